Source: an optimization exercise on an open RTL-to-GDS flow (aim: small area). Production flows keep margins and buffers that such runs may drop.
Function was checked by simulation only, so behaviour that the tests miss may differ from the original.
The runs stand in the order in which they began. Some may have run side by side, so a run need not build on the results above it, and the first need not be the original design.
Not every run is shown, and edits may drop behaviour that the tests do not exercise.
Power figures rest on the tool's default switching activity, not on a simulated workload.

## flow/design.v

```verilog
`timescale 1ns / 1ps
module ALU(
    input [7:0] A,
    input [7:0] B,
    output [7:0] Y
    );    
    assign Y = A + B;
endmodule
`timescale 1ns / 1ps
module ControlUnit(
    input [1:0] op,
    output reg ALUControl,
    output reg RegWrite,
    output reg MemRead,
    output reg MemWrite,
    output reg Branch
    );
    always @(op) begin
        case (op)
            2'b00: begin  
                ALUControl <= 1;
                RegWrite <= 1;
                MemRead <= 0;
                MemWrite <= 0;
                Branch <= 0;
            end
            2'b01: begin  
                ALUControl <= 0;
                RegWrite <= 1;
                MemRead <= 1;
                MemWrite <= 0;
                Branch <= 0;
            end
            2'b10: begin  
                ALUControl <= 0;
                RegWrite <= 0;
                MemRead <= 0;
                MemWrite <= 1;
                Branch <= 0;
            end
            2'b11: begin  
                ALUControl <= 0;
                RegWrite <= 0;
                MemRead <= 0;
                MemWrite <= 0;
                Branch <= 1;
            end
        endcase
    end
endmodule
`timescale 1ns / 1ps
module DataMemory(
	 input reset, 
    input clk,
    input [7:0] address,
    input [7:0] writeData,
    input MemWrite,
    input MemRead,
    output [7:0] readData
    );
    wire [7:0] memory [31:0];
    wire [4:0] index = address[4:0];
    genvar g;
    generate
        for (g = 0; g < 32; g = g + 1) begin : word
            reg [7:0] q;
            always @(posedge clk or posedge reset) begin
                if (reset)
                    q <= (g < 16) ? g : (8'd0 - (g - 16));
                else if (MemWrite && index == g)
                    q <= writeData;
            end
            assign memory[g] = q;
        end
    endgenerate
    assign readData = (MemRead) ? memory[index] : writeData;
endmodule
`timescale 1ns / 1ps
module Hex_to_7seg(
    input [3:0] hex,
    output reg [6:0] seg
    );
    always @ (hex) begin
        case (hex)
            4'd0: seg = 7'b0111111;  
            4'd1: seg = 7'b0000110;  
            4'd2: seg = 7'b1011011;  
            4'd3: seg = 7'b1001111;  
            4'd4: seg = 7'b1100110;  
            4'd5: seg = 7'b1101101;  
            4'd6: seg = 7'b1111101;  
            4'd7: seg = 7'b0000111;  
            4'd8: seg = 7'b1111111;  
            4'd9: seg = 7'b1101111;  
            4'd10: seg = 7'b1110111;  
            4'd11: seg = 7'b1111100;  
            4'd12: seg = 7'b0111001;  
            4'd13: seg = 7'b1011110;  
            4'd14: seg = 7'b1111001;  
            4'd15: seg = 7'b1110001;  
            default: seg = 7'b0000000;  
        endcase
    end
endmodule
`timescale 1ns / 1ps
module ProgramCounter(
    input clk,
    input reset,
    input [7:0] nextPC,
    output reg [7:0] PC
    );
    always @(posedge clk or posedge reset) begin
        if (reset)
            PC <= 8'b0;
        else
            PC <= nextPC;
    end
endmodule
`timescale 1ns / 1ps
module RegisterFile(
	 input reset,
    input [1:0] rs, rt, rd,
    input [7:0] writeData,
    input RegWrite,
    input clk,
    output [7:0] rsData, rtData
    );
    reg [7:0] registers [3:0];
always @(posedge clk or posedge reset) begin
    if (reset) begin
        registers[0] <= 8'b00000000;
        registers[1] <= 8'b00000000;
        registers[2] <= 8'b00000000;
        registers[3] <= 8'b00000000;
    end else if (RegWrite) begin
        registers[rd] <= writeData;
    end
end
    assign rsData = registers[rs];
    assign rtData = registers[rt];
endmodule
`timescale 1ns / 1ps
module Microprocessor(
    input oscillator,
    input reset,
    input [7:0] instruction,
    output [6:0] seg1,
    output [6:0] seg2,
    output [6:0] seg3,
    output [6:0] seg4,
    output [7:0] PC
);
    wire clk;
    wire [7:0] nextPC;
    wire [1:0] rs, rt, rd, RegisterDestination, operation;
    wire [7:0] rsData, rtData, writeData, ALUResult, MemoryResult, MemoryAddress;
    wire RegWrite, MemRead, MemWrite, Branch;
    assign clk = oscillator;
    assign rs = instruction[5:4];
    assign rt = instruction[3:2];
    assign rd = instruction[1:0];
    assign operation = instruction[7:6];
    ControlUnit cu(
        .op(instruction[7:6]),
        .ALUControl(ALUControl),
        .RegWrite(RegWrite),
        .MemRead(MemRead),
        .MemWrite(MemWrite),
        .Branch(Branch)
    );
	 assign writeData = (operation==2'b00) ? ALUResult 
	 			: (operation == 2'b11) ? {6'b000000, rd}
	 			: MemoryResult;
	 assign RegisterDestination = ALUControl ? rd : rt;
    RegisterFile rf(
        .reset(reset),
        .rs(rs),
        .rt(rt),
        .rd(RegisterDestination),
        .writeData(writeData),
        .RegWrite(RegWrite),
        .clk(clk),
        .rsData(rsData),
        .rtData(rtData)
    );
    ALU alu(
        .A(rsData),
        .B(rtData),
        .Y(ALUResult)
    );
	 assign MemoryAddress = (rd == 2'b00) ? rsData :
									(rd ==2'b01) ? rsData + 8'b00000001:
									(rd ==2'b10) ? rsData - 8'b00000010:
									(rd ==2'b11) ? rsData - 8'b00000001 :
									rsData;
    DataMemory dm(
        .reset(reset),
        .clk(clk),
        .address(MemoryAddress),
        .writeData(rtData),
        .MemWrite(MemWrite),
        .MemRead(MemRead),
        .readData(MemoryResult)
    );
    ProgramCounter pc(
        .clk(clk),
        .reset(reset),
        .nextPC(nextPC),
        .PC(PC)
    );
	 assign nextPC = (rd == 2'b00) ? PC + 1 :
                    (rd == 2'b01) ? (Branch ? PC + 2 : PC + 1) :
                    (rd == 2'b10) ? (Branch ? PC - 1 : PC + 1) :
                    (rd == 2'b11) ? (Branch ? PC : PC + 1) :
                    PC + 1;
    Hex_to_7seg display1(
        .hex(writeData[7:4]),
        .seg(seg1)
    );
    Hex_to_7seg display2(
        .hex(writeData[3:0]),
        .seg(seg2)
    );
	 Hex_to_7seg display3(
        .hex(PC[7:4]),
        .seg(seg3)
    );
    Hex_to_7seg display4(
        .hex(PC[3:0]),
        .seg(seg4)
    );
endmodule
```

## flow/run.sh

```bash
#!/bin/bash
# synth_recipe.tcl (not shown) runs the flow's synth.tcl, then flattens the netlist and writes it again
# the make line also repeats each setting of config.mk as NAME=value (left out here)
make -C /OpenROAD-flow-scripts/flow DESIGN_CONFIG=/design/flow/config.mk WORK_HOME=/design/flow/orfs CLKGATE_MAP_FILE= SYNTH_SCRIPT=/design/flow/synth_recipe.tcl finish
```

## flow/config.mk

```make
export PLATFORM = sky130hd
export DESIGN_NAME = Microprocessor
export DESIGN_NICKNAME = Microprocessor
export VERILOG_FILES = /design/flow/design.v
export SDC_FILE = /design/flow/constraint.sdc
export NUM_CORES = 4
export LEC_CHECK = 0
export CAP_MARGIN = 20
export CORE_MARGIN = 2
export CORE_UTILIZATION = 40
export SLEW_MARGIN = 20
```

## flow/constraint.sdc

```tcl
create_clock -name core_clock -period 10.0 [get_ports {oscillator}]
set_input_delay 2.0000 -clock core_clock [delete_from_list [all_inputs] [get_ports {oscillator}]]
set_output_delay 2.0000 -clock core_clock [all_outputs]
set_load 0.01 [all_outputs]
```

==> flow_metrics.tcl, run 1 <==
set metrics [dict create \
    outcome "complete, no violations" \
    vias 13429 \
    hold_ws_ps 499 \
    routabilityCongestion 1.02 \
    post-dp-hpwl_microns 43100 \
    ys_warn_count 7 \
    dr.pass1.iters 5 \
    rows 74 \
    yosys_register_bits 296 \
    fmax_mhz 104 \
    setup_viol 0 \
    cts-root-buf "clkbuf_16" \
    drc 0 \
    nFillCells 3804 \
    design_area_sq_mm 0.0196 \
    ios 46 \
    numCtsBuffers 34 \
    hold_class "register to register" \
    crit_chain "dlymetal6s2s_1 -> mux4_2 -> buf_4 -> ha_1 -> nor3_1 -> a211o_1 -> nand3_1 -> buf_4 -> nor3_1 -> a221oi_1 -> nand4_1 -> a211o_1 -> a21oi_2 -> buf_4 -> ha_1 -> a21oi_1 -> o21ai_0 -> o21ai_0 -> clkdlybuf4s50_1" \
    drt_wl_total_microns 60800 \
    crit_top_cell "buf_4" \
    worst_r2r_path_depth 17 \
    layout_commonest_cell "mux2_2" \
    dpl_cell_area_sq_mm 0.0184 \
    synthTopCellsByArea "dfrtp_1 26%, dfstp_2 20%, mux2_2 18%" \
    worst-endpoint-required_ps 8000 \
    cp.arrival_ps 7650 \
    die_y_microns 208 \
    drtAntennaViolNets 0 \
    cts_hold_buf 0 \
    grt-ovfl-total 0 \
    r2r_slack_ps 4860 \
    syn_inst 1502 \
    drive_gt1_share_pct 39.2 \
    grt_pass1_vias 13473 \
    powerDensity_mw_per_mm2 265 \
    timing.rr.start "rf.registers[1][1]" \
    post-route-util_pct 47.9 \
    yosysUniqueCellTypes 89 \
    first_iter_violations 1466 \
    peakVddDrop_mv 0.134 \
    endpoint "seg1[3]" \
    avgRoutedWirePerCell_microns 28.0 \
    port_buffers 45 \
    final.min_clock_period_ps 9650 \
    r2r-end "rf.registers[1][7]" \
    endpoint_kind "output pin" \
    yosysTopAreaCell "dfrtp_1" \
    slowest_delay_ps 800 \
    yosysSeqAreaShare_pct 45.5 \
    p_leak_uw 0.00842 \
    cap_violations 0 \
    worstPathMaxFanout 10 \
    antenna_found_initial 2 \
    synth_edf_count 0 \
    grt_use_total_pct 28.1 \
    path_clk_slew_ps 60 \
    rsz0062_at_grt "no" \
    tritoncts "built" \
    timing.slew.headroom_pct 21.3 \
    synthArstFlopShare_pct 100 \
    vias_per_cell 6.19 \
    most-common-layout-cells "266 x mux2_2, 172 x dfrtp_1, 139 x nand2_1" \
    grt_pass1_wl_microns 90600 \
    synth_area_sq_mm 0.0166 \
    grt_start_max_net_pins 145 \
    core_sq_mm 0.0409 \
    cts_sinks 296 \
    criticalPathCategory "primary input to output pin" \
    cts-htree-levels 2 \
    nets 1670 \
    fin_total_pwr_uw 5200 \
    worst_path_max_delay_cell "nor3_1" \
    initial_core_util_pct 40.6 \
    fp.dieArea_sq_mm 0.0432 \
    startpoint "instruction[5]" \
    period_share_pct 96.5 \
    final.setup_skew_ps 16.7 \
    synth_area_per_cell_sq_um 11.1 \
    synth_flop_cell "dfrtp_1" \
    clock_path_buffers 3 \
    slew_violations 0 \
    die_x_microns 208 \
    tightestPinTransition_ps 1170 \
    clk_latency_ps 550 \
    synth_top_area_share_pct 25.9 \
    area_growth_pct 17.9 \
    hold_viol 0 \
    synth_nets 1560 \
    start_kind "primary input" \
]
==> Yosys cell counts, drive strengths merged, types with 8 or more instances <==
cell type	number
mux2	267
dfrtp	172
nand2	140
dfstp	124
o21ai	79
clkbuf	65
nor3	58
nor2	56
nand3	51
a21oi	48
ha	47
a22oi	40
mux2i	38
buf	34
inv	32
a31oi	25
nand4	20
mux4	16
a22o	13
xnor2	13
a32oi	12
a2111oi	8
a211oi	8
and3	8
o31ai	8
==> logic make-up (layout without fill, tap and decap cells) <==
group           after synthesis  in the layout  synth area share [%]
xor+xnor                     16             16                 0.843
buf+inv                     133            268                  3.36
compound gates              304            304                  12.8
mux                         321            321                  22.6
simple gates                384            384                  11.3
flops                       296            296                  45.5
other cells                   0              1                     0
fa+ha+maj                    48             48                  3.66
==> cell type report <==
type | instances | area, sq um | area share [%]
Timing Repair Buffer | 173 | 1490 | 7.60
Multi-Input combinational cell | 1073 | 8690 | 44.3
Clock buffer | 50 | 982 | 5.01
Tap cell | 532 | 666 | 3.40
Inverter | 34 | 135 | 0.689
Antenna cell | 1 | 2.50 | 0.0128
Sequential cell | 296 | 7560 | 38.6
Clock inverter | 11 | 75.1 | 0.383
==> state kept, by name (all words and copies together), names as in the netlist <==
register,cells
dm.word.q,256
pc.PC,8
rf.registers,32
==> critical path, delay by kind of cell <==
family	cells	cell delay [ps]
multiplexers	1	580
AO/OA/AOI/OAI	7	1310
buffers and inverters	5	1500
adder cells (fa/ha/maj)	2	550
AND/OR/NAND/NOR	4	1670
==> per-stage QoR <==
stage               setup TNS (ps)  setup WS (ps)  std cells
finish                           0            354       2170
global route                     0            124       2170
CTS                          -5.30          -5.30       2167
detailed placement            -739           -159       2105
global placement             -30.5          -30.5       2105
floorplan                        0           29.4       1502
==> report_power, final <==
| group | switching [uW] | leakage [uW] | internal, uW |
|---|---|---|---|
| combinational | 1320 | 0.00429 | 908 |
| clock | 516 | 0.000517 | 687 |
| sequential | 247 | 0.00361 | 1520 |
==> how the worst min path moves through the flow <==
stage,cells past startpoint,end,startpoint
floorplan,2,rf.registers[1][3],rf.registers[1][3]
global placement,2,rf.registers[3][3],rf.registers[3][3]
detailed placement,1,dm.word[0].q[3],dm.word[0].q[3]
CTS,1,dm.word[0].q[3],dm.word[0].q[3]
global route,1,dm.word[1].q[7],dm.word[1].q[7]
finish,2,rf.registers[3][6],rf.registers[3][6]
==> metal layers <==
layer	vias to the layer above	GRT usage, %	routed length, microns
met2	635	43.8	27800
met1	6813	37.9	25600
li1	5816	-	-
met5	-	0	13
met4	2	13.4	3030
met3	163	4.83	4390
==> timing repair <==
action                                  4_1_cts  5_1_grt
endpoints found under the setup margin       10       14
pin swaps                                     0        1
setup buffers                                 1        1
resized for setup                             3        5
==> run 2, diff against run 1 <==
==> flow/design.v (replaced) <==
`timescale 1ns / 1ps
module ALU(
    input [7:0] A,
    input [7:0] B,
    output [7:0] Y
    );    
    assign Y = A + B;
endmodule
module ControlUnit(
    input  [1:0] op,
    output       isAdd,
    output       isLoad,
    output       isStore,
    output       isJump
    );
    assign isAdd   = (op == 2'b00);
    assign isLoad  = (op == 2'b01);
    assign isStore = (op == 2'b10);
    assign isJump  = (op == 2'b11);
endmodule
module DataMemory(
    input        clk,
    input        reset,
    input  [4:0] index,
    input  [7:0] writeData,
    input        MemWrite,
    output [7:0] readData
    );
    wire [7:0] wd0 = writeData & {8{~reset}};
    wire [7:0] wd1 = writeData | {8{reset}};
    wire [3:0] lo  = 4'b0001 << index[1:0];
    wire [7:0] hi  = 8'b00000001 << index[4:2];
    wire [7:0] hiw = hi & {8{MemWrite}};
    wire [7:0] rd_terms [0:31];
    genvar g, b;
    generate
        for (g = 0; g < 32; g = g + 1) begin : word
            localparam [7:0] INIT = (g < 16) ? g : (8'd0 - (g - 16));
            reg  [7:0] q;
            wire       hit  = lo[g % 4] & hi[g / 4];
            wire       hitw = lo[g % 4] & hiw[g / 4];
            wire       hold = ~(hitw | reset);
            wire       wr1  = hitw | reset;
            for (b = 0; b < 8; b = b + 1) begin : bit_
                always @(posedge clk) begin
                    if (INIT[b])
                        q[b] <= (wr1 & wd1[b]) | (hold & q[b]);
                    else
                        q[b] <= (hitw & wd0[b]) | (hold & q[b]);
                end
            end
            assign rd_terms[g] = {8{hit}} & q;
        end
    endgenerate
    reg [7:0] acc;
    integer k;
    always @(*) begin
        acc = 8'd0;
        for (k = 0; k < 32; k = k + 1)
            acc = acc | rd_terms[k];
    end
    assign readData = acc;
endmodule
module Hex_to_7seg(
    input  [3:0] hex,
    output [6:0] seg
    );
    localparam [111:0] TABLE = {
        7'h71, 7'h79, 7'h5E, 7'h39, 7'h7C, 7'h77, 7'h6F, 7'h7F,
        7'h07, 7'h7D, 7'h6D, 7'h66, 7'h4F, 7'h5B, 7'h06, 7'h3F };
    assign seg = TABLE[hex * 7 +: 7];
endmodule
module ProgramCounter(
    input            clk,
    input            reset,
    input            isJump,
    input      [1:0] rd,
    output reg [7:0] PC
    );
    wire [7:0] step = isJump ? ({{6{rd[1]}}, rd} + 8'd1) : 8'd1;
    always @(posedge clk) begin
        if (reset)
            PC <= 8'd0;
        else
            PC <= PC + step;
    end
endmodule
module RegisterFile(
    input        clk,
    input        reset,
    input  [1:0] rs, rt, rd,
    input  [7:0] writeData,
    input        RegWrite,
    output [7:0] rsData, rtData
    );
    wire [7:0] r [0:3];
    wire       wen = RegWrite & ~reset;
    genvar g;
    generate
        for (g = 0; g < 4; g = g + 1) begin : reg_
            reg  [7:0] q;
            wire       wr   = wen & (rd == g);
            wire       hold = ~reset & ~(RegWrite & (rd == g));
            always @(posedge clk)
                q <= ({8{wr}} & writeData) | ({8{hold}} & q);
            assign r[g] = q;
        end
    endgenerate
    assign rsData = r[rs];
    assign rtData = r[rt];
endmodule
module Microprocessor(
    input oscillator,
    input reset,
    input [7:0] instruction,
    output [6:0] seg1,
    output [6:0] seg2,
    output [6:0] seg3,
    output [6:0] seg4,
    output [7:0] PC
);
    wire [1:0] op = instruction[7:6];
    wire [1:0] rs = instruction[5:4];
    wire [1:0] rt = instruction[3:2];
    wire [1:0] rd = instruction[1:0];
    wire isAdd, isLoad, isStore, isJump;
    wire [7:0] rsData, rtData, sum, memData, writeData;
    ControlUnit cu(.op(op), .isAdd(isAdd), .isLoad(isLoad),
                   .isStore(isStore), .isJump(isJump));
    RegisterFile rf(.clk(oscillator), .reset(reset), .rs(rs), .rt(rt),
                    .rd(isAdd ? rd : rt), .writeData(writeData),
                    .RegWrite(isAdd | isLoad),
                    .rsData(rsData), .rtData(rtData));
    ALU alu(.A(rsData), .B(rtData), .Y(sum));
    wire [4:0] index = rsData[4:0] + {{3{rd[1]}}, rd};
    DataMemory dm(.clk(oscillator), .reset(reset), .index(index),
                  .writeData(rtData), .MemWrite(isStore), .readData(memData));
    assign writeData = isAdd   ? sum :
                       isLoad  ? memData :
                       isStore ? rtData : {6'b000000, rd};
    ProgramCounter pc(.clk(oscillator), .reset(reset), .isJump(isJump),
                      .rd(rd), .PC(PC));
    Hex_to_7seg display1(.hex(writeData[7:4]), .seg(seg1));
    Hex_to_7seg display2(.hex(writeData[3:0]), .seg(seg2));
    Hex_to_7seg display3(.hex(PC[7:4]), .seg(seg3));
    Hex_to_7seg display4(.hex(PC[3:0]), .seg(seg4));
endmodule
--- a/flow/config.mk
+++ b/flow/config.mk
@@ -6,4 +6,5 @@
 export NUM_CORES = 4
 export LEC_CHECK = 0
+export ABC_AREA = 1
 export CAP_MARGIN = 20
 export CORE_MARGIN = 2
==> flow_metrics.tcl, run 2 <==
set metrics [dict create \
    layout_commonest_cell "nand2_1" \
    synth_mux_area_share_pct 0 \
    cts_hold_buf 0 \
    grtUsageMet3_pct 6.12 \
    worst_r2r_path_depth 20 \
    nets 1877 \
    drtAntennaViolNets 0 \
    post-dp-hpwl_microns 33800 \
    synth_area_sq_mm 0.0144 \
    final.setup_skew_ps 26.5 \
    core_sq_mm 0.0356 \
    grt-ovfl-total 0 \
    rows 69 \
    r2r-end "rf.reg_[1].q[6]" \
    routabilityCongestion 0.933 \
    grt_use_total_pct 25.0 \
    synthTopCellsByCount "483 x nand2_1, 172 x dfxtp_1, 164 x o21ai_0, 161 x nand3_1, 149 x inv_1" \
    comb_power_share_pct 18.0 \
    die_y_microns 194 \
    instances_no_fill 2305 \
    synth_edf_count 124 \
    yosysUniqueCellTypes 42 \
    synthTopCellsByArea "edfxtp_1 26%, dfxtp_1 24%, nand2_1 13%" \
    internal_power_uw 2200 \
    clk_latency_ps 550 \
    ys_warn_count 3 \
    syn_inst 1776 \
    clock_path_buffers 3 \
    seq_power_share_pct 42.7 \
    synth_compound_gate_area_share_pct 10.9 \
    worstPathMaxFanout 14 \
    r2r_slack_ps 5490 \
    drt_wl_total_microns 48300 \
    start_kind "primary input" \
    synth_xor_area_share_pct 0.243 \
    period_share_pct 96.9 \
    first_iter_violations 1326 \
    worst-endpoint-required_ps 8000 \
    drc 0 \
    most-common-layout-cells "482 x nand2_1, 172 x dfxtp_1, 163 x o21ai_0" \
    dr.pass1.iters 5 \
    antenna_found_initial 2 \
    p_clk_share_pct 39.3 \
    slew_violations 0 \
    timing.rr.start "rf.reg_[3].q[0]" \
    tritoncts "built" \
    synth_top_family_by_area "simple AND/OR/NAND/NOR gates" \
    place_inst 2241 \
    fp.dieArea_sq_mm 0.0376 \
    synth_flop_cell "dfxtp_1" \
    dpl_cell_area_sq_mm 0.0153 \
    yosysMostFrequentCell "nand2_1" \
    tightestPinTransition_ps 1140 \
    synth_fa_ha_area_share_pct 4.49 \
    crit_top_cell "nand2_1" \
    yosys_register_bits 296 \
    synth_area_per_cell_sq_um 8.12 \
    gr-usage-met1_pct 33.4 \
    timing.slew.headroom_pct 24.1 \
    synth_top_area_share_pct 25.8 \
    cts-root-buf "clkbuf_16" \
    die_x_microns 194 \
    synthArstFlopShare_pct 0 \
    endpoint "seg2[3]" \
    synth-simple-area-share_pct 28.2 \
    busiest_layer "met2" \
    vias 12877 \
    post-route-util_pct 46.2 \
    drive_gt1_share_pct 7.76 \
    design_area_sq_mm 0.0164 \
    switching_share_pct 29.7 \
    p_sw_uw 929 \
    powerDensity_mw_per_mm2 190 \
    criticalPathCategory "primary input to output pin" \
    startpoint "instruction[4]" \
    fin_setup_tns_ps 0 \
    rsz0062_at_grt "no" \
    final.min_clock_period_ps 9690 \
    p_leak_uw 0.00669 \
    peakVddDrop_mv 0.139 \
    area_growth_pct 14.0 \
    numCtsBuffers 34 \
    endpoint_kind "output pin" \
    slowest_delay_ps 640 \
    vias_per_cell 5.59 \
    outcome "complete, no violations" \
    yosysTopAreaCell "edfxtp_1" \
    yosysSeqAreaShare_pct 49.7 \
    port_buffers 45 \
    ios 46 \
    avgRoutedWirePerCell_microns 20.9 \
    hold_viol 0 \
    synth_nets 1836 \
    grt_start_max_net_pins 58 \
    grt_pass1_vias 12022 \
    cts-htree-levels 2 \
    gr-usage-met2_pct 39.1 \
    initial_core_util_pct 40.5 \
    path_clk_slew_ps 60 \
    hold_class "register to register" \
    worst_path_max_delay_cell "clkdlybuf4s50_1" \
    setup_viol 0 \
    cts_sinks 296 \
    fmax_mhz 103 \
    cp.arrival_ps 7690 \
    grt_pass1_wl_microns 72000 \
    cap_violations 0 \
]
[run 2: cell types whose count changed after synthesis, sizes merged, moves of 106 or more]
cell / previous run / this run
dfrtp: 172 / 0
dfstp: 124 / 0
dfxtp: 0 / 172
edfxtp: 0 / 124
inv: 32 / 163
mux2: 267 / 0
nand2: 140 / 499
nand3: 51 / 162
nor2: 56 / 162
[run 2: through the flow]
stage               hold slack, ps  total power, uW  setup slack [ps]
global route                   487             3230              20.4
finish                         466             3130               311
CTS                            463             3120               272
global placement               442             1910               357
detailed placement             453             1910               302
floorplan                      426             1690              2580
[run 2: cell families (layout without fill, tap and decap cells)]
logic type | after synthesis | in the layout
AO/OA/AOI/OAI | 283 | 283
adder cells (fa/ha/maj) | 50 | 50
buffers and inverters | 231 | 297
other | 0 | 1
AND/OR/NAND/NOR | 912 | 913
XOR/XNOR | 4 | 4
flip-flops | 296 | 296
[run 2: area by class of cell]
class | instances | area (sq um)
flip-flops and latches | 296 | 7170
clock inverters | 17 | 149
diodes | 1 | 2.50
repair buffers | 70 | 641
clock buffers | 45 | 933
well taps | 461 | 577
inverters | 165 | 622
fillers | 3472 | 19100
multi-input cells | 1250 | 6350
[run 2: what timing repair did]
item,4_1_cts,5_1_grt
setup buffers,0,0
gates resized for setup,0,6
setup endpoints to repair,0,14
endpoints found under the hold margin,0,0
[run 2: per-layer routing]
metal | vias to the layer above | share of wire, %
li1 | 6076 | -
met1 | 6147 | 42
met2 | 532 | 45
met3 | 116 | 9.2
met4 | 6 | 3.7
met5 | - | 0.31
[run 2: worst min-delay path by stage]
stage / startpoint / endpoint / cells after the start / slack (ps)
after floorplan: rf.reg_[0].q[0] / rf.reg_[0].q[0] / 2 / 430
after global placement: rf.reg_[0].q[0] / rf.reg_[0].q[0] / 2 / 440
after detailed placement: rf.reg_[3].q[0] / rf.reg_[3].q[0] / 2 / 450
after CTS: rf.reg_[3].q[0] / rf.reg_[3].q[0] / 2 / 460
after global routing: rf.reg_[3].q[0] / rf.reg_[3].q[0] / 2 / 490
final: rf.reg_[3].q[0] / rf.reg_[3].q[0] / 2 / 470
[run 2: critical path, delay by kind of cell]
kind	cells	cell delay, ps
AO/OA/AOI/OAI	3	540
adder cells (fa/ha/maj)	3	680
AND/OR/NAND/NOR	22	2850
buffers and inverters	5	1640
[run 2: power groups by stage]
stage               registers [uW]  logic (uW)  clock network [uW]
floorplan                     1350         337                   0
global placement              1360         547                   0
detailed placement            1360         549                   0
CTS                           1340         551                1240
global route                  1340         609                1280
finish                        1340         563                1230
==> run 3, diff against run 2 <==
--- a/flow/config.mk
+++ b/flow/config.mk
@@ -7,6 +7,7 @@
 export LEC_CHECK = 0
 export ABC_AREA = 1
-export CAP_MARGIN = 20
+export CAP_MARGIN = 5
 export CORE_MARGIN = 2
 export CORE_UTILIZATION = 40
-export SLEW_MARGIN = 20
+export CTS_BUF_LIST = sky130_fd_sc_hd__clkbuf_4 sky130_fd_sc_hd__clkbuf_8
+export SLEW_MARGIN = 5
==> flow_metrics.tcl, run 3 <==
set metrics [dict create \
    path_clk_slew_ps 60 \
    setup_ws_ps 301 \
    synth_area_per_cell_sq_um 8.12 \
    cts-root-buf "clkbuf_8" \
    synthArstFlopShare_pct 0 \
    dr.pass1.iters 6 \
    slew_violations 0 \
    peakVddDrop_mv 0.169 \
    worstPathMaxFanout 13 \
    final.min_clock_period_ps 9700 \
    post-dp-hpwl_microns 33800 \
    yosysSeqAreaShare_pct 49.7 \
    clk_latency_ps 620 \
    fin_setup_tns_ps 0 \
    powerDensity_mw_per_mm2 185 \
    cp.arrival_ps 7700 \
    synth_nets 1836 \
    p_leak_uw 0.00672 \
    grt-ovfl-total 0 \
    first_iter_violations 1336 \
    syn_inst 1776 \
    critPathTopFamily "simple AND/OR/NAND/NOR gates" \
    numCtsBuffers 50 \
    fin_total_pwr_uw 3030 \
    yosysUniqueCellTypes 42 \
    criticalPathCategory "primary input to output pin" \
    avgRoutedWirePerCell_microns 20.7 \
    most-common-layout-cells "482 x nand2_1, 172 x dfxtp_1, 163 x o21ai_0" \
    routabilityCongestion 0.933 \
    dp_slack_ps 302 \
    core_sq_mm 0.0356 \
    critPathBufInv 4 \
    layout_commonest_cell "nand2_1" \
    cap_violations 0 \
    die_x_microns 194 \
    drive_gt1_share_pct 9.77 \
    drc 0 \
    cts-htree-levels 2 \
    slowest_delay_ps 640 \
    rsz0062_at_grt "no" \
    crit_top_cell "nand2_1" \
    worst_path_max_delay_cell "clkdlybuf4s50_1" \
    grt_pass1_wl_microns 72200 \
    clock_path_buffers 3 \
    yosysTopAreaCell "edfxtp_1" \
    period_share_pct 97.0 \
    antenna_found_initial 2 \
    tritoncts "built" \
    yosysMostFrequentCell "nand2_1" \
    synth_area_sq_mm 0.0144 \
    ys_warn_count 3 \
    rows 69 \
    worst-endpoint-required_ps 8000 \
    synth_flop_cell "dfxtp_1" \
    synthTopCellsByCount "483 x nand2_1, 172 x dfxtp_1, 164 x o21ai_0, 161 x nand3_1, 149 x inv_1" \
    synthTopCellsByArea "edfxtp_1 26%, dfxtp_1 24%, nand2_1 13%" \
    drt_wl_total_microns 48300 \
    vias_per_cell 5.52 \
    drtAntennaViolNets 0 \
    area_growth_pct 13.6 \
    hold_viol 0 \
    grt_pass1_vias 12136 \
    nets 1893 \
    synth_top_area_share_pct 25.8 \
    tightestPinTransition_ps 1170 \
    hold_class "register to register" \
    fp.dieArea_sq_mm 0.0376 \
    setup_viol 0 \
    final.setup_skew_ps 20.6 \
    grt_start_max_net_pins 58 \
    initial_core_util_pct 40.5 \
    synth_edf_count 124 \
    grt_use_total_pct 25.0 \
    start_kind "primary input" \
    endpoint_kind "output pin" \
    cts_sinks 296 \
    cts_setup_buffers 0 \
    fmax_mhz 103 \
    yosys_register_bits 296 \
    die_y_microns 194 \
    outcome "complete, no violations" \
    port_buffers 45 \
    timing.slew.headroom_pct 21.5 \
    vias 12898 \
    ios 46 \
]
run 3: cell count changes in the layout (fill, tap and decap cells not counted):
cell,change
clkbuf_1,-8
clkbuf_16,-35
clkbuf_4,+18
clkbuf_8,+51
clkinv_1,-1
clkinv_2,+6
clkinv_8,-2
inv_6,+1
inv_8,+1
run 3: cell families after synthesis:
group / after synthesis / share of synthesized area, %
AND/OR/NAND/NOR: 912 / 28.2
flip-flops: 296 / 49.7
AO/OA/AOI/OAI: 283 / 10.9
buffers and inverters: 231 / 6.48
adder cells (fa/ha/maj): 50 / 4.49
XOR/XNOR: 4 / 0.243
run 3: final timing paths:
check	depth (start not counted)	from	endpoint	slack, ps
setup / recovery	25	instruction[4]	seg2[3]	300
setup reg to reg	20	rf.reg_[3].q[0]	rf.reg_[3].q[6]	5480
hold / removal	2	rf.reg_[3].q[0]	rf.reg_[3].q[0]	460
hold reg to reg	2	rf.reg_[3].q[0]	rf.reg_[3].q[0]	460
run 3: routing by layer:
layer / up-vias / part of all wire, % / GRT usage, %
met5: - / 0.12 / 0.894
met4: 4 / 3.4 / 9.54
met3: 111 / 9.2 / 7.43
met2: 555 / 45 / 38.7
met1: 6092 / 43 / 33.1
li1: 6136 / - / -
run 3: metrics by stage:
| stage | hold WS, ps | utilization (%) | area [sq um] | cells |
|---|---|---|---|---|
| finish | 465 | 46.1 | 16400 | 2336 |
| global route | 488 | 46.1 | 16400 | 2335 |
| CTS | 463 | 46.0 | 16400 | 2334 |
| detailed placement | 453 | 43.1 | 15300 | 2241 |
| global placement | 442 | 43.1 | 15300 | 2241 |
| floorplan | 426 | - | 14400 | 1776 |
run 3: report_power, final:
part,switching [uW],internal (uW)
sequential,20.5,1320
clock,516,614
combinational,394,170
total,931,2100
run 3: repair_timing:
item	in CTS	in global routing
setup endpoints to repair	0	14
gates resized for setup	0	6
hold buffers	0	0
run 3: area by class of cell:
type	instances	area, sq um
fill	3500	19200
sequential	296	7170
multi-input combinational	1250	6350
clock buffer	71	865
timing repair buffer	70	641
inverter	165	622
tap	461	577
clock inverter	22	163
antenna	1	2.50
run 3: worst register-to-register path, stage by stage (launching register included):
cell     delay (ps)
dfxtp_1         340
inv_1            70
o21ai_0         170
a21oi_1          60
a21oi_1         250
ha_1            250
fa_1            500
nand2_1         400
inv_1           400
nand3_2         290
inv_1           110
nand2_1          70
nand2_1          40
nor2_1          200
nand2_1          80
nor2_1          260
nand2_1         150
nand2_1         100
nand2_2         130
nand2_1         360
o22ai_1         120
==> run 4, diff against run 3 <==
==> flow/design.v (replaced) <==
`timescale 1ns / 1ps
module ALU(
    input [7:0] A,
    input [7:0] B,
    output [7:0] Y
    );    
    assign Y = A + B;
endmodule
module ControlUnit(
    input  [1:0] op,
    input        reset,
    output       isAdd,
    output       isLoad,
    output       isStore,
    output       isJump
    );
    assign isAdd   = ~reset & (op == 2'b00);
    assign isLoad  = ~reset & (op == 2'b01);
    assign isStore = ~reset & (op == 2'b10);
    assign isJump  = ~reset & (op == 2'b11);
endmodule
module DataMemory(
    input        clk,
    input        reset,
    input  [4:0] index,
    input  [7:0] writeData,
    input        MemWrite,
    input        MemRead,
    output [7:0] readData
    );
    wire [7:0] rd_terms [0:31];
    genvar g, b;
    generate
        for (g = 0; g < 32; g = g + 1) begin : word
            localparam [7:0] INIT = (g < 16) ? g : (8'd0 - (g - 16));
            reg  [7:0] q;
            wire       hit  = (index == g);
            wire       wr   = MemWrite & hit;
            wire       hold = ~(wr | reset);
            always @(posedge clk)
                q <= ({8{wr}} & writeData) | ({8{hold}} & q) | ({8{reset}} & INIT);
            assign rd_terms[g] = {8{hit & MemRead}} & q;
        end
    endgenerate
    reg [7:0] acc;
    integer k;
    always @(*) begin
        acc = 8'd0;
        for (k = 0; k < 32; k = k + 1)
            acc = acc | rd_terms[k];
    end
    assign readData = acc;
endmodule
module Hex_to_7seg(
    input  [3:0] hex,
    output [6:0] seg
    );
    wire [15:0] d = 16'd1 << hex;    
    assign seg[0] = |(d & 16'b1101_0111_1110_1101);  
    assign seg[1] = |(d & 16'b0010_0111_1001_1111);  
    assign seg[2] = |(d & 16'b0010_1111_1111_1011);  
    assign seg[3] = |(d & 16'b0111_1011_0110_1101);  
    assign seg[4] = |(d & 16'b1111_1101_0100_0101);  
    assign seg[5] = |(d & 16'b1101_1111_0111_0001);  
    assign seg[6] = |(d & 16'b1110_1111_0111_1100);  
endmodule
module ProgramCounter(
    input            clk,
    input            reset,
    input            isJump,
    input      [1:0] rd,
    output reg [7:0] PC
    );
    wire [7:0] step = isJump ? ({{6{rd[1]}}, rd} + 8'd1) : 8'd1;
    wire [7:0] next = PC + step;
    always @(posedge clk)
        PC <= next & {8{~reset}};
endmodule
module RegisterFile(
    input        clk,
    input        reset,
    input  [1:0] rs, rt, rd,
    input  [7:0] writeData,
    input        RegWrite,
    output [7:0] rsData, rtData
    );
    wire [7:0] r [0:3];
    genvar g;
    generate
        for (g = 0; g < 4; g = g + 1) begin : reg_
            reg  [7:0] q;
            wire       wr   = RegWrite & (rd == g);
            wire       hold = ~(wr | reset);
            always @(posedge clk)
                q <= ({8{wr}} & writeData) | ({8{hold}} & q);
            assign r[g] = q;
        end
    endgenerate
    assign rsData = r[rs];
    assign rtData = r[rt];
endmodule
module Microprocessor(
    input oscillator,
    input reset,
    input [7:0] instruction,
    output [6:0] seg1,
    output [6:0] seg2,
    output [6:0] seg3,
    output [6:0] seg4,
    output [7:0] PC
);
    wire [1:0] op = instruction[7:6];
    wire [1:0] rs = instruction[5:4];
    wire [1:0] rt = instruction[3:2];
    wire [1:0] rd = instruction[1:0];
    wire isAdd, isLoad, isStore, isJump;
    wire [7:0] rsData, rtData, sum, memData, wd;
    ControlUnit cu(.op(op), .reset(reset), .isAdd(isAdd), .isLoad(isLoad),
                   .isStore(isStore), .isJump(isJump));
    RegisterFile rf(.clk(oscillator), .reset(reset), .rs(rs), .rt(rt),
                    .rd(isAdd ? rd : rt), .writeData(wd),
                    .RegWrite(isAdd | isLoad),
                    .rsData(rsData), .rtData(rtData));
    ALU alu(.A(rsData), .B(rtData), .Y(sum));
    wire [4:0] index = rsData[4:0] + {{3{rd[1]}}, rd};
    DataMemory dm(.clk(oscillator), .reset(reset), .index(index),
                  .writeData(wd), .MemWrite(isStore), .MemRead(isLoad),
                  .readData(memData));
    assign wd = ({8{isAdd}} & sum) | memData | ({8{isStore}} & rtData) |
                ({8{isJump}} & {6'b000000, rd});
    ProgramCounter pc(.clk(oscillator), .reset(reset), .isJump(isJump),
                      .rd(rd), .PC(PC));
    Hex_to_7seg display1(.hex(wd[7:4]), .seg(seg1));
    Hex_to_7seg display2(.hex(wd[3:0]), .seg(seg2));
    Hex_to_7seg display3(.hex(PC[7:4]), .seg(seg3));
    Hex_to_7seg display4(.hex(PC[3:0]), .seg(seg4));
endmodule
==> flow/flow/run.sh (new file) <==
#!/bin/bash
# Own layout flow: the standard synthesis, then the combinational logic
# is rebuilt from a structural netlist (gen.py: memory, register file, read
# multiplexers and adders as hand-placed sky130hd cells; the small decoders
# mapped by Yosys/ABC with an area script). The registers keep the standard
# synthesis's names and cell types. The rest is the standard layout,
# with port buffers of buf_1 and a clock tree without dummy loads.
set -euo pipefail
cd "$(dirname "$0")/.."
W=$PWD
R=$W/orfs/results/${FLOW_PLATFORM:-sky130hd}/Microprocessor/base

bash standard.sh synth > $W/std_synth.log 2>&1
cp $R/1_2_yosys.v $W/std_1_2_yosys.v
python3 flow/gen.py $W/std_1_2_yosys.v $W/hand.v > $W/gen.log 2>&1
bash flow/map.sh $W/hand.v $W/mapped.v $W/map.log
cp $W/mapped.v $R/1_2_yosys.v
rm -f $R/1_synth.odb

bash standard.sh \
  "BUFFER_PORTS_ARGS=-buffer_cell sky130_fd_sc_hd__buf_1" \
  "CTS_ARGS=-sink_clustering_enable -repair_clock_nets -dont_use_dummy_load -buf_list sky130_fd_sc_hd__clkbuf_8" \
  finish > $W/layout.log 2>&1
==> flow/flow/area.abc (new file) <==
strash; &get -n; &fraig -x; &put; scorr; dc2; dch -f; amap; topo
==> flow/flow/gen.py (new file) <==
#!/usr/bin/env python3
"""Write a structural netlist of Microprocessor: the memory, register file,
read multiplexers and adders as sky130hd cells, the small decoders as
assign statements for Yosys/ABC to map. Register instance names and cell
types are taken from the standard synthesis netlist given as argv[1].
usage: gen.py STD_NETLIST OUT.v"""
import re
import sys

std = open(sys.argv[1]).read()
flops = re.findall(r'(sky130_fd_sc_hd__\w*df\w*)\s+(\\\S+)\s*\(', std)
names = {}
for typ, name in flops:
    assert typ == 'sky130_fd_sc_hd__dfxtp_1', (typ, name)
    m = re.match(r'\\dm\.word\[(\d+)\]\.q\[(\d)\]\$_DFF_P_$', name)
    if m:
        names[('m', int(m.group(1)), int(m.group(2)))] = name
        continue
    m = re.match(r'\\rf\.reg_\[(\d)\]\.q\[(\d)\]\$_DFF_P_$', name)
    if m:
        names[('r', int(m.group(1)), int(m.group(2)))] = name
        continue
    m = re.match(r'\\pc\.PC\[(\d)\]\$_DFF_P_$', name)
    if m:
        names[('p', 0, int(m.group(1)))] = name
        continue
    raise SystemExit('unknown register ' + name)
assert len(names) == 296 and len(flops) == 296, len(names)

P = 'sky130_fd_sc_hd__'
out = []
cnt = [0]


def cell(typ, **pins):
    cnt[0] += 1
    conn = ', '.join('.%s(%s)' % (k, v) for k, v in pins.items())
    out.append('  %s%s u%d (%s);' % (P, typ, cnt[0], conn))


def init(g):
    return g if g < 16 else (-(g - 16)) & 0xFF


w = out.append
w('module Microprocessor(oscillator, reset, instruction, seg1, seg2, seg3, seg4, PC);')
w('  input oscillator; input reset; input [7:0] instruction;')
w('  output [6:0] seg1; output [6:0] seg2; output [6:0] seg3; output [6:0] seg4;')
w('  output [7:0] PC;')
# state
for g in range(32):
    w('  wire [7:0] m%d, md%d;' % (g, g))
for k in range(4):
    w('  wire [7:0] r%d, rd%d;' % (k, k))
w('  wire [7:0] pcd, pcs;')
w('  assign PC = pcq;')
w('  wire [7:0] pcq;')
w('  wire [1:0] op = instruction[7:6];')
w('  wire [1:0] rs = instruction[5:4];')
w('  wire [1:0] rt = instruction[3:2];')
w('  wire [1:0] rdf = instruction[1:0];')
# control (ABC)
w('  wire isAdd = ~reset & (op == 2\'b00);')
w('  wire isLoad = ~reset & (op == 2\'b01);')
w('  wire isStore = ~reset & (op == 2\'b10);')
w('  wire isJump = ~reset & (op == 2\'b11);')
w('  wire [3:0] rso = 4\'b0001 << rs;')
w('  wire [3:0] rto = 4\'b0001 << rt;')
# register read ports (cells)
w('  wire [7:0] a, b, a0n, a1n, b0n, b1n;')
for bit in range(8):
    cell('a22oi_1', A1='rso[0]', A2='r0[%d]' % bit, B1='rso[1]', B2='r1[%d]' % bit, Y='a0n[%d]' % bit)
    cell('a22oi_1', A1='rso[2]', A2='r2[%d]' % bit, B1='rso[3]', B2='r3[%d]' % bit, Y='a1n[%d]' % bit)
    cell('nand2_1', A='a0n[%d]' % bit, B='a1n[%d]' % bit, Y='a[%d]' % bit)
    cell('a22oi_1', A1='rto[0]', A2='r0[%d]' % bit, B1='rto[1]', B2='r1[%d]' % bit, Y='b0n[%d]' % bit)
    cell('a22oi_1', A1='rto[2]', A2='r2[%d]' % bit, B1='rto[3]', B2='r3[%d]' % bit, Y='b1n[%d]' % bit)
    cell('nand2_1', A='b0n[%d]' % bit, B='b1n[%d]' % bit, Y='b[%d]' % bit)
# ALU: ripple carry a + b
w('  wire [7:0] sum; wire [8:0] ac;')
cell('ha_1', A='a[0]', B='b[0]', COUT='ac[1]', SUM='sum[0]')
for bit in range(1, 8):
    cell('fa_1', A='a[%d]' % bit, B='b[%d]' % bit, CIN='ac[%d]' % bit, COUT='ac[%d]' % (bit + 1), SUM='sum[%d]' % bit)
# memory index: a[4:0] + sext(rd)
w('  wire [4:0] idx; wire [5:0] ic;')
cell('ha_1', A='a[0]', B='rdf[0]', COUT='ic[1]', SUM='idx[0]')
for bit in range(1, 5):
    cell('fa_1', A='a[%d]' % bit, B='rdf[1]', CIN='ic[%d]' % bit, COUT='ic[%d]' % (bit + 1), SUM='idx[%d]' % bit)
# predecode (ABC)
w('  wire [3:0] loL_n = ~({4{isLoad}} & (4\'b0001 << idx[1:0]));')
w('  wire [7:0] hi_n = ~(8\'b00000001 << idx[4:2]);')
w('  wire [3:0] loW = ({4{isStore}} & (4\'b0001 << idx[1:0])) | {4{reset}};')
w('  wire [7:0] hiW = (8\'b00000001 << idx[4:2]) | {8{reset}};')
w('  wire [3:0] loW_n = ~loW;')
w('  wire [7:0] hiW_n = ~hiW;')
w('  wire [31:0] hit, W1, H;')
for g in range(32):
    cell('nor2_1', A='loL_n[%d]' % (g % 4), B='hi_n[%d]' % (g // 4), Y='hit[%d]' % g)
    cell('nor2_1', A='loW_n[%d]' % (g % 4), B='hiW_n[%d]' % (g // 4), Y='W1[%d]' % g)
    cell('nand2_1', A='loW[%d]' % (g % 4), B='hiW[%d]' % (g // 4), Y='H[%d]' % g)
# value bus wd: NAND of inverted terms
w('  wire [7:0] wd, wd1;')
w('  assign wd1 = wd | {8{reset}};')
for bit in range(8):
    terms = []
    for j in range(11):
        t = 'mt%d_%d' % (bit, j)
        w('  wire %s;' % t)
        terms.append(t)
        gs = list(range(3 * j, min(3 * j + 3, 32)))
        pins = {}
        for letter, g in zip('ABC', gs):
            pins[letter + '1'] = 'hit[%d]' % g
            pins[letter + '2'] = 'm%d[%d]' % (g, bit)
        if len(gs) == 3:
            cell('a222oi_1', Y=t, **pins)
        else:
            cell('a22oi_1', Y=t, **pins)
    t = 'ot%d' % bit
    w('  wire %s;' % t)
    terms.append(t)
    if bit < 2:
        cell('a222oi_1', A1='isAdd', A2='sum[%d]' % bit, B1='isStore', B2='b[%d]' % bit,
             C1='isJump', C2='rdf[%d]' % bit, Y=t)
    else:
        cell('a22oi_1', A1='isAdd', A2='sum[%d]' % bit, B1='isStore', B2='b[%d]' % bit, Y=t)
    w('  wire [2:0] wp%d;' % bit)
    for q in range(3):
        cell('nand4_1', A=terms[4 * q], B=terms[4 * q + 1], C=terms[4 * q + 2], D=terms[4 * q + 3],
             Y='wp%d[%d]' % (bit, q))
    cell('or3_1', A='wp%d[0]' % bit, B='wp%d[1]' % bit, C='wp%d[2]' % bit, X='wd[%d]' % bit)
# memory cells
for g in range(32):
    for bit in range(8):
        data = 'wd1[%d]' % bit if (init(g) >> bit) & 1 else 'wd[%d]' % bit
        cell('a22o_1', A1='W1[%d]' % g, A2=data, B1='H[%d]' % g, B2='m%d[%d]' % (g, bit), X='md%d[%d]' % (g, bit))
# register file write strobes (ABC) and cells
w('  wire RegWrite = isAdd | isLoad;')
w('  wire [1:0] dest = isAdd ? rdf : rt;')
w('  wire [3:0] rW1 = ({4{RegWrite}} & (4\'b0001 << dest)) | {4{reset}};')
w('  wire [3:0] rH = ~rW1;')
for k in range(4):
    for bit in range(8):
        cell('a22o_1', A1='rW1[%d]' % k, A2='wd[%d]' % bit, B1='rH[%d]' % k, B2='r%d[%d]' % (k, bit), X='rd%d[%d]' % (k, bit))
# program counter: PC + K, K = 1, or for JUMP 1 + sext(rd)
w('  wire k0 = ~isJump | ~rdf[0];')                  # rd = 0, 2 -> bit0 of 1+s is 1
w('  wire k1 = isJump & (rdf[0] ^ rdf[1]);')          # rd = 1 (2), rd = 2 (-1 = ff)
w('  wire kd = isJump & rdf[1] & ~rdf[0];')           # rd = 2 -> -1
w('  wire [8:0] pc_c;')
cell('ha_1', A='pcq[0]', B='k0', COUT='pc_c[1]', SUM='pcs[0]')
cell('fa_1', A='pcq[1]', B='k1', CIN='pc_c[1]', COUT='pc_c[2]', SUM='pcs[1]')
for bit in range(2, 8):
    cell('fa_1', A='pcq[%d]' % bit, B='kd', CIN='pc_c[%d]' % bit, COUT='pc_c[%d]' % (bit + 1), SUM='pcs[%d]' % bit)
w('  assign pcd = pcs & {8{~reset}};')
# seven-segment decoders (ABC)
w('  function [6:0] seg7(input [3:0] h);')
w('    reg [15:0] d;')
w('    begin')
w('      d = 16\'d1 << h;')
for s, mask in enumerate([0xD7ED, 0x279F, 0x2FFB, 0x7B6D, 0xFD45, 0xDF71, 0xEF7C]):
    w('      seg7[%d] = |(d & 16\'h%04X);' % (s, mask))
w('    end')
w('  endfunction')
w('  assign seg1 = seg7(wd[7:4]);')
w('  assign seg2 = seg7(wd[3:0]);')
w('  assign seg3 = seg7(pcq[7:4]);')
w('  assign seg4 = seg7(pcq[3:0]);')
# flip-flops
for (kind, i, bit), name in sorted(names.items()):
    if kind == 'm':
        d, q = 'md%d[%d]' % (i, bit), 'm%d[%d]' % (i, bit)
    elif kind == 'r':
        d, q = 'rd%d[%d]' % (i, bit), 'r%d[%d]' % (i, bit)
    else:
        d, q = 'pcd[%d]' % bit, 'pcq[%d]' % bit
    out.append('  %sdfxtp_1 %s (.CLK(oscillator), .D(%s), .Q(%s));' % (P, name, d, q))
w('endmodule')
open(sys.argv[2], 'w').write('\n'.join(out) + '\n')
==> flow/flow/map.sh (new file) <==
#!/bin/bash
# usage: map.sh HAND.v OUT.v LOG  (run from anywhere)
set -euo pipefail
D=$(cd "$(dirname "$0")" && pwd)
LIB=${FLOW_HOME:-/OpenROAD-flow-scripts/flow}/platforms/sky130hd/lib/sky130_fd_sc_hd__tt_025C_1v80.lib
DU=""
for c in $(sed -n '/^export DONT_USE_CELLS/,/^$/p' ${FLOW_HOME:-/OpenROAD-flow-scripts/flow}/platforms/sky130hd/config.mk | grep -o 'sky130_fd_sc_hd__[a-z0-9_]*'); do DU="$DU -dont_use $c"; done
sed -e "s#LIBFILE#$LIB#g" -e "s#HANDV#$1#" -e "s#OUTV#$2#" -e "s#DONTUSE#$DU#" -e "s#ABCSCRIPT#$D/area.abc#" $D/map.ys > $3.ys
yosys -s $3.ys > $3 2>&1
==> flow/flow/map.ys (new file) <==
# Map the assign statements of the structural netlist to sky130hd cells.
# The netlist's own cell instances are library blackboxes and stay as they are.
read_liberty -lib -ignore_miss_dir -setattr blackbox LIBFILE
read_verilog -defer HANDV
hierarchy -check -top Microprocessor
proc
flatten
opt -purge
techmap
opt -fast -purge
abc -liberty LIBFILE DONTUSE -script ABCSCRIPT
opt_clean -purge
setundef -zero
splitnets
opt_clean -purge
hilomap -singleton -hicell sky130_fd_sc_hd__conb_1 HI -locell sky130_fd_sc_hd__conb_1 LO
insbuf -buf sky130_fd_sc_hd__buf_1 A X
check -assert
stat -liberty LIBFILE
write_verilog -noexpr -nohex -nodec -noattr OUTV
==> flow/standard.sh (new file) <==
#!/bin/bash
# synth_recipe.tcl (not shown) runs the flow's synth.tcl, then flattens the netlist and writes it again
# the make line also repeats each setting of config.mk as NAME=value (left out here)
make -C /OpenROAD-flow-scripts/flow DESIGN_CONFIG=/design/flow/config.mk WORK_HOME=/design/flow/orfs CLKGATE_MAP_FILE= SYNTH_SCRIPT=/design/flow/synth_recipe.tcl "${@:-finish}"
--- a/flow/config.mk
+++ b/flow/config.mk
@@ -7,7 +7,6 @@
 export LEC_CHECK = 0
 export ABC_AREA = 1
-export CAP_MARGIN = 5
+export CAP_MARGIN = 20
 export CORE_MARGIN = 2
 export CORE_UTILIZATION = 40
-export CTS_BUF_LIST = sky130_fd_sc_hd__clkbuf_4 sky130_fd_sc_hd__clkbuf_8
-export SLEW_MARGIN = 5
+export SLEW_MARGIN = 20
removed: flow/run.sh
==> flow_metrics.tcl, run 4 <==
set metrics [dict create \
    outcome "complete, no violations" \
    avgRoutedWirePerCell_microns 23.4 \
    die_x_microns 175 \
    synth_area_sq_mm 0.0117 \
    grt-ovfl-total 0 \
    top_regs "dm.word.q (256), rf.reg_.q (32), pc.PC (8)" \
    slowest_delay_ps 620 \
    hold_class "register to register" \
    final.min_clock_period_ps 9660 \
    path_clk_slew_ps 50 \
    r2r_slack_ps 4050 \
    cap_violations 0 \
    slew_violations 0 \
    p_sw_uw 1460 \
    internal_power_uw 2610 \
    start_kind "primary input" \
    grt_pass1_wl_microns 57800 \
    clock_path_buffers 3 \
    period_share_pct 96.6 \
    cts_hold_buf 0 \
    crit_chain "buf_1 -> nor2_1 -> a22oi_1 -> nand2_1 -> ha_1 -> fa_1 -> fa_1 -> fa_1 -> fa_1 -> clkinv_1 -> nor3_1 -> clkinv_1 -> nor2_1 -> a222oi_1 -> nand4_1 -> or3_1 -> buf_4 -> nor2_1 -> nor2_1 -> a21oi_1 -> nor2_1 -> nor2_1 -> o21ai_0 -> buf_1" \
    comb_power_share_pct 30.3 \
    min_path_cells 1 \
    critPathTopFamily "adder cells" \
    nFillCells 2759 \
    worst-endpoint-required_ps 8000 \
    gr-usage-met2_pct 36.0 \
    dr.pass1.iters 9 \
    grt_start_max_net_pins 27 \
    synth_area_per_cell_sq_um 10.6 \
    hp-start "dm.word[2].q[4]" \
    worstPathMaxFanout 24 \
    design_area_sq_mm 0.0133 \
    busiest_layer "met2" \
    rsz0062_at_grt "no" \
    vias 10474 \
    peakVddDrop_mv 0.137 \
    p_clk_share_pct 20.8 \
    r2r-end "dm.word[17].q[7]" \
    numCtsBuffers 48 \
    largest_reg_flops 256 \
    antenna_found_initial 0 \
    cts-htree-levels 2 \
    vias_per_cell 6.47 \
    drc 0 \
    cts_sinks 296 \
    min_to "dm.word[2].q[4]" \
    cts-root-buf "clkbuf_8" \
    layout_commonest_cell "dfxtp_1" \
    grtUsageMet3_pct 4.40 \
    first_iter_violations 1579 \
    switching_share_pct 36.0 \
    timing.slew.headroom_pct 35.7 \
    diodes 0 \
    seqCellArea_sq_mm 0.00593 \
    seq_power_share_pct 48.9 \
    routabilityCongestion 0.924 \
    dpl_cell_area_sq_mm 0.0126 \
    endpoint_kind "output pin" \
    fmax_mhz 104 \
    clk_latency_ps 580 \
    fp.dieArea_sq_mm 0.0306 \
    rows 62 \
    die_y_microns 175 \
    timing.rr.start "rf.reg_[0].q[0]" \
    cp.arrival_ps 7660 \
    drtAntennaViolNets 0 \
    p_leak_uw 0.00527 \
    cts_resized 0 \
    nets 1268 \
    core_sq_mm 0.0287 \
    post-dp-hpwl_microns 25200 \
    area_growth_pct 13.6 \
    ys_warn_count 3 \
    tightestPinTransition_ps 963 \
    ios 46 \
    initial_core_util_pct 40.7 \
    crit_top_cell "nor2_1" \
    regMostFlops "dm.word.q" \
    drt_wl_total_microns 38000 \
    grt_pass1_vias 9986 \
    most-common-layout-cells "296 x dfxtp_1, 288 x a22o_1, 129 x nor2_1" \
    tritoncts "built" \
    cts_setup_buffers 0 \
    final.setup_skew_ps 62.3 \
    hold_viol 0 \
    powerDensity_mw_per_mm2 307 \
    grt_use_total_pct 24.0 \
    critPathBufInv 5 \
    post-route-util_pct 46.2 \
    gr-usage-met1_pct 34.5 \
    multiInputGateArea_sq_mm 0.00553 \
    port_buffers 45 \
    setup_viol 0 \
    fin_total_pwr_uw 4070 \
    criticalPathCategory "primary input to output pin" \
    worst_path_max_delay_cell "fa_1" \
    syn_inst 1105 \
    synth_nets 1136 \
    worst_r2r_path_depth 17 \
    fin_setup_tns_ps 0 \
    drive_gt1_share_pct 6.88 \
]
[run 4: cell type report]
type / count / share of cell area [%]
multi-input cells: 752 / 41.7
repair buffers: 82 / 3.37
flip-flops and latches: 296 / 44.7
well taps: 384 / 3.62
clock buffers: 48 / 4.98
inverters: 57 / 1.61
[run 4: worst max-delay path by stage]
stage	endpoint	cells past startpoint	from	slack, ps
2_1_floorplan	seg1[1]	21	instruction[5]	1110
6_report	seg2[3]	24	instruction[4]	340
5_1_grt	seg1[1]	23	instruction[4]	50
3_3_place_gp	seg1[0]	22	instruction[5]	580
3_5_place_dp	seg1[1]	23	instruction[4]	460
4_1_cts	seg1[1]	23	instruction[4]	470
[run 4: per-layer routing]
metal	routed length [microns]	part of all wire, %
met1	17000	45
met2	16400	43
met3	3400	8.9
met4	1120	2.9
met5	0	0
[run 4: per-stage QoR]
stage | worst slack, ps | instances | hold WS (ps)
6_report | 340 | 1619 | 473
3_3_place_gp | 584 | 1571 | 455
3_5_place_dp | 459 | 1571 | 454
5_1_grt | 54.4 | 1619 | 482
4_1_cts | 469 | 1619 | 474
2_1_floorplan | 1110 | 1105 | 442
[run 4: power groups by stage]
stage / Combinational, uW / Clock (uW) / Sequential (uW)
floorplan: 858 / 0 / 1890
global placement: 1180 / 0 / 2010
detailed placement: 1210 / 0 / 1980
CTS: 1210 / 865 / 1970
global route: 1340 / 921 / 2040
finish: 1230 / 848 / 1990
==> run 5, diff against run 4 <==
--- a/flow/flow/run.sh
+++ b/flow/flow/run.sh
@@ -20,4 +20,4 @@
 bash standard.sh \
   "BUFFER_PORTS_ARGS=-buffer_cell sky130_fd_sc_hd__buf_1" \
-  "CTS_ARGS=-sink_clustering_enable -repair_clock_nets -dont_use_dummy_load -buf_list sky130_fd_sc_hd__clkbuf_8" \
+  "CTS_ARGS=-sink_clustering_enable -repair_clock_nets -dont_use_dummy_load -buf_list sky130_fd_sc_hd__clkbuf_16 -sink_clustering_size 24 -sink_clustering_max_diameter 80" \
   finish > $W/layout.log 2>&1
--- a/flow/flow/gen.py
+++ b/flow/flow/gen.py
@@ -86,11 +86,24 @@
 for bit in range(1, 5):
     cell('fa_1', A='a[%d]' % bit, B='rdf[1]', CIN='ic[%d]' % bit, COUT='ic[%d]' % (bit + 1), SUM='idx[%d]' % bit)
-# predecode (ABC)
-w('  wire [3:0] loL_n = ~({4{isLoad}} & (4\'b0001 << idx[1:0]));')
-w('  wire [7:0] hi_n = ~(8\'b00000001 << idx[4:2]);')
-w('  wire [3:0] loW = ({4{isStore}} & (4\'b0001 << idx[1:0])) | {4{reset}};')
-w('  wire [7:0] hiW = (8\'b00000001 << idx[4:2]) | {8{reset}};')
-w('  wire [3:0] loW_n = ~loW;')
-w('  wire [7:0] hiW_n = ~hiW;')
+# predecode of the memory index (cells)
+w('  wire [4:0] idx_n;')
+w('  wire [3:0] loL_n, loW, loW_n;')
+w('  wire [7:0] hi_n, hiW, hiW_n;')
+for k in range(5):
+    cell('inv_1', A='idx[%d]' % k, Y='idx_n[%d]' % k)
+
+
+def lit(k, v):
+    return ('idx[%d]' if v else 'idx_n[%d]') % k
+
+
+for j in range(4):
+    cell('nand3_1', A='isLoad', B=lit(1, j >> 1), C=lit(0, j & 1), Y='loL_n[%d]' % j)
+    cell('a31oi_1', A1='isStore', A2=lit(1, j >> 1), A3=lit(0, j & 1), B1='reset', Y='loW_n[%d]' % j)
+    cell('inv_1', A='loW_n[%d]' % j, Y='loW[%d]' % j)
+for i in range(8):
+    cell('nand3_1', A=lit(4, i >> 2), B=lit(3, (i >> 1) & 1), C=lit(2, i & 1), Y='hi_n[%d]' % i)
+    cell('a31oi_1', A1=lit(4, i >> 2), A2=lit(3, (i >> 1) & 1), A3=lit(2, i & 1), B1='reset', Y='hiW_n[%d]' % i)
+    cell('inv_1', A='hiW_n[%d]' % i, Y='hiW[%d]' % i)
 w('  wire [31:0] hit, W1, H;')
 for g in range(32):
@@ -99,5 +112,5 @@
     cell('nand2_1', A='loW[%d]' % (g % 4), B='hiW[%d]' % (g // 4), Y='H[%d]' % g)
 # value bus wd: NAND of inverted terms
-w('  wire [7:0] wd, wd1;')
+w('  wire [7:0] wd, wdd, wd1;')
 w('  assign wd1 = wd | {8{reset}};')
 for bit in range(8):
@@ -129,4 +142,6 @@
              Y='wp%d[%d]' % (bit, q))
     cell('or3_1', A='wp%d[0]' % bit, B='wp%d[1]' % bit, C='wp%d[2]' % bit, X='wd[%d]' % bit)
+    # a second driver of the same value for the displays, off the memory's write-data net
+    cell('or3_1', A='wp%d[0]' % bit, B='wp%d[1]' % bit, C='wp%d[2]' % bit, X='wdd[%d]' % bit)
 # memory cells
 for g in range(32):
@@ -152,17 +167,9 @@
     cell('fa_1', A='pcq[%d]' % bit, B='kd', CIN='pc_c[%d]' % bit, COUT='pc_c[%d]' % (bit + 1), SUM='pcs[%d]' % bit)
 w('  assign pcd = pcs & {8{~reset}};')
-# seven-segment decoders (ABC)
-w('  function [6:0] seg7(input [3:0] h);')
-w('    reg [15:0] d;')
-w('    begin')
-w('      d = 16\'d1 << h;')
-for s, mask in enumerate([0xD7ED, 0x279F, 0x2FFB, 0x7B6D, 0xFD45, 0xDF71, 0xEF7C]):
-    w('      seg7[%d] = |(d & 16\'h%04X);' % (s, mask))
-w('    end')
-w('  endfunction')
-w('  assign seg1 = seg7(wd[7:4]);')
-w('  assign seg2 = seg7(wd[3:0]);')
-w('  assign seg3 = seg7(pcq[7:4]);')
-w('  assign seg4 = seg7(pcq[3:0]);')
+# seven-segment decoders: a fixed cell netlist (seg7.v, module seg7_cells)
+w('  seg7_cells d1 (.hex(wdd[7:4]), .seg(seg1));')
+w('  seg7_cells d2 (.hex(wdd[3:0]), .seg(seg2));')
+w('  seg7_cells d3 (.hex(pcq[7:4]), .seg(seg3));')
+w('  seg7_cells d4 (.hex(pcq[3:0]), .seg(seg4));')
 # flip-flops
 for (kind, i, bit), name in sorted(names.items()):
@@ -175,3 +182,4 @@
     out.append('  %sdfxtp_1 %s (.CLK(oscillator), .D(%s), .Q(%s));' % (P, name, d, q))
 w('endmodule')
-open(sys.argv[2], 'w').write('\n'.join(out) + '\n')
+seg7 = open(__file__.rsplit('/', 1)[0] + '/seg7.v' if '/' in __file__ else 'seg7.v').read()
+open(sys.argv[2], 'w').write('\n'.join(out) + '\n' + seg7)
==> flow/flow/seg7.v (new file) <==

module seg7_cells(hex, seg);
  input [3:0] hex;
  wire [3:0] hex;
  output [6:0] seg;
  wire [6:0] seg;
  wire _00_;
  wire _01_;
  wire _02_;
  wire _03_;
  wire _04_;
  wire _05_;
  wire _06_;
  wire _07_;
  wire _08_;
  wire _09_;
  wire _10_;
  wire _11_;
  wire _12_;
  wire _13_;
  wire _14_;
  wire _15_;
  wire _16_;
  sky130_fd_sc_hd__clkinv_1 _17_ (
    .A(hex[3]),
    .Y(_00_)
  );
  sky130_fd_sc_hd__nand2_1 _18_ (
    .A(_00_),
    .B(hex[0]),
    .Y(_01_)
  );
  sky130_fd_sc_hd__clkinv_1 _19_ (
    .A(hex[0]),
    .Y(_02_)
  );
  sky130_fd_sc_hd__nor2_1 _20_ (
    .A(hex[2]),
    .B(_02_),
    .Y(_03_)
  );
  sky130_fd_sc_hd__a21oi_1 _21_ (
    .A1(_00_),
    .A2(hex[2]),
    .B1(_03_),
    .Y(_04_)
  );
  sky130_fd_sc_hd__a21o_2 _22_ (
    .A1(hex[1]),
    .A2(_01_),
    .B1(_04_),
    .X(seg[4])
  );
  sky130_fd_sc_hd__clkinv_1 _23_ (
    .A(hex[1]),
    .Y(_05_)
  );
  sky130_fd_sc_hd__clkinv_1 _24_ (
    .A(hex[2]),
    .Y(_06_)
  );
  sky130_fd_sc_hd__nor2_1 _25_ (
    .A(hex[0]),
    .B(_06_),
    .Y(_07_)
  );
  sky130_fd_sc_hd__nor2_1 _26_ (
    .A(_03_),
    .B(_07_),
    .Y(_08_)
  );
  sky130_fd_sc_hd__clkinv_1 _27_ (
    .A(_08_),
    .Y(_09_)
  );
  sky130_fd_sc_hd__a211oi_1 _28_ (
    .A1(_00_),
    .A2(_06_),
    .B1(_05_),
    .C1(_09_),
    .Y(_10_)
  );
  sky130_fd_sc_hd__a31oi_1 _29_ (
    .A1(_00_),
    .A2(_05_),
    .A3(_09_),
    .B1(_10_),
    .Y(seg[3])
  );
  sky130_fd_sc_hd__a21oi_1 _30_ (
    .A1(hex[3]),
    .A2(hex[0]),
    .B1(_06_),
    .Y(_11_)
  );
  sky130_fd_sc_hd__nor3_1 _31_ (
    .A(_00_),
    .B(_02_),
    .C(_05_),
    .Y(_12_)
  );
  sky130_fd_sc_hd__a21oi_1 _32_ (
    .A1(seg[3]),
    .A2(_11_),
    .B1(_12_),
    .Y(seg[1])
  );
  sky130_fd_sc_hd__o21ai_0 _33_ (
    .A1(hex[3]),
    .A2(_05_),
    .B1(seg[1]),
    .Y(_13_)
  );
  sky130_fd_sc_hd__nand2_1 _34_ (
    .A(_13_),
    .B(_04_),
    .Y(seg[2])
  );
  sky130_fd_sc_hd__nor2_1 _35_ (
    .A(hex[3]),
    .B(_05_),
    .Y(_14_)
  );
  sky130_fd_sc_hd__a21oi_1 _36_ (
    .A1(_06_),
    .A2(_01_),
    .B1(_13_),
    .Y(_15_)
  );
  sky130_fd_sc_hd__o22ai_1 _37_ (
    .A1(hex[0]),
    .A2(_06_),
    .B1(_14_),
    .B2(_15_),
    .Y(seg[5])
  );
  sky130_fd_sc_hd__a21oi_1 _38_ (
    .A1(_06_),
    .A2(_12_),
    .B1(_15_),
    .Y(seg[0])
  );
  sky130_fd_sc_hd__a21oi_1 _39_ (
    .A1(_00_),
    .A2(hex[2]),
    .B1(hex[1]),
    .Y(_16_)
  );
  sky130_fd_sc_hd__o22ai_1 _40_ (
    .A1(_00_),
    .A2(_07_),
    .B1(_16_),
    .B2(_10_),
    .Y(seg[6])
  );
endmodule
--- a/flow/config.mk
+++ b/flow/config.mk
@@ -9,4 +9,5 @@
 export CAP_MARGIN = 20
 export CORE_MARGIN = 2
-export CORE_UTILIZATION = 40
+export CORE_UTILIZATION = 55
+export GPL_TIMING_DRIVEN = 0
 export SLEW_MARGIN = 20
==> flow_metrics.tcl, run 5 <==
set metrics [dict create \
    criticalPathCategory "primary input to output pin" \
    die_y_microns 149 \
    layout_commonest_cell "dfxtp_1" \
    tritoncts "built" \
    top_regs "dm.word.q (256), rf.reg_.q (32), pc.PC (8)" \
    cts_sinks 296 \
    synth_area_sq_mm 0.0116 \
    vias 10089 \
    clk_latency_ps 510 \
    ios 46 \
    path_clk_slew_ps 70 \
    startpoint "instruction[5]" \
    largest_reg_flops 256 \
    routabilityCongestion 0.911 \
    die_x_microns 149 \
    hold_class "register to register" \
    r2r-end "dm.word[25].q[7]" \
    antenna_found_initial 0 \
    p_leak_uw 0.00510 \
    drive_gt1_share_pct 7.63 \
    synth_nets 1106 \
    timing.slew.headroom_pct 18.0 \
    final.setup_skew_ps 36.7 \
    design_area_sq_mm 0.0129 \
    ys_warn_count 3 \
    synth_area_per_cell_sq_um 10.8 \
    initial_core_util_pct 55.6 \
    nets 1187 \
    numCtsBuffers 16 \
    cts-root-buf "clkbuf_16" \
    cap_violations 0 \
    core_sq_mm 0.0209 \
    powerDensity_mw_per_mm2 306 \
    endpoint_kind "output pin" \
    period_share_pct 98.6 \
    grt_pass1_wl_microns 55500 \
    diodes 0 \
    hp-start "dm.word[31].q[4]" \
    start_kind "primary input" \
    drtAntennaViolNets 0 \
    grt_use_total_pct 32.2 \
    endpoint "seg2[5]" \
    fin_total_pwr_uw 3950 \
    drt_wl_total_microns 36600 \
    vias_per_cell 7.06 \
    dpl_cell_area_sq_mm 0.0122 \
    final.min_clock_period_ps 9860 \
    most-common-layout-cells "296 x dfxtp_1, 288 x a22o_1, 82 x a222oi_1" \
    grt_start_max_net_pins 34 \
    fmax_mhz 101 \
    avgRoutedWirePerCell_microns 25.6 \
    r2r_slack_ps 3560 \
    syn_inst 1075 \
    first_iter_violations 1452 \
    post-route-util_pct 61.8 \
    setup_viol 0 \
    hold_viol 0 \
    tightestPinTransition_ps 1230 \
    dr.pass1.iters 9 \
    post-dp-hpwl_microns 23800 \
    grt-ovfl-total 0 \
    fp.dieArea_sq_mm 0.0223 \
    nFillCells 1768 \
    regMostFlops "dm.word.q" \
    drc 0 \
    clock_path_buffers 3 \
    cp.arrival_ps 7860 \
    worst_r2r_path_depth 17 \
    port_buffers 45 \
    peakVddDrop_mv 0.161 \
    rows 53 \
    grt_pass1_vias 9400 \
    outcome "complete, no violations" \
    cts_hold_buf 0 \
    worst-endpoint-required_ps 8000 \
    timing.rr.start "rf.reg_[0].q[0]" \
    slew_violations 0 \
    area_growth_pct 11.2 \
    cts-htree-levels 1 \
    worstPathMaxFanout 8 \
]
-- run 5: cell type report --
class	count	area (sq um)	share of cell area [%]
flip-flops and latches	296	5930	45.9
multi-input cells	729	5690	44.1
inverters	50	195	1.51
well taps	275	344	2.67
repair buffers	63	349	2.70
clock buffers	16	400	3.10
-- run 5: critical path: stages --
cell	delay, ps
clkbuf_2	120
clkinv_1	80
nor2_2	100
a22oi_1	180
nand2_1	120
ha_1	220
fa_1	400
fa_1	400
fa_2	360
fa_2	470
buf_4	190
nand3_1	140
nor2_1	200
a222oi_1	690
nand4_1	300
or3_4	480
buf_4	160
nor2_1	160
nor2_1	80
inv_2	70
a211oi_2	50
a31oi_2	200
a21oi_2	90
o21ai_1	150
a21oi_2	80
o22ai_2	190
buf_1	180
-- run 5: worst min path at each step --
| stage | cells after the start | end | slack [ps] |
|---|---|---|---|
| after floorplan | 1 | dm.word[0].q[0] | 440 |
| after global placement | 1 | dm.word[18].q[7] | 460 |
| after detailed placement | 1 | dm.word[22].q[1] | 450 |
| after CTS | 1 | dm.word[31].q[4] | 480 |
| after global routing | 1 | dm.word[31].q[4] | 490 |
| final | 1 | dm.word[31].q[4] | 480 |
-- run 5: through the flow --
| stage | instances | TNS [ps] | setup WS [ps] | hold slack, ps |
|---|---|---|---|---|
| 2_1_floorplan | 1075 | 0 | 966 | 442 |
| 3_3_place_gp | 1395 | -1100 | -428 | 456 |
| 3_5_place_dp | 1397 | -1870 | -538 | 455 |
| 4_1_cts | 1416 | 0 | 12.0 | 480 |
| 5_1_grt | 1429 | -92.8 | -41.7 | 486 |
| 6_report | 1429 | 0 | 140 | 477 |
-- run 5: power by group --
group	internal (uW)	leakage, uW	switching (uW)	total, uW
clock network	288	0.000197	374	662
logic	547	0.00246	775	1320
registers	1670	0.00244	289	1960
total	2510	0.00510	1440	3950
-- run 5: layer usage --
metal	GRT usage, %	share of wire [%]	vias to the layer above
met3	6.85	10	100
met5	0	0	-
met4	10.1	3.5	0
met1	46.8	43	4883
li1	-	-	4562
met2	48.1	43	544
-- run 5: repair_timing --
action | in CTS | in global routing
setup endpoints to repair | 7 | 7
resized for setup | 9 | 39
buffers inserted | 3 | 13
pin swaps | 8 | 24
==> run 6, diff against run 5 <==
--- a/flow/flow/run.sh
+++ b/flow/flow/run.sh
@@ -20,4 +20,4 @@
 bash standard.sh \
   "BUFFER_PORTS_ARGS=-buffer_cell sky130_fd_sc_hd__buf_1" \
-  "CTS_ARGS=-sink_clustering_enable -repair_clock_nets -dont_use_dummy_load -buf_list sky130_fd_sc_hd__clkbuf_16 -sink_clustering_size 24 -sink_clustering_max_diameter 80" \
+  "CTS_ARGS=-sink_clustering_enable -repair_clock_nets -dont_use_dummy_load -buf_list sky130_fd_sc_hd__clkbuf_8 -sink_clustering_size 16 -sink_clustering_max_diameter 60" \
   finish > $W/layout.log 2>&1
==> flow_metrics.tcl, run 6 <==
set metrics [dict create \
    outcome "complete, no violations" \
    endpoint_kind "output pin" \
    nFillCells 1785 \
    tritoncts "built" \
    hp-start "dm.word[31].q[4]" \
    most-common-layout-cells "296 x dfxtp_1, 288 x a22o_1, 82 x a222oi_1" \
    timing.slew.headroom_pct 16.4 \
    die_x_microns 149 \
    tightestPinTransition_ps 1250 \
    grt-ovfl-total 0 \
    period_share_pct 98.7 \
    setup_viol 0 \
    design_area_sq_mm 0.0128 \
    largest_reg_flops 256 \
    multiInputGateArea_sq_mm 0.00569 \
    synth_area_per_cell_sq_um 10.8 \
    dpl_cell_area_sq_mm 0.0122 \
    path_clk_slew_ps 60 \
    post-route-util_pct 61.4 \
    initial_core_util_pct 55.6 \
    seqCellArea_sq_mm 0.00593 \
    cp.arrival_ps 7870 \
    hold_class "register to register" \
    cts_sinks 296 \
    final.min_clock_period_ps 9870 \
    regMostFlops "dm.word.q" \
    start_kind "primary input" \
    fp.dieArea_sq_mm 0.0223 \
    slew_violations 0 \
    setup_ws_ps 134 \
    grt_use_total_pct 32.4 \
    die_y_microns 149 \
    dp_slack_ps -538 \
    dr.pass1.iters 10 \
    cts-root-buf "clkbuf_8" \
    top_regs "dm.word.q (256), rf.reg_.q (32), pc.PC (8)" \
    ys_warn_count 3 \
    first_iter_violations 1556 \
    min_to "dm.word[31].q[4]" \
    drc 0 \
    area_growth_pct 10.4 \
    routed.top_layer "met5" \
    diodes 0 \
    fmax_mhz 101 \
    powerDensity_mw_per_mm2 302 \
    final.setup_skew_ps 46.4 \
    grt_pass1_wl_microns 55800 \
    clock_path_buffers 3 \
    peakVddDrop_mv 0.159 \
    syn_inst 1075 \
    grt_start_max_net_pins 34 \
    r2r-end "dm.word[28].q[7]" \
    p_leak_uw 0.00507 \
    cap_violations 0 \
    clk_latency_ps 580 \
    drive_gt1_share_pct 8.02 \
    wl_met2_microns 15800 \
    timing.rr.start "rf.reg_[0].q[0]" \
    worstPathMaxFanout 8 \
    port_buffers 45 \
    avgRoutedWirePerCell_microns 25.6 \
    rows 53 \
    synth_area_sq_mm 0.0116 \
    numCtsBuffers 24 \
    cts_hold_buf 0 \
    worst_r2r_path_depth 17 \
    met3_length_microns 3990 \
    antenna_found_initial 0 \
    min_path_cells 1 \
    routabilityCongestion 0.911 \
    criticalPathCategory "primary input to output pin" \
    nets 1193 \
    cts-htree-levels 1 \
    r2r_slack_ps 3560 \
    worst-endpoint-required_ps 8000 \
    wl_met1_microns 15500 \
    ios 46 \
    vias 10111 \
    drtAntennaViolNets 0 \
    fin_setup_tns_ps 0 \
    core_sq_mm 0.0209 \
    drt_wl_total_microns 36700 \
    post-dp-hpwl_microns 23800 \
    synth_nets 1106 \
    layout_commonest_cell "dfxtp_1" \
    vias_per_cell 7.05 \
    grt_pass1_vias 9456 \
    hold_viol 0 \
]
run 6: layout make-up:
class	count	area share [%]
tap	275	2.68
multi-input combinational	729	44.4
sequential	296	46.2
inverter	50	1.52
timing repair buffer	61	2.61
clock buffer	24	2.58
run 6: where the power goes:
group / switching, uW / internal [uW] / total (uW)
Clock: 375 / 215 / 589
Sequential: 287 / 1670 / 1960
Combinational: 772 / 544 / 1320
run 6: worst max-delay path: stages:
cell and delay, ps:
clkbuf_2 120, clkinv_1 80, nor2_2 100, a22oi_1 180, nand2_1 120, ha_1 220, fa_1 400, fa_1 400
fa_2 360, fa_2 590, clkinvlp_4 200, buf_12 190, nand3_4 70, nor2_1 150, a222oi_1 510, nand4_1 290
or3_4 470, clkinvlp_4 120, nor2_1 70, nor2_1 110, inv_2 60, a211oi_2 250, a31oi_2 80, a21oi_2 160
o21ai_1 120, a21oi_2 180, o22ai_2 130, buf_1 150
run 6: timing repair:
| item | CTS | global route |
|---|---|---|
| setup buffers | 3 | 11 |
| setup endpoints to repair | 7 | 7 |
| pin swaps | 10 | 23 |
| resized for setup | 9 | 38 |
run 6: stage by stage:
step                      hold slack, ps  cells  power, uW
after floorplan                      442   1075       2740
after global placement               456   1395       3110
after detailed placement             455   1397       3150
after CTS                            478   1424       3750
after global routing                 485   1435       4080
final                                475   1435       3870
run 6: worst max path at each step:
stage,from,to,slack (ps)
6_report,instruction[5],seg2[5],130
5_1_grt,instruction[5],seg2[5],-90
4_1_cts,instruction[5],seg2[5],0.6
3_5_place_dp,instruction[5],seg2[5],-540
3_3_place_gp,instruction[5],seg2[5],-430
2_1_floorplan,instruction[5],seg1[0],970
run 6: routing by layer:
metal	up-vias	global-route usage [%]
met1	4849	47.2
li1	4574	-
met5	-	0
met2	586	47.8
met4	2	11.6
met3	100	6.67
==> run 7, diff against run 6 <==
--- a/flow/flow/gen.py
+++ b/flow/flow/gen.py
@@ -81,19 +81,28 @@
 for bit in range(1, 8):
     cell('fa_1', A='a[%d]' % bit, B='b[%d]' % bit, CIN='ac[%d]' % bit, COUT='ac[%d]' % (bit + 1), SUM='sum[%d]' % bit)
-# memory index: a[4:0] + sext(rd)
-w('  wire [4:0] idx; wire [5:0] ic;')
+# memory index idx = a[4:0] + sext(rd). The low two bits come from a half
+# and a full adder; the high three bits are a[4:2] + delta with
+# delta = c2 - rd[1] in {-1, 0, +1}, so their one-hot decode is the
+# one-hot decode of a[4:2] rotated by delta (no carry chain).
+w('  wire [1:0] idx; wire [2:1] ic;')
 cell('ha_1', A='a[0]', B='rdf[0]', COUT='ic[1]', SUM='idx[0]')
-for bit in range(1, 5):
-    cell('fa_1', A='a[%d]' % bit, B='rdf[1]', CIN='ic[%d]' % bit, COUT='ic[%d]' % (bit + 1), SUM='idx[%d]' % bit)
-# predecode of the memory index (cells)
-w('  wire [4:0] idx_n;')
+cell('fa_1', A='a[1]', B='rdf[1]', CIN='ic[1]', COUT='ic[2]', SUM='idx[1]')
+w('  wire [1:0] idx_n; wire [4:2] a_n;')
 w('  wire [3:0] loL_n, loW, loW_n;')
-w('  wire [7:0] hi_n, hiW, hiW_n;')
-for k in range(5):
+w('  wire [7:0] oh, hi_n, hiW, hiW_n;')
+w('  wire d0, dp, dm;')
+for k in range(2):
     cell('inv_1', A='idx[%d]' % k, Y='idx_n[%d]' % k)
+for k in range(2, 5):
+    cell('inv_1', A='a[%d]' % k, Y='a_n[%d]' % k)
 
 
 def lit(k, v):
     return ('idx[%d]' if v else 'idx_n[%d]') % k
+
+
+def nlit(k, v):
+    # the literal that is 0 when a[k] == v
+    return ('a_n[%d]' if v else 'a[%d]') % k
 
 
@@ -102,8 +111,14 @@
     cell('a31oi_1', A1='isStore', A2=lit(1, j >> 1), A3=lit(0, j & 1), B1='reset', Y='loW_n[%d]' % j)
     cell('inv_1', A='loW_n[%d]' % j, Y='loW[%d]' % j)
+cell('xnor2_1', A='ic[2]', B='rdf[1]', Y='d0')
+cell('nor2b_1', A='rdf[1]', B_N='ic[2]', Y='dp')
+cell('nor2b_1', A='ic[2]', B_N='rdf[1]', Y='dm')
 for i in range(8):
-    cell('nand3_1', A=lit(4, i >> 2), B=lit(3, (i >> 1) & 1), C=lit(2, i & 1), Y='hi_n[%d]' % i)
-    cell('a31oi_1', A1=lit(4, i >> 2), A2=lit(3, (i >> 1) & 1), A3=lit(2, i & 1), B1='reset', Y='hiW_n[%d]' % i)
-    cell('inv_1', A='hiW_n[%d]' % i, Y='hiW[%d]' % i)
+    cell('nor3_1', A=nlit(4, i >> 2), B=nlit(3, (i >> 1) & 1), C=nlit(2, i & 1), Y='oh[%d]' % i)
+for i in range(8):
+    cell('a222oi_1', A1='d0', A2='oh[%d]' % i, B1='dp', B2='oh[%d]' % ((i - 1) % 8),
+         C1='dm', C2='oh[%d]' % ((i + 1) % 8), Y='hi_n[%d]' % i)
+    cell('nor2b_1', A='reset', B_N='hi_n[%d]' % i, Y='hiW_n[%d]' % i)
+    cell('nand2b_1', A_N='reset', B='hi_n[%d]' % i, Y='hiW[%d]' % i)
 w('  wire [31:0] hit, W1, H;')
 for g in range(32):
==> flow_metrics.tcl, run 7 <==
set metrics [dict create \
    fin_setup_tns_ps 0 \
    timing.slew.headroom_pct 16.7 \
    dp_slack_ps 140 \
    grt-ovfl-total 0 \
    numCtsBuffers 25 \
    vias_per_cell 7.06 \
    nets 1195 \
    worst_path_max_delay_cell "fa_1" \
    rows 53 \
    slowest_delay_ps 450 \
    setup_ws_ps 303 \
    first_iter_violations 1436 \
    crit_top_cell "fa_1" \
    setup_viol 0 \
    initial_core_util_pct 55.7 \
    syn_inst 1083 \
    area_growth_pct 8.86 \
    port_buffers 45 \
    drc 0 \
    grt_pass1_wl_microns 56000 \
    powerDensity_mw_per_mm2 210 \
    cp.arrival_ps 7700 \
    die_y_microns 150 \
    nFillCells 1829 \
    synth_nets 1111 \
    clk_latency_ps 580 \
    drive_gt1_share_pct 5.15 \
    worst-endpoint-required_ps 8000 \
    tightestPinTransition_ps 1250 \
    grt_start_max_net_pins 42 \
    most-common-layout-cells "296 x dfxtp_1, 288 x a22o_1, 90 x a222oi_1" \
    drtAntennaViolNets 0 \
    dr.pass1.iters 8 \
    routabilityCongestion 0.875 \
    cts-htree-levels 1 \
    hold_class "register to register" \
    path_clk_slew_ps 90 \
    p_leak_uw 0.00500 \
    top_regs "dm.word.q (256), rf.reg_.q (32), pc.PC (8)" \
    tritoncts "built" \
    fp.dieArea_sq_mm 0.0224 \
    grt_use_total_pct 32.3 \
    synth_area_sq_mm 0.0117 \
    largest_reg_flops 256 \
    endpoint_kind "output pin" \
    hold_viol 0 \
    rsz0062_at_grt "no" \
    final.min_clock_period_ps 9700 \
    peakVddDrop_mv 0.148 \
    drt_wl_total_microns 37100 \
    outcome "complete, no violations" \
    criticalPathCategory "primary input to output pin" \
    core_sq_mm 0.0210 \
    final.setup_skew_ps 44.6 \
    die_x_microns 150 \
    worstPathMaxFanout 8 \
    slew_violations 0 \
    layout_commonest_cell "dfxtp_1" \
    period_share_pct 97.0 \
    crit_chain "buf_1 -> nor2_1 -> a22oi_1 -> nand2_1 -> ha_1 -> fa_1 -> fa_1 -> fa_1 -> fa_1 -> fa_1 -> fa_1 -> fa_1 -> a22oi_2 -> nand4_1 -> or3_4 -> clkinv_1 -> a211oi_1 -> a31oi_1 -> a21oi_1 -> o21ai_0 -> a21oi_1 -> a21oi_1 -> buf_1" \
    vias 10167 \
    cts_sinks 296 \
    regMostFlops "dm.word.q" \
    grt_pass1_vias 9422 \
    antenna_found_initial 1 \
    ios 46 \
    synth_area_per_cell_sq_um 10.8 \
    cap_violations 0 \
    ys_warn_count 3 \
    fmax_mhz 103 \
    cts-root-buf "clkbuf_8" \
    avgRoutedWirePerCell_microns 25.7 \
    start_kind "primary input" \
    post-dp-hpwl_microns 24200 \
    clock_path_buffers 3 \
]
[run 7: cell types whose count changed in the layout (fill, tap and decap cells not counted), moves of 7 or more]
| cell | before | now |
|---|---|---|
| a222oi_1 | 82 | 90 |
| a31oi_1 | 11 | 4 |
| inv_1 | 16 | 9 |
| nand2b_1 | 0 | 8 |
| nor2_1 | 77 | 86 |
| nor2_2 | 12 | 3 |
| nor2b_1 | 8 | 18 |
| nor3_1 | 6 | 14 |
[run 7: stage by stage]
| step | std cells | hold slack (ps) | instance area (sq um) | total power, uW | utilization [%] |
|---|---|---|---|---|---|
| 6_report | 1441 | 481 | 12700 | 2660 | 60.6 |
| 5_1_grt | 1440 | 492 | 12700 | 2780 | 60.6 |
| 4_1_cts | 1430 | 480 | 12600 | 2640 | 60.1 |
| 3_5_place_dp | 1405 | 454 | 12300 | 2060 | 58.5 |
| 3_3_place_gp | 1403 | 455 | 12200 | 2050 | 58.1 |
| 2_1_floorplan | 1083 | 442 | 11700 | 1880 | - |
[run 7: final timing paths]
path | startpoint | endpoint | slack [ps] | depth (start not counted)
min reg2reg | dm.word[12].q[5] | dm.word[12].q[5] | 480 | 1
max reg2reg | rf.reg_[0].q[0] | dm.word[29].q[7] | 3880 | 15
min | dm.word[12].q[5] | dm.word[12].q[5] | 480 | 1
max | instruction[5] | seg1[0] | 300 | 23
[run 7: where the power goes]
part	switching, uW	total (uW)	internal, uW
Combinational	332	552	221
Sequential	127	1520	1390
Clock	371	594	223
[run 7: worst max-delay path: cells and delay by family]
kind | cells | cell delay, ps
AND/OR/NAND/NOR | 4 | 950
buffers and inverters | 3 | 410
adder cells (fa/ha/maj) | 8 | 3070
AO/OA/AOI/OAI | 8 | 1240
[run 7: metal layers]
layer	track usage, %	vias up	share of wire (%)
li1	-	4626	-
met1	47.1	4924	43
met2	47.8	520	43
met3	6.25	97	10
met4	11.6	0	3.8
met5	0	-	0
[run 7: what timing repair did]
action | 4_1_cts | 5_1_grt
setup buffers | 0 | 9
setup endpoints to repair | 0 | 7
hold buffers | 0 | 0
gates resized for setup | 0 | 9
[run 7: cell type report]
type / count / area, sq um / share of cell area [%]
Antenna cell: 1 / 2.50 / 0.0197
Clock buffer: 25 / 344 / 2.71
Inverter: 42 / 158 / 1.24
Multi-Input combinational cell: 745 / 5650 / 44.5
Sequential cell: 296 / 5930 / 46.6
Tap cell: 275 / 344 / 2.71
Timing Repair Buffer: 57 / 277 / 2.18
==> run 8, diff against run 7 <==
--- a/flow/config.mk
+++ b/flow/config.mk
@@ -9,5 +9,5 @@
 export CAP_MARGIN = 20
 export CORE_MARGIN = 2
-export CORE_UTILIZATION = 55
+export CORE_UTILIZATION = 45
 export GPL_TIMING_DRIVEN = 0
 export SLEW_MARGIN = 20
==> flow_metrics.tcl, run 8 <==
set metrics [dict create \
    routabilityCongestion 0.882 \
    antenna_found_initial 0 \
    first_iter_violations 1531 \
    timing.slew.headroom_pct 22.2 \
    drtAntennaViolNets 0 \
    core_sq_mm 0.0253 \
    multiInputGateArea_sq_mm 0.00566 \
    worst_r2r_path_depth 15 \
    port_buffers 45 \
    regMostFlops "dm.word.q" \
    timing.rr.start "rf.reg_[0].q[0]" \
    hp-start "dm.word[6].q[7]" \
    period_share_pct 97.8 \
    final.min_clock_period_ps 9780 \
    synth_area_sq_mm 0.0117 \
    nFillCells 2299 \
    grt_use_total_pct 27.3 \
    post-dp-hpwl_microns 24400 \
    fin_setup_tns_ps 0 \
    drc 0 \
    min_path_cells 1 \
    setup_viol 0 \
    area_growth_pct 9.58 \
    endpoint_kind "output pin" \
    layout_commonest_cell "dfxtp_1" \
    diodes 0 \
    path_clk_slew_ps 70 \
    busiest_layer "met2" \
    start_kind "primary input" \
    clock_path_buffers 3 \
    cts_sinks 296 \
    cts-htree-levels 1 \
    fp.dieArea_sq_mm 0.0272 \
    rows 58 \
    powerDensity_mw_per_mm2 208 \
    grt_pass1_wl_microns 56700 \
    grt-ovfl-total 0 \
    nets 1196 \
    dr.pass1.iters 7 \
    die_y_microns 165 \
    hold_ws_ps 476 \
    r2r-end "dm.word[30].q[7]" \
    synth_nets 1111 \
    synth_area_per_cell_sq_um 10.8 \
    hold_class "register to register" \
    p_leak_uw 0.00500 \
    grtUsageMet3_pct 4.60 \
    final.setup_skew_ps 45.2 \
    worst-endpoint-required_ps 8000 \
    r2r_slack_ps 3700 \
    numCtsBuffers 25 \
    fmax_mhz 102 \
    hold_viol 0 \
    tightestPinTransition_ps 1170 \
    cap_violations 0 \
    outcome "complete, no violations" \
    cp.arrival_ps 7780 \
    largest_reg_flops 256 \
    slew_violations 0 \
    vias_per_cell 6.76 \
    top_regs "dm.word.q (256), rf.reg_.q (32), pc.PC (8)" \
    syn_inst 1083 \
    grt_start_max_net_pins 34 \
    die_x_microns 165 \
    most-common-layout-cells "296 x dfxtp_1, 288 x a22o_1, 90 x a222oi_1" \
    peakVddDrop_mv 0.121 \
    clk_latency_ps 570 \
    seqCellArea_sq_mm 0.00593 \
    vias 10116 \
    cts-root-buf "clkbuf_8" \
    initial_core_util_pct 46.1 \
    gr-usage-met2_pct 40.1 \
    grt_pass1_vias 9389 \
    ys_warn_count 3 \
    drt_wl_total_microns 37500 \
    drive_gt1_share_pct 5.15 \
    avgRoutedWirePerCell_microns 25.1 \
    gr-usage-met1_pct 39.6 \
    ios 46 \
    min_to "dm.word[6].q[7]" \
    worstPathMaxFanout 8 \
    tritoncts "built" \
    criticalPathCategory "primary input to output pin" \
]
-- run 8: layout make-up --
type	instances	share of cell area, %
Sequential cell	296	46.3
Tap cell	330	3.23
Clock buffer	25	2.69
Timing Repair Buffer	58	2.28
Multi-Input combinational cell	745	44.2
Inverter	42	1.23
-- run 8: timing repair --
item | in CTS | in global routing
hold buffers | 0 | 0
gates resized for setup | 0 | 7
endpoints found under the setup margin | 0 | 7
buffers inserted | 0 | 10
-- run 8: worst max-delay path by stage --
stage	startpoint	end	slack, ps
final	instruction[3]	seg1[5]	220
after global routing	instruction[2]	seg1[5]	-1
after CTS	instruction[5]	seg2[5]	70
after detailed placement	instruction[5]	seg2[5]	100
after global placement	instruction[5]	seg2[5]	180
after floorplan	instruction[5]	seg1[0]	970
-- run 8: worst max-delay path, cell delays in order --
cell and delay [ps]:
buf_1 190, nor2_1 170, a22oi_1 220, nand2_1 130
ha_1 210, fa_1 410, fa_1 400, fa_1 390
fa_1 410, fa_1 410, fa_1 410, fa_1 450
a22oi_2 260, nand4_1 200, or3_4 430, clkinv_1 150
a211oi_2 100, a31oi_1 220, a21oi_1 110, o21ai_0 110
a21oi_1 90, o22ai_1 130, buf_1 170
-- run 8: through the flow --
stage          cell area, sq um  total power [uW]  utilization, %  std cells  setup WS [ps]
4_1_cts                   12700              2650            50.1       1486           69.0
2_1_floorplan             11700              1880               -       1083            966
3_3_place_gp              12300              2050            48.4       1458            175
3_5_place_dp              12300              2070            48.7       1461           98.2
5_1_grt                   12800              2780            50.5       1496          -1.06
6_report                  12800              2660            50.5       1496            216
-- run 8: power breakdown --
group          switching [uW]  internal (uW)  leakage [uW]
Sequential                122           1390       0.00244
Combinational             333            225       0.00238
Clock                     370            223      0.000180
Total                     825           1840       0.00500
-- run 8: per-layer routing --
metal / routed length (microns) / vias to the layer above
met5: 0 / -
met4: 1680 / 0
met3: 2840 / 106
met2: 15900 / 469
met1: 17100 / 4913
li1: - / 4628
==> run 9, diff against run 8 <==
--- a/flow/flow/run.sh
+++ b/flow/flow/run.sh
@@ -20,4 +20,4 @@
 bash standard.sh \
   "BUFFER_PORTS_ARGS=-buffer_cell sky130_fd_sc_hd__buf_1" \
-  "CTS_ARGS=-sink_clustering_enable -repair_clock_nets -dont_use_dummy_load -buf_list sky130_fd_sc_hd__clkbuf_8 -sink_clustering_size 16 -sink_clustering_max_diameter 60" \
+  "CTS_ARGS=-sink_clustering_enable -repair_clock_nets -dont_use_dummy_load -buf_list sky130_fd_sc_hd__clkbuf_4 -sink_clustering_size 10 -sink_clustering_max_diameter 40" \
   finish > $W/layout.log 2>&1
==> flow_metrics.tcl, run 9 <==
set metrics [dict create \
    outcome "complete, no violations" \
    cts-root-buf "clkbuf_4" \
    most-common-layout-cells "296 x dfxtp_1, 288 x a22o_1, 90 x a222oi_1" \
    vias 10265 \
    fp.dieArea_sq_mm 0.0272 \
    cp.arrival_ps 7810 \
    slew_violations 0 \
    layout_commonest_cell "dfxtp_1" \
    endpoint_kind "output pin" \
    first_iter_violations 1316 \
    nets 1212 \
    synth_nets 1111 \
    fmax_mhz 102 \
    hp-start "dm.word[21].q[4]" \
    timing.slew.headroom_pct 22.8 \
    cap_violations 0 \
    final.min_clock_period_ps 9810 \
    drt_wl_total_microns 37800 \
    regMostFlops "dm.word.q" \
    r2r_slack_ps 3650 \
    numCtsBuffers 41 \
    instances_no_fill 1513 \
    peakVddDrop_mv 0.121 \
    clock_path_buffers 3 \
    avgRoutedWirePerCell_microns 25.0 \
    die_x_microns 165 \
    antenna_found_initial 1 \
    setup_viol 0 \
    drc 0 \
    dr.pass1.iters 10 \
    cts-htree-levels 2 \
    final.setup_skew_ps 67.5 \
    grt_pass1_wl_microns 57000 \
    die_y_microns 165 \
    port_buffers 45 \
    rows 58 \
    hold_class "register to register" \
    drtAntennaViolNets 0 \
    synth_area_sq_mm 0.0117 \
    worst_r2r_path_depth 15 \
    min_to "dm.word[21].q[4]" \
    startpoint "instruction[3]" \
    routabilityCongestion 0.882 \
    grt_start_max_net_pins 34 \
    seqCellArea_sq_mm 0.00593 \
    multiInputGateArea_sq_mm 0.00566 \
    post-dp-hpwl_microns 24400 \
    largest_reg_flops 256 \
    worstPathMaxFanout 8 \
    syn_inst 1083 \
    synth_area_per_cell_sq_um 10.8 \
    criticalPathCategory "primary input to output pin" \
    initial_core_util_pct 46.1 \
    timing.rr.start "rf.reg_[0].q[0]" \
    vias_per_cell 6.78 \
    worst-endpoint-required_ps 8000 \
    cts_sinks 296 \
    p_leak_uw 0.00501 \
    grt_pass1_vias 9522 \
    fin_total_pwr_uw 2640 \
    grt_use_total_pct 27.6 \
    place_inst 1461 \
    powerDensity_mw_per_mm2 207 \
    ys_warn_count 3 \
    path_clk_slew_ps 50 \
    drive_gt1_share_pct 6.43 \
    top_regs "dm.word.q (256), rf.reg_.q (32), pc.PC (8)" \
    r2r-end "dm.word[22].q[7]" \
    grt-ovfl-total 0 \
    start_kind "primary input" \
    tritoncts "built" \
    period_share_pct 98.1 \
    core_sq_mm 0.0253 \
    area_growth_pct 9.30 \
    min_path_cells 1 \
    ios 46 \
    tightestPinTransition_ps 1160 \
    clk_latency_ps 680 \
    nFillCells 2322 \
    hold_viol 0 \
]
run 9: worst max path at each step:
stage                    to  slack, ps
CTS                 seg2[5]         70
floorplan           seg1[0]        970
detailed placement  seg2[5]        100
finish              seg1[5]        190
global route        seg1[5]         -1
global placement    seg2[5]        180
run 9: timing repair:
action / CTS / global route
endpoints found under the setup margin: 0 / 7
resized for setup: 0 / 7
hold buffers: 0 / 0
buffers inserted: 0 / 10
run 9: critical path: stages:
cell	delay, ps
buf_1	190
nor2_1	170
a22oi_1	230
nand2_1	130
ha_1	210
fa_1	410
fa_1	400
fa_1	390
fa_1	410
fa_1	410
fa_1	410
fa_1	450
a22oi_2	250
nand4_1	220
or3_4	450
clkinv_1	150
a211oi_2	100
a31oi_1	220
a21oi_1	110
o21ai_0	110
a21oi_1	90
o22ai_1	130
buf_1	170
run 9: cell type report:
cell class / count / share of cell area [%]
Tap cell: 330 / 3.24
Timing Repair Buffer: 58 / 2.29
Antenna cell: 1 / 0.0196
Inverter: 42 / 1.24
Multi-Input combinational cell: 745 / 44.3
Clock buffer: 41 / 2.41
Sequential cell: 296 / 46.5
run 9: power by group:
part | leakage, uW | internal [uW] | switching, uW | total [uW]
Clock | 0.000189 | 189 | 385 | 574
Sequential | 0.00244 | 1390 | 123 | 1510
Combinational | 0.00238 | 225 | 333 | 557
Total | 0.00501 | 1800 | 841 | 2640
run 9: stage by stage:
stage | TNS (ps) | utilization (%) | area [sq um] | hold WS [ps] | setup WS (ps)
after floorplan | 0 | - | 11700 | 442 | 966
after global placement | 0 | 48.4 | 12300 | 455 | 175
after detailed placement | 0 | 48.7 | 12300 | 455 | 98.2
after CTS | 0 | 49.9 | 12600 | 476 | 69.0
after global routing | -1.06 | 50.4 | 12800 | 488 | -1.06
final | 0 | 50.4 | 12800 | 477 | 185
run 9: layer usage:
metal | track usage [%] | up-vias | routed length, microns
met1 | 39.2 | 4952 | 17000
met4 | 12.6 | 0 | 1560
met3 | 5.73 | 106 | 3300
li1 | - | 4688 | -
met5 | 0 | - | 0
met2 | 40.2 | 519 | 16000
==> run 10, diff against run 9 <==
--- a/flow/flow/gen.py
+++ b/flow/flow/gen.py
@@ -182,7 +182,8 @@
     cell('fa_1', A='pcq[%d]' % bit, B='kd', CIN='pc_c[%d]' % bit, COUT='pc_c[%d]' % (bit + 1), SUM='pcs[%d]' % bit)
 w('  assign pcd = pcs & {8{~reset}};')
-# seven-segment decoders: a fixed cell netlist (seg7.v, module seg7_cells)
-w('  seg7_cells d1 (.hex(wdd[7:4]), .seg(seg1));')
-w('  seg7_cells d2 (.hex(wdd[3:0]), .seg(seg2));')
+# seven-segment decoders: fixed cell netlists, a shallow one (seg7f.v) for the
+# value bus, which ends the longest paths, and a smaller one (seg7.v) for PC
+w('  seg7_fast d1 (.hex(wdd[7:4]), .seg(seg1));')
+w('  seg7_fast d2 (.hex(wdd[3:0]), .seg(seg2));')
 w('  seg7_cells d3 (.hex(pcq[7:4]), .seg(seg3));')
 w('  seg7_cells d4 (.hex(pcq[3:0]), .seg(seg4));')
@@ -197,4 +198,5 @@
     out.append('  %sdfxtp_1 %s (.CLK(oscillator), .D(%s), .Q(%s));' % (P, name, d, q))
 w('endmodule')
-seg7 = open(__file__.rsplit('/', 1)[0] + '/seg7.v' if '/' in __file__ else 'seg7.v').read()
+here = __file__.rsplit('/', 1)[0] + '/' if '/' in __file__ else ''
+seg7 = open(here + 'seg7.v').read() + open(here + 'seg7f.v').read()
 open(sys.argv[2], 'w').write('\n'.join(out) + '\n' + seg7)
==> flow/flow/seg7f.v (new file) <==

module seg7_fast(hex, seg);
  input [3:0] hex;
  wire [3:0] hex;
  output [6:0] seg;
  wire [6:0] seg;
  wire _00_;
  wire _01_;
  wire _02_;
  wire _03_;
  wire _04_;
  wire _05_;
  wire _06_;
  wire _07_;
  wire _08_;
  wire _09_;
  wire _10_;
  wire _11_;
  wire _12_;
  wire _13_;
  wire _14_;
  wire _15_;
  wire _16_;
  wire _17_;
  wire _18_;
  wire _19_;
  wire _20_;
  wire _21_;
  wire _22_;
  wire _23_;
  wire _24_;
  sky130_fd_sc_hd__o21ai_0 _25_ (
    .A1(hex[1]),
    .A2(hex[2]),
    .B1(hex[3]),
    .Y(_00_)
  );
  sky130_fd_sc_hd__clkinv_1 _26_ (
    .A(hex[2]),
    .Y(_01_)
  );
  sky130_fd_sc_hd__nor2_1 _27_ (
    .A(hex[3]),
    .B(_01_),
    .Y(_02_)
  );
  sky130_fd_sc_hd__clkinv_1 _28_ (
    .A(hex[1]),
    .Y(_03_)
  );
  sky130_fd_sc_hd__a22oi_1 _29_ (
    .A1(_00_),
    .A2(hex[0]),
    .B1(_02_),
    .B2(_03_),
    .Y(seg[4])
  );
  sky130_fd_sc_hd__nand2_1 _30_ (
    .A(hex[3]),
    .B(hex[2]),
    .Y(_04_)
  );
  sky130_fd_sc_hd__a21oi_1 _31_ (
    .A1(_03_),
    .A2(hex[0]),
    .B1(_04_),
    .Y(_05_)
  );
  sky130_fd_sc_hd__clkinv_1 _32_ (
    .A(hex[3]),
    .Y(_06_)
  );
  sky130_fd_sc_hd__nand2_1 _33_ (
    .A(_06_),
    .B(_01_),
    .Y(_07_)
  );
  sky130_fd_sc_hd__nor3_1 _34_ (
    .A(hex[0]),
    .B(_03_),
    .C(_07_),
    .Y(_08_)
  );
  sky130_fd_sc_hd__nor2_1 _35_ (
    .A(_05_),
    .B(_08_),
    .Y(seg[2])
  );
  sky130_fd_sc_hd__nand2_1 _36_ (
    .A(_01_),
    .B(hex[0]),
    .Y(_09_)
  );
  sky130_fd_sc_hd__nand2_1 _37_ (
    .A(_09_),
    .B(_03_),
    .Y(_10_)
  );
  sky130_fd_sc_hd__clkinv_1 _38_ (
    .A(hex[0]),
    .Y(_11_)
  );
  sky130_fd_sc_hd__nand2_1 _39_ (
    .A(_11_),
    .B(hex[2]),
    .Y(_12_)
  );
  sky130_fd_sc_hd__nand2_1 _40_ (
    .A(_03_),
    .B(hex[0]),
    .Y(_13_)
  );
  sky130_fd_sc_hd__nor2_1 _41_ (
    .A(_04_),
    .B(_13_),
    .Y(_14_)
  );
  sky130_fd_sc_hd__a31oi_1 _42_ (
    .A1(_10_),
    .A2(_06_),
    .A3(_12_),
    .B1(_14_),
    .Y(seg[5])
  );
  sky130_fd_sc_hd__o21ai_0 _43_ (
    .A1(hex[3]),
    .A2(_11_),
    .B1(_03_),
    .Y(_15_)
  );
  sky130_fd_sc_hd__nand2_1 _44_ (
    .A(hex[0]),
    .B(hex[1]),
    .Y(_16_)
  );
  sky130_fd_sc_hd__a21oi_1 _45_ (
    .A1(_12_),
    .A2(_16_),
    .B1(_06_),
    .Y(_17_)
  );
  sky130_fd_sc_hd__a31oi_1 _46_ (
    .A1(hex[2]),
    .A2(_15_),
    .A3(_16_),
    .B1(_17_),
    .Y(seg[1])
  );
  sky130_fd_sc_hd__nand2_1 _47_ (
    .A(_09_),
    .B(_12_),
    .Y(_18_)
  );
  sky130_fd_sc_hd__nor2_1 _48_ (
    .A(hex[3]),
    .B(hex[1]),
    .Y(_19_)
  );
  sky130_fd_sc_hd__nand3_1 _49_ (
    .A(_11_),
    .B(_01_),
    .C(hex[3]),
    .Y(_20_)
  );
  sky130_fd_sc_hd__o21ai_0 _50_ (
    .A1(_11_),
    .A2(_01_),
    .B1(_20_),
    .Y(_21_)
  );
  sky130_fd_sc_hd__a22oi_1 _51_ (
    .A1(_18_),
    .A2(_19_),
    .B1(_21_),
    .B2(hex[1]),
    .Y(seg[3])
  );
  sky130_fd_sc_hd__nand2_1 _52_ (
    .A(_07_),
    .B(_04_),
    .Y(_22_)
  );
  sky130_fd_sc_hd__o21ai_0 _53_ (
    .A1(hex[2]),
    .A2(_06_),
    .B1(hex[1]),
    .Y(_23_)
  );
  sky130_fd_sc_hd__o221ai_1 _54_ (
    .A1(hex[0]),
    .A2(_02_),
    .B1(_13_),
    .B2(_22_),
    .C1(_23_),
    .Y(seg[0])
  );
  sky130_fd_sc_hd__o211ai_1 _55_ (
    .A1(hex[0]),
    .A2(_04_),
    .B1(_16_),
    .C1(_07_),
    .Y(_24_)
  );
  sky130_fd_sc_hd__o21ai_0 _56_ (
    .A1(_03_),
    .A2(_02_),
    .B1(_24_),
    .Y(seg[6])
  );
endmodule
==> flow_metrics.tcl, run 10 <==
set metrics [dict create \
    outcome "complete, no violations" \
    drtAntennaViolNets 0 \
    grt_pass1_vias 9516 \
    cts_resized 0 \
    peakVddDrop_mv 0.0665 \
    synth_nets 1127 \
    clock_path_buffers 3 \
    post-dp-hpwl_microns 24400 \
    grt-ovfl-total 0 \
    worstPathMaxFanout 8 \
    drt_wl_total_microns 37300 \
    dp_slack_ps 767 \
    dr.pass1.iters 10 \
    final.min_clock_period_ps 9250 \
    multiInputGateArea_sq_mm 0.00570 \
    crit_chain "buf_1 -> nor2_1 -> a22oi_1 -> nand2_1 -> ha_1 -> fa_1 -> fa_1 -> fa_1 -> fa_1 -> fa_1 -> fa_1 -> fa_1 -> a22oi_1 -> nand4_1 -> or3_1 -> nand2_1 -> nand2_1 -> o221ai_1 -> buf_1" \
    antenna_found_initial 1 \
    fmax_mhz 108 \
    worst-endpoint-required_ps 8000 \
    drive_gt1_share_pct 4.79 \
    p_leak_uw 0.00500 \
    die_x_microns 166 \
    cts-root-buf "clkbuf_4" \
    post-route-util_pct 49.4 \
    path_clk_slew_ps 50 \
    final.setup_skew_ps 110 \
    grt_start_max_net_pins 29 \
    synth_area_per_cell_sq_um 10.7 \
    setup_viol 0 \
    ys_warn_count 3 \
    timing.rr.start "rf.reg_[2].q[0]" \
    top_regs "dm.word.q (256), rf.reg_.q (32), pc.PC (8)" \
    slowest_delay_ps 530 \
    cts-htree-levels 2 \
    largest_reg_flops 256 \
    port_buffers 45 \
    syn_inst 1099 \
    grt_pass1_wl_microns 57100 \
    vias 10333 \
    start_kind "primary input" \
    worst_r2r_path_depth 15 \
    r2r-end "dm.word[31].q[7]" \
    cap_violations 0 \
    seqCellArea_sq_mm 0.00593 \
    rows 59 \
    design_area_sq_mm 0.0128 \
    synth_area_sq_mm 0.0117 \
    crit_top_cell "fa_1" \
    worst_path_max_delay_cell "or3_1" \
    powerDensity_mw_per_mm2 207 \
    fin_setup_tns_ps 0 \
    fp.dieArea_sq_mm 0.0274 \
    tritoncts "built" \
    avgRoutedWirePerCell_microns 24.5 \
    vias_per_cell 6.77 \
    r2r_slack_ps 3880 \
    first_iter_violations 1454 \
    tightestPinTransition_ps 1130 \
    timing.slew.headroom_pct 24.1 \
    endpoint_kind "output pin" \
    layout_commonest_cell "dfxtp_1" \
    area_growth_pct 8.60 \
    routabilityCongestion 0.862 \
    core_sq_mm 0.0258 \
    cts_hold_buf 0 \
    most-common-layout-cells "296 x dfxtp_1, 288 x a22o_1, 90 x a222oi_1" \
    clk_latency_ps 700 \
    rsz0062_at_grt "no" \
    dpl_cell_area_sq_mm 0.0124 \
    setup_ws_ps 746 \
    numCtsBuffers 43 \
    cts_setup_buffers 0 \
    ios 46 \
    drc 0 \
    cp.arrival_ps 7250 \
    min_to "dm.word[30].q[3]" \
    hold_class "register to register" \
    min_path_cells 1 \
    grt_use_total_pct 27.1 \
    cts_sinks 296 \
    nFillCells 2419 \
    hp-start "dm.word[30].q[3]" \
    nets 1220 \
    die_y_microns 166 \
    period_share_pct 92.5 \
    initial_core_util_pct 45.4 \
    slew_violations 0 \
    hold_viol 0 \
    regMostFlops "dm.word.q" \
    criticalPathCategory "primary input to output pin" \
]
run 10: final cells by class:
type / instances / share of cell area (%)
flip-flops and latches: 296 / 46.5
diodes: 1 / 0.0196
multi-input cells: 763 / 44.7
repair buffers: 48 / 1.79
well taps: 335 / 3.29
clock buffers: 43 / 2.53
inverters: 40 / 1.18
run 10: stage by stage:
stage	hold WS, ps	total power, uW	instances
floorplan	442	1880	1099
global placement	457	2050	1479
detailed placement	454	2060	1482
CTS	477	2640	1525
global route	490	2770	1526
finish	479	2650	1526
run 10: worst max-delay path by stage:
| stage | start | endpoint | slack, ps |
|---|---|---|---|
| 2_1_floorplan | instruction[5] | seg1[0] | 1600 |
| 3_3_place_gp | instruction[5] | seg1[0] | 780 |
| 3_5_place_dp | instruction[2] | seg1[0] | 770 |
| 4_1_cts | instruction[2] | seg1[0] | 750 |
| 5_1_grt | instruction[2] | seg1[2] | 370 |
| 6_report | instruction[2] | seg1[0] | 750 |
run 10: critical path, delay by kind of cell:
family	cells	cell delay, ps
compound gates	3	610
fa+ha+maj	8	2970
buf+inv	2	320
simple gates	6	1340
run 10: per-layer routing:
| metal | vias up | track usage, % | part of all wire (%) |
|---|---|---|---|
| met2 | 508 | 39.6 | 43 |
| met3 | 77 | 4.85 | 8.5 |
| met1 | 5044 | 40.7 | 46 |
| met4 | 0 | 8.27 | 2.7 |
| met5 | - | 0 | 0 |
| li1 | 4704 | - | - |
run 10: power breakdown:
group          internal, uW  switching (uW)
clock                   197             391
sequential             1390             125
combinational           216             327
==> run 11, diff against run 10 <==
--- a/flow/flow/gen.py
+++ b/flow/flow/gen.py
@@ -182,8 +182,7 @@
     cell('fa_1', A='pcq[%d]' % bit, B='kd', CIN='pc_c[%d]' % bit, COUT='pc_c[%d]' % (bit + 1), SUM='pcs[%d]' % bit)
 w('  assign pcd = pcs & {8{~reset}};')
-# seven-segment decoders: fixed cell netlists, a shallow one (seg7f.v) for the
-# value bus, which ends the longest paths, and a smaller one (seg7.v) for PC
-w('  seg7_fast d1 (.hex(wdd[7:4]), .seg(seg1));')
-w('  seg7_fast d2 (.hex(wdd[3:0]), .seg(seg2));')
+# seven-segment decoders: a fixed cell netlist (seg7.v, module seg7_cells)
+w('  seg7_cells d1 (.hex(wdd[7:4]), .seg(seg1));')
+w('  seg7_cells d2 (.hex(wdd[3:0]), .seg(seg2));')
 w('  seg7_cells d3 (.hex(pcq[7:4]), .seg(seg3));')
 w('  seg7_cells d4 (.hex(pcq[3:0]), .seg(seg4));')
@@ -198,5 +197,4 @@
     out.append('  %sdfxtp_1 %s (.CLK(oscillator), .D(%s), .Q(%s));' % (P, name, d, q))
 w('endmodule')
-here = __file__.rsplit('/', 1)[0] + '/' if '/' in __file__ else ''
-seg7 = open(here + 'seg7.v').read() + open(here + 'seg7f.v').read()
+seg7 = open(__file__.rsplit('/', 1)[0] + '/seg7.v' if '/' in __file__ else 'seg7.v').read()
 open(sys.argv[2], 'w').write('\n'.join(out) + '\n' + seg7)
--- a/flow/config.mk
+++ b/flow/config.mk
@@ -7,7 +7,7 @@
 export LEC_CHECK = 0
 export ABC_AREA = 1
-export CAP_MARGIN = 20
+export CAP_MARGIN = 5
 export CORE_MARGIN = 2
 export CORE_UTILIZATION = 45
 export GPL_TIMING_DRIVEN = 0
-export SLEW_MARGIN = 20
+export SLEW_MARGIN = 5
removed: flow/flow/seg7f.v
==> flow_metrics.tcl, run 11 <==
set metrics [dict create \
    initial_core_util_pct 46.1 \
    port_buffers 45 \
    start_kind "primary input" \
    design_area_sq_mm 0.0127 \
    synth_area_sq_mm 0.0117 \
    synth_area_per_cell_sq_um 10.8 \
    routabilityCongestion 0.882 \
    worst-path-stages 23 \
    die_x_microns 165 \
    startpoint "instruction[3]" \
    ios 46 \
    crit_chain "buf_1 -> nor2_1 -> a22oi_1 -> nand2_1 -> ha_1 -> fa_1 -> fa_1 -> fa_1 -> fa_1 -> fa_1 -> fa_1 -> fa_1 -> a22oi_2 -> nand4_1 -> or3_4 -> clkinv_1 -> a211oi_2 -> a31oi_1 -> a21oi_1 -> o21ai_0 -> a21oi_1 -> o22ai_1 -> buf_1" \
    nets 1210 \
    cp.arrival_ps 7780 \
    antenna_found_initial 1 \
    slew_violations 0 \
    vias 10227 \
    p_clk_share_pct 21.7 \
    drive_gt1_share_pct 5.85 \
    worstPathMaxFanout 8 \
    min_path_cells 1 \
    tritoncts "built" \
    p_sw_uw 838 \
    dpl_cell_area_sq_mm 0.0123 \
    drt_wl_total_microns 37600 \
    setup_viol 0 \
    ys_warn_count 3 \
    clk_latency_ps 680 \
    criticalPathCategory "primary input to output pin" \
    switching_share_pct 31.8 \
    period_share_pct 97.8 \
    final.setup_skew_ps 72.1 \
    regMostFlops "dm.word.q" \
    grt-ovfl-total 0 \
    endpoint_kind "output pin" \
    seq_power_share_pct 57.4 \
    grt_pass1_wl_microns 56700 \
    nFillCells 2379 \
    syn_inst 1083 \
    timing.rr.start "rf.reg_[0].q[0]" \
    avgRoutedWirePerCell_microns 24.9 \
    critPathTopFamily "adder cells" \
    dr.pass1.iters 10 \
    rsz0062_at_grt "no" \
    grt_use_total_pct 27.4 \
    synth_nets 1111 \
    core_sq_mm 0.0253 \
    gr-usage-met2_pct 39.9 \
    largest_reg_flops 256 \
    timing.slew.headroom_pct 16.1 \
    top_regs "dm.word.q (256), rf.reg_.q (32), pc.PC (8)" \
    fin_setup_tns_ps 0 \
    post-route-util_pct 50.2 \
    cap_violations 0 \
    hold_viol 0 \
    grt_start_max_net_pins 42 \
    drtAntennaViolNets 0 \
    rows 58 \
    path_clk_slew_ps 80 \
    hold_class "register to register" \
    hp-start "dm.word[21].q[4]" \
    fp.dieArea_sq_mm 0.0272 \
    crit_top_cell "fa_1" \
    cts-htree-levels 2 \
    powerDensity_mw_per_mm2 207 \
    tightestPinTransition_ps 1260 \
    layout_commonest_cell "dfxtp_1" \
    worst-endpoint-required_ps 8000 \
    worst_path_max_delay_cell "fa_1" \
    vias_per_cell 6.77 \
    post-dp-hpwl_microns 24400 \
    internal_power_uw 1800 \
    peakVddDrop_mv 0.110 \
    worst_r2r_path_depth 15 \
    slowest_delay_ps 450 \
    first_iter_violations 1396 \
    gr-usage-met1_pct 39.4 \
    outcome "complete, no violations" \
    die_y_microns 165 \
    busiest_layer "met2" \
    p_leak_uw 0.00499 \
    cts-root-buf "clkbuf_4" \
    comb_power_share_pct 21.0 \
    numCtsBuffers 41 \
    critPathBufInv 3 \
    grt_pass1_vias 9399 \
    final.min_clock_period_ps 9780 \
    clock_path_buffers 3 \
    fmax_mhz 102 \
    area_growth_pct 8.93 \
    grtUsageMet3_pct 5.27 \
    drc 0 \
    cts_sinks 296 \
    most-common-layout-cells "296 x dfxtp_1, 288 x a22o_1, 90 x a222oi_1" \
]
[run 11: path summary, 6_finish.rpt]
check                           to  slack [ps]
hold reg to reg   dm.word[21].q[4]         480
setup / recovery           seg1[5]         220
setup reg to reg  dm.word[25].q[7]        3470
hold / removal    dm.word[21].q[4]         480
[run 11: power groups by stage]
stage                     Clock, uW  Combinational, uW  Sequential, uW
after global placement            0                517            1530
after CTS                       586                534            1510
after floorplan                   0                376            1500
after detailed placement          0                533            1530
after global routing            631                598            1540
final                           572                553            1510
[run 11: worst reg2reg max path, cell delays in order (launching register included)]
cell and delay [ps]:
dfxtp_1 350, a22oi_1 260, nand2_1 140, ha_1 220, fa_1 410, fa_1 400, fa_1 390, fa_1 400
fa_1 410, fa_1 410, fa_1 450, a22oi_2 260, nand4_1 200, or3_1 870, or2_0 810, a22o_1 420
[run 11: stage by stage]
step,instances,setup WS [ps],power [uW],hold slack [ps]
finish,1511,217,2640,480
global route,1511,20.2,2760,492
detailed placement,1460,118,2060,455
global placement,1458,175,2050,455
floorplan,1083,966,1880,442
CTS,1501,87.6,2630,478
[run 11: area by class of cell]
type	instances	area, sq um	share of cell area (%)
clock buffer	41	308	2.42
sequential	296	5930	46.6
inverter	42	158	1.24
multi-input combinational	745	5650	44.4
timing repair buffer	56	260	2.05
tap	330	413	3.25
antenna	1	2.50	0.0197
[run 11: repair_timing]
item                                    CTS  global route
resized for setup                         0             7
buffers inserted                          0             9
endpoints found under the setup margin    0             8
hold buffers                              0             0
[run 11: per-layer routing]
layer | share of wire [%] | wire length [microns] | up-vias
li1 | - | - | 4662
met1 | 45 | 16800 | 4907
met2 | 43 | 16100 | 557
met3 | 8.9 | 3330 | 101
met4 | 3.9 | 1470 | 0
met5 | 0 | 0 | -
==> run 12, diff against run 11 <==
--- a/flow/flow/gen.py
+++ b/flow/flow/gen.py
@@ -127,5 +127,5 @@
     cell('nand2_1', A='loW[%d]' % (g % 4), B='hiW[%d]' % (g // 4), Y='H[%d]' % g)
 # value bus wd: NAND of inverted terms
-w('  wire [7:0] wd, wdd, wd1;')
+w('  wire [7:0] wd, wd1;')
 w('  assign wd1 = wd | {8{reset}};')
 for bit in range(8):
@@ -157,6 +157,4 @@
              Y='wp%d[%d]' % (bit, q))
     cell('or3_1', A='wp%d[0]' % bit, B='wp%d[1]' % bit, C='wp%d[2]' % bit, X='wd[%d]' % bit)
-    # a second driver of the same value for the displays, off the memory's write-data net
-    cell('or3_1', A='wp%d[0]' % bit, B='wp%d[1]' % bit, C='wp%d[2]' % bit, X='wdd[%d]' % bit)
 # memory cells
 for g in range(32):
@@ -182,7 +180,8 @@
     cell('fa_1', A='pcq[%d]' % bit, B='kd', CIN='pc_c[%d]' % bit, COUT='pc_c[%d]' % (bit + 1), SUM='pcs[%d]' % bit)
 w('  assign pcd = pcs & {8{~reset}};')
-# seven-segment decoders: a fixed cell netlist (seg7.v, module seg7_cells)
-w('  seg7_cells d1 (.hex(wdd[7:4]), .seg(seg1));')
-w('  seg7_cells d2 (.hex(wdd[3:0]), .seg(seg2));')
+# seven-segment decoders: fixed cell netlists, a shallow one (seg7f.v) for the
+# value bus, which ends the longest paths, and a smaller one (seg7.v) for PC
+w('  seg7_fast d1 (.hex(wd[7:4]), .seg(seg1));')
+w('  seg7_fast d2 (.hex(wd[3:0]), .seg(seg2));')
 w('  seg7_cells d3 (.hex(pcq[7:4]), .seg(seg3));')
 w('  seg7_cells d4 (.hex(pcq[3:0]), .seg(seg4));')
@@ -197,4 +196,5 @@
     out.append('  %sdfxtp_1 %s (.CLK(oscillator), .D(%s), .Q(%s));' % (P, name, d, q))
 w('endmodule')
-seg7 = open(__file__.rsplit('/', 1)[0] + '/seg7.v' if '/' in __file__ else 'seg7.v').read()
+here = __file__.rsplit('/', 1)[0] + '/' if '/' in __file__ else ''
+seg7 = open(here + 'seg7.v').read() + open(here + 'seg7f.v').read()
 open(sys.argv[2], 'w').write('\n'.join(out) + '\n' + seg7)
==> flow/flow/seg7f.v: back to that of run 10 <==
==> flow_metrics.tcl, run 12 <==
set metrics [dict create \
    worst_path_max_delay_cell "or3_2" \
    design_area_sq_mm 0.0127 \
    clock_path_buffers 3 \
    port_buffers 45 \
    die_y_microns 165 \
    dpl_cell_area_sq_mm 0.0123 \
    timing.slew.headroom_pct 12.0 \
    area_growth_pct 8.46 \
    final.min_clock_period_ps 9640 \
    drtAntennaViolNets 0 \
    vias_per_cell 6.82 \
    worst-endpoint-required_ps 8000 \
    die_x_microns 165 \
    period_share_pct 96.4 \
    final.setup_skew_ps 66.4 \
    grt_pass1_vias 9532 \
    peakVddDrop_mv 0.0998 \
    clk_latency_ps 680 \
    start_kind "primary input" \
    initial_core_util_pct 46.2 \
    hold_ws_ps 475 \
    place_inst 1469 \
    synth_nets 1119 \
    top_regs "dm.word.q (256), rf.reg_.q (32), pc.PC (8)" \
    slowest_delay_ps 820 \
    antenna_found_initial 1 \
    rows 58 \
    cts_hold_buf 0 \
    hold_viol 0 \
    fp.dieArea_sq_mm 0.0273 \
    first_iter_violations 1405 \
    critPathTopFamily "adder cells" \
    criticalPathCategory "primary input to output pin" \
    worstPathMaxFanout 29 \
    outcome "complete, no violations" \
    numCtsBuffers 42 \
    dr.pass1.iters 9 \
    instances_no_fill 1513 \
    ios 46 \
    tightestPinTransition_ps 1320 \
    post-dp-hpwl_microns 23500 \
    grt_start_max_net_pins 42 \
    ys_warn_count 3 \
    hold_class "register to register" \
    path_clk_slew_ps 70 \
    crit_top_cell "fa_1" \
    layout_commonest_cell "dfxtp_1" \
    regMostFlops "dm.word.q" \
    tritoncts "built" \
    cap_violations 0 \
    post-route-util_pct 50.1 \
    synth_area_per_cell_sq_um 10.7 \
    synth_area_sq_mm 0.0117 \
    routabilityCongestion 0.906 \
    fmax_mhz 104 \
    cp.arrival_ps 7640 \
    endpoint_kind "output pin" \
    drt_wl_total_microns 36900 \
    most-common-layout-cells "296 x dfxtp_1, 288 x a22o_1, 90 x a222oi_1" \
    drc 0 \
    critPathBufInv 2 \
    largest_reg_flops 256 \
    cts-htree-levels 2 \
    nets 1212 \
    core_sq_mm 0.0253 \
    avgRoutedWirePerCell_microns 24.4 \
    cts-root-buf "clkbuf_4" \
    grt_pass1_wl_microns 56100 \
    drive_gt1_share_pct 4.82 \
    fin_total_pwr_uw 2620 \
    grt_use_total_pct 26.9 \
    setup_viol 0 \
    cts_sinks 296 \
    slew_violations 0 \
    powerDensity_mw_per_mm2 207 \
    rsz0062_at_grt "no" \
    p_leak_uw 0.00494 \
    grt-ovfl-total 0 \
    syn_inst 1091 \
    vias 10314 \
    crit_chain "buf_1 -> nor2_1 -> a22oi_1 -> nand2_1 -> ha_1 -> fa_1 -> fa_1 -> fa_1 -> fa_1 -> fa_1 -> fa_1 -> fa_1 -> a22oi_1 -> nand4_1 -> or3_2 -> nand2_1 -> nand2_1 -> o221ai_1 -> buf_1" \
]
[run 12: changes by cell type in the layout (fill, tap and decap cells not counted), sizes merged, moves of 4 or more]
cell and change:
o21ai +8, o22ai -4, a21oi -8, a22oi +4, or3 -8, nand2 +14
buf -7
[run 12: worst register-to-register path: stages (launching register included)]
cell and delay [ps]:
dfxtp_1 330, a22oi_1 220, nand2_1 130, ha_1 220, fa_1 410, xnor2_1 280
a222oi_1 1080, nor2_1 390, a222oi_1 620, nand4_1 260, or3_1 910, or2_0 870
a22o_1 440
[run 12: area by class of cell]
class,instances,area (sq um)
repair buffers,49,235
clock buffers,42,315
fillers,2343,12600
diodes,1,2.50
inverters,40,150
multi-input cells,755,5640
flip-flops and latches,296,5930
well taps,330,413
[run 12: metal layers]
layer / vias up / global-route usage (%) / part of all wire (%)
li1: 4695 / - / -
met1: 4963 / 38.7 / 44
met2: 544 / 39.6 / 43
met3: 112 / 5.07 / 9.0
met4: 0 / 10.6 / 3.9
met5: - / 0 / 0
[run 12: final timing paths]
check                   start          endpoint  slack, ps  cells past startpoint
min          dm.word[18].q[2]  dm.word[18].q[2]        470                      1
max reg2reg   rf.reg_[2].q[0]  dm.word[19].q[3]       3730                     12
max            instruction[2]           seg1[0]        360                     19
min reg2reg  dm.word[18].q[2]  dm.word[18].q[2]        470                      1
[run 12: through the flow]
step	setup TNS [ps]	worst slack, ps
6_report	0	362
2_1_floorplan	0	1260
5_1_grt	0	54.3
3_3_place_gp	-83.4	-50.0
4_1_cts	0	197
3_5_place_dp	-80.3	-52.8
[run 12: what timing repair did]
item                       4_1_cts  5_1_grt
gates resized for setup          1        0
setup endpoints to repair        2        0
setup buffers                    0        0
[run 12: where the power goes]
group          internal [uW]  switching, uW  leakage [uW]
Sequential              1390            127       0.00244
Combinational            215            319       0.00231
Clock                    193            379      0.000193
Total                   1800            826       0.00494
==> run 13, diff against run 12 <==
--- a/flow/flow/run.sh
+++ b/flow/flow/run.sh
@@ -20,4 +20,4 @@
 bash standard.sh \
   "BUFFER_PORTS_ARGS=-buffer_cell sky130_fd_sc_hd__buf_1" \
-  "CTS_ARGS=-sink_clustering_enable -repair_clock_nets -dont_use_dummy_load -buf_list sky130_fd_sc_hd__clkbuf_4 -sink_clustering_size 10 -sink_clustering_max_diameter 40" \
+  "CTS_ARGS=-sink_clustering_enable -repair_clock_nets -dont_use_dummy_load -buf_list sky130_fd_sc_hd__clkbuf_4 -sink_clustering_size 12 -sink_clustering_max_diameter 45" \
   finish > $W/layout.log 2>&1
==> flow_metrics.tcl, run 13 <==
set metrics [dict create \
    dr.pass1.iters 15 \
    layout_commonest_cell "dfxtp_1" \
    die_x_microns 165 \
    regMostFlops "dm.word.q" \
    tightestPinTransition_ps 1340 \
    final.min_clock_period_ps 9670 \
    outcome "complete, no violations" \
    clock_path_buffers 3 \
    first_iter_violations 1338 \
    clk_latency_ps 670 \
    post-route-util_pct 49.9 \
    avgRoutedWirePerCell_microns 24.5 \
    hold_class "register to register" \
    grt-ovfl-total 0 \
    worstPathMaxFanout 29 \
    cts-root-buf "clkbuf_4" \
    timing.slew.headroom_pct 11.0 \
    vias 10259 \
    core_sq_mm 0.0253 \
    drive_gt1_share_pct 4.42 \
    ys_warn_count 3 \
    powerDensity_mw_per_mm2 205 \
    slew_violations 0 \
    most-common-layout-cells "296 x dfxtp_1, 288 x a22o_1, 90 x a222oi_1" \
    routabilityCongestion 0.906 \
    worst_r2r_path_depth 15 \
    start_kind "primary input" \
    worst-endpoint-required_ps 8000 \
    hp-start "dm.word[28].q[6]" \
    drtAntennaViolNets 0 \
    cts_setup_buffers 0 \
    synth_nets 1119 \
    cp.arrival_ps 7670 \
    rows 58 \
    top_regs "dm.word.q (256), rf.reg_.q (32), pc.PC (8)" \
    final.setup_skew_ps 59.0 \
    timing.rr.start "rf.reg_[3].q[0]" \
    grt_pass1_wl_microns 56000 \
    peakVddDrop_mv 0.0864 \
    tritoncts "built" \
    cap_violations 0 \
    area_growth_pct 8.19 \
    r2r_slack_ps 3770 \
    fin_total_pwr_uw 2600 \
    vias_per_cell 6.79 \
    ios 46 \
    largest_reg_flops 256 \
    nets 1207 \
    initial_core_util_pct 46.2 \
    fp.dieArea_sq_mm 0.0273 \
    cts_sinks 296 \
    die_y_microns 165 \
    post-dp-hpwl_microns 23500 \
    port_buffers 45 \
    startpoint "instruction[2]" \
    nFillCells 2355 \
    antenna_found_initial 1 \
    r2r-end "dm.word[28].q[7]" \
    numCtsBuffers 37 \
    syn_inst 1091 \
    synth_area_sq_mm 0.0117 \
    synth_area_per_cell_sq_um 10.7 \
    period_share_pct 96.7 \
    grt_start_max_net_pins 42 \
    fmax_mhz 103 \
    path_clk_slew_ps 80 \
    drt_wl_total_microns 36900 \
    cts-htree-levels 2 \
    grt_pass1_vias 9456 \
    rsz0062_at_grt "no" \
    setup_viol 0 \
    drc 0 \
    criticalPathCategory "primary input to output pin" \
    hold_viol 0 \
    endpoint_kind "output pin" \
    grt_use_total_pct 26.8 \
    p_leak_uw 0.00492 \
    endpoint "seg1[0]" \
]
run 13: changes by cell type in the layout (fill, tap and decap cells not counted), sizes merged:
cell and delta:
clkbuf -5, diode +2
run 13: worst min path at each step:
stage                       end  slack, ps  cells past startpoint
6_report       dm.word[28].q[6]        480                      1
5_1_grt        dm.word[31].q[7]        500                      1
4_1_cts        dm.word[29].q[3]        480                      1
3_5_place_dp   dm.word[30].q[5]        460                      1
3_3_place_gp   dm.word[18].q[7]        450                      1
2_1_floorplan   dm.word[0].q[0]        440                      1
run 13: worst max-delay path, stage by stage:
cell,delay (ps)
buf_1,160
nor2_1,180
a22oi_1,230
nand2_1,120
ha_1,200
fa_1,380
fa_1,380
fa_1,410
fa_1,400
fa_1,400
fa_1,390
fa_1,440
a22oi_1,290
nand4_1,180
or3_2,820
nand2_1,260
nand2_1,80
o221ai_1,150
buf_1,180
run 13: final cells by class:
cell class                      instances  area [sq um]  share of cell area [%]
Multi-Input combinational cell        755          5640                    44.6
Timing Repair Buffer                   49           235                    1.86
Clock buffer                           37           278                    2.20
Antenna cell                            3          7.51                  0.0593
Sequential cell                       296          5930                    46.8
Tap cell                              330           413                    3.26
Inverter                               40           150                    1.19
run 13: metrics by stage:
stage | setup WS (ps) | hold slack (ps) | cells | cell area, sq um | TNS [ps]
2_1_floorplan | 1260 | 442 | 1091 | 11700 | 0
3_3_place_gp | -50.0 | 455 | 1466 | 12300 | -83.4
3_5_place_dp | -52.8 | 457 | 1469 | 12300 | -80.3
4_1_cts | 197 | 482 | 1506 | 12600 | 0
5_1_grt | 52.7 | 495 | 1510 | 12600 | 0
6_report | 327 | 480 | 1510 | 12600 | 0
run 13: per-layer routing:
layer  vias up  track usage (%)  share of wire, %
met4         0             10.3               3.7
met5         -                0                 0
met3       101             4.97               9.1
li1       4680                -                 -
met1      4957             38.5                44
met2       521             39.7                43
run 13: power by group:
group,internal [uW],switching (uW)
Combinational,215,320
Sequential,1390,128
Clock,171,374
Total,1780,822
run 13: timing repair:
item	CTS	global route
gates resized for setup	1	0
hold buffers	0	0
endpoints found under the setup margin	2	0
==> run 14, diff against run 13 <==
==> flow/flow/run.sh (replaced) <==
#!/bin/bash
# Own layout flow: the standard synthesis, then the combinational logic
# is rebuilt from a structural netlist (gen.py: memory, register file, read
# multiplexers, index decode and adders as sky130hd cells, the seven-segment
# decoders from seg7.v/seg7f.v, the remaining small decoders mapped by
# Yosys/ABC with an area script; map.sh). The registers keep the standard
# synthesis's names and cell types. The rest is the standard layout,
# with port buffers of buf_1 and a clock tree of clkbuf_4 without dummy loads.
# Each tool's output goes to its own log here (std_synth.log, gen.log,
# map.log, layout.log; ORFS's own logs under orfs/logs).
set -euo pipefail
cd "$(dirname "$0")/.."
W=$PWD
R=$W/orfs/results/${FLOW_PLATFORM:-sky130hd}/Microprocessor/base

bash standard.sh synth > $W/std_synth.log 2>&1
cp $R/1_2_yosys.v $W/std_1_2_yosys.v
python3 flow/gen.py $W/std_1_2_yosys.v $W/hand.v > $W/gen.log 2>&1
bash flow/map.sh $W/hand.v $W/mapped.v $W/map.log
cp $W/mapped.v $R/1_2_yosys.v
rm -f $R/1_synth.odb

bash standard.sh \
  "BUFFER_PORTS_ARGS=-buffer_cell sky130_fd_sc_hd__buf_1" \
  "CTS_ARGS=-sink_clustering_enable -repair_clock_nets -dont_use_dummy_load -buf_list sky130_fd_sc_hd__clkbuf_4 -sink_clustering_size 10 -sink_clustering_max_diameter 40" \
  finish > $W/layout.log 2>&1
==> flow_metrics.tcl, run 14 <==
set metrics [dict create \
    hold_ws_ps 475 \
    criticalPathCategory "primary input to output pin" \
    drive_gt1_share_pct 4.82 \
    avgRoutedWirePerCell_microns 24.4 \
    cts-root-buf "clkbuf_4" \
    post-dp-hpwl_microns 23500 \
    grt_pass1_wl_microns 56100 \
    largest_reg_flops 256 \
    endpoint "seg1[0]" \
    multiInputGateArea_sq_mm 0.00564 \
    top_regs "dm.word.q (256), rf.reg_.q (32), pc.PC (8)" \
    min_path_cells 1 \
    p_leak_uw 0.00494 \
    start_kind "primary input" \
    final.min_clock_period_ps 9640 \
    endpoint_kind "output pin" \
    cts_setup_buffers 0 \
    fp.dieArea_sq_mm 0.0273 \
    timing.slew.headroom_pct 12.0 \
    syn_inst 1091 \
    timing.rr.start "rf.reg_[2].q[0]" \
    first_iter_violations 1405 \
    layout_commonest_cell "dfxtp_1" \
    drc 0 \
    final.setup_skew_ps 66.4 \
    cts-htree-levels 2 \
    most-common-layout-cells "296 x dfxtp_1, 288 x a22o_1, 90 x a222oi_1" \
    hold_viol 0 \
    routabilityCongestion 0.906 \
    tritoncts "built" \
    synth_area_sq_mm 0.0117 \
    fin_setup_tns_ps 0 \
    vias_per_cell 6.82 \
    startpoint "instruction[2]" \
    worst_r2r_path_depth 12 \
    post-route-util_pct 50.1 \
    dr.pass1.iters 9 \
    r2r-end "dm.word[19].q[3]" \
    hold_class "register to register" \
    drtAntennaViolNets 0 \
    slew_violations 0 \
    powerDensity_mw_per_mm2 207 \
    seqCellArea_sq_mm 0.00593 \
    vias 10314 \
    setup_viol 0 \
    area_growth_pct 8.46 \
    dp_slack_ps -52.8 \
    grt_use_total_pct 26.9 \
    antenna_found_initial 1 \
    clk_latency_ps 680 \
    worstPathMaxFanout 29 \
    worst-endpoint-required_ps 8000 \
    setup_ws_ps 362 \
    rows 58 \
    cp.arrival_ps 7640 \
    die_y_microns 165 \
    grt-ovfl-total 0 \
    design_area_sq_mm 0.0127 \
    port_buffers 45 \
    period_share_pct 96.4 \
    rsz0062_at_grt "no" \
    tightestPinTransition_ps 1320 \
    synth_area_per_cell_sq_um 10.7 \
    cap_violations 0 \
    nFillCells 2343 \
    ys_warn_count 3 \
    fmax_mhz 104 \
    regMostFlops "dm.word.q" \
    cts_sinks 296 \
    dpl_cell_area_sq_mm 0.0123 \
    core_sq_mm 0.0253 \
    drt_wl_total_microns 36900 \
    peakVddDrop_mv 0.0998 \
    grt_start_max_net_pins 42 \
    initial_core_util_pct 46.2 \
    synth_nets 1119 \
    nets 1212 \
    r2r_slack_ps 3730 \
    outcome "complete, no violations" \
    path_clk_slew_ps 70 \
    numCtsBuffers 42 \
    ios 46 \
    grt_pass1_vias 9532 \
    die_x_microns 165 \
    clock_path_buffers 3 \
]
-- run 14: final cells by class --
| type | instances | area share, % |
|---|---|---|
| multi-input combinational | 755 | 44.5 |
| sequential | 296 | 46.7 |
| antenna | 1 | 0.0197 |
| timing repair buffer | 49 | 1.85 |
| clock buffer | 42 | 2.49 |
| inverter | 40 | 1.18 |
| tap | 330 | 3.26 |
-- run 14: power breakdown --
group          total, uW  internal (uW)  switching (uW)
Clock                573            193             379
Sequential          1520           1390             127
Combinational        534            215             319
-- run 14: metal layers --
| layer | vias up | routed length [microns] | track usage, % |
|---|---|---|---|
| li1 | 4695 | - | - |
| met1 | 4963 | 16400 | 38.7 |
| met2 | 544 | 15700 | 39.6 |
| met3 | 112 | 3340 | 5.07 |
| met4 | 0 | 1420 | 10.6 |
| met5 | - | 0 | 0 |
-- run 14: critical path, cell delays in order --
cell and delay, ps:
buf_1 160, nor2_1 170, a22oi_1 230, nand2_1 120, ha_1 200, fa_1 380
fa_1 380, fa_1 400, fa_1 390, fa_1 400, fa_1 390, fa_1 440
a22oi_1 270, nand4_1 180, or3_2 820, nand2_1 260, nand2_1 80, o221ai_1 150
buf_1 180
-- run 14: what timing repair did --
action / in CTS / in global routing
endpoints found under the setup margin: 2 / 0
hold endpoints to repair: 0 / 0
gates resized for setup: 1 / 0
hold buffers: 0 / 0
-- run 14: how the worst min path moves through the flow --
stage / startpoint / endpoint / slack (ps)
finish: dm.word[18].q[2] / dm.word[18].q[2] / 470
global route: dm.word[0].q[7] / dm.word[0].q[7] / 490
CTS: dm.word[0].q[7] / dm.word[0].q[7] / 480
detailed placement: dm.word[30].q[5] / dm.word[30].q[5] / 460
global placement: dm.word[18].q[7] / dm.word[18].q[7] / 450
floorplan: dm.word[0].q[0] / dm.word[0].q[0] / 440
-- run 14: through the flow --
step / std cells / total power [uW]
floorplan: 1091 / 1870
finish: 1513 / 2620
CTS: 1511 / 2620
detailed placement: 1469 / 2050
global placement: 1466 / 2040
global route: 1513 / 2760
==> run 15, diff against run 14 <==
--- a/flow/config.mk
+++ b/flow/config.mk
@@ -9,5 +9,5 @@
 export CAP_MARGIN = 5
 export CORE_MARGIN = 2
-export CORE_UTILIZATION = 45
+export CORE_UTILIZATION = 50
 export GPL_TIMING_DRIVEN = 0
 export SLEW_MARGIN = 5
==> flow_metrics.tcl, run 15 <==
set metrics [dict create \
    ys_warn_count 3 \
    cts_setup_buffers 0 \
    nets 1209 \
    synth_area_sq_mm 0.0117 \
    fin_total_pwr_uw 2620 \
    tightestPinTransition_ps 1340 \
    routed.top_layer "met4" \
    wl_met1_microns 16600 \
    grt_start_max_net_pins 42 \
    hold_class "register to register" \
    worstPathMaxFanout 28 \
    hold_viol 0 \
    grt_use_total_pct 29.7 \
    met3_length_microns 3340 \
    initial_core_util_pct 51.3 \
    clk_latency_ps 660 \
    post-route-util_pct 55.6 \
    setup_viol 0 \
    p_leak_uw 0.00492 \
    die_y_microns 157 \
    vias 10154 \
    criticalPathCategory "primary input to output pin" \
    vias_per_cell 6.80 \
    cp.arrival_ps 7600 \
    wl_met2_microns 15300 \
    timing.slew.headroom_pct 10.7 \
    syn_inst 1091 \
    outcome "complete, no violations" \
    seqCellArea_sq_mm 0.00593 \
    final.min_clock_period_ps 9600 \
    port_buffers 45 \
    drive_gt1_share_pct 5.00 \
    peakVddDrop_mv 0.113 \
    cts-root-buf "clkbuf_4" \
    dr.pass1.iters 9 \
    largest_reg_flops 256 \
    slew_violations 0 \
    rows 55 \
    cts-htree-levels 2 \
    synth_nets 1119 \
    tritoncts "built" \
    multiInputGateArea_sq_mm 0.00566 \
    grt_pass1_wl_microns 56000 \
    drt_wl_total_microns 36600 \
    regMostFlops "dm.word.q" \
    post-dp-hpwl_microns 23200 \
    ios 46 \
    avgRoutedWirePerCell_microns 24.5 \
    rsz0062_at_grt "no" \
    grt-ovfl-total 0 \
    drc 0 \
    fmax_mhz 104 \
    synth_area_per_cell_sq_um 10.7 \
    grt_pass1_vias 9493 \
    fp.dieArea_sq_mm 0.0246 \
    nFillCells 2030 \
    most-common-layout-cells "296 x dfxtp_1, 288 x a22o_1, 90 x a222oi_1" \
    cts_sinks 296 \
    cap_violations 0 \
    antenna_found_initial 2 \
    worst-endpoint-required_ps 8000 \
    top_regs "dm.word.q (256), rf.reg_.q (32), pc.PC (8)" \
    endpoint_kind "output pin" \
    area_growth_pct 8.23 \
    path_clk_slew_ps 60 \
    clock_path_buffers 3 \
    numCtsBuffers 41 \
    first_iter_violations 1260 \
    r2r_slack_ps 3810 \
    powerDensity_mw_per_mm2 207 \
    core_sq_mm 0.0228 \
    period_share_pct 96.0 \
    final.setup_skew_ps 72.2 \
    drtAntennaViolNets 0 \
    die_x_microns 157 \
    layout_commonest_cell "dfxtp_1" \
    routabilityCongestion 0.957 \
    start_kind "primary input" \
]
run 15: power breakdown:
group	internal [uW]	leakage, uW	switching (uW)
logic	215	0.00230	318
registers	1390	0.00244	129
clock network	189	0.000189	377
total	1790	0.00492	824
run 15: layout make-up:
class / count / area share [%]
diodes: 1 / 0.0198
repair buffers: 47 / 1.68
inverters: 40 / 1.19
clock buffers: 41 / 2.43
multi-input cells: 755 / 44.8
well taps: 313 / 3.09
flip-flops and latches: 296 / 46.8
run 15: per-stage QoR:
step	hold WS [ps]	cells	worst slack, ps	cell area (sq um)	setup TNS, ps
floorplan	442	1091	1260	11700	0
global placement	455	1449	-175	12300	-535
detailed placement	454	1450	-208	12300	-621
CTS	477	1491	142	12600	0
global route	487	1493	83.7	12700	0
finish	478	1493	398	12700	0
run 15: repair_timing:
item	CTS	global route
resized for setup	1	3
setup endpoints to repair	5	8
hold buffers	0	0
run 15: worst max-delay path, cell delays in order:
cell	delay, ps
buf_1	120
clkinv_1	90
nor2_1	500
a22oi_1	180
nand2_1	160
ha_1	180
fa_1	230
xnor2_1	210
a222oi_1	930
nor2_1	370
a222oi_1	600
nand4_1	340
or3_2	920
clkinv_1	270
o21ai_0	120
a31oi_1	180
buf_1	170
run 15: per-layer routing:
metal	global-route usage, %	up-vias
met3	5.64	100
met2	43.2	467
met1	43.1	4910
li1	-	4677
met4	12.3	0
met5	0	-
run 15: final timing paths:
path	to	cells after the start	start
max	seg1[1]	17	instruction[5]
min	dm.word[11].q[0]	1	dm.word[11].q[0]
max reg2reg	dm.word[18].q[5]	12	rf.reg_[0].q[0]
min reg2reg	dm.word[11].q[0]	1	dm.word[11].q[0]
==> run 16, diff against run 15 <==
--- a/flow/flow/run.sh
+++ b/flow/flow/run.sh
@@ -23,4 +23,4 @@
 bash standard.sh \
   "BUFFER_PORTS_ARGS=-buffer_cell sky130_fd_sc_hd__buf_1" \
-  "CTS_ARGS=-sink_clustering_enable -repair_clock_nets -dont_use_dummy_load -buf_list sky130_fd_sc_hd__clkbuf_4 -sink_clustering_size 10 -sink_clustering_max_diameter 40" \
+  "CTS_ARGS=-sink_clustering_enable -repair_clock_nets -dont_use_dummy_load -buf_list sky130_fd_sc_hd__clkbuf_2 -sink_clustering_size 6 -sink_clustering_max_diameter 30" \
   finish > $W/layout.log 2>&1
--- a/flow/config.mk
+++ b/flow/config.mk
@@ -9,5 +9,5 @@
 export CAP_MARGIN = 5
 export CORE_MARGIN = 2
-export CORE_UTILIZATION = 50
+export CORE_UTILIZATION = 45
 export GPL_TIMING_DRIVEN = 0
 export SLEW_MARGIN = 5
==> flow_metrics.tcl, run 16 <==
set metrics [dict create \
    outcome "complete, no violations" \
    cp.arrival_ps 7670 \
    fp.dieArea_sq_mm 0.0273 \
    path_clk_slew_ps 50 \
    initial_core_util_pct 46.2 \
    final.min_clock_period_ps 9670 \
    slew_violations 0 \
    grt_pass1_vias 9689 \
    top_regs "dm.word.q (256), rf.reg_.q (32), pc.PC (8)" \
    hold_viol 0 \
    numCtsBuffers 71 \
    setup_viol 0 \
    busiest_layer "met2" \
    gr-usage-met1_pct 38.2 \
    grtUsageMet3_pct 6.24 \
    p_leak_uw 0.00505 \
    first_iter_violations 1462 \
    fmax_mhz 103 \
    layout_commonest_cell "dfxtp_1" \
    gr-usage-met2_pct 40.1 \
    antenna_found_initial 1 \
    dr.pass1.iters 14 \
    grt_pass1_wl_microns 56500 \
    post-dp-hpwl_microns 23500 \
    cts_sinks 296 \
    timing.slew.headroom_pct 8.10 \
    synth_area_per_cell_sq_um 10.7 \
    synth_area_sq_mm 0.0117 \
    setup_ws_ps 328 \
    rsz0062_at_grt "no" \
    syn_inst 1091 \
    die_y_microns 165 \
    final.setup_skew_ps 102 \
    cts-htree-levels 3 \
    powerDensity_mw_per_mm2 209 \
    fin_total_pwr_uw 2660 \
    fin_setup_tns_ps 0 \
    period_share_pct 96.7 \
    clk_latency_ps 850 \
    routabilityCongestion 0.906 \
    synth_nets 1119 \
    regMostFlops "dm.word.q" \
    vias_per_cell 6.75 \
    port_buffers 45 \
    nFillCells 2351 \
    grt_use_total_pct 27.1 \
    rows 58 \
    tightestPinTransition_ps 1380 \
    ys_warn_count 3 \
    dpl_cell_area_sq_mm 0.0123 \
    die_x_microns 165 \
    dp_slack_ps -52.8 \
    avgRoutedWirePerCell_microns 24.1 \
    most-common-layout-cells "296 x dfxtp_1, 288 x a22o_1, 90 x a222oi_1" \
    clock_path_buffers 3 \
    drive_gt1_share_pct 7.18 \
    tritoncts "built" \
    drt_wl_total_microns 37200 \
    vias 10420 \
    grt_start_max_net_pins 42 \
    cap_violations 0 \
    endpoint_kind "output pin" \
    place_inst 1469 \
    hold_class "register to register" \
    drc 0 \
    worstPathMaxFanout 29 \
    largest_reg_flops 256 \
    criticalPathCategory "primary input to output pin" \
    peakVddDrop_mv 0.0886 \
    area_growth_pct 8.90 \
    cts-root-buf "clkbuf_2" \
    worst-endpoint-required_ps 8000 \
    drtAntennaViolNets 0 \
    nets 1242 \
    ios 46 \
    grt-ovfl-total 0 \
    core_sq_mm 0.0253 \
    instances_no_fill 1543 \
    design_area_sq_mm 0.0127 \
    start_kind "primary input" \
]
==> run 16: cell count changes in the layout (fill, tap and decap cells not counted), sizes merged <==
cell    previous run  this run
buf               47        50
clkbuf            41        71
==> run 16: repair_timing <==
item,in CTS,in global routing
gates resized for setup,1,0
setup endpoints to repair,2,0
hold buffers,0,0
setup buffers,0,0
==> run 16: report_power, final <==
part / total, uW / internal, uW / switching (uW)
clock: 603 / 184 / 419
combinational: 536 / 216 / 321
sequential: 1520 / 1390 / 128
==> run 16: per-layer routing <==
metal / vias up / routed length [microns]
li1: 4744 / -
met1: 5024 / 16800
met4: 0 / 1380
met3: 113 / 3050
met5: - / 0
met2: 539 / 16000
==> run 16: metrics by stage <==
stage	utilization (%)	hold WS (ps)
after global placement	48.5	455
after floorplan	-	442
final	50.3	477
after detailed placement	48.6	457
after CTS	50.0	474
after global routing	50.3	491
==> run 16: path summary, 6_finish.rpt <==
check                    from                to  slack [ps]  cells past startpoint
min          dm.word[14].q[4]  dm.word[14].q[4]         480                      1
max reg2reg   rf.reg_[2].q[0]  dm.word[19].q[2]        3740                     12
min reg2reg  dm.word[14].q[4]  dm.word[14].q[4]         480                      1
max            instruction[2]           seg1[0]         330                     19
==> run 16: worst max-delay path, cell delays in order <==
cell	delay, ps
buf_1	160
nor2_1	170
a22oi_1	230
nand2_1	120
ha_1	200
fa_1	380
fa_1	380
fa_1	400
fa_1	400
fa_1	400
fa_1	390
fa_1	440
a22oi_1	290
nand4_1	180
or3_2	820
nand2_1	260
nand2_1	80
o221ai_1	150
buf_1	180
==> run 16: layout make-up <==
cell class,instances,area (sq um),share of cell area [%]
Sequential cell,296,5930,46.5
Tap cell,330,413,3.24
Multi-Input combinational cell,755,5640,44.3
Inverter,40,150,1.18
Timing Repair Buffer,50,246,1.94
Antenna cell,1,2.50,0.0197
Clock buffer,71,355,2.79

## port drivers added, routing unchanged
How much do the figures lean on ideal ports? The routed layouts below were timed once more, with nothing changed but the port constraints. Step 1: set_driving_cell puts a clkbuf_16 on oscillator and a buf_2 on each other input, an assumption about the parent block. Step 2 moves the port delays by t, midway between the first and last clock arrival at a register: inputs arrive t later, outputs are due t later. That takes back most of the time a late clock gives input paths. Three values: ideal, step 1, step 2; two values: the first two.
run | shift t [ns] | setup WS [ns] | worst setup path at the end | latest minus earliest clock arrival (ns) | cell pins on the clock port's net
run 1 | 0.599 | 0.354 / 0.314 / 0.314 | input to output | 0.021 / 0.021 | 1
run 2 | 0.582 | 0.311 / 0.283 / 0.283 | input to output | 0.041 / 0.040 | 1
run 3 | 0.660 | 0.301 / 0.273 / 0.273 | input to output | 0.024 / 0.024 | 1
run 4 | 0.590 | 0.340 / 0.309 / 0.309 | input to output | 0.062 / 0.063 | 1
run 5 | 0.538 | 0.140 / 0.119 / 0.119 | input to output | 0.036 / 0.037 | 1
run 6 | 0.599 | 0.134 / 0.114 / 0.114 | input to output | 0.046 / 0.047 | 1
run 7 | 0.599 | 0.303 / 0.282 / 0.282 | input to output | 0.045 / 0.045 | 1
run 8 | 0.587 | 0.216 / 0.194 / 0.194 | input to output | 0.045 / 0.046 | 1
run 9 | 0.689 | 0.185 / 0.163 / 0.163 | input to output | 0.078 / 0.078 | 1
run 10 | 0.687 | 0.746 / 0.709 / 0.709 | input to output | 0.110 / 0.110 | 1
run 11 | 0.683 | 0.217 / 0.195 / 0.195 | input to output | 0.072 / 0.072 | 1
run 12 | 0.693 | 0.362 / 0.336 / 0.336 | input to output | 0.067 / 0.066 | 1
run 13 | 0.683 | 0.327 / 0.302 / 0.302 | input to output | 0.059 / 0.059 | 1
run 14 | 0.693 | 0.362 / 0.336 / 0.336 | input to output | 0.067 / 0.066 | 1
run 15 | 0.665 | 0.398 / 0.377 / 0.377 | input to output | 0.072 / 0.073 | 1
run 16 | 0.836 | 0.328 / 0.300 / 0.300 | input to output | 0.118 / 0.118 | 1
After both steps setup and hold are still met in every run listed. The setup slack of run 1, which loses most, moves by -0.040 ns with the drivers and by -0.040 ns with both steps.
